What follows belongs to an exercise in optimizing a design on an open flow for small area, a short achievable clock period and few clock cycles; a production flow would make more cautious choices. Where RTL was checked, it was by simulation tests only, not by an equivalence proof against the original. Order is by start time. A run may have started before the one above it ended, and the first run may already hold edits. Some runs may be left out. An edit can pass the tests and still lose a function that they never use. The RTL of runs 2, 3 and 7 was laid out without a check of its function. Power figures rest on the tool's default switching activity, not on a simulated workload.

==> flow/design.v <==
package rv32i_types_pkg;
localparam DATA_WIDTH = 32;
typedef enum logic [1:0]
{
    MUX_F_A_RS1_DATA_D,
    MUX_F_A_ALU_RESULT_M,
    MUX_F_A_ALU_RESULT_W,
    MUX_F_A_NONE
} mux_forward_A_enum;
typedef enum logic [1:0]
{
    MUX_F_B_RS2_DATA_D,
    MUX_F_B_ALU_RESULT_M,
    MUX_F_B_ALU_RESULT_W,
    MUX_F_B_NONE
} mux_forward_B_enum;
typedef enum logic
{
    MUX_ALU_OPERAND_A_RS1,
    MUX_ALU_OPERAND_A_PC
} mux_ALU_operand_A_enum;
typedef enum logic
{
    MUX_ALU_OPERAND_B_RS2,
    MUX_ALU_OPERAND_B_IMMEDIATE
} mux_ALU_operand_B_enum;
typedef enum logic [2:0]
{
    COND_EQUALS,
    COND_NOT_EQUALS,
    COND_LOWER,
    COND_GREATER_OR_EQUAL,
    COND_LOWER_UNSIGNED,
    COND_GREATER_OR_EQUAL_UNSIGNED,
    COND_NONE
} cond_code_enum;
typedef enum logic [3:0]
{
    ALU_ADD,
    ALU_SUB,
    ALU_XOR,
    ALU_OR,
    ALU_AND,
    ALU_SLL,
    ALU_SRL,
    ALU_SRA,
    ALU_SLT,
    ALU_SLTU,
    ALU_OPERAND_A,
    ALU_OPERAND_B,
    ALU_NONE
} ALU_op_enum;
typedef enum logic [2:0]
{
    WT_BYTE,                
    WT_HALF_WORD,           
    WT_WORD,               
    WT_BYTE_UNSIGNED,       
    WT_HALF_WORD_UNSIGNED   
} width_type_enum;
typedef enum logic [1:0]
{
    MUX_WB_ALU,
    MUX_WB_MEMORY,
    MUX_WB_PC_PLUS_4,
    MUX_WB_NONE
} mux_writeback_enum;
typedef struct packed
{
    logic [DATA_WIDTH-1:0] instruction_F;
    logic [DATA_WIDTH-1:0] PC_F;
    logic [DATA_WIDTH-1:0] PC_plus_4_F;
} pipe_FD_bus_t;
typedef struct packed
{
    logic [31:0] instruction_D;
        logic jump;
        logic i_jump;
        logic branch;
        cond_code_enum cond_code;
        mux_ALU_operand_A_enum mux_ALU_operand_A_select;
        mux_ALU_operand_B_enum mux_ALU_operand_B_select;
        ALU_op_enum ALU_op;
        logic memory_transaction;
        logic mem_write;
        width_type_enum width_type;
        logic reg_write;
        mux_writeback_enum mux_writeback_select;
        logic [4:0] rs1_addr;
        logic [4:0] rs2_addr;
        logic [4:0] rd_addr;
    logic [31:0] rs1_data_D;
    logic [31:0] rs2_data_D;
    logic [31:0] immediate_D;
    logic [31:0] PC_D;
    logic [31:0] PC_plus_4_D;
} DE_pipe_bus_t;
typedef struct packed
{
        logic memory_transaction;
        logic mem_write;
        width_type_enum width_type;
        logic reg_write;
        mux_writeback_enum mux_writeback_select;
        logic [4:0] rd_addr;
    logic [31:0] ALU_result_E;
    logic [31:0] store_data_E;
    logic [31:0] PC_plus_4_E;
} EM_pipe_bus_t;
typedef struct packed
{
    logic reg_write;
    logic [4:0] rd_addr;
    logic [31:0] result_M;
} MW_pipe_bus_t;
endpackage
module mux_generic
#(
    parameter int unsigned CHANNELS_COUNT = 4,
    parameter int unsigned CHANNELS_WIDTH = 8
)
(
	input logic [$clog2(CHANNELS_COUNT)-1:0] select,
	input logic [CHANNELS_COUNT-1:0][CHANNELS_WIDTH-1:0] channels,
	output logic [CHANNELS_WIDTH-1:0] channel_out
);
initial begin
    if (CHANNELS_COUNT < 2) $fatal("multiplexer_mxn: CHANNELS_COUNT must be >= 2 (got %0d)", CHANNELS_COUNT);
    if (CHANNELS_WIDTH < 1) $fatal("multiplexer_mxn: CHANNELS_WIDTH must be >= 1 (got %0d)", CHANNELS_WIDTH);
end
always_comb begin
    int unsigned sel;
    sel = select;
    if (sel < CHANNELS_COUNT) begin
        channel_out = channels[sel];
    end
    else begin
        channel_out = '0;
    end
end
endmodule
module dff_async_rst_n_en
#(
    parameter int unsigned WIDTH = 4
)
(
    input logic clk,
    input logic async_rst_n,
    input logic enabler,
    input logic [WIDTH-1:0] data,
    output logic [WIDTH-1:0] q
);
always_ff @(posedge clk, negedge async_rst_n)
begin
    if(!async_rst_n)
        q <= {WIDTH{1'b0}};
    else if (enabler)
        q <= data;
end
endmodule
module pipe
#(
    parameter int unsigned WIDTH = 32
)
(
        input logic clk,
        input logic async_rst_n,
        input logic sync_rst_n,
        input logic flush,
            input logic [WIDTH-1:0] d,
                output logic ready_out,  
                input logic valid_in,  
            output logic [WIDTH-1:0] q,
                input logic ready_in,  
                output logic valid_out  
);
    assign ready_out = ready_in || !valid_out;
    always_ff @(posedge clk or negedge async_rst_n) begin
        if (!async_rst_n) begin
            q <= '0;
            valid_out <= 1'b0;
        end
        else if (!sync_rst_n) begin
            q <= '0;
            valid_out <= 1'b0;
        end
        else if (flush) begin
            q <= '0;
            valid_out <= 1'b0;
        end
        else begin
            if (ready_in && valid_out) valid_out <= 1'b0;
            if (ready_out && valid_in) begin
                q <= d;
                valid_out <= 1'b1;
            end
        end
    end
endmodule
module regfile
#(
    parameter int unsigned DATA_WIDTH = 32,
    parameter int unsigned ADDR_WIDTH = 5
)
(
    input logic clk,
    input logic async_rst_n,
    input logic write_enable,
    input logic [ADDR_WIDTH-1:0] write_addr,
    input logic [DATA_WIDTH-1:0] write_data,
    input logic [ADDR_WIDTH-1:0] rs1_addr,
    input logic [ADDR_WIDTH-1:0] rs2_addr,
    output logic [DATA_WIDTH-1:0] rs1_data,
    output logic [DATA_WIDTH-1:0] rs2_data
);
localparam int unsigned POSSIBLE_REG_COUNT = 2**ADDR_WIDTH;
localparam int unsigned REAL_REG_COUNT = POSSIBLE_REG_COUNT - 1;  
logic [REAL_REG_COUNT-1:0][DATA_WIDTH-1:0] rf;
integer i;
always_ff @(negedge clk or negedge async_rst_n) begin
    if (!async_rst_n)begin
        for (i = 0; i < REAL_REG_COUNT; i = i + 1) begin
            rf[i] <= '0;
        end
    end
    else begin
        if (write_enable && (write_addr != '0)) begin
            rf[write_addr - 1] <= write_data;
        end
    end
end
assign rs1_data = (rs1_addr != '0) ? rf[rs1_addr - 1] : '0;
assign rs2_data = (rs2_addr != '0) ? rf[rs2_addr - 1] : '0;
endmodule
import rv32i_types_pkg::*;
module ALU
#(
    parameter DATA_WIDTH = 32
)
(
        input rv32i_types_pkg::ALU_op_enum ALU_op,
        input logic [DATA_WIDTH-1:0] A,
        input logic [DATA_WIDTH-1:0] B,
        output logic [DATA_WIDTH-1:0] ALU_result
);
    always_comb begin
        ALU_result = '0;
        unique case (ALU_op)
            ALU_ADD:        ALU_result = A + B;
            ALU_SUB:        ALU_result = A - B;
            ALU_XOR:        ALU_result = A ^ B;
            ALU_OR:         ALU_result = A | B;
            ALU_AND:        ALU_result = A & B;
            ALU_SLL:        ALU_result = A << B[$clog2(DATA_WIDTH)-1:0];
            ALU_SRL:        ALU_result = $unsigned(A) >> B[$clog2(DATA_WIDTH)-1:0];
            ALU_SRA:        ALU_result = $signed(A) >>> B[$clog2(DATA_WIDTH)-1:0];
            ALU_SLT: begin
                if ($signed(A) < $signed(B))
                            ALU_result = {{(DATA_WIDTH-1){1'b0}}, 1'b1};
            end
            ALU_SLTU: begin
                if ($unsigned(A) < $unsigned(B))
                            ALU_result = {{(DATA_WIDTH-1){1'b0}}, 1'b1};
            end
            ALU_OPERAND_A:  ALU_result = A;
            ALU_OPERAND_B:  ALU_result = B;
            ALU_NONE:       ALU_result = '0;
            default:        ALU_result = '0;
        endcase
    end
endmodule
import rv32i_types_pkg::*;
module decode_stage
#(
    parameter DATA_WIDTH = 32
)
(
    input  logic clk,
    input  logic async_rst_n,
    input logic [4:0] rf_write_addr_W,
    input logic rf_write_enable_W,
    input logic [DATA_WIDTH-1:0] instruction,
    input logic [DATA_WIDTH-1:0] rf_write_data_W,
    input logic [DATA_WIDTH-1:0] PC_D,
    output logic jump_D,
    output logic i_jump_D,
    output logic branch_D,
    output rv32i_types_pkg::cond_code_enum cond_code_D,
    output rv32i_types_pkg::mux_ALU_operand_A_enum mux_ALU_operand_A_select_D,
    output rv32i_types_pkg::mux_ALU_operand_B_enum mux_ALU_operand_B_select_D,
    output rv32i_types_pkg::ALU_op_enum ALU_op_D,
    output logic memory_transaction_D,
    output logic mem_write_D,
    output rv32i_types_pkg::width_type_enum width_type_D,
    output logic reg_write_D,
    output rv32i_types_pkg::mux_writeback_enum mux_writeback_select_D,
    output logic [4:0] rs1_addr_D,
    output logic [4:0] rs2_addr_D,
    output logic [4:0] rd_addr_D,
    output logic [DATA_WIDTH-1:0]    rs1_data_D,
    output logic [DATA_WIDTH-1:0]    rs2_data_D,
    output logic [DATA_WIDTH-1:0]    immediate_D,
    output logic [DATA_WIDTH-1:0]    predicted_PC_addr_D
);
    typedef enum logic [2:0]
    {
        IMM_I       = 3'd0,
        IMM_S       = 3'd1,
        IMM_B       = 3'd2,
        IMM_U       = 3'd3,
        IMM_J       = 3'd4,
        IMM_NONE    = 3'd7
    } immediate_enum;
    immediate_enum immediate_type;
    typedef enum logic [6:0]
    {
        OPCODE_R       = 7'b0110011,
        OPCODE_I_ALU   = 7'b0010011,
        OPCODE_I_LOAD  = 7'b0000011,
        OPCODE_S       = 7'b0100011,
        OPCODE_B       = 7'b1100011,
        OPCODE_J       = 7'b1101111,
        OPCODE_I_JUMP  = 7'b1100111,
        OPCODE_U       = 7'b0110111,
        OPCODE_U_PC    = 7'b0010111
    } opcode_enum;
    opcode_enum opcode;
    logic [2:0] funct3;
    logic [6:0] funct7;
    assign opcode = opcode_enum'(instruction[6:0]);
    assign rd_addr_D = instruction[11:7];
    assign funct3 = instruction[14:12];
    assign rs1_addr_D = instruction[19:15];
    assign rs2_addr_D = instruction[24:20];
    assign funct7 = instruction[31:25];
    always_comb begin
        unique case (opcode)  
            OPCODE_R: begin
                immediate_type = IMM_NONE;
                jump_D = 0;
                i_jump_D = 0;
                branch_D = 0;
                mux_ALU_operand_A_select_D = MUX_ALU_OPERAND_A_RS1;
                mux_ALU_operand_B_select_D = MUX_ALU_OPERAND_B_RS2;
                memory_transaction_D = 0;
                mem_write_D = 0;
                reg_write_D = 1;
            end
            OPCODE_I_ALU: begin
                immediate_type = IMM_I;
                jump_D = 0;
                i_jump_D = 0;
                branch_D = 0;
                mux_ALU_operand_A_select_D = MUX_ALU_OPERAND_A_RS1;
                mux_ALU_operand_B_select_D = MUX_ALU_OPERAND_B_IMMEDIATE;
                memory_transaction_D = 0;
                mem_write_D = 0;
                reg_write_D = 1;
            end
            OPCODE_I_LOAD: begin
                immediate_type = IMM_I;
                jump_D = 0;
                i_jump_D = 0;
                branch_D = 0;
                mux_ALU_operand_A_select_D = MUX_ALU_OPERAND_A_RS1;
                mux_ALU_operand_B_select_D = MUX_ALU_OPERAND_B_IMMEDIATE;
                memory_transaction_D = 1;
                mem_write_D = 0;
                reg_write_D = 1;
            end
            OPCODE_S: begin
                immediate_type = IMM_S;
                jump_D = 0;
                i_jump_D = 0;
                branch_D = 0;
                mux_ALU_operand_A_select_D = MUX_ALU_OPERAND_A_RS1;
                mux_ALU_operand_B_select_D = MUX_ALU_OPERAND_B_IMMEDIATE;
                memory_transaction_D = 1;
                mem_write_D = 1;
                reg_write_D = 0;
            end
            OPCODE_B: begin
                immediate_type = IMM_B;
                jump_D = 0;
                i_jump_D = 0;
                branch_D = 1;
                mux_ALU_operand_A_select_D = MUX_ALU_OPERAND_A_PC;
                mux_ALU_operand_B_select_D = MUX_ALU_OPERAND_B_IMMEDIATE;
                memory_transaction_D = 0;
                mem_write_D = 0;
                reg_write_D = 0;
            end
            OPCODE_J: begin
                immediate_type = IMM_J;
                jump_D = 1;
                i_jump_D = 0;
                branch_D = 0;
                mux_ALU_operand_A_select_D = MUX_ALU_OPERAND_A_PC;
                mux_ALU_operand_B_select_D = MUX_ALU_OPERAND_B_IMMEDIATE;
                memory_transaction_D = 0;
                mem_write_D = 0;
                reg_write_D = 1;
            end
            OPCODE_I_JUMP: begin
                immediate_type = IMM_I;
                jump_D = 0;
                i_jump_D = 1;
                branch_D = 0;
                mux_ALU_operand_A_select_D = MUX_ALU_OPERAND_A_RS1;
                mux_ALU_operand_B_select_D = MUX_ALU_OPERAND_B_IMMEDIATE;
                memory_transaction_D = 0;
                mem_write_D = 0;
                reg_write_D = 1;
            end
            OPCODE_U: begin
                immediate_type = IMM_U;
                jump_D = 0;
                i_jump_D = 0;
                branch_D = 0;
                mux_ALU_operand_A_select_D = MUX_ALU_OPERAND_A_RS1;
                mux_ALU_operand_B_select_D = MUX_ALU_OPERAND_B_IMMEDIATE;
                memory_transaction_D = 0;
                mem_write_D = 0;
                reg_write_D = 1;
            end
            OPCODE_U_PC: begin
                immediate_type = IMM_U;
                jump_D = 0;
                i_jump_D = 0;
                branch_D = 0;
                mux_ALU_operand_A_select_D = MUX_ALU_OPERAND_A_PC;
                mux_ALU_operand_B_select_D = MUX_ALU_OPERAND_B_IMMEDIATE;
                memory_transaction_D = 0;
                mem_write_D = 0;
                reg_write_D = 1;
            end
            default: begin
                immediate_type = IMM_NONE;
                jump_D = 0;
                i_jump_D = 0;
                branch_D = 0;
                mux_ALU_operand_A_select_D = MUX_ALU_OPERAND_A_RS1;
                mux_ALU_operand_B_select_D = MUX_ALU_OPERAND_B_RS2;
                memory_transaction_D = 0;
                mem_write_D = 0;
                reg_write_D = 0;
            end
        endcase
    end
    always_comb begin
        unique case (opcode)
            OPCODE_R: begin
                unique case ({funct3, funct7})
                    {3'h0, 7'h0}:   ALU_op_D = ALU_ADD;
                    {3'h0, 7'h20}:  ALU_op_D = ALU_SUB;
                    {3'h4, 7'h0}:   ALU_op_D = ALU_XOR;
                    {3'h6, 7'h0}:   ALU_op_D = ALU_OR;
                    {3'h7, 7'h0}:   ALU_op_D = ALU_AND;
                    {3'h1, 7'h0}:   ALU_op_D = ALU_SLL;
                    {3'h5, 7'h0}:   ALU_op_D = ALU_SRL;
                    {3'h5, 7'h20}:  ALU_op_D = ALU_SRA;
                    {3'h2, 7'h0}:   ALU_op_D = ALU_SLT;
                    {3'h3, 7'h0}:   ALU_op_D = ALU_SLTU;
                    default:        ALU_op_D = ALU_ADD;
                endcase
            end
            OPCODE_I_ALU: begin
                ALU_op_D = ALU_ADD;  
                unique case (funct3)
                    3'h0:   ALU_op_D = ALU_ADD;
                    3'h4:   ALU_op_D = ALU_XOR;
                    3'h6:   ALU_op_D = ALU_OR;
                    3'h7:   ALU_op_D = ALU_AND;
                    3'h1: begin
                        if (funct7 == 7'h0)
                            ALU_op_D = ALU_SLL;
                    end
                    3'h5: begin
                        if (funct7 == 7'h0)
                            ALU_op_D = ALU_SRL;
                        else if (funct7 == 7'h20)
                            ALU_op_D = ALU_SRA;
                    end    
                    3'h2:       ALU_op_D = ALU_SLT;
                    3'h3:       ALU_op_D = ALU_SLTU;
                    default:    ALU_op_D = ALU_ADD;
                endcase
            end
            OPCODE_U: ALU_op_D = ALU_OPERAND_B;
            OPCODE_U_PC: ALU_op_D = ALU_ADD;
            default: ALU_op_D = ALU_ADD;
        endcase
    end
    always_comb begin
        unique case ({opcode, funct3})
            {OPCODE_B, 3'h0}: cond_code_D = COND_EQUALS;
            {OPCODE_B, 3'h1}: cond_code_D = COND_NOT_EQUALS;
            {OPCODE_B, 3'h4}: cond_code_D = COND_LOWER;
            {OPCODE_B, 3'h5}: cond_code_D = COND_GREATER_OR_EQUAL;
            {OPCODE_B, 3'h6}: cond_code_D = COND_LOWER_UNSIGNED;
            {OPCODE_B, 3'h7}: cond_code_D = COND_GREATER_OR_EQUAL_UNSIGNED;
            default: cond_code_D          = COND_NONE;
        endcase
    end
    always_comb begin
        unique case (immediate_type)
            IMM_I:      immediate_D = { {20{instruction[31]}}, instruction[31:20] };
            IMM_S:      immediate_D = {{20{instruction[31]}}, instruction[31:25], instruction[11:7] };
            IMM_B:      immediate_D = { {19{instruction[31]}}, instruction[31], instruction[7], instruction[30:25], instruction[11:8] , 1'b0 };
            IMM_U:      immediate_D = { instruction[31:12], 12'b0 };
            IMM_J:      immediate_D = { {11{instruction[31]}}, instruction[31], instruction[19:12], instruction[20], instruction[30:21], 1'b0 };
            IMM_NONE:   immediate_D = '0;
            default:    immediate_D = '0;
        endcase
    end
    always_comb begin
        unique case (opcode)
            OPCODE_I_LOAD:      mux_writeback_select_D = MUX_WB_MEMORY;
            OPCODE_J:           mux_writeback_select_D = MUX_WB_PC_PLUS_4;
            OPCODE_I_JUMP: begin
                unique case (funct3)
                    3'h0:       mux_writeback_select_D = MUX_WB_PC_PLUS_4;
                    default:    mux_writeback_select_D = MUX_WB_ALU;
                endcase
            end
            default:            mux_writeback_select_D = MUX_WB_ALU;
        endcase
    end
    always_comb begin
        unique case ({opcode, funct3})
            {OPCODE_I_LOAD, 3'h0}:  width_type_D = WT_BYTE;
            {OPCODE_I_LOAD, 3'h1}:  width_type_D = WT_HALF_WORD;
            {OPCODE_I_LOAD, 3'h2}:  width_type_D = WT_WORD;
            {OPCODE_I_LOAD, 3'h4}:  width_type_D = WT_BYTE_UNSIGNED;
            {OPCODE_I_LOAD, 3'h5}:  width_type_D = WT_HALF_WORD_UNSIGNED;
            {OPCODE_S, 3'h0}:       width_type_D = WT_BYTE;
            {OPCODE_S, 3'h1}:       width_type_D = WT_HALF_WORD;
            {OPCODE_S, 3'h2}:       width_type_D = WT_WORD;
            default:                width_type_D = WT_WORD;
        endcase
    end
    regfile
    #(
        .DATA_WIDTH(DATA_WIDTH),
        .ADDR_WIDTH(5)
    )
    rf
    (
        .clk(clk),
        .async_rst_n(async_rst_n),
        .write_enable(rf_write_enable_W),
        .write_addr(rf_write_addr_W),
        .write_data(rf_write_data_W),
        .rs1_addr(rs1_addr_D),
        .rs2_addr(rs2_addr_D),
        .rs1_data(rs1_data_D),
        .rs2_data(rs2_data_D)
    );
    assign predicted_PC_addr_D = PC_D + immediate_D;
endmodule
module fetch_stage
#(
    parameter PC_WIDTH = 32
)
(
    input  logic                     clk,
    input  logic                     async_rst_n,
    input logic [1:0] PC_source_E,
    input logic enable_fetch,
    input logic prediction_source_D,
    input logic [PC_WIDTH-1:0]    PC_plus_4_E,
    input logic [PC_WIDTH-1:0]    ALU_result_E,
    input logic [PC_WIDTH-1:0]    predicted_PC_D,
    output logic [PC_WIDTH-1:0]    PC_F,
    output logic [PC_WIDTH-1:0]    PC_plus_4_F
);
    logic [PC_WIDTH-1:0] mux_PC_source_out;
    logic [PC_WIDTH-1:0] reg_PC_out;
    mux_generic
    #(
        .CHANNELS_COUNT(4),
        .CHANNELS_WIDTH(PC_WIDTH)
    )
    mux_PC_source
    (
        .select(PC_source_E),
        .channels
        (
            {
                '0,              
                ALU_result_E,    
                PC_plus_4_E,     
                PC_plus_4_F      
            }
        ),
        .channel_out(mux_PC_source_out)
    );
    dff_async_rst_n_en
    #(
        .WIDTH(PC_WIDTH)
    )
    reg_PC
    (
        .clk(clk),
        .async_rst_n(async_rst_n),
        .enabler(enable_fetch),
        .data(mux_PC_source_out),
        .q(reg_PC_out)
    );
    mux_generic
    #(
        .CHANNELS_COUNT(2),
        .CHANNELS_WIDTH(PC_WIDTH)
    )
    mux_predictor
    (
        .select(prediction_source_D),
        .channels
        (
            {
                predicted_PC_D,  
                reg_PC_out       
            }
        ),
        .channel_out(PC_F)
    );
    assign PC_plus_4_F = PC_F + 4;
endmodule
import rv32i_types_pkg::*;
module execute_stage
#(
    parameter DATA_WIDTH = 32
)
(
            input logic jump_E,
            input logic i_jump_E,
            input logic branch_E,
            input rv32i_types_pkg::ALU_op_enum ALU_op_E,
            input rv32i_types_pkg::cond_code_enum cond_code_E,
            input rv32i_types_pkg::mux_forward_A_enum mux_forward_A_select_E,
            input rv32i_types_pkg::mux_forward_B_enum mux_forward_B_select_E,
            input rv32i_types_pkg::mux_ALU_operand_A_enum mux_ALU_operand_A_select_E,
            input rv32i_types_pkg::mux_ALU_operand_B_enum mux_ALU_operand_B_select_E,        
            input logic [DATA_WIDTH-1:0] rs1_data_E,
            input logic [DATA_WIDTH-1:0] rs2_data_E,
            input logic [DATA_WIDTH-1:0] ALU_result_M,
            input logic [DATA_WIDTH-1:0] ALU_result_W,
            input logic [DATA_WIDTH-1:0] PC_E,
            input logic [DATA_WIDTH-1:0] immediate_E,
        output logic [1:0] PC_source_E,
        output logic fk_go_back_E,
        output logic [DATA_WIDTH-1:0] ALU_result_E,
        output logic [DATA_WIDTH-1:0] mux_forward_B_out_E
);
    logic [DATA_WIDTH-1:0] mux_forward_A_out_E;
    always_comb begin
        unique case (mux_forward_A_select_E)
            MUX_F_A_RS1_DATA_D:     mux_forward_A_out_E = rs1_data_E;
            MUX_F_A_ALU_RESULT_M:   mux_forward_A_out_E = ALU_result_M;
            MUX_F_A_ALU_RESULT_W:   mux_forward_A_out_E = ALU_result_W;
            MUX_F_A_NONE:           mux_forward_A_out_E = '0;
            default:                mux_forward_A_out_E = '0;
        endcase
    end
    always_comb begin
        unique case (mux_forward_B_select_E)
            MUX_F_B_RS2_DATA_D:     mux_forward_B_out_E = rs2_data_E;
            MUX_F_B_ALU_RESULT_M:   mux_forward_B_out_E = ALU_result_M;
            MUX_F_B_ALU_RESULT_W:   mux_forward_B_out_E = ALU_result_W;
            MUX_F_B_NONE:           mux_forward_B_out_E = '0;
            default:                mux_forward_B_out_E = '0;
        endcase
    end
    logic [DATA_WIDTH-1:0] mux_ALU_operand_A_out;
    always_comb begin
        unique case (mux_ALU_operand_A_select_E)
            MUX_ALU_OPERAND_A_RS1:  mux_ALU_operand_A_out = mux_forward_A_out_E;
            MUX_ALU_OPERAND_A_PC:   mux_ALU_operand_A_out = PC_E;
            default:                mux_ALU_operand_A_out = mux_forward_A_out_E;
        endcase
    end
    logic [DATA_WIDTH-1:0] mux_ALU_operand_B_out;
    always_comb begin
        unique case (mux_ALU_operand_B_select_E)
            MUX_ALU_OPERAND_B_RS2:          mux_ALU_operand_B_out = mux_forward_B_out_E;
            MUX_ALU_OPERAND_B_IMMEDIATE:    mux_ALU_operand_B_out = immediate_E;
            default:                        mux_ALU_operand_B_out = mux_forward_B_out_E;
        endcase
    end
    logic cmp_taken;
    always_comb begin
        cmp_taken = 1'b0;
        unique case (cond_code_E)
            COND_EQUALS: begin
                if (mux_forward_A_out_E == mux_forward_B_out_E)
                    cmp_taken = 1'b1;
            end
            COND_NOT_EQUALS: begin
                if (mux_forward_A_out_E != mux_forward_B_out_E)
                    cmp_taken = 1'b1;
            end
            COND_LOWER: begin
                if ($signed(mux_forward_A_out_E) < $signed(mux_forward_B_out_E))
                    cmp_taken = 1'b1;
            end
            COND_GREATER_OR_EQUAL: begin
                if ($signed(mux_forward_A_out_E) >= $signed(mux_forward_B_out_E))
                    cmp_taken = 1'b1;
            end
            COND_LOWER_UNSIGNED: begin
                if ($unsigned(mux_forward_A_out_E) < $unsigned(mux_forward_B_out_E))
                    cmp_taken = 1'b1;
            end
            COND_GREATER_OR_EQUAL_UNSIGNED: begin
                if ($unsigned(mux_forward_A_out_E) >= $unsigned(mux_forward_B_out_E))
                    cmp_taken = 1'b1;
            end
            COND_NONE: begin
                    cmp_taken = 1'b0;
            end
            default: cmp_taken = 1'b0;
        endcase
    end
    always_comb begin
        PC_source_E = 2'b00;
        if (i_jump_E)                       PC_source_E = 2'b10;  
        else if (branch_E && !cmp_taken)    PC_source_E = 2'b01;  
    end
    assign fk_go_back_E = PC_source_E != 2'b00;  
    ALU
    #(
        .DATA_WIDTH(32)
    )
    alu
    (
            .ALU_op(ALU_op_E),
            .A(mux_ALU_operand_A_out),
            .B(mux_ALU_operand_B_out),
            .ALU_result(ALU_result_E)
    );
endmodule
import rv32i_types_pkg::*;
module memory_stage
#(
    parameter DATA_WIDTH = 32
)
(
            input logic memory_transaction_M,
            input logic mem_write_M,
            input rv32i_types_pkg::width_type_enum width_type_M,
            input rv32i_types_pkg::mux_writeback_enum mux_writeback_select_M,
            input logic [DATA_WIDTH-1:0] ALU_result_M,
            input logic [DATA_WIDTH-1:0] store_data_M,
            input logic [DATA_WIDTH-1:0] PC_plus_4_M,
            input logic [DATA_WIDTH-1:0] data_from_dmem,
            output logic write_enable,
            output logic [DATA_WIDTH-1:0] addr,
            output logic [DATA_WIDTH-1:0] data_to_dmem,
            output logic [3:0] byte_enablers,
            output logic [DATA_WIDTH-1:0] result_M,
            output logic [DATA_WIDTH-1:0] forward_M
);
    assign addr = ALU_result_M;
    assign write_enable = memory_transaction_M && mem_write_M;
    always_comb begin
        data_to_dmem = store_data_M;
        byte_enablers = 4'b0000;
        unique case (width_type_M)
            WT_BYTE: begin
                data_to_dmem = {4{store_data_M[7:0]}};
                byte_enablers = 4'b0001 << ALU_result_M[1:0];
            end
            WT_HALF_WORD: begin
                data_to_dmem = {2{store_data_M[15:0]}};
                byte_enablers = ALU_result_M[1] ? 4'b1100 : 4'b0011;
            end
            default: begin
                data_to_dmem = store_data_M;
                byte_enablers = 4'b1111;
            end
        endcase
        if (!write_enable) byte_enablers = 4'b0000;
    end
    logic [7:0] load_byte;
    logic [15:0] load_half;
    logic [DATA_WIDTH-1:0] load_data;
    always_comb begin
        load_byte = data_from_dmem[8*ALU_result_M[1:0] +: 8];
        load_half = ALU_result_M[1] ? data_from_dmem[31:16] : data_from_dmem[15:0];
        unique case (width_type_M)
            WT_BYTE:                load_data = {{24{load_byte[7]}}, load_byte};
            WT_HALF_WORD:           load_data = {{16{load_half[15]}}, load_half};
            WT_BYTE_UNSIGNED:       load_data = {24'b0, load_byte};
            WT_HALF_WORD_UNSIGNED:  load_data = {16'b0, load_half};
            default:                load_data = data_from_dmem;
        endcase
    end
    assign forward_M = (mux_writeback_select_M == MUX_WB_PC_PLUS_4) ? PC_plus_4_M : ALU_result_M;
    always_comb begin
        unique case (mux_writeback_select_M)
            MUX_WB_MEMORY:      result_M = load_data;
            MUX_WB_PC_PLUS_4:   result_M = PC_plus_4_M;
            default:            result_M = ALU_result_M;
        endcase
    end
endmodule
import rv32i_types_pkg::*;
module core
#(
    parameter PC_WIDTH = 32,
    parameter DATA_WIDTH = 32
)
(
        input logic clk,
        input logic async_rst_n,
        output logic [PC_WIDTH-1:0] PC_F,
        input logic [DATA_WIDTH-1:0] instruction,
        output logic write_enable,
        output logic [DATA_WIDTH-1:0] addr,  
        output logic [DATA_WIDTH-1:0] data_to_dmem,
        output logic [3:0] byte_enablers,
        input logic [DATA_WIDTH-1:0] data_from_dmem
);
        logic stall_D;       
        logic redirect_E;    
                logic [1:0] PC_source_E;
                logic prediction_source_D;
                logic [PC_WIDTH-1:0] PC_plus_4_E;
                logic [DATA_WIDTH-1:0] ALU_result_E;
                logic [PC_WIDTH-1:0] predicted_PC_D;
            logic [PC_WIDTH-1:0] PC_plus_4_F;
            fetch_stage
            #(
                .PC_WIDTH(PC_WIDTH)
            )
            fetch_stage_i
            (
                    .clk(clk),
                    .async_rst_n(async_rst_n),
                    .PC_source_E(PC_source_E),
                    .enable_fetch(!stall_D || redirect_E),
                    .prediction_source_D(prediction_source_D),
                    .PC_plus_4_E(PC_plus_4_E),
                    .ALU_result_E({ALU_result_E[DATA_WIDTH-1:1], 1'b0}),  
                    .predicted_PC_D(predicted_PC_D),
                    .PC_F(PC_F),
                    .PC_plus_4_F(PC_plus_4_F)
            );
        rv32i_types_pkg::pipe_FD_bus_t pipe_FD_d;
        rv32i_types_pkg::pipe_FD_bus_t pipe_FD_q;
        logic pipe_FD_ready_out, pipe_FD_valid_out;
        assign pipe_FD_d.instruction_F = instruction;
        assign pipe_FD_d.PC_F = PC_F;
        assign pipe_FD_d.PC_plus_4_F = PC_plus_4_F;
        pipe
        #(
            .WIDTH($bits(pipe_FD_d))
        )
        pipe_FD_i
        (
            .clk(clk),
            .async_rst_n(async_rst_n),
            .sync_rst_n(1'b1),
            .flush(redirect_E),
            .d(pipe_FD_d),
            .ready_out(pipe_FD_ready_out),
            .valid_in(1'b1),
            .q(pipe_FD_q),
            .ready_in(!stall_D),
            .valid_out(pipe_FD_valid_out)
        );
            logic [4:0] rf_write_addr_W;
            logic rf_write_enable_W;
            logic [DATA_WIDTH-1:0] result_W;
        rv32i_types_pkg::DE_pipe_bus_t pipe_DE_d;
        rv32i_types_pkg::DE_pipe_bus_t pipe_DE_q;
        assign pipe_DE_d.instruction_D = pipe_FD_q.instruction_F;
        assign pipe_DE_d.PC_D = pipe_FD_q.PC_F;
        assign pipe_DE_d.PC_plus_4_D = pipe_FD_q.PC_plus_4_F;
        decode_stage
        #(
            .DATA_WIDTH(DATA_WIDTH)
        )
        decode_stage_i
        (
                .clk(clk),
                .async_rst_n(async_rst_n),
                .rf_write_addr_W(rf_write_addr_W),
                .rf_write_enable_W(rf_write_enable_W),
                .instruction(pipe_FD_q.instruction_F),
                .rf_write_data_W(result_W),
                .PC_D(pipe_FD_q.PC_F),
                .jump_D(pipe_DE_d.jump),
                .i_jump_D(pipe_DE_d.i_jump),
                .branch_D(pipe_DE_d.branch),
                .cond_code_D(pipe_DE_d.cond_code),
                .mux_ALU_operand_A_select_D(pipe_DE_d.mux_ALU_operand_A_select),
                .mux_ALU_operand_B_select_D(pipe_DE_d.mux_ALU_operand_B_select),
                .ALU_op_D(pipe_DE_d.ALU_op),
                .memory_transaction_D(pipe_DE_d.memory_transaction),
                .mem_write_D(pipe_DE_d.mem_write),
                .width_type_D(pipe_DE_d.width_type),
                .reg_write_D(pipe_DE_d.reg_write),
                .mux_writeback_select_D(pipe_DE_d.mux_writeback_select),
                .rs1_addr_D(pipe_DE_d.rs1_addr),
                .rs2_addr_D(pipe_DE_d.rs2_addr),
                .rd_addr_D(pipe_DE_d.rd_addr),
                .rs1_data_D(pipe_DE_d.rs1_data_D),
                .rs2_data_D(pipe_DE_d.rs2_data_D),
                .immediate_D(pipe_DE_d.immediate_D),
                .predicted_PC_addr_D(predicted_PC_D)
        );
        assign prediction_source_D = pipe_DE_d.jump || pipe_DE_d.branch;
        logic pipe_DE_ready_out, pipe_DE_valid_out;
        pipe
        #(
            .WIDTH($bits(pipe_DE_d))
        )
        pipe_DE_i
        (
            .clk(clk),
            .async_rst_n(async_rst_n),
            .sync_rst_n(1'b1),
            .flush(redirect_E || stall_D),
            .d(pipe_DE_d),
            .ready_out(pipe_DE_ready_out),
            .valid_in(1'b1),
            .q(pipe_DE_q),
            .ready_in(1'b1),
            .valid_out(pipe_DE_valid_out)
        );
        rv32i_types_pkg::mux_forward_A_enum mux_forward_A_select_E;
        rv32i_types_pkg::mux_forward_B_enum mux_forward_B_select_E;
        logic fk_go_back_E;
        logic [DATA_WIDTH-1:0] forward_M;
        logic [DATA_WIDTH-1:0] mux_forward_B_out_E;
        rv32i_types_pkg::EM_pipe_bus_t pipe_EM_d;
        rv32i_types_pkg::EM_pipe_bus_t pipe_EM_q;
        rv32i_types_pkg::MW_pipe_bus_t pipe_MW_d;
        rv32i_types_pkg::MW_pipe_bus_t pipe_MW_q;
        execute_stage
        #(
            .DATA_WIDTH(DATA_WIDTH)
        )
        execute_stage_i
        (
            .jump_E(pipe_DE_q.jump),
            .i_jump_E(pipe_DE_q.i_jump),
            .branch_E(pipe_DE_q.branch),
            .ALU_op_E(pipe_DE_q.ALU_op),
            .cond_code_E(pipe_DE_q.cond_code),
            .mux_forward_A_select_E(mux_forward_A_select_E),
            .mux_forward_B_select_E(mux_forward_B_select_E),
            .mux_ALU_operand_A_select_E(pipe_DE_q.mux_ALU_operand_A_select),
            .mux_ALU_operand_B_select_E(pipe_DE_q.mux_ALU_operand_B_select),
            .rs1_data_E(pipe_DE_q.rs1_data_D),
            .rs2_data_E(pipe_DE_q.rs2_data_D),
            .ALU_result_M(forward_M),
            .ALU_result_W(result_W),
            .PC_E(pipe_DE_q.PC_D),
            .immediate_E(pipe_DE_q.immediate_D),
            .PC_source_E(PC_source_E),
            .fk_go_back_E(fk_go_back_E),
            .ALU_result_E(ALU_result_E),
            .mux_forward_B_out_E(mux_forward_B_out_E)
        );
        assign redirect_E = fk_go_back_E;
        assign PC_plus_4_E = pipe_DE_q.PC_plus_4_D;
        always_comb begin
            mux_forward_A_select_E = MUX_F_A_RS1_DATA_D;
            if (pipe_EM_q.reg_write && (pipe_EM_q.rd_addr != '0) && (pipe_EM_q.rd_addr == pipe_DE_q.rs1_addr))
                mux_forward_A_select_E = MUX_F_A_ALU_RESULT_M;
            else if (pipe_MW_q.reg_write && (pipe_MW_q.rd_addr != '0) && (pipe_MW_q.rd_addr == pipe_DE_q.rs1_addr))
                mux_forward_A_select_E = MUX_F_A_ALU_RESULT_W;
        end
        always_comb begin
            mux_forward_B_select_E = MUX_F_B_RS2_DATA_D;
            if (pipe_EM_q.reg_write && (pipe_EM_q.rd_addr != '0) && (pipe_EM_q.rd_addr == pipe_DE_q.rs2_addr))
                mux_forward_B_select_E = MUX_F_B_ALU_RESULT_M;
            else if (pipe_MW_q.reg_write && (pipe_MW_q.rd_addr != '0) && (pipe_MW_q.rd_addr == pipe_DE_q.rs2_addr))
                mux_forward_B_select_E = MUX_F_B_ALU_RESULT_W;
        end
        assign stall_D = pipe_DE_q.memory_transaction && !pipe_DE_q.mem_write && pipe_DE_q.reg_write
                      && (pipe_DE_q.rd_addr != '0)
                      && ((pipe_DE_q.rd_addr == pipe_DE_d.rs1_addr) || (pipe_DE_q.rd_addr == pipe_DE_d.rs2_addr))
                      && !redirect_E;
        logic pipe_EM_ready_out, pipe_EM_valid_out;
        assign pipe_EM_d.memory_transaction = pipe_DE_q.memory_transaction;
        assign pipe_EM_d.mem_write = pipe_DE_q.mem_write;
        assign pipe_EM_d.width_type = pipe_DE_q.width_type;
        assign pipe_EM_d.reg_write = pipe_DE_q.reg_write;
        assign pipe_EM_d.mux_writeback_select = pipe_DE_q.mux_writeback_select;
        assign pipe_EM_d.rd_addr = pipe_DE_q.rd_addr;
        assign pipe_EM_d.ALU_result_E = ALU_result_E;
        assign pipe_EM_d.store_data_E = mux_forward_B_out_E;
        assign pipe_EM_d.PC_plus_4_E = pipe_DE_q.PC_plus_4_D;
        pipe
        #(
            .WIDTH($bits(pipe_EM_d))
        )
        pipe_EM_i
        (
            .clk(clk),
            .async_rst_n(async_rst_n),
            .sync_rst_n(1'b1),
            .flush(1'b0),
            .d(pipe_EM_d),
            .ready_out(pipe_EM_ready_out),
            .valid_in(1'b1),
            .q(pipe_EM_q),
            .ready_in(1'b1),
            .valid_out(pipe_EM_valid_out)
        );
        logic [DATA_WIDTH-1:0] result_M;
        memory_stage
        #(
            .DATA_WIDTH(DATA_WIDTH)
        )
        memory_stage_i
        (
            .memory_transaction_M(pipe_EM_q.memory_transaction),
            .mem_write_M(pipe_EM_q.mem_write),
            .width_type_M(pipe_EM_q.width_type),
            .mux_writeback_select_M(pipe_EM_q.mux_writeback_select),
            .ALU_result_M(pipe_EM_q.ALU_result_E),
            .store_data_M(pipe_EM_q.store_data_E),
            .PC_plus_4_M(pipe_EM_q.PC_plus_4_E),
            .data_from_dmem(data_from_dmem),
            .write_enable(write_enable),
            .addr(addr),
            .data_to_dmem(data_to_dmem),
            .byte_enablers(byte_enablers),
            .result_M(result_M),
            .forward_M(forward_M)
        );
        logic pipe_MW_ready_out, pipe_MW_valid_out;
        assign pipe_MW_d.reg_write = pipe_EM_q.reg_write;
        assign pipe_MW_d.rd_addr = pipe_EM_q.rd_addr;
        assign pipe_MW_d.result_M = result_M;
        pipe
        #(
            .WIDTH($bits(pipe_MW_d))
        )
        pipe_MW_i
        (
            .clk(clk),
            .async_rst_n(async_rst_n),
            .sync_rst_n(1'b1),
            .flush(1'b0),
            .d(pipe_MW_d),
            .ready_out(pipe_MW_ready_out),
            .valid_in(1'b1),
            .q(pipe_MW_q),
            .ready_in(1'b1),
            .valid_out(pipe_MW_valid_out)
        );
        assign rf_write_addr_W = pipe_MW_q.rd_addr;
        assign rf_write_enable_W = pipe_MW_q.reg_write;
        assign result_W = pipe_MW_q.result_M;
endmodule
==> flow/run.sh <==
#!/bin/bash
# synth_recipe.tcl (not shown) runs the flow's synth.tcl, then flattens the netlist and writes it again
# the make line also repeats each setting of config.mk as NAME=value (left out here)
make -C /OpenROAD-flow-scripts/flow DESIGN_CONFIG=/design/flow/config.mk WORK_HOME=/design/flow/orfs CLKGATE_MAP_FILE= SYNTH_SCRIPT=/design/flow/synth_recipe.tcl finish
==> flow/config.mk <==
export PLATFORM = sky130hd
export DESIGN_NAME = core
export DESIGN_NICKNAME = core
export VERILOG_FILES = /design/flow/design.v
export SDC_FILE = /design/flow/constraint.sdc
export NUM_CORES = 8
export LEC_CHECK = 0
export CAP_MARGIN = 20
export CORE_MARGIN = 2
export CORE_UTILIZATION = 40
export SLEW_MARGIN = 20
==> flow/constraint.sdc <==
create_clock -name core_clock -period 10.0 [get_ports {clk}]
set_input_delay 2.0000 -clock core_clock [delete_from_list [all_inputs] [get_ports {clk}]]
set_output_delay 2.0000 -clock core_clock [all_outputs]
set_load 0.01 [all_outputs]
==> impl_metrics.env, run 1 <==
export IMPL_min_to="pipe_EM_i.q[102]$_DFF_PN0_"
export IMPL_final_hold_viol_count=0
export IMPL_grt_start_max_net_pins=128
export IMPL_fp_dieW_um=470
export IMPL_fin_setup_tns_ns=0
export IMPL_p_leak_nw=44.1
export IMPL_crit_chain="buf_4 -> nor2_1 -> xnor2_1 -> a21oi_1 -> or3b_2 -> inv_1 -> ha_1 -> nor4_1 -> nand3_1 -> nor3_1 -> a31oi_1 -> or3_1 -> or3_1 -> or3_4 -> nor2_4 -> buf_12 -> mux2_2"
export IMPL_dr_pass1_iters=8
export IMPL_r2r_cells=17
export IMPL_die_y_um=470
export IMPL_post_place_cells=9982
export IMPL_synth_cell_area_sq_um=86900
export IMPL_synth_cell_types=111
export IMPL_hold_path_class="reg2reg"
export IMPL_gp_congestion=1.01
export IMPL_setup_viol=0
export IMPL_drt_iter0_drc=7175
export IMPL_final_util_pct=45.2
export IMPL_synth_top_area_share_pct=28.6
export IMPL_synth_top_cells_by_count="1,068 x mux2_2, 992 x dfrtn_1, 581 x mux4_2"
export IMPL_max_slew_worst_pin_slew_ns=1.19
export IMPL_crit_buf_inv=3
export IMPL_dieArea_sq_um=221000
export IMPL_synth_seq_area_share_pct=42.0
export IMPL_intPower_mw=11.5
export IMPL_crit_path_frequent_cell="or3_1"
export IMPL_route_vias_total=65249
export IMPL_yosysTopAreaCell="dfrtn_1"
export IMPL_initial_utilization_pct=40.1
export IMPL_io_pins=167
export IMPL_cts_resized=0
export IMPL_route_met3_wl_mm=26.1
export IMPL_critPathMaxStageDelay_ns=0.46
export IMPL_ys_seq_elements=1458
export IMPL_pwr_share_clk_pct=34.3
export IMPL_port_buffers=166
export IMPL_antenna_found_initial=28
export IMPL_r2r_slack_ns=0.25
export IMPL_seq_power_share_pct=41.1
export IMPL_reg2reg_to="decode_stage_i.rf.rf[358]$_DFFE_NN0P_"
export IMPL_grt_pass1_vias=64894
export IMPL_drive_above_1_share_pct=31.9
export IMPL_area_delta_synth_final_pct=12.7
export IMPL_powerDensity_nw_per_um2=181
export IMPL_htree_levels=4
export IMPL_cts_tree="done"
export IMPL_ys_top_cells_by_area="dfrtn_1 29%, mux4_2 15%, mux2_2 14%, dfrtp_1 13%, mux2i_1 3.0%"
export IMPL_top_layer="met5"
export IMPL_core_sq_um=217000
export IMPL_dr_wl_met2_mm=154
export IMPL_synthCells=7378
export IMPL_cp_top_family="simple AND/OR/NAND/NOR gates"
export IMPL_finalPower_mw=17.7
export IMPL_fp_row_count=171
export IMPL_hold_depth=0
export IMPL_end_kind="flip-flop"
export IMPL_synthArstFlopShare_pct=100
export IMPL_cts_setup_buffers=0
export IMPL_worst_clock_skew_ns=0.122
export IMPL_slew_viol_final=0
export IMPL_hpwlAfterDp_mm=234
export IMPL_power_share_switching_pct=35.0
export IMPL_synth_edf_count=0
export IMPL_wl_per_cell_um=32.7
export IMPL_crit_fanout=19
export IMPL_critPathKind="reg2reg"
export IMPL_rr_startpoint="pipe_MW_i.q[32]$_DFF_PN0_"
export IMPL_wl_met1_mm=135
export IMPL_regArea_sq_um=36500
export IMPL_syn_area_per_cell_sq_um=11.8
export IMPL_cts_sinks=1458
export IMPL_ir_drop_v=0.000178
export IMPL_ctsRootBufferMaster="clkbuf_16"
export IMPL_cp_slowest_cell="or3b_2"
export IMPL_multi_input_area_sq_um=47200
export IMPL_yosysWarnings=13
export IMPL_grt_usage_pct=30.1
export IMPL_overflow=0
export IMPL_min_from="pipe_DE_i.q[176]$_DFF_PN0_"
export IMPL_critPathRequiredTime_ns=5.58
export IMPL_max_clock_path_buffers=3
export IMPL_max_cap_viol_count=0
export IMPL_drcViolationCount=0
export IMPL_routed_via_density=6.34
export IMPL_max_slew_margin_pct=20.4
export IMPL_cts_hold_fix_buffers=0
export IMPL_antenna_left=0
export IMPL_final_cells=10286
export IMPL_critical_path_arrival_ns=5.34
export IMPL_clock_latency_ns=0.84
export IMPL_fillers=19771
export IMPL_startpoint_type="flip-flop"
export IMPL_nNetsFinal=7535
export IMPL_cts_buffers=160
export IMPL_p_switching_mw=6.19
export IMPL_synth_flop_cell="dfrtn_1"
export IMPL_cts_reportedPaths_clkPinSlew_ns=0.06
export IMPL_status="complete, no violations"
export IMPL_pwr_share_comb_pct=24.6
export IMPL_finalWirelength_mm=337
export IMPL_grt_pass1_wl_mm=484
export IMPL_yosysMostFrequentCell="mux2_2"
==> state kept, by name (all words and copies together), names as in the netlist <==
register,flops
pipe_DE_i.q,192
pipe_FD_i.valid_out,1
pipe_MW_i.q,38
decode_stage_i.rf.rf,992
pipe_FD_i.q,94
pipe_EM_i.q,109
fetch_stage_i.reg_PC.q,32
==> per-stage QoR <==
step           setup WS (ns)  hold slack [ns]  area, sq um
2_1_floorplan          0.102            0.331        86900
3_3_place_gp           0.112            0.337        92400
3_5_place_dp           0.357            0.346        92500
4_1_cts                0.182            0.349        97800
5_1_grt             -0.00321            0.352        97900
6_report               0.246            0.333        97900
==> power by group through the flow <==
stage | Combinational [mW] | Sequential (mW) | Clock (mW)
finish | 4.35 | 7.27 | 6.08
global route | 4.59 | 7.30 | 6.43
CTS | 4.28 | 7.23 | 6.17
detailed placement | 4.26 | 7.31 | 0
global placement | 4.23 | 7.30 | 0
floorplan | 2.63 | 6.85 | 0
==> cells in the final DEF, fill, tap and decap left out, drive strengths merged, types with 24 or more instances in the layout <==
cell type / count
buf: 275
a211oi: 69
nor2b: 24
ha: 176
o221ai: 26
dfrtp: 466
clkbuf: 229
o31ai: 46
o211ai: 49
nand2: 524
and2: 24
dfrtn: 992
nand4: 37
or3: 27
mux4: 581
a21o: 45
nor3: 168
a31oi: 74
mux2: 1069
a21oi: 281
and3: 114
clkdlybuf4s50: 165
mux2i: 291
inv: 199
o21ai: 328
xor2: 27
a221oi: 38
nand3: 143
clkinv: 46
nor2: 449
xnor2: 79
==> how the worst max path moves through the flow <==
stage,startpoint,to,depth (start not counted)
after floorplan,pipe_MW_i.q[32]$_DFF_PN0_,decode_stage_i.rf.rf[482]$_DFFE_NN0P_,20
after global placement,pipe_MW_i.q[32]$_DFF_PN0_,decode_stage_i.rf.rf[481]$_DFFE_NN0P_,20
after detailed placement,pipe_MW_i.q[32]$_DFF_PN0_,decode_stage_i.rf.rf[371]$_DFFE_NN0P_,18
after CTS,pipe_FD_i.q[65]$_DFFE_PN0P_,PC_F[31],16
after global routing,pipe_MW_i.q[32]$_DFF_PN0_,decode_stage_i.rf.rf[96]$_DFFE_NN0P_,19
final,pipe_MW_i.q[32]$_DFF_PN0_,decode_stage_i.rf.rf[358]$_DFFE_NN0P_,17
==> logic make-up after synthesis <==
| kind of cell | after synthesis | share of synthesized area (%) |
|---|---|---|
| flip-flops | 1458 | 42.0 |
| AND/OR/NAND/NOR | 1610 | 8.57 |
| AO/OA/AOI/OAI | 1199 | 9.06 |
| adder cells (fa/ha/maj) | 179 | 2.60 |
| XOR/XNOR | 106 | 1.07 |
| buffers and inverters | 885 | 4.17 |
| multiplexers | 1941 | 32.5 |
==> metal layers <==
layer  up-vias  global-route usage, %
li1      27310                      -
met1     34341                   39.8
met2      2906                   46.7
met3       678                   6.20
met4        14                   15.7
met5         -                      0
==> layout make-up <==
class,instances,share of cell area (%)
clock buffers,229,4.71
flip-flops and latches,1458,37.3
repair buffers,440,4.58
multi-input cells,5035,48.2
inverters,195,0.755
diodes,14,0.0358
clock inverters,61,0.783
well taps,2854,3.65
Testbench counts, summed over its fixed seeds: cycles 62,981.
==> run 2, diff against run 1 <==
==> flow/design.v (replaced) <==
module regfile
(
    input  logic        clk,
    input  logic        async_rst_n,
    input  logic        write_enable,    
    input  logic [4:0]  write_addr,
    input  logic [31:0] write_data,
    input  logic [4:0]  rs1_addr,
    input  logic [4:0]  rs2_addr,
    output logic [31:0] rs1_data,
    output logic [31:0] rs2_data
);
    logic [31:0] rf [1:31];
    logic [31:0] written;    
    genvar i;
    generate
        for (i = 1; i < 32; i = i + 1) begin : g_reg
            always_ff @(posedge clk) begin
                if (write_enable && write_addr == i)
                    rf[i] <= write_data;
            end
            always_ff @(posedge clk or negedge async_rst_n) begin
                if (!async_rst_n)
                    written[i] <= 1'b0;
                else if (write_enable && write_addr == i)
                    written[i] <= 1'b1;
            end
        end
    endgenerate
    assign written[0] = 1'b0;
    logic [31:0] sel1, sel2;
    always_comb begin
        for (int k = 0; k < 32; k++) begin
            sel1[k] = (rs1_addr == k) && written[k];
            sel2[k] = (rs2_addr == k) && written[k];
        end
    end
    always_comb begin
        rs1_data = '0;
        rs2_data = '0;
        for (int k = 1; k < 32; k++) begin
            rs1_data = rs1_data | ({32{sel1[k]}} & rf[k]);
            rs2_data = rs2_data | ({32{sel2[k]}} & rf[k]);
        end
    end
endmodule
module core
#(
    parameter PC_WIDTH = 32,
    parameter DATA_WIDTH = 32
)
(
    input  logic        clk,
    input  logic        async_rst_n,
    output logic [PC_WIDTH-1:0]   PC_F,
    input  logic [DATA_WIDTH-1:0] instruction,
    output logic                  write_enable,
    output logic [DATA_WIDTH-1:0] addr,
    output logic [DATA_WIDTH-1:0] data_to_dmem,
    output logic [3:0]            byte_enablers,
    input  logic [DATA_WIDTH-1:0] data_from_dmem
);
    localparam int R_SUM  = 0;
    localparam int R_XOR  = 1;
    localparam int R_OR   = 2;
    localparam int R_AND  = 3;
    localparam int R_SLL  = 4;
    localparam int R_SR   = 5;
    localparam int R_SLT  = 6;
    localparam int R_SLTU = 7;
    localparam int R_X    = 8;
    logic        stall_D;
    logic        redirect_E;
    logic [31:2] redirect_pc_E;
    logic [31:2] pc_q;
    assign PC_F = {pc_q, 2'b00};
    logic [31:0] ins_F;
    assign ins_F = instruction;
    logic f_is_br, f_is_jal, f_is_auipc, f_pred;
    assign f_is_br    = ins_F[6:2] == 5'b11000;
    assign f_is_jal   = ins_F[6:2] == 5'b11011;
    assign f_is_auipc = ins_F[6:2] == 5'b00101;
    assign f_pred     = f_is_jal || (f_is_br && ins_F[31]);
    logic [31:2] f_imm;
    always_comb begin
        if (!ins_F[2])
            f_imm = {{19{ins_F[31]}}, ins_F[31], ins_F[7], ins_F[30:25], ins_F[11:9]};
        else if (ins_F[3])
            f_imm = {{11{ins_F[31]}}, ins_F[31], ins_F[19:12], ins_F[20], ins_F[30:22]};
        else
            f_imm = {ins_F[31:12], 10'b0};
    end
    logic [31:2] f_target, f_seq, f_alt, pc_next;
    assign f_target = pc_q + f_imm;
    assign f_seq    = pc_q + 30'd1;
    assign f_alt    = ((f_is_br && !ins_F[31]) || f_is_auipc) ? f_target : f_seq;
    always_comb begin
        if (redirect_E)   pc_next = redirect_pc_E;
        else if (stall_D) pc_next = pc_q;
        else if (f_pred)  pc_next = f_target;
        else              pc_next = f_seq;
    end
    always_ff @(posedge clk or negedge async_rst_n) begin
        if (!async_rst_n) pc_q <= '0;
        else              pc_q <= pc_next;
    end
    logic        valid_D;
    logic [31:0] ir_D;
    logic [31:2] alt_D;      
    logic        pred_D;
    always_ff @(posedge clk or negedge async_rst_n) begin
        if (!async_rst_n)     valid_D <= 1'b0;
        else if (redirect_E)  valid_D <= 1'b0;
        else if (!stall_D)    valid_D <= 1'b1;
    end
    always_ff @(posedge clk) begin
        if (!stall_D) begin
            ir_D   <= ins_F;
            alt_D  <= f_alt;
            pred_D <= f_pred;
        end
    end
    logic [4:0] rd_D, rs1_D, rs2_D;
    logic [2:0] f3_D;
    assign rd_D  = ir_D[11:7];
    assign f3_D  = ir_D[14:12];
    assign rs1_D = ir_D[19:15];
    assign rs2_D = ir_D[24:20];
    logic d_lui, d_auipc, d_jal, d_jalr, d_br, d_load, d_store, d_opimm, d_op;
    assign d_lui   = ir_D[6:2] == 5'b01101;
    assign d_auipc = ir_D[6:2] == 5'b00101;
    assign d_jal   = ir_D[6:2] == 5'b11011;
    assign d_jalr  = ir_D[6:2] == 5'b11001;
    assign d_br    = ir_D[6:2] == 5'b11000;
    assign d_load  = ir_D[6:2] == 5'b00000;
    assign d_store = ir_D[6:2] == 5'b01000;
    assign d_opimm = ir_D[6:2] == 5'b00100;
    assign d_op    = ir_D[6:2] == 5'b01100;
    logic d_use1, d_use2, d_rw;
    assign d_use1 = d_jalr || d_br || d_load || d_store || d_opimm || d_op;
    assign d_use2 = d_br || d_store || d_op;
    assign d_rw   = (d_lui || d_auipc || d_jal || d_jalr || d_load || d_opimm || d_op) && (rd_D != 5'd0);
    logic [8:0] d_rsel;
    logic       d_sub, d_sra;
    always_comb begin
        d_rsel = '0;
        d_sub  = 1'b0;
        d_sra  = ir_D[30];
        if (d_op || d_opimm) begin
            case (f3_D)
                3'd0: d_rsel[R_SUM]  = 1'b1;
                3'd1: d_rsel[R_SLL]  = 1'b1;
                3'd2: d_rsel[R_SLT]  = 1'b1;
                3'd3: d_rsel[R_SLTU] = 1'b1;
                3'd4: d_rsel[R_XOR]  = 1'b1;
                3'd5: d_rsel[R_SR]   = 1'b1;
                3'd6: d_rsel[R_OR]   = 1'b1;
                default: d_rsel[R_AND] = 1'b1;
            endcase
            d_sub = (d_op && f3_D == 3'd0 && ir_D[30]) || f3_D == 3'd2 || f3_D == 3'd3;
        end
        else if (d_lui || d_auipc || d_jal || d_jalr)
            d_rsel[R_X] = 1'b1;
        else begin
            d_rsel[R_SUM] = 1'b1;           
            d_sub = d_br;                   
        end
    end
    logic        rw_W;
    logic [4:0]  rd_W;
    logic [31:0] res_W;
    logic [31:0] rf1, rf2, rs1v, rs2v;
    regfile rf_i
    (
        .clk(clk),
        .async_rst_n(async_rst_n),
        .write_enable(rw_W),
        .write_addr(rd_W),
        .write_data(res_W),
        .rs1_addr(rs1_D),
        .rs2_addr(rs2_D),
        .rs1_data(rf1),
        .rs2_data(rf2)
    );
    assign rs1v = (rw_W && rd_W == rs1_D) ? res_W : rf1;
    assign rs2v = (rw_W && rd_W == rs2_D) ? res_W : rf2;
    logic [31:0] imm_I, imm_S, imm_U;
    assign imm_I = {{20{ir_D[31]}}, ir_D[31:20]};
    assign imm_S = {{20{ir_D[31]}}, ir_D[31:25], ir_D[11:7]};
    assign imm_U = {ir_D[31:12], 12'b0};
    logic [31:0] a_D, b_D, x_D;
    assign a_D = rs1v;
    assign b_D = (d_op || d_br) ? rs2v : (d_store ? imm_S : imm_I);
    assign x_D = d_store ? rs2v : (d_lui ? imm_U : {alt_D, 2'b00});
    logic        rw_E, ld_E;
    logic [4:0]  rd_E;
    logic        rw_M;
    logic [4:0]  rd_M;
    assign stall_D = valid_D && ld_E &&
                     ((d_use1 && rd_E == rs1_D) || (d_use2 && rd_E == rs2_D));
    logic fa_M_D, fa_W_D, fb_M_D, fb_W_D, fx_M_D, fx_W_D;
    assign fa_M_D = rw_E && rd_E == rs1_D;
    assign fa_W_D = rw_M && rd_M == rs1_D && !fa_M_D;
    assign fb_M_D = (d_op || d_br) && rw_E && rd_E == rs2_D;
    assign fb_W_D = (d_op || d_br) && rw_M && rd_M == rs2_D && !(rw_E && rd_E == rs2_D);
    assign fx_M_D = d_store && rw_E && rd_E == rs2_D;
    assign fx_W_D = d_store && rw_M && rd_M == rs2_D && !(rw_E && rd_E == rs2_D);
    logic go_D;
    assign go_D = valid_D && !stall_D && !redirect_E;
    logic        st_E, br_E, jalr_E;
    logic [31:0] a_E, b_E, x_E;
    logic [8:0]  rsel_E;
    logic        sub_E, sra_E, pred_E;
    logic [2:0]  f3_E;
    logic        fa_M, fa_W, fb_M, fb_W, fx_M, fx_W;
    always_ff @(posedge clk or negedge async_rst_n) begin
        if (!async_rst_n) begin
            rw_E   <= 1'b0;
            ld_E   <= 1'b0;
            st_E   <= 1'b0;
            br_E   <= 1'b0;
            jalr_E <= 1'b0;
        end
        else begin
            rw_E   <= go_D && d_rw;
            ld_E   <= go_D && d_load && (rd_D != 5'd0);
            st_E   <= go_D && d_store;
            br_E   <= go_D && d_br;
            jalr_E <= go_D && d_jalr;
        end
    end
    always_ff @(posedge clk) begin
        rd_E   <= rd_D;
        a_E    <= a_D;
        b_E    <= b_D;
        x_E    <= x_D;
        rsel_E <= d_rsel;
        sub_E  <= d_sub;
        sra_E  <= d_sra;
        pred_E <= pred_D;
        f3_E   <= f3_D;
        fa_M   <= fa_M_D;
        fa_W   <= fa_W_D;
        fb_M   <= fb_M_D;
        fb_W   <= fb_W_D;
        fx_M   <= fx_M_D;
        fx_W   <= fx_W_D;
    end
    logic [31:0] res_M;
    logic [31:0] a, b, x;
    assign a = fa_M ? res_M : (fa_W ? res_W : a_E);
    assign b = fb_M ? res_M : (fb_W ? res_W : b_E);
    assign x = fx_M ? res_M : (fx_W ? res_W : x_E);
    logic [32:0] sum;
    assign sum = {1'b0, a} + {1'b0, (sub_E ? ~b : b)} + {32'b0, sub_E};
    logic lt, ltu, eq;
    assign eq  = a == b;
    assign ltu = !sum[32];
    assign lt  = (a[31] != b[31]) ? a[31] : sum[31];
    logic [31:0] sll, sr;
    assign sll = a << b[4:0];
    assign sr  = $signed({sra_E && a[31], a}) >>> b[4:0];
    logic [31:0] result_E;
    always_comb begin
        result_E = ({32{rsel_E[R_SUM]}}  & sum[31:0])
                 | ({32{rsel_E[R_XOR]}}  & (a ^ b))
                 | ({32{rsel_E[R_OR]}}   & (a | b))
                 | ({32{rsel_E[R_AND]}}  & (a & b))
                 | ({32{rsel_E[R_SLL]}}  & sll)
                 | ({32{rsel_E[R_SR]}}   & sr)
                 | ({32{rsel_E[R_SLT]}}  & {31'b0, lt})
                 | ({32{rsel_E[R_SLTU]}} & {31'b0, ltu})
                 | ({32{rsel_E[R_X]}}    & x);
    end
    logic taken;
    always_comb begin
        case (f3_E)
            3'd0: taken = eq;
            3'd1: taken = !eq;
            3'd4: taken = lt;
            3'd5: taken = !lt;
            3'd6: taken = ltu;
            default: taken = !ltu;
        endcase
    end
    assign redirect_E    = (br_E && (taken != pred_E)) || jalr_E;
    assign redirect_pc_E = jalr_E ? sum[31:2] : x[31:2];
    logic [31:0] sd_E;
    logic [3:0]  be_E;
    always_comb begin
        case (f3_E[1:0])
            2'd0: begin
                sd_E = {4{x[7:0]}};
                be_E = 4'b0001 << sum[1:0];
            end
            2'd1: begin
                sd_E = {2{x[15:0]}};
                be_E = sum[1] ? 4'b1100 : 4'b0011;
            end
            default: begin
                sd_E = x;
                be_E = 4'b1111;
            end
        endcase
    end
    logic        ld_M, we_M;
    logic [2:0]  f3_M;
    logic [31:0] sd_M;
    logic [3:0]  be_M;
    always_ff @(posedge clk or negedge async_rst_n) begin
        if (!async_rst_n) begin
            rw_M <= 1'b0;
            ld_M <= 1'b0;
            we_M <= 1'b0;
        end
        else begin
            rw_M <= rw_E;
            ld_M <= ld_E;
            we_M <= st_E;
        end
    end
    always_ff @(posedge clk) begin
        rd_M  <= rd_E;
        f3_M  <= f3_E;
        res_M <= result_E;
        sd_M  <= sd_E;
        be_M  <= be_E;
    end
    assign write_enable  = we_M;
    assign addr          = res_M;
    assign data_to_dmem  = sd_M;
    assign byte_enablers = be_M;
    logic [7:0]  ld_byte;
    logic [15:0] ld_half;
    logic [31:0] ld_data;
    always_comb begin
        case (res_M[1:0])
            2'd0: ld_byte = data_from_dmem[7:0];
            2'd1: ld_byte = data_from_dmem[15:8];
            2'd2: ld_byte = data_from_dmem[23:16];
            default: ld_byte = data_from_dmem[31:24];
        endcase
        ld_half = res_M[1] ? data_from_dmem[31:16] : data_from_dmem[15:0];
        case (f3_M)
            3'd0: ld_data = {{24{ld_byte[7]}}, ld_byte};
            3'd1: ld_data = {{16{ld_half[15]}}, ld_half};
            3'd4: ld_data = {24'b0, ld_byte};
            3'd5: ld_data = {16'b0, ld_half};
            default: ld_data = data_from_dmem;
        endcase
    end
    always_ff @(posedge clk or negedge async_rst_n) begin
        if (!async_rst_n) rw_W <= 1'b0;
        else              rw_W <= rw_M;
    end
    always_ff @(posedge clk) begin
        rd_W  <= rd_M;
        res_W <= ld_M ? ld_data : res_M;
    end
endmodule
--- a/flow/config.mk
+++ b/flow/config.mk
@@ -6,6 +6,8 @@
 export NUM_CORES = 8
 export LEC_CHECK = 0
+export ABC_CLOCK_PERIOD_IN_PS = 3000
 export CAP_MARGIN = 20
 export CORE_MARGIN = 2
 export CORE_UTILIZATION = 40
+export SETUP_SLACK_MARGIN = 5
 export SLEW_MARGIN = 20
==> run 2 against run 1 <==
  * Worst setup slack gained 4.7 ns
  * Still clean
  * Clock-buffer cell count shrank 53
  * Core utilization grew 1.4 points
  * Highest routed layer unchanged
  * Cell count shrank 21%
  * Clock power shrank 7.2%
  * Largest cell class is now flip-flops and latches
  * Via count shrank 10%
  * Routed wire length shrank 0.37%
  * Non-clock buffer count shrank 37
  * Clock skew shrank 0.053 ns
  * Sequential cell count shrank 99
  * Synthesized cell count shrank 22%
==> impl_metrics.env, run 2 <==
export IMPL_p_switching_mw=5.79
export IMPL_dieArea_sq_um=168000
export IMPL_r2r_slack_ns=4.98
export IMPL_synthCells=5763
export IMPL_startpoint_type="flip-flop"
export IMPL_synthArstFlopShare_pct=5.22
export IMPL_largest_reg_flops=992
export IMPL_crit_fanout=19
export IMPL_synth_edf_count=1053
export IMPL_min_to="pred_E$_DFF_P_"
export IMPL_powerDensity_nw_per_um2=224
export IMPL_dr_pass1_iters=12
export IMPL_rsz0062_at_grt="yes"
export IMPL_status="complete, no violations"
export IMPL_synth_cell_types=82
export IMPL_yosysTopAreaCell="edfxtp_1"
export IMPL_synth_top_cells_by_count="1,053 x edfxtp_1, 425 x nand2_1, 402 x clkbuf_1"
export IMPL_core_sq_um=164000
export IMPL_holdWs_ns=0.344
export IMPL_grt_start_max_net_pins=95
export IMPL_ys_top_cells_by_area="edfxtp_1 48%, dfxtp_1 7.1%, a221oi_1 4.1%, a22o_1 3.9%, a22oi_1 3.8%"
export IMPL_drive_above_1_share_pct=13.0
export IMPL_final_common_cell="edfxtp_1"
export IMPL_setup_viol=0
export IMPL_reg2reg_to="pc_q[31]$_DFFE_PN0P_"
export IMPL_grt_pass1_vias=55202
export IMPL_drt_iter0_drc=12717
export IMPL_drcViolationCount=0
export IMPL_grt_usage_pct=38.3
export IMPL_fin_crit_sh_pct=50.2
export IMPL_hold_depth=0
export IMPL_min_from="pred_D$_DFFE_PN_"
export IMPL_nNetsFinal=6033
export IMPL_finalCriticalPeriod_ns=5.02
export IMPL_intPower_mw=11.4
export IMPL_antenna_left=0
export IMPL_port_buffers=162
export IMPL_syn_area_per_cell_sq_um=11.5
export IMPL_final_hold_viol_count=0
export IMPL_synth_top_area_share_pct=47.9
export IMPL_final_area_sq_um=76700
export IMPL_wl_per_cell_um=41.1
export IMPL_critPathKind="reg2reg"
export IMPL_ctsRootBufferMaster="clkbuf_16"
export IMPL_cts_tree="done"
export IMPL_cts_sinks=1359
export IMPL_area_delta_synth_final_pct=16.1
export IMPL_fp_dieW_um=410
export IMPL_routed_via_density=7.19
export IMPL_antenna_found_initial=17
export IMPL_max_slew_worst_pin_slew_ns=1.36
export IMPL_slew_viol_final=0
export IMPL_placed_area_sq_um=70300
export IMPL_end_kind="flip-flop"
export IMPL_pwr_share_comb_pct=22.6
export IMPL_fin_setup_tns_ns=0
export IMPL_cts_reportedPaths_clkPinSlew_ns=0.06
export IMPL_finalPower_mw=17.2
export IMPL_critPathRequiredTime_ns=10.71
export IMPL_finalWirelength_mm=335
export IMPL_synth_flop_cell="edfxtp_1"
export IMPL_layout_common_cells="1,053 x edfxtp_1, 424 x nand2_1, 334 x a22oi_1, 310 x nor2_1, 305 x a221oi_1"
export IMPL_route_vias_total=58620
export IMPL_max_cap_viol_count=0
export IMPL_ir_drop_v=0.000179
export IMPL_max_clock_path_buffers=3
export IMPL_clock_latency_ns=0.86
export IMPL_power_share_switching_pct=33.7
export IMPL_regMostFlops="rf_i.rf"
export IMPL_seq_power_share_pct=44.5
export IMPL_gp_congestion=0.985
export IMPL_ys_seq_elements=1359
export IMPL_max_freq_mhz=199
export IMPL_cts_buffers=147
export IMPL_hold_path_class="reg2reg"
export IMPL_cts_hold_fix_buffers=0
export IMPL_yosysWarnings=4
export IMPL_synth_seq_area_share_pct=57.7
export IMPL_worst_clock_skew_ns=0.0691
export IMPL_p_leak_nw=26.7
export IMPL_final_cells=8154
export IMPL_die_y_um=410
export IMPL_io_pins=167
export IMPL_rr_startpoint="fb_W$_DFF_P_"
export IMPL_pwr_share_clk_pct=32.8
export IMPL_r2r_cells=19
export IMPL_hpwlAfterDp_mm=206
export IMPL_overflow=0
export IMPL_critical_path_arrival_ns=5.73
export IMPL_max_slew_margin_pct=8.33
export IMPL_htree_levels=4
export IMPL_synth_cell_area_sq_um=66000
export IMPL_grt_pass1_wl_mm=448
export IMPL_initial_utilization_pct=40.2
export IMPL_post_place_cells=7809
export IMPL_fp_row_count=149
export IMPL_yosysMostFrequentCell="edfxtp_1"
==> run 2: changes by cell type in the layout (fill, tap and decap cells not counted), sizes merged, moves of 235 or more <==
cell	previous run	this run
a22o	6	297
dfxtp	0	235
dfrtn	992	0
dfrtp	466	71
a22oi	9	334
mux4	581	0
mux2	1069	24
edfxtp	0	1053
a221oi	38	307
==> run 2: area by class of cell <==
type | instances | area, sq um
fill | 14992 | 87700
inverter | 115 | 442
tap | 2189 | 2740
clock buffer | 176 | 3830
timing repair buffer | 403 | 3810
antenna | 5 | 12.5
clock inverter | 94 | 1100
multi-input combinational | 3813 | 26600
sequential | 1359 | 38200
==> run 2: worst max path at each step <==
| stage | startpoint | slack, ns | endpoint | cells after the start |
|---|---|---|---|---|
| floorplan | instruction[2] | 4.94 | pc_q[28]$_DFFE_PN0P_ | 17 |
| global placement | instruction[2] | 3.31 | pc_q[31]$_DFFE_PN0P_ | 17 |
| detailed placement | instruction[2] | 3.30 | pc_q[31]$_DFFE_PN0P_ | 17 |
| CTS | instruction[22] | 5.00 | pc_q[28]$_DFFE_PN0P_ | 16 |
| global route | fb_W$_DFF_P_ | 4.90 | pc_q[31]$_DFFE_PN0P_ | 21 |
| finish | fb_W$_DFF_P_ | 4.98 | pc_q[31]$_DFFE_PN0P_ | 19 |
==> run 2: metrics by stage <==
step                      worst slack, ns  utilization (%)
after detailed placement             3.30             42.8
after global placement               3.31             42.8
after global routing                 4.90             46.6
after floorplan                      4.94                -
after CTS                            5.00             46.1
final                                4.98             46.6
==> run 2: power groups by stage <==
stage / Combinational [mW] / Clock (mW) / Sequential [mW]
floorplan: 1.69 / 0 / 7.57
global placement: 3.61 / 0 / 7.70
detailed placement: 3.62 / 0 / 7.70
CTS: 3.68 / 5.62 / 7.59
global route: 4.04 / 5.84 / 7.66
finish: 3.89 / 5.64 / 7.65
==> run 2: cells by family after synthesis <==
kind of cell	after synthesis	share of synthesized area (%)
compound gates	1926	21.4
xor+xnor	145	1.92
fa+ha+maj	128	2.45
buf+inv	595	3.43
flops	1359	57.7
mux	198	3.07
other cells	1	0.00568
simple gates	1411	10.0
==> run 2: critical path, cell delays in order (launching register included) <==
cell,delay (ns)
dfxtp_4,0.42
clkbuf_16,0.18
buf_4,0.12
mux2i_4,0.41
o21a_4,0.22
xnor2_1,0.08
ha_1,0.37
nor2b_4,0.22
o31ai_4,0.08
a211o_1,0.37
o211a_4,0.31
o31ai_4,0.19
nand4_1,0.21
and3_1,0.25
a211o_1,0.32
buf_4,0.16
o21ai_4,0.31
buf_4,0.32
nand4_1,0.15
o311a_1,0.18
==> run 2: metal layers <==
metal	wire [um]	vias to the layer above	part of all wire (%)	GRT usage, %
met5	147	-	0.044	0
met4	29600	24	8.8	26.1
met3	51100	1662	15	14.5
met2	140000	5729	42	56.3
met1	115000	28328	34	46.4
li1	-	22877	-	-
==> run 2: what timing repair did <==
item | in CTS | in global routing
resized for setup | 94 | 72
gates cloned | 5 | 9
endpoints found under the setup margin | 62 | 40
pin swaps | 4 | 17
setup buffers | 16 | 38
==> run 3, diff against run 2 <==
==> flow/design.v (replaced) <==
module regfile
(
    input  logic        clk,
    input  logic        async_rst_n,
    input  logic        write_enable,    
    input  logic [4:0]  write_addr,
    input  logic [31:0] write_data,
    input  logic [4:0]  rs1_addr,
    input  logic [4:0]  rs2_addr,
    output logic [31:0] rs1_data,
    output logic [31:0] rs2_data
);
    logic [31:0] rf [1:31];
    logic [31:0] written;    
    genvar i;
    generate
        for (i = 1; i < 32; i = i + 1) begin : g_reg
            always_ff @(posedge clk) begin
                if (write_enable && write_addr == i)
                    rf[i] <= write_data;
            end
            always_ff @(posedge clk or negedge async_rst_n) begin
                if (!async_rst_n)
                    written[i] <= 1'b0;
                else if (write_enable && write_addr == i)
                    written[i] <= 1'b1;
            end
        end
    endgenerate
    assign written[0] = 1'b0;
    logic [31:0] sel1, sel2;
    always_comb begin
        for (int k = 0; k < 32; k++) begin
            sel1[k] = (rs1_addr == k) && written[k];
            sel2[k] = (rs2_addr == k) && written[k];
        end
    end
    always_comb begin
        rs1_data = '0;
        rs2_data = '0;
        for (int k = 1; k < 32; k++) begin
            rs1_data = rs1_data | ({32{sel1[k]}} & rf[k]);
            rs2_data = rs2_data | ({32{sel2[k]}} & rf[k]);
        end
    end
endmodule
module core
#(
    parameter PC_WIDTH = 32,
    parameter DATA_WIDTH = 32
)
(
    input  logic        clk,
    input  logic        async_rst_n,
    output logic [PC_WIDTH-1:0]   PC_F,
    input  logic [DATA_WIDTH-1:0] instruction,
    output logic                  write_enable,
    output logic [DATA_WIDTH-1:0] addr,
    output logic [DATA_WIDTH-1:0] data_to_dmem,
    output logic [3:0]            byte_enablers,
    input  logic [DATA_WIDTH-1:0] data_from_dmem
);
    localparam int R_SUM  = 0;
    localparam int R_XOR  = 1;
    localparam int R_OR   = 2;
    localparam int R_AND  = 3;
    localparam int R_SH   = 4;
    localparam int R_SLT  = 5;
    localparam int R_SLTU = 6;
    localparam int R_X    = 7;
    logic        stall_F;
    logic        redirect_E;
    logic [31:2] redirect_pc_E;
    logic [31:2] pc_q;
    assign PC_F = {pc_q, 2'b00};
    logic [31:0] ir;
    assign ir = instruction;
    logic [4:0] rd_F, rs1_F, rs2_F;
    logic [2:0] f3_F;
    assign rd_F  = ir[11:7];
    assign f3_F  = ir[14:12];
    assign rs1_F = ir[19:15];
    assign rs2_F = ir[24:20];
    logic is_lui, is_auipc, is_jal, is_jalr, is_br, is_load, is_store, is_opimm, is_op;
    assign is_lui   = ir[6:2] == 5'b01101;
    assign is_auipc = ir[6:2] == 5'b00101;
    assign is_jal   = ir[6:2] == 5'b11011;
    assign is_jalr  = ir[6:2] == 5'b11001;
    assign is_br    = ir[6:2] == 5'b11000;
    assign is_load  = ir[6:2] == 5'b00000;
    assign is_store = ir[6:2] == 5'b01000;
    assign is_opimm = ir[6:2] == 5'b00100;
    assign is_op    = ir[6:2] == 5'b01100;
    logic pred_F;
    assign pred_F = is_jal || (is_br && ir[31]);
    logic [31:2] f_imm;
    always_comb begin
        if (!ir[2])
            f_imm = {{19{ir[31]}}, ir[31], ir[7], ir[30:25], ir[11:9]};
        else if (ir[3])
            f_imm = {{11{ir[31]}}, ir[31], ir[19:12], ir[20], ir[30:22]};
        else
            f_imm = {ir[31:12], 10'b0};
    end
    logic [31:2] f_target, f_seq, f_alt, pc_next;
    assign f_target = pc_q + f_imm;
    assign f_seq    = pc_q + 30'd1;
    assign f_alt    = ((is_br && !ir[31]) || is_auipc) ? f_target : f_seq;
    always_comb begin
        if (redirect_E)   pc_next = redirect_pc_E;
        else if (stall_F) pc_next = pc_q;
        else if (pred_F)  pc_next = f_target;
        else              pc_next = f_seq;
    end
    always_ff @(posedge clk or negedge async_rst_n) begin
        if (!async_rst_n) pc_q <= '0;
        else              pc_q <= pc_next;
    end
    logic use1, use2, rw_F;
    assign use1 = is_jalr || is_br || is_load || is_store || is_opimm || is_op;
    assign use2 = is_br || is_store || is_op;
    assign rw_F = (is_lui || is_auipc || is_jal || is_jalr || is_load || is_opimm || is_op) && (rd_F != 5'd0);
    logic [7:0] rsel_F;
    logic       sub_F;
    always_comb begin
        rsel_F = '0;
        sub_F  = 1'b0;
        if (is_op || is_opimm) begin
            case (f3_F)
                3'd0: rsel_F[R_SUM]  = 1'b1;
                3'd2: rsel_F[R_SLT]  = 1'b1;
                3'd3: rsel_F[R_SLTU] = 1'b1;
                3'd4: rsel_F[R_XOR]  = 1'b1;
                3'd6: rsel_F[R_OR]   = 1'b1;
                3'd7: rsel_F[R_AND]  = 1'b1;
                default: rsel_F[R_SH] = 1'b1;
            endcase
            sub_F = (is_op && f3_F == 3'd0 && ir[30]) || f3_F == 3'd2 || f3_F == 3'd3;
        end
        else if (is_lui || is_auipc || is_jal || is_jalr)
            rsel_F[R_X] = 1'b1;
        else begin
            rsel_F[R_SUM] = 1'b1;           
            sub_F = is_br;                  
        end
    end
    logic        rw_W;
    logic [4:0]  rd_W;
    logic [31:0] res_W;
    logic [31:0] rf1, rf2, rs1v, rs2v;
    regfile rf_i
    (
        .clk(clk),
        .async_rst_n(async_rst_n),
        .write_enable(rw_W),
        .write_addr(rd_W),
        .write_data(res_W),
        .rs1_addr(rs1_F),
        .rs2_addr(rs2_F),
        .rs1_data(rf1),
        .rs2_data(rf2)
    );
    assign rs1v = (rw_W && rd_W == rs1_F) ? res_W : rf1;
    assign rs2v = (rw_W && rd_W == rs2_F) ? res_W : rf2;
    logic [31:0] imm_I, imm_S, imm_U;
    assign imm_I = {{20{ir[31]}}, ir[31:20]};
    assign imm_S = {{20{ir[31]}}, ir[31:25], ir[11:7]};
    assign imm_U = {ir[31:12], 12'b0};
    logic [31:0] a_F, b_F, x_F;
    assign a_F = rs1v;
    assign b_F = (is_op || is_br) ? rs2v : (is_store ? imm_S : imm_I);
    assign x_F = is_store ? rs2v : (is_lui ? imm_U : {f_alt, 2'b00});
    logic        rw_E, ld_E;
    logic [4:0]  rd_E;
    logic        rw_M;
    logic [4:0]  rd_M;
    assign stall_F = ld_E && ((use1 && rd_E == rs1_F) || (use2 && rd_E == rs2_F));
    logic m1, m2, w1, w2;
    assign m1 = rw_E && rd_E == rs1_F;
    assign m2 = rw_E && rd_E == rs2_F;
    assign w1 = rw_M && rd_M == rs1_F;
    assign w2 = rw_M && rd_M == rs2_F;
    logic go_F;
    assign go_F = !stall_F && !redirect_E;
    logic        st_E, br_E, jalr_E;
    logic [31:0] a_E, b_E, x_E;
    logic [7:0]  rsel_E;
    logic        sub_E, sra_E, left_E, pred_E;
    logic [2:0]  f3_E;
    logic        fa_M, fa_W, fb_M, fb_W, fx_M, fx_W;
    always_ff @(posedge clk or negedge async_rst_n) begin
        if (!async_rst_n) begin
            rw_E   <= 1'b0;
            ld_E   <= 1'b0;
            st_E   <= 1'b0;
            br_E   <= 1'b0;
            jalr_E <= 1'b0;
        end
        else begin
            rw_E   <= go_F && rw_F;
            ld_E   <= go_F && is_load && (rd_F != 5'd0);
            st_E   <= go_F && is_store;
            br_E   <= go_F && is_br;
            jalr_E <= go_F && is_jalr;
        end
    end
    always_ff @(posedge clk) begin
        rd_E   <= rd_F;
        a_E    <= a_F;
        b_E    <= b_F;
        x_E    <= x_F;
        rsel_E <= rsel_F;
        sub_E  <= sub_F;
        sra_E  <= ir[30];
        left_E <= !f3_F[2];
        pred_E <= pred_F;
        f3_E   <= f3_F;
        fa_M   <= m1;
        fa_W   <= w1 && !m1;
        fb_M   <= (is_op || is_br) && m2;
        fb_W   <= (is_op || is_br) && w2 && !m2;
        fx_M   <= is_store && m2;
        fx_W   <= is_store && w2 && !m2;
    end
    logic [31:0] res_M;
    logic [31:0] a, b, x;
    assign a = fa_M ? res_M : (fa_W ? res_W : a_E);
    assign b = fb_M ? res_M : (fb_W ? res_W : b_E);
    assign x = fx_M ? res_M : (fx_W ? res_W : x_E);
    logic [32:0] sum;
    assign sum = {1'b0, a} + {1'b0, (sub_E ? ~b : b)} + {32'b0, sub_E};
    logic lt, ltu, eq;
    assign eq  = a == b;
    assign ltu = !sum[32];
    assign lt  = (a[31] != b[31]) ? a[31] : sum[31];
    logic [31:0] sh_in, sh_out, sh;
    always_comb begin
        for (int k = 0; k < 32; k++) sh_in[k] = left_E ? a[31-k] : a[k];
    end
    assign sh_out = 32'($signed({sra_E && !left_E && a[31], sh_in}) >>> b[4:0]);
    always_comb begin
        for (int k = 0; k < 32; k++) sh[k] = left_E ? sh_out[31-k] : sh_out[k];
    end
    logic [31:0] result_E;
    always_comb begin
        result_E = ({32{rsel_E[R_SUM]}}  & sum[31:0])
                 | ({32{rsel_E[R_XOR]}}  & (a ^ b))
                 | ({32{rsel_E[R_OR]}}   & (a | b))
                 | ({32{rsel_E[R_AND]}}  & (a & b))
                 | ({32{rsel_E[R_SH]}}   & sh)
                 | ({32{rsel_E[R_SLT]}}  & {31'b0, lt})
                 | ({32{rsel_E[R_SLTU]}} & {31'b0, ltu})
                 | ({32{rsel_E[R_X]}}    & x);
    end
    logic taken;
    always_comb begin
        case (f3_E)
            3'd0: taken = eq;
            3'd1: taken = !eq;
            3'd4: taken = lt;
            3'd5: taken = !lt;
            3'd6: taken = ltu;
            default: taken = !ltu;
        endcase
    end
    assign redirect_E    = (br_E && (taken != pred_E)) || jalr_E;
    assign redirect_pc_E = jalr_E ? sum[31:2] : x[31:2];
    logic [31:0] sd_E;
    logic [3:0]  be_E;
    always_comb begin
        case (f3_E[1:0])
            2'd0: begin
                sd_E = {4{x[7:0]}};
                be_E = 4'b0001 << sum[1:0];
            end
            2'd1: begin
                sd_E = {2{x[15:0]}};
                be_E = sum[1] ? 4'b1100 : 4'b0011;
            end
            default: begin
                sd_E = x;
                be_E = 4'b1111;
            end
        endcase
    end
    logic        ld_M, we_M;
    logic [2:0]  f3_M;
    logic [31:0] sd_M;
    logic [3:0]  be_M;
    always_ff @(posedge clk or negedge async_rst_n) begin
        if (!async_rst_n) begin
            rw_M <= 1'b0;
            ld_M <= 1'b0;
            we_M <= 1'b0;
        end
        else begin
            rw_M <= rw_E;
            ld_M <= ld_E;
            we_M <= st_E;
        end
    end
    always_ff @(posedge clk) begin
        rd_M  <= rd_E;
        f3_M  <= f3_E;
        res_M <= result_E;
        sd_M  <= sd_E;
        be_M  <= be_E;
    end
    assign write_enable  = we_M;
    assign addr          = res_M;
    assign data_to_dmem  = sd_M;
    assign byte_enablers = be_M;
    logic [7:0]  ld_byte;
    logic [15:0] ld_half;
    logic [31:0] ld_data;
    always_comb begin
        case (res_M[1:0])
            2'd0: ld_byte = data_from_dmem[7:0];
            2'd1: ld_byte = data_from_dmem[15:8];
            2'd2: ld_byte = data_from_dmem[23:16];
            default: ld_byte = data_from_dmem[31:24];
        endcase
        ld_half = res_M[1] ? data_from_dmem[31:16] : data_from_dmem[15:0];
        case (f3_M)
            3'd0: ld_data = {{24{ld_byte[7]}}, ld_byte};
            3'd1: ld_data = {{16{ld_half[15]}}, ld_half};
            3'd4: ld_data = {24'b0, ld_byte};
            3'd5: ld_data = {16'b0, ld_half};
            default: ld_data = data_from_dmem;
        endcase
    end
    always_ff @(posedge clk or negedge async_rst_n) begin
        if (!async_rst_n) rw_W <= 1'b0;
        else              rw_W <= rw_M;
    end
    always_ff @(posedge clk) begin
        rd_W  <= rd_M;
        res_W <= ld_M ? ld_data : res_M;
    end
endmodule
==> flow/flow/run.sh (new file) <==
#!/bin/bash
set -euo pipefail
MARGIN=$(cat flow/setup_margin)
bash standard.sh SETUP_SLACK_MARGIN="$MARGIN" finish > standard_flow.log 2>&1
==> flow/flow/setup_margin (new file) <==
5.5
==> flow/standard.sh (new file) <==
#!/bin/bash
# synth_recipe.tcl (not shown) runs the flow's synth.tcl, then flattens the netlist and writes it again
# the make line also repeats each setting of config.mk as NAME=value (left out here)
make -C /OpenROAD-flow-scripts/flow DESIGN_CONFIG=/design/flow/config.mk WORK_HOME=/design/flow/orfs CLKGATE_MAP_FILE= SYNTH_SCRIPT=/design/flow/synth_recipe.tcl "${@:-finish}"
--- a/flow/config.mk
+++ b/flow/config.mk
@@ -6,8 +6,6 @@
 export NUM_CORES = 8
 export LEC_CHECK = 0
-export ABC_CLOCK_PERIOD_IN_PS = 3000
 export CAP_MARGIN = 20
 export CORE_MARGIN = 2
 export CORE_UTILIZATION = 40
-export SETUP_SLACK_MARGIN = 5
 export SLEW_MARGIN = 20
removed: flow/run.sh
==> run 3 against run 2 <==
  * Still clean
  * Maximum frequency increased by 4.9%
  * Hold slack improved by 0.016 ns
  * Synthesized area decreased by 4.1%
  * Power decreased by 0.29%
  * Cell count decreased by 4.2%
  * Register-to-register slack improved by 0.24 ns
  * Critical endpoint is now pc_q[22]$_DFFE_PN0P_
  * Highest routed layer unchanged
==> impl_metrics.env, run 3 <==
export IMPL_fin_crit_sh_pct=47.9
export IMPL_port_buffers=162
export IMPL_p_switching_mw=5.79
export IMPL_drt_iter0_drc=14210
export IMPL_ir_drop_v=0.000196
export IMPL_critPathMaxStageDelay_ns=0.46
export IMPL_antenna_found_initial=26
export IMPL_grt_pass1_vias=53033
export IMPL_grt_start_max_net_pins=89
export IMPL_dieArea_sq_um=162000
export IMPL_wl_per_cell_um=41.6
export IMPL_fp_dieW_um=402
export IMPL_grt_pass1_wl_mm=434
export IMPL_post_place_cells=7362
export IMPL_hpwlAfterDp_mm=190
export IMPL_cts_tree="done"
export IMPL_regMostFlops="rf_i.rf"
export IMPL_ys_seq_elements=1297
export IMPL_pwr_share_clk_pct=31.3
export IMPL_max_cap_viol_count=0
export IMPL_crit_fanout=7
export IMPL_synthArstFlopShare_pct=5.40
export IMPL_routed_via_density=7.39
export IMPL_drive_above_1_share_pct=20.3
export IMPL_setup_viol=0
export IMPL_syn_area_per_cell_sq_um=11.8
export IMPL_synth_top_cells_by_count="992 x edfxtp_1, 379 x clkbuf_1, 325 x a22oi_1"
export IMPL_area_delta_synth_final_pct=21.6
export IMPL_intPower_mw=11.3
export IMPL_yosysTopAreaCell="edfxtp_1"
export IMPL_final_hold_viol_count=0
export IMPL_final_area_sq_um=77000
export IMPL_finalPower_mw=17.1
export IMPL_seq_power_share_pct=41.6
export IMPL_htree_levels=4
export IMPL_status="complete, no violations"
export IMPL_overflow=0
export IMPL_power_share_switching_pct=33.8
export IMPL_initial_utilization_pct=40.1
export IMPL_holdWs_ns=0.360
export IMPL_synth_cell_types=85
export IMPL_layout_common_cells="992 x edfxtp_1, 324 x a22oi_1, 317 x nand2_1, 295 x a221oi_1, 295 x buf_4"
export IMPL_hold_path_class="reg2reg"
export IMPL_nNetsFinal=5812
export IMPL_cts_buffers=138
export IMPL_route_vias_total=57749
export IMPL_route_met3_wl_mm=58.5
export IMPL_synth_edf_count=992
export IMPL_ctsRootBufferMaster="clkbuf_16"
export IMPL_drcViolationCount=0
export IMPL_final_cells=7811
export IMPL_pwr_share_comb_pct=27.1
export IMPL_synthCells=5383
export IMPL_max_freq_mhz=209
export IMPL_max_slew_margin_pct=13.1
export IMPL_clock_latency_ns=0.81
export IMPL_fp_row_count=146
export IMPL_placed_area_sq_um=67900
export IMPL_powerDensity_nw_per_um2=222
export IMPL_dpl_worst_slack_ns=2.91
export IMPL_synth_seq_area_share_pct=57.2
export IMPL_ys_top_cells_by_area="edfxtp_1 47%, dfxtp_1 7.4%, a221oi_1 4.1%, a22o_1 4.1%, a22oi_1 3.9%"
export IMPL_grt_usage_pct=38.7
export IMPL_antenna_left=0
export IMPL_p_leak_nw=27.2
export IMPL_startpoint_type="flip-flop"
export IMPL_rsz0062_at_grt="yes"
export IMPL_io_pins=167
export IMPL_layout_setup_ws_ns=5.21
export IMPL_top_layer="met5"
export IMPL_synth_top_area_share_pct=47.0
export IMPL_dr_wl_met2_mm=126
export IMPL_synth_cell_area_sq_um=63400
export IMPL_wl_met1_mm=116
export IMPL_slew_viol_final=0
export IMPL_worst_clock_skew_ns=0.0535
export IMPL_critPathRequiredTime_ns=10.68
export IMPL_final_util_pct=48.8
export IMPL_max_slew_worst_pin_slew_ns=1.29
export IMPL_final_common_cell="edfxtp_1"
export IMPL_core_sq_um=158000
export IMPL_finalWirelength_mm=325
export IMPL_fin_setup_tns_ns=0
export IMPL_cts_reportedPaths_clkPinSlew_ns=0.06
export IMPL_cts_sinks=1297
export IMPL_yosysWarnings=4
export IMPL_cp_slowest_cell="dfxtp_4"
export IMPL_largest_reg_flops=992
export IMPL_dr_pass1_iters=17
export IMPL_gp_congestion=1.03
export IMPL_finalCriticalPeriod_ns=4.79
export IMPL_synth_flop_cell="edfxtp_1"
export IMPL_yosysMostFrequentCell="edfxtp_1"
export IMPL_crit_chain="buf_8 -> buf_12 -> mux2i_1 -> nor2_1 -> a21oi_4 -> xnor2_1 -> ha_4 -> and4_4 -> a21bo_4 -> o21ai_4 -> o211ai_1 -> a21o_1 -> a31o_2 -> o41ai_4 -> buf_4 -> and2_4 -> buf_8 -> nand3_4 -> buf_4 -> a2bb2oi_2"
export IMPL_critPathKind="reg2reg"
export IMPL_critical_path_arrival_ns=5.47
export IMPL_end_kind="flip-flop"
export IMPL_die_y_um=402
export IMPL_max_clock_path_buffers=3
==> run 3: cell types whose count changed in the layout (fill, tap and decap cells not counted), moves of 27 or more <==
| cell | before | now |
|---|---|---|
| o21ai_0 | 242 | 162 |
| nor3_1 | 84 | 56 |
| edfxtp_1 | 1053 | 992 |
| buf_4 | 215 | 295 |
| mux4_2 | 0 | 31 |
| nor3_4 | 0 | 28 |
| o211ai_1 | 58 | 30 |
| a21oi_1 | 275 | 218 |
| mux2i_1 | 172 | 145 |
| ha_1 | 120 | 93 |
| nand2_1 | 424 | 317 |
| nor2_1 | 310 | 258 |
| a21oi_2 | 18 | 52 |
| mux2_2 | 23 | 58 |
==> run 3: final cells by class <==
| type | count | area (sq um) |
|---|---|---|
| Antenna cell | 11 | 27.5 |
| Clock buffer | 178 | 3840 |
| Clock inverter | 71 | 796 |
| Fill cell | 13972 | 80800 |
| Inverter | 112 | 424 |
| Multi-Input combinational cell | 3534 | 27700 |
| Sequential cell | 1297 | 36300 |
| Tap cell | 2072 | 2590 |
| Timing Repair Buffer | 536 | 5310 |
==> run 3: cell families after synthesis <==
logic type | Yosys count | share of synthesized area (%)
and+or+nand+nor | 1225 | 9.23
AOI/OAI and AO/OA | 1762 | 20.6
adders and majority gates | 127 | 2.53
buffers and inverters | 558 | 3.39
muxes | 267 | 4.97
other | 1 | 0.00592
xor gates and xnor gates | 146 | 2.03
DFF | 1297 | 57.2
==> run 3: path summary, 6_finish.rpt <==
kind,from,endpoint,cells past startpoint,slack (ns)
worst min register to register,st_E$_DFF_PN0_,we_M$_DFF_PN0_,0,0.36
worst max register to register,fb_W$_DFF_P_,pc_q[22]$_DFFE_PN0P_,20,5.21
max in group asynchronous,async_rst_n,rf_i.written[29]$_DFFE_PN0P_,2,7.83
worst min-delay path,st_E$_DFF_PN0_,we_M$_DFF_PN0_,0,0.36
worst max-delay path,fb_W$_DFF_P_,pc_q[22]$_DFFE_PN0P_,20,5.21
min in group asynchronous,async_rst_n,pc_q[2]$_DFFE_PN0P_,1,1.03
==> run 3: power groups by stage <==
stage | registers [mW] | logic, mW | clock network, mW
CTS | 7.09 | 4.16 | 5.34
global route | 7.14 | 4.77 | 5.52
detailed placement | 7.20 | 3.74 | 0
finish | 7.13 | 4.64 | 5.36
floorplan | 7.24 | 1.72 | 0
global placement | 7.19 | 3.71 | 0
==> run 3: worst max-delay path, delay by kind of cell, from the launching register on <==
family / cells / cell delay, ns
muxes: 1 / 0.20
and+or+nand+nor: 4 / 0.67
adders and majority gates: 1 / 0.37
buffers and inverters: 5 / 0.84
AOI/OAI and AO/OA: 8 / 1.96
DFF: 1 / 0.46
xor gates and xnor gates: 1 / 0.16
==> run 3: repair_timing <==
action | CTS | global route
setup endpoints to repair | 158 | 124
pin swaps | 82 | 81
buffers inserted | 114 | 55
hold buffers | 0 | 0
gates resized for setup | 422 | 211
cloned | 15 | 5
==> run 3: metal layers <==
| metal | up-vias | GRT usage, % |
|---|---|---|
| met3 | 1493 | 18.0 |
| li1 | 21874 | - |
| met1 | 28141 | 51.0 |
| met5 | - | 0.149 |
| met4 | 29 | 22.9 |
| met2 | 6212 | 51.4 |
==> run 4, diff against run 3 <==
--- a/flow/design.v
+++ b/flow/design.v
@@ -45,4 +45,56 @@
     end
 endmodule
+module ks_add
+#(
+    parameter int W = 32
+)
+(
+    input  logic [W-1:0] a,
+    input  logic [W-1:0] b,
+    input  logic         cin,
+    output logic [W-1:0] sum,
+    output logic         cout
+);
+    localparam int L = $clog2(W);
+    logic [W-1:0] g [0:L];
+    logic [W-1:0] p [0:L];
+    logic [W-1:0] p0;
+    assign p0 = a ^ b;
+    always_comb begin
+        g[0] = a & b;
+        p[0] = p0;
+        g[0][0] = (a[0] & b[0]) | (p0[0] & cin);
+        for (int l = 0; l < L; l++) begin
+            for (int i = 0; i < W; i++) begin
+                if (i >= (1 << l)) begin
+                    g[l+1][i] = g[l][i] | (p[l][i] & g[l][i - (1 << l)]);
+                    p[l+1][i] = p[l][i] & p[l][i - (1 << l)];
+                end
+                else begin
+                    g[l+1][i] = g[l][i];
+                    p[l+1][i] = p[l][i];
+                end
+            end
+        end
+    end
+    assign sum[0] = p0[0] ^ cin;
+    always_comb begin
+        for (int i = 1; i < W; i++) sum[i] = p0[i] ^ g[L][i-1];
+    end
+    assign cout = g[L][W-1];
+endmodule
+module br_cond
+(
+    input  logic [31:0] p,
+    input  logic [31:0] q,
+    input  logic [2:0]  f3,
+    output logic        c
+);
+    always_comb begin
+        if (!f3[2])     c = p == q;
+        else if (f3[1]) c = p < q;
+        else            c = $signed(p) < $signed(q);
+    end
+endmodule
 module core
 #(
@@ -72,4 +124,11 @@
     logic        redirect_E;
     logic [31:2] redirect_pc_E;
+    logic        rw_E, ld_E;
+    logic [4:0]  rd_E;
+    logic        rw_M;
+    logic [4:0]  rd_M;
+    logic        rw_W;
+    logic [4:0]  rd_W;
+    logic [31:0] res_M, res_W, wb_next;
     logic [31:2] pc_q;
     assign PC_F = {pc_q, 2'b00};
@@ -103,13 +162,16 @@
             f_imm = {ir[31:12], 10'b0};
     end
-    logic [31:2] f_target, f_seq, f_alt, pc_next;
-    assign f_target = pc_q + f_imm;
-    assign f_seq    = pc_q + 30'd1;
-    assign f_alt    = ((is_br && !ir[31]) || is_auipc) ? f_target : f_seq;
-    always_comb begin
-        if (redirect_E)   pc_next = redirect_pc_E;
-        else if (stall_F) pc_next = pc_q;
-        else if (pred_F)  pc_next = f_target;
-        else              pc_next = f_seq;
+    logic [31:2] f_target, f_seq, f_alt;
+    ks_add #(.W(30)) f_add (.a(pc_q), .b(f_imm), .cin(1'b0), .sum(f_target), .cout());
+    assign f_seq = pc_q + 30'd1;
+    assign f_alt = ((is_br && !ir[31]) || is_auipc) ? f_target : f_seq;
+    logic        take_t;
+    logic [31:2] pc_hold_seq, pc_next;
+    assign take_t      = pred_F && !stall_F;
+    assign pc_hold_seq = stall_F ? pc_q : f_seq;
+    always_comb begin
+        if (redirect_E)  pc_next = redirect_pc_E;
+        else if (take_t) pc_next = f_target;
+        else             pc_next = pc_hold_seq;
     end
     always_ff @(posedge clk or negedge async_rst_n) begin
@@ -145,8 +207,5 @@
         end
     end
-    logic        rw_W;
-    logic [4:0]  rd_W;
-    logic [31:0] res_W;
-    logic [31:0] rf1, rf2, rs1v, rs2v;
+    logic [31:0] rf1, rf2;
     regfile rf_i
     (
@@ -161,24 +220,38 @@
         .rs2_data(rf2)
     );
-    assign rs1v = (rw_W && rd_W == rs1_F) ? res_W : rf1;
-    assign rs2v = (rw_W && rd_W == rs2_F) ? res_W : rf2;
+    logic hit1_M, hit1_W, hit2_M, hit2_W;
+    assign hit1_M = rw_M && rd_M == rs1_F;
+    assign hit1_W = rw_W && rd_W == rs1_F && !hit1_M;
+    assign hit2_M = rw_M && rd_M == rs2_F;
+    assign hit2_W = rw_W && rd_W == rs2_F && !hit2_M;
     logic [31:0] imm_I, imm_S, imm_U;
     assign imm_I = {{20{ir[31]}}, ir[31:20]};
     assign imm_S = {{20{ir[31]}}, ir[31:25], ir[11:7]};
     assign imm_U = {ir[31:12], 12'b0};
+    logic b_reg, x_reg;                 
+    assign b_reg = is_op || is_br;
+    assign x_reg = is_store;
     logic [31:0] a_F, b_F, x_F;
-    assign a_F = rs1v;
-    assign b_F = (is_op || is_br) ? rs2v : (is_store ? imm_S : imm_I);
-    assign x_F = is_store ? rs2v : (is_lui ? imm_U : {f_alt, 2'b00});
-    logic        rw_E, ld_E;
-    logic [4:0]  rd_E;
-    logic        rw_M;
-    logic [4:0]  rd_M;
+    always_comb begin
+        a_F = ({32{hit1_M}} & wb_next)
+            | ({32{hit1_W}} & res_W)
+            | ({32{!hit1_M && !hit1_W}} & rf1);
+        b_F = ({32{b_reg && hit2_M}} & wb_next)
+            | ({32{b_reg && hit2_W}} & res_W)
+            | ({32{b_reg && !hit2_M && !hit2_W}} & rf2)
+            | ({32{!b_reg && is_store}} & imm_S)
+            | ({32{!b_reg && !is_store}} & imm_I);
+        x_F = ({32{x_reg && hit2_M}} & wb_next)
+            | ({32{x_reg && hit2_W}} & res_W)
+            | ({32{x_reg && !hit2_M && !hit2_W}} & rf2)
+            | ({32{!x_reg && is_lui}} & imm_U)
+            | ({32{!x_reg && !is_lui}} & {f_alt, 2'b00});
+    end
     assign stall_F = ld_E && ((use1 && rd_E == rs1_F) || (use2 && rd_E == rs2_F));
-    logic m1, m2, w1, w2;
+    logic m1, m2;
     assign m1 = rw_E && rd_E == rs1_F;
     assign m2 = rw_E && rd_E == rs2_F;
-    assign w1 = rw_M && rd_M == rs1_F;
-    assign w2 = rw_M && rd_M == rs2_F;
+    logic k_F;
+    assign k_F = f3_F[0] ^ pred_F;
     logic go_F;
     assign go_F = !stall_F && !redirect_E;
@@ -186,7 +259,7 @@
     logic [31:0] a_E, b_E, x_E;
     logic [7:0]  rsel_E;
-    logic        sub_E, sra_E, left_E, pred_E;
+    logic        sub_E, sra_E, left_E, k_E;
     logic [2:0]  f3_E;
-    logic        fa_M, fa_W, fb_M, fb_W, fx_M, fx_W;
+    logic        fa_M, fb_M, fx_M;
     always_ff @(posedge clk or negedge async_rst_n) begin
         if (!async_rst_n) begin
@@ -214,24 +287,20 @@
         sra_E  <= ir[30];
         left_E <= !f3_F[2];
-        pred_E <= pred_F;
+        k_E    <= k_F;
         f3_E   <= f3_F;
-        fa_M   <= m1;
-        fa_W   <= w1 && !m1;
-        fb_M   <= (is_op || is_br) && m2;
-        fb_W   <= (is_op || is_br) && w2 && !m2;
-        fx_M   <= is_store && m2;
-        fx_W   <= is_store && w2 && !m2;
+        fa_M   <= use1 && m1;
+        fb_M   <= b_reg && m2;
+        fx_M   <= x_reg && m2;
     end
-    logic [31:0] res_M;
     logic [31:0] a, b, x;
-    assign a = fa_M ? res_M : (fa_W ? res_W : a_E);
-    assign b = fb_M ? res_M : (fb_W ? res_W : b_E);
-    assign x = fx_M ? res_M : (fx_W ? res_W : x_E);
-    logic [32:0] sum;
-    assign sum = {1'b0, a} + {1'b0, (sub_E ? ~b : b)} + {32'b0, sub_E};
-    logic lt, ltu, eq;
-    assign eq  = a == b;
-    assign ltu = !sum[32];
-    assign lt  = (a[31] != b[31]) ? a[31] : sum[31];
+    assign a = fa_M ? res_M : a_E;
+    assign b = fb_M ? res_M : b_E;
+    assign x = fx_M ? res_M : x_E;
+    logic [31:0] sum;
+    logic        cout;
+    ks_add #(.W(32)) e_add (.a(a), .b(sub_E ? ~b : b), .cin(sub_E), .sum(sum), .cout(cout));
+    logic lt, ltu;
+    assign ltu = !cout;
+    assign lt  = ltu ^ a[31] ^ b[31];
     logic [31:0] sh_in, sh_out, sh;
     always_comb begin
@@ -244,5 +313,5 @@
     logic [31:0] result_E;
     always_comb begin
-        result_E = ({32{rsel_E[R_SUM]}}  & sum[31:0])
+        result_E = ({32{rsel_E[R_SUM]}}  & sum)
                  | ({32{rsel_E[R_XOR]}}  & (a ^ b))
                  | ({32{rsel_E[R_OR]}}   & (a | b))
@@ -253,17 +322,19 @@
                  | ({32{rsel_E[R_X]}}    & x);
     end
-    logic taken;
+    logic c_EE, c_ME, c_EM, c_MM, cond;
+    br_cond cmp_EE (.p(a_E),   .q(b_E),   .f3(f3_E), .c(c_EE));
+    br_cond cmp_ME (.p(res_M), .q(b_E),   .f3(f3_E), .c(c_ME));
+    br_cond cmp_EM (.p(a_E),   .q(res_M), .f3(f3_E), .c(c_EM));
+    assign c_MM = !f3_E[2];             
     always_comb begin
-        case (f3_E)
-            3'd0: taken = eq;
-            3'd1: taken = !eq;
-            3'd4: taken = lt;
-            3'd5: taken = !lt;
-            3'd6: taken = ltu;
-            default: taken = !ltu;
+        case ({fa_M, fb_M})
+            2'b00: cond = c_EE;
+            2'b10: cond = c_ME;
+            2'b01: cond = c_EM;
+            default: cond = c_MM;
         endcase
     end
-    assign redirect_E    = (br_E && (taken != pred_E)) || jalr_E;
-    assign redirect_pc_E = jalr_E ? sum[31:2] : x[31:2];
+    assign redirect_E    = (br_E && (cond ^ k_E)) || jalr_E;
+    assign redirect_pc_E = jalr_E ? sum[31:2] : x_E[31:2];
     logic [31:0] sd_E;
     logic [3:0]  be_E;
@@ -330,4 +401,5 @@
         endcase
     end
+    assign wb_next = ld_M ? ld_data : res_M;
     always_ff @(posedge clk or negedge async_rst_n) begin
         if (!async_rst_n) rw_W <= 1'b0;
@@ -336,5 +408,5 @@
     always_ff @(posedge clk) begin
         rd_W  <= rd_M;
-        res_W <= ld_M ? ld_data : res_M;
+        res_W <= wb_next;
     end
 endmodule
==> flow/flow/run.sh (replaced) <==
#!/bin/bash
set -euo pipefail
mapfile -t ARGS < flow/make_args
bash standard.sh "${ARGS[@]}" finish > standard_flow.log 2>&1
==> flow/flow/make_args (new file) <==
SETUP_SLACK_MARGIN=6.5
CTS_ARGS=-sink_clustering_enable -repair_clock_nets -dont_use_dummy_load -buf_list sky130_fd_sc_hd__clkbuf_16 -sink_clustering_size 25 -sink_clustering_max_diameter 60
--- a/flow/config.mk
+++ b/flow/config.mk
@@ -8,4 +8,4 @@
 export CAP_MARGIN = 20
 export CORE_MARGIN = 2
-export CORE_UTILIZATION = 40
+export CORE_UTILIZATION = 30
 export SLEW_MARGIN = 20
removed: flow/flow/setup_margin
==> run 4 against run 3 <==
  * Non-clock buffer count rose by 504
  * Design area rose by 15%
  * Combinational power rose by 24%
  * Via count rose by 13%
  * Clock power fell by 35%
  * Sequential power rose by 3%
  * Routed wire length rose by 18%
  * Critical endpoint is now x_E[30]$_DFF_P_
  * Largest power group unchanged
  * Highest routed layer unchanged
==> impl_metrics.env, run 4 <==
export IMPL_seq_power_share_pct=44.2
export IMPL_port_buffers=162
export IMPL_powerDensity_nw_per_um2=187
export IMPL_hpwlAfterDp_mm=210
export IMPL_reg2reg_to="pc_q[7]$_DFFE_PN0P_"
export IMPL_fin_crit_sh_pct=43.9
export IMPL_grt_pass1_wl_mm=495
export IMPL_area_delta_synth_final_pct=35.3
export IMPL_rsz0062_at_grt="yes"
export IMPL_synthArstFlopShare_pct=5.41
export IMPL_gp_congestion=1.02
export IMPL_crit_chain="buf_12 -> buf_12 -> and2_4 -> and3_4 -> buf_12 -> buf_12 -> a222oi_1 -> nand3_1 -> or4_4 -> a222oi_1 -> o221ai_1"
export IMPL_grt_start_max_net_pins=67
export IMPL_nNetsFinal=6632
export IMPL_initial_utilization_pct=30.2
export IMPL_crit_path_frequent_cell="buf_12"
export IMPL_synthCells=5653
export IMPL_synth_cell_types=87
export IMPL_synth_top_area_share_pct=45.4
export IMPL_min_from="st_E$_DFF_PN0_"
export IMPL_r2r_cells=14
export IMPL_final_common_cell="edfxtp_1"
export IMPL_hold_path_class="reg2reg"
export IMPL_synth_flop_cell="edfxtp_1"
export IMPL_cp_top_family="simple AND/OR/NAND/NOR gates"
export IMPL_overflow=0
export IMPL_dr_pass1_iters=22
export IMPL_final_util_pct=40.9
export IMPL_route_vias_total=65189
export IMPL_critical_path_arrival_ns=4.93
export IMPL_synth_edf_count=992
export IMPL_grt_pass1_vias=58574
export IMPL_cts_buffers=91
export IMPL_rr_startpoint="b_E[13]$_DFF_P_"
export IMPL_fp_row_count=171
export IMPL_end_kind="flip-flop"
export IMPL_p_leak_nw=32.1
export IMPL_cp_slowest_cell="or4_4"
export IMPL_synth_seq_area_share_pct=55.1
export IMPL_pwr_share_clk_pct=21.1
export IMPL_cts_hold_fix_buffers=0
export IMPL_finalWirelength_mm=382
export IMPL_status="complete, no violations"
export IMPL_ys_seq_elements=1294
export IMPL_critPathMaxStageDelay_ns=0.59
export IMPL_crit_fanout=16
export IMPL_ctsRootBufferMaster="clkbuf_16"
export IMPL_antenna_found_initial=34
export IMPL_critPathRequiredTime_ns=10.54
export IMPL_synth_top_cells_by_count="992 x edfxtp_1, 462 x a22oi_1, 352 x clkbuf_1"
export IMPL_max_slew_worst_pin_slew_ns=1.18
export IMPL_critPathKind="in2reg"
export IMPL_regMostFlops="rf_i.rf"
export IMPL_yosysMostFrequentCell="edfxtp_1"
export IMPL_slew_viol_final=0
export IMPL_p_switching_mw=6.08
export IMPL_crit_buf_inv=4
export IMPL_wl_per_cell_um=41.5
export IMPL_yosysTopAreaCell="edfxtp_1"
export IMPL_io_pins=167
export IMPL_startpoint_type="input port"
export IMPL_cts_reportedPaths_clkPinSlew_ns=0.06
export IMPL_yosysWarnings=11
export IMPL_layout_common_cells="992 x edfxtp_1, 531 x buf_4, 395 x a22oi_1, 314 x nand2_1, 227 x a22o_1"
export IMPL_max_cap_viol_count=0
export IMPL_max_slew_margin_pct=21.0
export IMPL_grt_usage_pct=32.1
export IMPL_htree_levels=3
export IMPL_placed_area_sq_um=72500
export IMPL_largest_reg_flops=992
export IMPL_fp_dieW_um=472
export IMPL_fillers=19863
export IMPL_max_freq_mhz=228
export IMPL_dieArea_sq_um=223000
export IMPL_die_y_um=472
export IMPL_finalCriticalPeriod_ns=4.39
export IMPL_antenna_left=0
export IMPL_final_area_sq_um=88800
export IMPL_drcViolationCount=0
export IMPL_setup_viol=0
export IMPL_r2r_slack_ns=6.12
export IMPL_clock_latency_ns=0.83
export IMPL_cts_sinks=1294
export IMPL_routed_via_density=7.07
export IMPL_core_sq_um=217000
export IMPL_ir_drop_v=0.000142
export IMPL_power_share_switching_pct=36.7
export IMPL_min_to="we_M$_DFF_PN0_"
export IMPL_syn_area_per_cell_sq_um=11.6
export IMPL_holdWs_ns=0.349
export IMPL_worst_clock_skew_ns=0.138
export IMPL_fin_setup_tns_ns=0
export IMPL_cts_tree="done"
export IMPL_final_hold_viol_count=0
export IMPL_drive_above_1_share_pct=34.6
export IMPL_max_clock_path_buffers=3
export IMPL_hold_depth=0
export IMPL_ys_top_cells_by_area="edfxtp_1 45%, dfxtp_1 7.1%, a22oi_1 5.3%, ha_1 4.2%, a221oi_1 3.5%"
export IMPL_intPower_mw=10.5
export IMPL_synth_cell_area_sq_um=65700
export IMPL_pwr_share_comb_pct=34.8
export IMPL_drt_iter0_drc=15997
[run 4: logic make-up after synthesis]
| logic type | after synthesis | synth area share (%) |
|---|---|---|
| DFF | 1294 | 55.1 |
| AOI/OAI and AO/OA | 1836 | 20.8 |
| muxes | 237 | 4.42 |
| buffers and inverters | 647 | 3.92 |
| xor gates and xnor gates | 147 | 1.96 |
| and+or+nand+nor | 1268 | 9.47 |
| other | 1 | 0.00571 |
| adders and majority gates | 223 | 4.27 |
[run 4: metrics by stage]
step,cells,worst slack [ns],power [mW]
floorplan,5654,5.33,9.25
global placement,8413,3.33,11.4
detailed placement,8413,3.28,11.4
CTS,8991,5.65,15.8
global route,9200,5.61,16.8
finish,9217,5.61,16.6
[run 4: repair_timing]
action,4_1_cts,5_1_grt
setup buffers,432,191
setup endpoints to repair,288,194
gates cloned,55,12
pin swaps,376,358
resized for setup,1486,374
[run 4: how the worst max path moves through the flow]
stage	from	to	slack, ns	cells after the start
after global placement	instruction[23]	x_E[7]$_DFF_P_	3.33	9
after detailed placement	instruction[2]	x_E[16]$_DFF_P_	3.28	14
final	instruction[22]	x_E[30]$_DFF_P_	5.61	11
after floorplan	instruction[2]	pc_q[27]$_DFFE_PN0P_	5.33	17
after CTS	instruction[22]	x_E[7]$_DFF_P_	5.65	11
after global routing	instruction[24]	x_E[31]$_DFF_P_	5.61	17
[run 4: worst register-to-register path: cells and delay by family (launching register included)]
family,cells,cell delay (ns)
adders and majority gates,1,0.31
buffers and inverters,3,0.47
and+or+nand+nor,6,1.69
AOI/OAI and AO/OA,4,0.83
DFF,1,0.44
[run 4: final cells by class]
cell class / instances / area, sq um / share of cell area, %
clock buffers: 91 / 2280 / 2.56
well taps: 2854 / 3570 / 4.02
repair buffers: 1040 / 12300 / 13.8
inverters: 195 / 749 / 0.844
multi-input cells: 3721 / 33400 / 37.7
diodes: 22 / 55.1 / 0.0620
flip-flops and latches: 1294 / 36400 / 41.0
[run 4: power by group through the flow]
stage               registers [mW]  logic [mW]  clock network (mW)
finish                        7.32        5.76                3.49
global route                  7.29        5.92                3.62
CTS                           7.23        5.14                3.44
detailed placement            7.45        3.97                   0
global placement              7.44        3.93                   0
floorplan                     7.24        2.01                   0
[run 4: metal layers]
layer  part of all wire [%]  global-route usage (%)
met2                     39                    43.9
met1                     32                    36.7
met4                     11                    26.0
met5                   0.40                    1.88
met3                     18                    17.0
Testbench counts for the RTL of run 4, summed over its fixed seeds: cycles 58,520.
==> run 5, diff against run 4 <==
--- a/flow/config.mk
+++ b/flow/config.mk
@@ -8,4 +8,4 @@
 export CAP_MARGIN = 20
 export CORE_MARGIN = 2
-export CORE_UTILIZATION = 30
+export CORE_UTILIZATION = 40
 export SLEW_MARGIN = 20
==> run 5 against run 4 <==
  * Cell count decreased by 7.0%
  * Global-route usage is 12 points higher
  * Hold slack got worse by 0.0031 ns
  * Clock power rose by 9.2%
  * Register-to-register slack gained 0.13 ns
  * Synthesized cell count is the same
  * Largest power group unchanged
  * Highest routed layer unchanged
==> impl_metrics.env, run 5 <==
export IMPL_grt_pass1_wl_mm=507
export IMPL_crit_chain="buf_8 -> buf_12 -> nor2b_4 -> buf_8 -> nor2b_1 -> ha_1 -> o211ai_1 -> o21ai_2 -> o211ai_1 -> buf_4 -> a31o_4 -> a31oi_4 -> a21oi_2 -> xor2_1 -> o21ai_1 -> a221oi_2 -> o31ai_1"
export IMPL_hold_depth=0
export IMPL_setup_viol=0
export IMPL_startpoint_type="input port"
export IMPL_syn_area_per_cell_sq_um=11.6
export IMPL_max_clock_path_buffers=3
export IMPL_critPathRequiredTime_ns=10.58
export IMPL_r2r_slack_ns=6.25
export IMPL_finalWirelength_mm=388
export IMPL_initial_utilization_pct=40.3
export IMPL_status="complete, no violations"
export IMPL_critPathMaxStageDelay_ns=0.36
export IMPL_drt_iter0_drc=15926
export IMPL_max_freq_mhz=229
export IMPL_gp_congestion=1.03
export IMPL_dr_wl_met2_mm=152
export IMPL_antenna_found_initial=17
export IMPL_dieArea_sq_um=167000
export IMPL_wl_met1_mm=122
export IMPL_yosysWarnings=11
export IMPL_fillers=13371
export IMPL_route_met3_wl_mm=64.8
export IMPL_drcViolationCount=0
export IMPL_synthCells=5653
export IMPL_yosysTopAreaCell="edfxtp_1"
export IMPL_synth_edf_count=992
export IMPL_critical_path_arrival_ns=4.95
export IMPL_fp_dieW_um=409
export IMPL_grt_start_max_net_pins=71
export IMPL_grt_pass1_vias=59375
export IMPL_slew_viol_final=0
export IMPL_min_to="we_M$_DFF_PN0_"
export IMPL_ys_seq_elements=1294
export IMPL_ir_drop_v=0.000157
export IMPL_r2r_cells=15
export IMPL_overflow=0
export IMPL_cts_reportedPaths_clkPinSlew_ns=0.06
export IMPL_synth_flop_cell="edfxtp_1"
export IMPL_end_kind="flip-flop"
export IMPL_dr_pass1_iters=17
export IMPL_crit_fanout=6
export IMPL_synthArstFlopShare_pct=5.41
export IMPL_core_sq_um=163000
export IMPL_wl_per_cell_um=45.2
export IMPL_fp_row_count=148
export IMPL_grt_usage_pct=44.0
export IMPL_regMostFlops="rf_i.rf"
export IMPL_route_vias_total=65500
export IMPL_yosysMostFrequentCell="edfxtp_1"
export IMPL_fin_crit_sh_pct=43.7
export IMPL_antenna_left=0
export IMPL_synth_seq_area_share_pct=55.1
export IMPL_layout_common_cells="992 x edfxtp_1, 524 x buf_4, 394 x a22oi_1, 315 x nand2_1, 226 x a22o_1"
export IMPL_finalCriticalPeriod_ns=4.37
export IMPL_clock_latency_ns=0.85
export IMPL_powerDensity_nw_per_um2=191
export IMPL_ctsRootBufferMaster="clkbuf_16"
export IMPL_synth_cell_types=87
export IMPL_nNetsFinal=6657
export IMPL_p_leak_nw=32.3
export IMPL_die_y_um=409
export IMPL_hpwlAfterDp_mm=208
export IMPL_area_delta_synth_final_pct=34.2
export IMPL_cts_sinks=1294
export IMPL_rsz0062_at_grt="yes"
export IMPL_holdWs_ns=0.346
export IMPL_max_slew_worst_pin_slew_ns=1.24
export IMPL_min_from="st_E$_DFF_PN0_"
export IMPL_final_hold_viol_count=0
export IMPL_cp_slowest_cell="ha_1"
export IMPL_port_buffers=162
export IMPL_ys_top_cells_by_area="edfxtp_1 45%, dfxtp_1 7.1%, a22oi_1 5.3%, ha_1 4.2%, a221oi_1 3.5%"
export IMPL_cts_buffers=107
export IMPL_worst_clock_skew_ns=0.152
export IMPL_max_cap_viol_count=0
export IMPL_reg2reg_to="pc_q[15]$_DFFE_PN0P_"
export IMPL_fin_setup_tns_ns=0
export IMPL_final_common_cell="edfxtp_1"
export IMPL_max_slew_margin_pct=17.4
export IMPL_synth_cell_area_sq_um=65700
export IMPL_synth_top_area_share_pct=45.4
export IMPL_hold_path_class="reg2reg"
export IMPL_routed_via_density=7.64
export IMPL_htree_levels=3
export IMPL_cts_tree="done"
export IMPL_io_pins=167
export IMPL_drive_above_1_share_pct=34.4
export IMPL_rr_startpoint="res_M[8]$_DFF_P_"
export IMPL_top_layer="met5"
export IMPL_synth_top_cells_by_count="992 x edfxtp_1, 462 x a22oi_1, 352 x clkbuf_1"
export IMPL_critPathKind="in2reg"
export IMPL_largest_reg_flops=992
## run 5: final cells by class
| cell class | instances | area, sq um | share of cell area (%) |
|---|---|---|---|
| inverters | 195 | 749 | 0.850 |
| flip-flops and latches | 1294 | 36400 | 41.3 |
| repair buffers | 1046 | 12400 | 14.1 |
| diodes | 27 | 67.6 | 0.0767 |
| well taps | 2175 | 2720 | 3.09 |
| clock buffers | 107 | 2680 | 3.04 |
| multi-input cells | 3724 | 33100 | 37.5 |
## run 5: how the worst max path moves through the flow
stage                           end  cells after the start  slack [ns]       startpoint
2_1_floorplan  pc_q[27]$_DFFE_PN0P_                     17        5.33   instruction[2]
5_1_grt        pc_q[29]$_DFFE_PN0P_                     17        5.57   instruction[2]
4_1_cts        pc_q[27]$_DFFE_PN0P_                     17        5.68   instruction[2]
3_3_place_gp         x_E[9]$_DFF_P_                     11        3.44  instruction[23]
6_report       pc_q[27]$_DFFE_PN0P_                     17        5.63   instruction[2]
3_5_place_dp         x_E[9]$_DFF_P_                     11        3.42  instruction[23]
## run 5: per-layer routing
metal / up-vias / GRT usage [%]
li1: 23932 / -
met1: 31369 / 49.2
met2: 7499 / 60.6
met3: 2648 / 22.0
met4: 52 / 39.4
met5: - / 7.18
## run 5: kinds of logic (layout without fill, tap and decap cells)
group / Yosys count / after routing / share of synthesized area (%)
flip-flops: 1294 / 1294 / 55.1
adder cells (fa/ha/maj): 223 / 223 / 4.27
buffers and inverters: 647 / 1348 / 3.92
AND/OR/NAND/NOR: 1268 / 1279 / 9.47
XOR/XNOR: 147 / 147 / 1.96
multiplexers: 237 / 237 / 4.42
AO/OA/AOI/OAI: 1836 / 1836 / 20.8
other: 1 / 29 / 0.00571
## run 5: timing repair
item / CTS / global route
endpoints found under the setup margin: 281 / 184
pin swaps: 427 / 301
cloned: 66 / 6
hold buffers: 0 / 0
gates resized for setup: 1466 / 339
setup buffers: 485 / 142
## run 5: where the power goes
part | leakage, nW | internal, mW | switching [mW]
Combinational | 19.2 | 2.30 | 3.43
Clock | 1.32 | 1.87 | 1.95
Sequential | 11.8 | 6.59 | 0.718
## run 5: per-stage QoR
step | cells | utilization, % | instance area [sq um] | total power, mW | setup slack (ns)
finish | 8568 | 54.1 | 88100 | 16.9 | 5.63
global route | 8546 | 54.0 | 88100 | 17.1 | 5.57
CTS | 8393 | 52.3 | 85300 | 16.1 | 5.68
detailed placement | 7735 | 43.9 | 71600 | 11.4 | 3.42
global placement | 7735 | 43.9 | 71600 | 11.4 | 3.44
floorplan | 5654 | - | 68700 | 9.25 | 5.33
## run 5: worst max-delay path, delay by kind of cell
family | cells | cell delay [ns]
AO/OA/AOI/OAI | 9 | 1.59
XOR/XNOR | 1 | 0.23
adder cells (fa/ha/maj) | 1 | 0.36
buffers and inverters | 4 | 0.51
AND/OR/NAND/NOR | 2 | 0.25
==> run 6, diff against run 5 <==
--- a/flow/design.v
+++ b/flow/design.v
@@ -128,7 +128,5 @@
     logic        rw_M;
     logic [4:0]  rd_M;
-    logic        rw_W;
-    logic [4:0]  rd_W;
-    logic [31:0] res_M, res_W, wb_next;
+    logic [31:0] res_M, wb_next;
     logic [31:2] pc_q;
     assign PC_F = {pc_q, 2'b00};
@@ -170,9 +168,7 @@
     assign take_t      = pred_F && !stall_F;
     assign pc_hold_seq = stall_F ? pc_q : f_seq;
-    always_comb begin
-        if (redirect_E)  pc_next = redirect_pc_E;
-        else if (take_t) pc_next = f_target;
-        else             pc_next = pc_hold_seq;
-    end
+    assign pc_next = ({30{redirect_E}} & redirect_pc_E)
+                   | ({30{!redirect_E && take_t}} & f_target)
+                   | ({30{!redirect_E && !take_t}} & pc_hold_seq);
     always_ff @(posedge clk or negedge async_rst_n) begin
         if (!async_rst_n) pc_q <= '0;
@@ -212,7 +208,7 @@
         .clk(clk),
         .async_rst_n(async_rst_n),
-        .write_enable(rw_W),
-        .write_addr(rd_W),
-        .write_data(res_W),
+        .write_enable(rw_M),
+        .write_addr(rd_M),
+        .write_data(wb_next),
         .rs1_addr(rs1_F),
         .rs2_addr(rs2_F),
@@ -220,31 +216,23 @@
         .rs2_data(rf2)
     );
-    logic hit1_M, hit1_W, hit2_M, hit2_W;
+    logic hit1_M, hit2_M;
     assign hit1_M = rw_M && rd_M == rs1_F;
-    assign hit1_W = rw_W && rd_W == rs1_F && !hit1_M;
     assign hit2_M = rw_M && rd_M == rs2_F;
-    assign hit2_W = rw_W && rd_W == rs2_F && !hit2_M;
     logic [31:0] imm_I, imm_S, imm_U;
     assign imm_I = {{20{ir[31]}}, ir[31:20]};
     assign imm_S = {{20{ir[31]}}, ir[31:25], ir[11:7]};
     assign imm_U = {ir[31:12], 12'b0};
-    logic b_reg, x_reg;                 
-    assign b_reg = is_op || is_br;
-    assign x_reg = is_store;
+    logic b_reg;                        
+    assign b_reg = is_op || is_br || is_store;
     logic [31:0] a_F, b_F, x_F;
     always_comb begin
         a_F = ({32{hit1_M}} & wb_next)
-            | ({32{hit1_W}} & res_W)
-            | ({32{!hit1_M && !hit1_W}} & rf1);
+            | ({32{!hit1_M}} & rf1);
         b_F = ({32{b_reg && hit2_M}} & wb_next)
-            | ({32{b_reg && hit2_W}} & res_W)
-            | ({32{b_reg && !hit2_M && !hit2_W}} & rf2)
-            | ({32{!b_reg && is_store}} & imm_S)
-            | ({32{!b_reg && !is_store}} & imm_I);
-        x_F = ({32{x_reg && hit2_M}} & wb_next)
-            | ({32{x_reg && hit2_W}} & res_W)
-            | ({32{x_reg && !hit2_M && !hit2_W}} & rf2)
-            | ({32{!x_reg && is_lui}} & imm_U)
-            | ({32{!x_reg && !is_lui}} & {f_alt, 2'b00});
+            | ({32{b_reg && !hit2_M}} & rf2)
+            | ({32{!b_reg}} & imm_I);
+        x_F = ({32{is_store}} & imm_S)
+            | ({32{is_lui}} & imm_U)
+            | ({32{!is_store && !is_lui}} & {f_alt, 2'b00});
     end
     assign stall_F = ld_E && ((use1 && rd_E == rs1_F) || (use2 && rd_E == rs2_F));
@@ -261,5 +249,5 @@
     logic        sub_E, sra_E, left_E, k_E;
     logic [2:0]  f3_E;
-    logic        fa_M, fb_M, fx_M;
+    logic        fa_M, fb_M, ob_M, ob_E, ob_X;
     always_ff @(posedge clk or negedge async_rst_n) begin
         if (!async_rst_n) begin
@@ -291,21 +279,24 @@
         fa_M   <= use1 && m1;
         fb_M   <= b_reg && m2;
-        fx_M   <= x_reg && m2;
+        ob_M   <= b_reg && m2 && !is_store;
+        ob_E   <= !(b_reg && m2) && !is_store;
+        ob_X   <= is_store;
     end
-    logic [31:0] a, b, x;
+    logic [31:0] a, b;
     assign a = fa_M ? res_M : a_E;
-    assign b = fb_M ? res_M : b_E;
-    assign x = fx_M ? res_M : x_E;
+    logic [31:0] bo;
+    assign b  = fb_M ? res_M : b_E;
+    assign bo = ({32{ob_M}} & res_M) | ({32{ob_E}} & b_E) | ({32{ob_X}} & x_E);
     logic [31:0] sum;
     logic        cout;
-    ks_add #(.W(32)) e_add (.a(a), .b(sub_E ? ~b : b), .cin(sub_E), .sum(sum), .cout(cout));
+    ks_add #(.W(32)) e_add (.a(a), .b(sub_E ? ~bo : bo), .cin(sub_E), .sum(sum), .cout(cout));
     logic lt, ltu;
     assign ltu = !cout;
-    assign lt  = ltu ^ a[31] ^ b[31];
+    assign lt  = ltu ^ a[31] ^ bo[31];
     logic [31:0] sh_in, sh_out, sh;
     always_comb begin
         for (int k = 0; k < 32; k++) sh_in[k] = left_E ? a[31-k] : a[k];
     end
-    assign sh_out = 32'($signed({sra_E && !left_E && a[31], sh_in}) >>> b[4:0]);
+    assign sh_out = 32'($signed({sra_E && !left_E && a[31], sh_in}) >>> bo[4:0]);
     always_comb begin
         for (int k = 0; k < 32; k++) sh[k] = left_E ? sh_out[31-k] : sh_out[k];
@@ -314,11 +305,11 @@
     always_comb begin
         result_E = ({32{rsel_E[R_SUM]}}  & sum)
-                 | ({32{rsel_E[R_XOR]}}  & (a ^ b))
-                 | ({32{rsel_E[R_OR]}}   & (a | b))
-                 | ({32{rsel_E[R_AND]}}  & (a & b))
+                 | ({32{rsel_E[R_XOR]}}  & (a ^ bo))
+                 | ({32{rsel_E[R_OR]}}   & (a | bo))
+                 | ({32{rsel_E[R_AND]}}  & (a & bo))
                  | ({32{rsel_E[R_SH]}}   & sh)
                  | ({32{rsel_E[R_SLT]}}  & {31'b0, lt})
                  | ({32{rsel_E[R_SLTU]}} & {31'b0, ltu})
-                 | ({32{rsel_E[R_X]}}    & x);
+                 | ({32{rsel_E[R_X]}}    & x_E);
     end
     logic c_EE, c_ME, c_EM, c_MM, cond;
@@ -342,13 +333,13 @@
         case (f3_E[1:0])
             2'd0: begin
-                sd_E = {4{x[7:0]}};
+                sd_E = {4{b[7:0]}};
                 be_E = 4'b0001 << sum[1:0];
             end
             2'd1: begin
-                sd_E = {2{x[15:0]}};
+                sd_E = {2{b[15:0]}};
                 be_E = sum[1] ? 4'b1100 : 4'b0011;
             end
             default: begin
-                sd_E = x;
+                sd_E = b;
                 be_E = 4'b1111;
             end
@@ -402,11 +393,3 @@
     end
     assign wb_next = ld_M ? ld_data : res_M;
-    always_ff @(posedge clk or negedge async_rst_n) begin
-        if (!async_rst_n) rw_W <= 1'b0;
-        else              rw_W <= rw_M;
-    end
-    always_ff @(posedge clk) begin
-        rd_W  <= rd_M;
-        res_W <= wb_next;
-    end
 endmodule
==> flow/flow/make_args (replaced) <==
SETUP_SLACK_MARGIN=5.0
CTS_ARGS=-sink_clustering_enable -repair_clock_nets -dont_use_dummy_load -buf_list sky130_fd_sc_hd__clkbuf_16 -sink_clustering_size 25 -sink_clustering_max_diameter 60
==> run 6 against run 5 <==
  * Clock power shrank 5%
  * Critical path depth shrank 6
  * Die area shrank 3.1%
  * Hold slack gained 0.0030 ns
  * Largest cell class unchanged
  * Clock skew grew 0.022 ns
  * Combinational power shrank 36%
  * Clock-buffer cell count shrank 5
  * Register-to-register slack lost 1.2 ns
  * Routed wire length shrank 18%
  * Via count shrank 14%
  * Highest routed layer unchanged
==> impl_metrics.env, run 6 <==
export IMPL_synthArstFlopShare_pct=5.48
export IMPL_route_vias_total=56459
export IMPL_antenna_left=0
export IMPL_cts_hold_fix_buffers=0
export IMPL_status="complete, no violations"
export IMPL_synth_mux_area_fraction_pct=2.75
export IMPL_worst_clock_skew_ns=0.173
export IMPL_initial_utilization_pct=40.2
export IMPL_powerDensity_nw_per_um2=199
export IMPL_max_slew_margin_pct=19.8
export IMPL_grt_pass1_vias=52424
export IMPL_yosysMostFrequentCell="edfxtp_1"
export IMPL_final_common_cell="edfxtp_1"
export IMPL_synth_simple_area_share_pct=9.37
export IMPL_synth_top_area_share_pct=46.8
export IMPL_cp_slowest_cell="nor3_1"
export IMPL_drive_above_1_share_pct=11.4
export IMPL_routed_via_density=7.42
export IMPL_synth_flop_cell="edfxtp_1"
export IMPL_max_clock_path_buffers=3
export IMPL_critPathLaunch="instruction[24]"
export IMPL_setup_viol=0
export IMPL_grt_pass1_wl_mm=427
export IMPL_largest_reg_flops=992
export IMPL_holdWs_ns=0.349
export IMPL_ctsRootBufferMaster="clkbuf_16"
export IMPL_r2r_cells=14
export IMPL_cts_sinks=1258
export IMPL_r2r_slack_ns=5.03
export IMPL_p_leak_nw=25.4
export IMPL_synth_top_cells_by_count="992 x edfxtp_1, 378 x clkbuf_1, 345 x a22oi_1"
export IMPL_hold_depth=0
export IMPL_regMostFlops="rf_i.rf"
export IMPL_synth_xor_area_share_pct=1.93
export IMPL_reg2reg_to="pc_q[31]$_DFF_PN0_"
export IMPL_synthCells=5499
export IMPL_yosysTopAreaCell="edfxtp_1"
export IMPL_synth_compound_area_share_pct=22.1
export IMPL_critical_path_arrival_ns=5.65
export IMPL_io_pins=167
export IMPL_grt_start_max_net_pins=66
export IMPL_drt_iter0_drc=12593
export IMPL_dr_pass1_iters=12
export IMPL_drcViolationCount=0
export IMPL_synth_fa_ha_area_share_pct=4.41
export IMPL_max_slew_worst_pin_slew_ns=1.20
export IMPL_finalWirelength_mm=317
export IMPL_wl_per_cell_um=41.7
export IMPL_antenna_found_initial=11
export IMPL_synth_edf_count=992
export IMPL_max_freq_mhz=199
export IMPL_fin_crit_sh_pct=50.4
export IMPL_crit_fanout=20
export IMPL_die_y_um=403
export IMPL_hpwlAfterDp_mm=191
export IMPL_yosysWarnings=11
export IMPL_crit_chain="clkdlybuf4s15_2 -> and3b_1 -> and3_2 -> buf_4 -> a22o_1 -> a221oi_1 -> nand4_1 -> nor3_1 -> nand2_1 -> o21ai_0 -> o21ai_0"
export IMPL_clock_latency_ns=0.82
export IMPL_fp_dieW_um=403
export IMPL_cts_tree="done"
export IMPL_synth_cell_types=87
export IMPL_syn_area_per_cell_sq_um=11.6
export IMPL_synth_seq_area_share_pct=55.8
export IMPL_core_sq_um=158000
export IMPL_cts_reportedPaths_clkPinSlew_ns=0.08
export IMPL_overflow=0
export IMPL_port_buffers=162
export IMPL_nNetsFinal=5816
export IMPL_fp_row_count=146
export IMPL_hold_path_class="reg2reg"
export IMPL_ir_drop_v=0.000161
export IMPL_slew_viol_final=0
export IMPL_max_cap_viol_count=0
export IMPL_gp_congestion=1.01
export IMPL_grt_usage_pct=37.8
export IMPL_dieArea_sq_um=162000
export IMPL_synth_top_family_by_area="compound AO/OA/AOI/OAI gates"
export IMPL_min_from="st_E$_DFF_PN0_"
export IMPL_rr_startpoint="fa_M$_DFF_P_"
export IMPL_ys_top_cells_by_area="edfxtp_1 47%, dfxtp_1 6.2%, ha_1 4.3%, a221oi_1 4.1%, a22oi_1 4.1%"
export IMPL_area_delta_synth_final_pct=11.9
export IMPL_synth_cell_area_sq_um=63600
export IMPL_layout_common_cells="992 x edfxtp_1, 345 x a22oi_1, 310 x nand2_1, 300 x a221oi_1, 291 x a22o_1"
export IMPL_startpoint_type="input port"
export IMPL_crit_path_frequent_cell="o21ai_0"
export IMPL_finalCriticalPeriod_ns=5.04
export IMPL_final_hold_viol_count=0
export IMPL_critPathKind="in2reg"
export IMPL_critPathMaxStageDelay_ns=0.64
export IMPL_end_kind="flip-flop"
export IMPL_rsz0062_at_grt="yes"
export IMPL_cts_buffers=102
export IMPL_min_to="we_M$_DFF_PN0_"
export IMPL_fin_setup_tns_ns=0
export IMPL_critPathRequiredTime_ns=10.61
export IMPL_htree_levels=3
export IMPL_ys_seq_elements=1258
==> run 6: cell count changes after synthesis, moves of 33 or more <==
cell,change
a22oi_1,-117
a21oi_1,+91
nor2_1,+77
a22o_1,+64
nand3_1,-56
mux2i_1,-48
o211ai_1,-44
mux2_2,-42
a221oi_1,+37
dfxtp_1,-35
nand2_1,-33
==> run 6: worst max-delay path: cells and delay by family <==
kind                   cells  cell delay [ns]
buffers and inverters      2             0.90
AO/OA/AOI/OAI              4             0.88
AND/OR/NAND/NOR            5             1.84
==> run 6: timing repair <==
| action | in CTS | in global routing |
|---|---|---|
| pin swaps | 2 | 6 |
| hold endpoints to repair | 0 | 0 |
| setup endpoints to repair | 112 | 62 |
| gates resized for setup | 64 | 61 |
| cloned | 1 | 0 |
| setup buffers | 2 | 6 |
==> run 6: area by class of cell <==
cell class	count	area (sq um)
tap	2072	2590
multi-input combinational	3633	26700
inverter	165	627
clock buffer	102	2550
sequential	1258	35500
antenna	8	20.0
fill	14529	87000
timing repair buffer	367	3180
==> run 6: where the power goes <==
group          internal, mW  switching [mW]
combinational          1.31            2.33
clock                  1.78            1.84
sequential             6.31           0.589
total                  9.40            4.76
==> run 6: how the worst max path moves through the flow <==
| stage | end | slack [ns] | depth (start not counted) |
|---|---|---|---|
| after floorplan | pc_q[30]$_DFF_PN0_ | 4.92 | 18 |
| after global placement | pc_q[22]$_DFF_PN0_ | 3.36 | 15 |
| after detailed placement | pc_q[30]$_DFF_PN0_ | 3.26 | 11 |
| after CTS | pc_q[30]$_DFF_PN0_ | 4.93 | 17 |
| after global routing | pc_q[30]$_DFF_PN0_ | 4.83 | 17 |
| final | b_E[10]$_DFF_P_ | 4.96 | 11 |
==> run 6: cells by family (layout without fill, tap and decap cells) <==
group,Yosys count,in the layout
simple gates,1243,1243
flops,1258,1258
xor+xnor,139,139
other cells,1,10
compound gates,1889,1889
fa+ha+maj,223,223
buf+inv,609,634
mux,137,137
==> run 6: per-layer routing <==
| metal | vias up | part of all wire, % | global-route usage (%) |
|---|---|---|---|
| li1 | 21833 | - | - |
| met1 | 27254 | 33 | 45.6 |
| met2 | 5733 | 42 | 55.2 |
| met3 | 1629 | 15 | 14.0 |
| met4 | 10 | 9.7 | 27.9 |
| met5 | - | 0.023 | 0 |
==> run 6: metrics by stage <==
step / area (sq um) / setup slack [ns] / util, % / instances / power, mW
2_1_floorplan: 63700 / 4.92 / - / 5500 / 8.68
3_3_place_gp: 68100 / 3.36 / 43.1 / 7486 / 10.4
5_1_grt: 71200 / 4.83 / 45.0 / 7601 / 14.5
3_5_place_dp: 68200 / 3.26 / 43.1 / 7486 / 10.4
6_report: 71200 / 4.96 / 45.0 / 7605 / 14.2
4_1_cts: 70900 / 4.93 / 44.8 / 7591 / 13.9
Testbench counts for the RTL of run 6, summed over its fixed seeds: cycles 58,520.
==> run 7, diff against run 6 <==
--- a/flow/design.v
+++ b/flow/design.v
@@ -84,16 +84,15 @@
     assign cout = g[L][W-1];
 endmodule
-module br_cond
+module br_cmp
 (
     input  logic [31:0] p,
     input  logic [31:0] q,
-    input  logic [2:0]  f3,
-    output logic        c
+    output logic        eq,
+    output logic        lt,
+    output logic        ltu
 );
-    always_comb begin
-        if (!f3[2])     c = p == q;
-        else if (f3[1]) c = p < q;
-        else            c = $signed(p) < $signed(q);
-    end
+    assign eq  = p == q;
+    assign ltu = p < q;
+    assign lt  = $signed(p) < $signed(q);
 endmodule
 module core
@@ -151,17 +150,33 @@
     logic pred_F;
     assign pred_F = is_jal || (is_br && ir[31]);
-    logic [31:2] f_imm;
+    logic [20:2] f_imm;
+    always_comb begin
+        if (!ir[2])    
+            f_imm = {{9{ir[31]}}, ir[7], ir[30:25], ir[11:9]};
+        else           
+            f_imm = {ir[31], ir[19:12], ir[20], ir[30:22]};
+    end
+    logic [20:2] f_lo;
+    logic        f_c;
+    ks_add #(.W(19)) f_add (.a(pc_q[20:2]), .b(f_imm), .cin(1'b0), .sum(f_lo), .cout(f_c));
+    logic [31:21] pc_hi_p1, pc_hi_m1, f_hi;
+    assign pc_hi_p1 = pc_q[31:21] + 11'd1;
+    assign pc_hi_m1 = pc_q[31:21] - 11'd1;
+    always_comb begin
+        case ({ir[31], f_c})
+            2'b01:   f_hi = pc_hi_p1;
+            2'b10:   f_hi = pc_hi_m1;
+            default: f_hi = pc_q[31:21];
+        endcase
+    end
+    logic [31:2] f_target, f_seq, f_alt, f_auipc;
+    assign f_target = {f_hi, f_lo};
+    assign f_seq    = pc_q + 30'd1;
+    assign f_auipc  = {pc_q[31:12] + ir[31:12], pc_q[11:2]};
     always_comb begin
-        if (!ir[2])
-            f_imm = {{19{ir[31]}}, ir[31], ir[7], ir[30:25], ir[11:9]};
-        else if (ir[3])
-            f_imm = {{11{ir[31]}}, ir[31], ir[19:12], ir[20], ir[30:22]};
-        else
-            f_imm = {ir[31:12], 10'b0};
-    end
-    logic [31:2] f_target, f_seq, f_alt;
-    ks_add #(.W(30)) f_add (.a(pc_q), .b(f_imm), .cin(1'b0), .sum(f_target), .cout());
-    assign f_seq = pc_q + 30'd1;
-    assign f_alt = ((is_br && !ir[31]) || is_auipc) ? f_target : f_seq;
+        if (is_auipc)                f_alt = f_auipc;
+        else if (is_br && !ir[31])   f_alt = f_target;
+        else                         f_alt = f_seq;
+    end
     logic        take_t;
     logic [31:2] pc_hold_seq, pc_next;
@@ -200,5 +215,5 @@
         else begin
             rsel_F[R_SUM] = 1'b1;           
-            sub_F = is_br;                  
+            sub_F = 1'b0;                   
         end
     end
@@ -236,4 +251,6 @@
             | ({32{!is_store && !is_lui}} & {f_alt, 2'b00});
     end
+    logic go_F;
+    assign go_F = !stall_F && !redirect_E;
     assign stall_F = ld_E && ((use1 && rd_E == rs1_F) || (use2 && rd_E == rs2_F));
     logic m1, m2;
@@ -242,10 +259,26 @@
     logic k_F;
     assign k_F = f3_F[0] ^ pred_F;
-    logic go_F;
-    assign go_F = !stall_F && !redirect_E;
-    logic        st_E, br_E, jalr_E;
+    logic fa_F, fb_F;
+    assign fa_F = use1 && m1;
+    assign fb_F = b_reg && m2;
+    logic [2:0] case_F, kind_F;         
+    assign case_F = {!fa_F && fb_F, fa_F && !fb_F, !fa_F && !fb_F};
+    assign kind_F = {f3_F[2] && f3_F[1], f3_F[2] && !f3_F[1], !f3_F[2]};
+    logic [8:0] pos_F, neg_F;
+    always_comb begin
+        for (int c = 0; c < 3; c++)
+            for (int t = 0; t < 3; t++) begin
+                pos_F[3*c+t] = go_F && is_br && case_F[c] && kind_F[t] && !k_F;
+                neg_F[3*c+t] = go_F && is_br && case_F[c] && kind_F[t] && k_F;
+            end
+    end
+    logic mpc_F;
+    assign mpc_F = go_F && is_br && fa_F && fb_F && (!f3_F[2] ^ k_F);
+    logic        st_E, jalr_E;
+    logic [8:0]  pos_E, neg_E;
+    logic        mpc_E;
     logic [31:0] a_E, b_E, x_E;
     logic [7:0]  rsel_E;
-    logic        sub_E, sra_E, left_E, k_E;
+    logic        sub_E, sra_E, left_E;
     logic [2:0]  f3_E;
     logic        fa_M, fb_M, ob_M, ob_E, ob_X;
@@ -255,6 +288,8 @@
             ld_E   <= 1'b0;
             st_E   <= 1'b0;
-            br_E   <= 1'b0;
             jalr_E <= 1'b0;
+            pos_E  <= '0;
+            neg_E  <= '0;
+            mpc_E  <= 1'b0;
         end
         else begin
@@ -262,6 +297,8 @@
             ld_E   <= go_F && is_load && (rd_F != 5'd0);
             st_E   <= go_F && is_store;
-            br_E   <= go_F && is_br;
             jalr_E <= go_F && is_jalr;
+            pos_E  <= pos_F;
+            neg_E  <= neg_F;
+            mpc_E  <= mpc_F;
         end
     end
@@ -269,5 +306,5 @@
         rd_E   <= rd_F;
         a_E    <= a_F;
-        b_E    <= b_F;
+        b_E    <= sub_F ? ~b_F : b_F;    
         x_E    <= x_F;
         rsel_E <= rsel_F;
@@ -275,8 +312,7 @@
         sra_E  <= ir[30];
         left_E <= !f3_F[2];
-        k_E    <= k_F;
         f3_E   <= f3_F;
-        fa_M   <= use1 && m1;
-        fb_M   <= b_reg && m2;
+        fa_M   <= fa_F;
+        fb_M   <= fb_F;
         ob_M   <= b_reg && m2 && !is_store;
         ob_E   <= !(b_reg && m2) && !is_store;
@@ -287,11 +323,11 @@
     logic [31:0] bo;
     assign b  = fb_M ? res_M : b_E;
-    assign bo = ({32{ob_M}} & res_M) | ({32{ob_E}} & b_E) | ({32{ob_X}} & x_E);
+    assign bo = ({32{ob_M}} & (res_M ^ {32{sub_E}})) | ({32{ob_E}} & b_E) | ({32{ob_X}} & x_E);
     logic [31:0] sum;
     logic        cout;
-    ks_add #(.W(32)) e_add (.a(a), .b(sub_E ? ~bo : bo), .cin(sub_E), .sum(sum), .cout(cout));
+    ks_add #(.W(32)) e_add (.a(a), .b(bo), .cin(sub_E), .sum(sum), .cout(cout));
     logic lt, ltu;
     assign ltu = !cout;
-    assign lt  = ltu ^ a[31] ^ bo[31];
+    assign lt  = ltu ^ a[31] ^ !bo[31];    
     logic [31:0] sh_in, sh_out, sh;
     always_comb begin
@@ -313,18 +349,9 @@
                  | ({32{rsel_E[R_X]}}    & x_E);
     end
-    logic c_EE, c_ME, c_EM, c_MM, cond;
-    br_cond cmp_EE (.p(a_E),   .q(b_E),   .f3(f3_E), .c(c_EE));
-    br_cond cmp_ME (.p(res_M), .q(b_E),   .f3(f3_E), .c(c_ME));
-    br_cond cmp_EM (.p(a_E),   .q(res_M), .f3(f3_E), .c(c_EM));
-    assign c_MM = !f3_E[2];             
-    always_comb begin
-        case ({fa_M, fb_M})
-            2'b00: cond = c_EE;
-            2'b10: cond = c_ME;
-            2'b01: cond = c_EM;
-            default: cond = c_MM;
-        endcase
-    end
-    assign redirect_E    = (br_E && (cond ^ k_E)) || jalr_E;
+    logic [8:0] r;
+    br_cmp cmp_EE (.p(a_E),   .q(b_E),   .eq(r[0]), .lt(r[1]), .ltu(r[2]));
+    br_cmp cmp_ME (.p(res_M), .q(b_E),   .eq(r[3]), .lt(r[4]), .ltu(r[5]));
+    br_cmp cmp_EM (.p(a_E),   .q(res_M), .eq(r[6]), .lt(r[7]), .ltu(r[8]));
+    assign redirect_E    = |(pos_E & r) || |(neg_E & ~r) || mpc_E || jalr_E;
     assign redirect_pc_E = jalr_E ? sum[31:2] : x_E[31:2];
     logic [31:0] sd_E;
@@ -350,4 +377,5 @@
     logic [31:0] sd_M;
     logic [3:0]  be_M;
+    logic [31:0] addr_M;              
     always_ff @(posedge clk or negedge async_rst_n) begin
         if (!async_rst_n) begin
@@ -366,9 +394,10 @@
         f3_M  <= f3_E;
         res_M <= result_E;
+        addr_M <= sum;
         sd_M  <= sd_E;
         be_M  <= be_E;
     end
     assign write_enable  = we_M;
-    assign addr          = res_M;
+    assign addr          = addr_M;
     assign data_to_dmem  = sd_M;
     assign byte_enablers = be_M;
@@ -377,5 +406,5 @@
     logic [31:0] ld_data;
     always_comb begin
-        case (res_M[1:0])
+        case (addr_M[1:0])
             2'd0: ld_byte = data_from_dmem[7:0];
             2'd1: ld_byte = data_from_dmem[15:8];
@@ -383,5 +412,5 @@
             default: ld_byte = data_from_dmem[31:24];
         endcase
-        ld_half = res_M[1] ? data_from_dmem[31:16] : data_from_dmem[15:0];
+        ld_half = addr_M[1] ? data_from_dmem[31:16] : data_from_dmem[15:0];
         case (f3_M)
             3'd0: ld_data = {{24{ld_byte[7]}}, ld_byte};
==> flow/flow/make_args (replaced) <==
SETUP_SLACK_MARGIN=5.5
CTS_ARGS=-sink_clustering_enable -repair_clock_nets -dont_use_dummy_load -buf_list sky130_fd_sc_hd__clkbuf_16 -sink_clustering_size 25 -sink_clustering_max_diameter 60
--- a/flow/config.mk
+++ b/flow/config.mk
@@ -9,3 +9,4 @@
 export CORE_MARGIN = 2
 export CORE_UTILIZATION = 40
+export PLACE_DENSITY = 0.6
 export SLEW_MARGIN = 20
==> run 7 against run 6 <==
  * Global-route usage shrank 0.090 points
  * First-iteration DRC count increased by 1.6%
  * Power rose by 8.6%
  * Combinational power rose by 23%
  * Core utilization up 0.97 points
  * Sequential cell count rose by 49
  * Hold slack got worse by 0.016 ns
  * Clock power is 4% higher
  * Synthesized area grew 3.8%
  * Synthesized cell count rose by 3.4%
  * Highest routed layer unchanged
  * Still clean on timing, DRC and antenna
==> impl_metrics.env, run 7 <==
export IMPL_final_common_cell="edfxtp_1"
export IMPL_antenna_left=0
export IMPL_synth_cell_area_sq_um=66000
export IMPL_min_to="f3_M[2]$_DFF_P_"
export IMPL_synth_edf_count=992
export IMPL_final_cells=7984
export IMPL_ys_seq_elements=1307
export IMPL_layout_common_cells="992 x edfxtp_1, 336 x a22oi_1, 305 x a221oi_1, 295 x a22o_1, 275 x a21oi_1"
export IMPL_wl_per_cell_um=41.3
export IMPL_layout_setup_ws_ns=4.30
export IMPL_fp_dieW_um=410
export IMPL_synth_top_cells_by_count="992 x edfxtp_1, 358 x clkbuf_1, 341 x a22oi_1"
export IMPL_pwr_share_comb_pct=29.1
export IMPL_cts_reportedPaths_clkPinSlew_ns=0.05
export IMPL_intPower_mw=10.1
export IMPL_nNetsFinal=6064
export IMPL_max_clock_path_buffers=3
export IMPL_final_util_pct=46.0
export IMPL_finalPower_mw=15.4
export IMPL_core_sq_um=164000
export IMPL_grt_pass1_vias=54585
export IMPL_initial_utilization_pct=40.2
export IMPL_cts_buffers=106
export IMPL_htree_levels=3
export IMPL_p_switching_mw=5.27
export IMPL_finalCriticalPeriod_ns=5.70
export IMPL_max_freq_mhz=176
export IMPL_end_kind="flip-flop"
export IMPL_final_hold_viol_count=0
export IMPL_ctsRootBufferMaster="clkbuf_16"
export IMPL_hold_path_class="reg2reg"
export IMPL_reg2reg_to="x_E[31]$_DFF_P_"
export IMPL_slew_viol_final=0
export IMPL_drive_above_1_share_pct=14.4
export IMPL_dieArea_sq_um=168000
export IMPL_dr_pass1_iters=14
export IMPL_p_leak_nw=26.7
export IMPL_syn_area_per_cell_sq_um=11.6
export IMPL_cts_tree="done"
export IMPL_hold_depth=0
export IMPL_finalWirelength_mm=330
export IMPL_max_cap_viol_count=0
export IMPL_antenna_found_initial=19
export IMPL_gp_congestion=1.03
export IMPL_synth_cell_types=85
export IMPL_fp_row_count=149
export IMPL_powerDensity_nw_per_um2=203
export IMPL_synthCells=5685
export IMPL_dpl_worst_slack_ns=2.43
export IMPL_pwr_share_clk_pct=24.5
export IMPL_synthArstFlopShare_pct=6.66
export IMPL_drcViolationCount=0
export IMPL_worst_clock_skew_ns=0.165
export IMPL_regMostFlops="rf_i.rf"
export IMPL_grt_usage_pct=37.7
export IMPL_ir_drop_v=0.000164
export IMPL_die_y_um=410
export IMPL_synth_flop_cell="edfxtp_1"
export IMPL_synth_seq_area_share_pct=55.3
export IMPL_critPathRequiredTime_ns=10.63
export IMPL_largest_reg_flops=992
export IMPL_fin_setup_tns_ns=0
export IMPL_r2r_slack_ns=5.43
export IMPL_setup_viol=0
export IMPL_cts_hold_fix_buffers=0
export IMPL_io_pins=167
export IMPL_grt_pass1_wl_mm=443
export IMPL_critPathKind="in2reg"
export IMPL_area_delta_synth_final_pct=14.5
export IMPL_overflow=0
export IMPL_clock_latency_ns=0.83
export IMPL_drt_iter0_drc=12793
export IMPL_yosysWarnings=10
export IMPL_port_buffers=162
export IMPL_r2r_cells=22
export IMPL_power_share_switching_pct=34.3
export IMPL_route_vias_total=58956
export IMPL_synth_top_area_share_pct=45.1
export IMPL_min_from="f3_E[2]$_DFF_P_"
export IMPL_post_place_cells=7807
export IMPL_yosysMostFrequentCell="edfxtp_1"
export IMPL_rr_startpoint="pc_q[6]$_DFF_PN0_"
export IMPL_yosysTopAreaCell="edfxtp_1"
export IMPL_max_slew_margin_pct=17.3
export IMPL_critical_path_arrival_ns=6.33
export IMPL_status="complete, no violations"
export IMPL_routed_via_density=7.38
export IMPL_hpwlAfterDp_mm=199
export IMPL_rsz0062_at_grt="yes"
export IMPL_startpoint_type="input port"
export IMPL_seq_power_share_pct=46.4
export IMPL_crit_fanout=5
export IMPL_fin_crit_sh_pct=57.0
export IMPL_cts_sinks=1307
export IMPL_ys_top_cells_by_area="edfxtp_1 45%, dfxtp_1 6.9%, a221oi_1 4.1%, ha_1 4.0%, a22o_1 3.9%"
export IMPL_max_slew_worst_pin_slew_ns=1.24
export IMPL_grt_start_max_net_pins=64
[run 7: changes by cell type after synthesis, sizes merged, moves of 28 or more]
cell / delta
mux2i: +83
nand2: -47
o21ai: -52
xor2: +30
mux2: +28
dfxtp: +31
[run 7: critical path: stages]
cell             delay (ns)
clkdlybuf4s15_2        0.35
ha_1                   0.44
nor3_1                 0.07
nor2_1                 0.16
nand4_1                0.18
o21ba_4                0.25
o21ai_4                0.16
a31oi_4                0.11
o21ai_2                0.16
a21o_1                 0.17
a21oi_2                0.09
ha_4                   0.20
fa_2                   0.35
a21o_1                 0.23
a21oi_4                0.18
buf_4                  0.14
o2111ai_2              0.13
a21oi_2                0.20
xnor2_2                0.16
a22oi_2                0.12
xnor2_1                0.16
nor2_1                 0.07
nor4_1                 0.24
[run 7: timing repair]
action | CTS | global route
pin swaps | 55 | 67
resized for setup | 252 | 154
setup buffers | 30 | 22
cloned | 4 | 2
endpoints found under the setup margin | 260 | 216
[run 7: power by group through the flow]
stage / logic (mW) / registers [mW] / clock network (mW)
floorplan: 2.35 / 6.97 / 0
global placement: 3.86 / 7.21 / 0
detailed placement: 3.90 / 7.21 / 0
CTS: 4.14 / 7.10 / 3.74
global route: 4.73 / 7.14 / 3.93
finish: 4.47 / 7.14 / 3.76
[run 7: cell type report]
type,instances,area [sq um]
flip-flops and latches,1307,36500
repair inverters,4,27.5
fillers,14835,88800
well taps,2189,2740
multi-input cells,3754,29000
clock buffers,106,2650
inverters,180,711
diodes,13,32.5
repair buffers,431,3910
[run 7: cells by family (layout without fill, tap and decap cells)]
| kind of cell | count (synthesis) | in the layout | share of synthesized area, % |
|---|---|---|---|
| AOI/OAI and AO/OA | 1893 | 1895 | 21.4 |
| and+or+nand+nor | 1238 | 1238 | 9.26 |
| muxes | 238 | 238 | 4.05 |
| buffers and inverters | 627 | 721 | 3.66 |
| adders and majority gates | 214 | 214 | 4.11 |
| DFF | 1307 | 1307 | 55.3 |
| other | 1 | 15 | 0.00568 |
| xor gates and xnor gates | 167 | 167 | 2.21 |
[run 7: worst max-delay path by stage]
stage	startpoint	endpoint	slack (ns)	depth (start not counted)
finish	instruction[26]	x_E[31]$_DFF_P_	4.30	23
global route	instruction[31]	pc_q[31]$_DFF_PN0_	4.15	24
CTS	instruction[23]	pc_q[29]$_DFF_PN0_	4.35	24
detailed placement	instruction[22]	pc_q[29]$_DFF_PN0_	2.43	23
global placement	instruction[22]	pc_q[29]$_DFF_PN0_	2.25	23
floorplan	instruction[2]	pc_q[29]$_DFF_PN0_	3.94	23
[run 7: through the flow]
stage / area (sq um) / hold WS [ns]
after CTS: 74800 / 0.333
after detailed placement: 70900 / 0.320
final: 75600 / 0.333
after floorplan: 66300 / 0.310
after global routing: 75600 / 0.335
after global placement: 70900 / 0.314
[run 7: layer usage]
| metal | wire, um | GRT usage, % | part of all wire, % |
|---|---|---|---|
| met4 | 32900 | 27.6 | 10 |
| met3 | 50400 | 14.3 | 15 |
| met1 | 110000 | 44.8 | 33 |
| met2 | 136000 | 55.4 | 41 |
| met5 | 232 | 0.0862 | 0.070 |
==> run 8, diff against run 7 <==
==> flow/design.v: back to that of run 6 <==
==> flow/flow/make_args (replaced) <==
SETUP_SLACK_MARGIN=6.0
CTS_ARGS=-sink_clustering_enable -repair_clock_nets -dont_use_dummy_load -buf_list sky130_fd_sc_hd__clkbuf_16 -sink_clustering_size 25 -sink_clustering_max_diameter 60
--- a/flow/config.mk
+++ b/flow/config.mk
@@ -8,5 +8,5 @@
 export CAP_MARGIN = 20
 export CORE_MARGIN = 2
-export CORE_UTILIZATION = 40
-export PLACE_DENSITY = 0.6
+export CORE_UTILIZATION = 50
+export PLACE_DENSITY = 0.7
 export SLEW_MARGIN = 20
==> run 8 against run 7 <==
  * Largest cell class unchanged
  * Maximum frequency grew 33%
  * Clock skew fell by 0.018 ns
  * Hold slack gained 0.014 ns
  * Critical path depth down 7
  * Die area fell by 23%
  * Clock power fell by 9.6%
  * Core utilization grew 14 points
  * Via count grew 3.0%
  * Critical path type unchanged
  * Combinational power shrank 4%
  * Worst setup slack improved by 1.4 ns
  * Power decreased by 4.6%
  * Sequential share of layout area fell by 1.2 points
==> impl_metrics.env, run 8 <==
export IMPL_status="complete, no violations"
export IMPL_synth_edf_count=992
export IMPL_area_delta_synth_final_pct=18.5
export IMPL_crit_fanout=11
export IMPL_r2r_cells=13
export IMPL_io_pins=167
export IMPL_final_util_pct=59.9
export IMPL_syn_area_per_cell_sq_um=11.6
export IMPL_route_met3_wl_mm=64.4
export IMPL_slew_viol_final=0
export IMPL_initial_utilization_pct=50.5
export IMPL_grt_pass1_vias=54404
export IMPL_grt_start_max_net_pins=70
export IMPL_synth_mux_area_fraction_pct=2.75
export IMPL_routed_via_density=8.19
export IMPL_max_slew_worst_pin_slew_ns=1.26
export IMPL_synth_top_cells_by_count="992 x edfxtp_1, 378 x clkbuf_1, 345 x a22oi_1"
export IMPL_powerDensity_nw_per_um2=194
export IMPL_htree_levels=3
export IMPL_ys_top_cells_by_area="edfxtp_1 47%, dfxtp_1 6.2%, ha_1 4.3%, a221oi_1 4.1%, a22oi_1 4.1%"
export IMPL_top_layer="met5"
export IMPL_synth_fa_ha_area_share_pct=4.41
export IMPL_layout_setup_ws_ns=5.72
export IMPL_die_y_um=361
export IMPL_fp_dieW_um=361
export IMPL_synth_cell_types=87
export IMPL_finalPower_mw=14.7
export IMPL_antenna_found_initial=27
export IMPL_fin_setup_tns_ns=0
export IMPL_critPathRequiredTime_ns=10.60
export IMPL_multi_input_area_sq_um=28600
export IMPL_critical_path_arrival_ns=4.87
export IMPL_ctsRootBufferMaster="clkbuf_16"
export IMPL_gp_congestion=1.11
export IMPL_drive_above_1_share_pct=19.2
export IMPL_cts_sinks=1258
export IMPL_cts_reportedPaths_clkPinSlew_ns=0.07
export IMPL_rsz0062_at_grt="yes"
export IMPL_cts_tree="done"
export IMPL_setup_viol=0
export IMPL_fin_crit_sh_pct=42.8
export IMPL_hpwlAfterDp_mm=173
export IMPL_max_clock_path_buffers=3
export IMPL_max_freq_mhz=234
export IMPL_regArea_sq_um=35600
export IMPL_ys_seq_elements=1258
export IMPL_yosysMostFrequentCell="edfxtp_1"
export IMPL_ir_drop_v=0.000148
export IMPL_yosysTopAreaCell="edfxtp_1"
export IMPL_critPathKind="in2reg"
export IMPL_dieArea_sq_um=130000
export IMPL_layout_common_cells="992 x edfxtp_1, 344 x a22oi_1, 303 x nand2_1, 290 x a22o_1, 269 x buf_4"
export IMPL_dr_pass1_iters=20
export IMPL_max_cap_viol_count=0
export IMPL_wl_per_cell_um=43.4
export IMPL_placed_area_sq_um=67400
export IMPL_finalCriticalPeriod_ns=4.28
export IMPL_drcViolationCount=0
export IMPL_holdWs_ns=0.347
export IMPL_synth_top_area_share_pct=46.8
export IMPL_core_sq_um=126000
export IMPL_final_cells=7414
export IMPL_hold_depth=0
export IMPL_synthCells=5499
export IMPL_yosysWarnings=11
export IMPL_fillers=9738
export IMPL_antenna_left=0
export IMPL_min_from="ld_E$_DFF_PN0_"
export IMPL_worst_clock_skew_ns=0.147
export IMPL_port_buffers=162
export IMPL_route_vias_total=60743
export IMPL_cts_buffers=92
export IMPL_final_area_sq_um=75400
export IMPL_wl_met1_mm=94.8
export IMPL_post_place_cells=7028
export IMPL_synth_flop_cell="edfxtp_1"
export IMPL_max_slew_margin_pct=15.5
export IMPL_synthArstFlopShare_pct=5.48
export IMPL_overflow=0
export IMPL_largest_reg_flops=992
export IMPL_nNetsFinal=6031
export IMPL_p_leak_nw=27.2
export IMPL_finalWirelength_mm=322
export IMPL_final_hold_viol_count=0
export IMPL_regMostFlops="rf_i.rf"
export IMPL_cts_hold_fix_buffers=0
export IMPL_dpl_worst_slack_ns=3.32
export IMPL_rr_startpoint="a_E[21]$_DFF_P_"
export IMPL_synth_simple_area_share_pct=9.37
export IMPL_synth_seq_area_share_pct=55.8
export IMPL_drt_iter0_drc=16281
export IMPL_clock_latency_ns=0.76
export IMPL_r2r_slack_ns=5.80
export IMPL_synth_cell_area_sq_um=63600
export IMPL_end_kind="flip-flop"
export IMPL_hold_path_class="reg2reg"
export IMPL_min_to="ld_M$_DFF_PN0_"
export IMPL_reg2reg_to="pc_q[30]$_DFF_PN0_"
export IMPL_final_common_cell="edfxtp_1"
export IMPL_dr_wl_met2_mm=122
export IMPL_grt_pass1_wl_mm=420
export IMPL_synth_top_family_by_area="compound AO/OA/AOI/OAI gates"
export IMPL_synth_xor_area_share_pct=1.93
export IMPL_synth_compound_area_share_pct=22.1
export IMPL_startpoint_type="input port"
export IMPL_fp_row_count=130
export IMPL_grt_usage_pct=46.0
==> run 8: changes by cell type after synthesis, sizes merged, moves of 28 or more <==
cell	previous run	this run
mux2i	168	85
nand2	265	312
xor2	83	53
o21ai	200	252
mux2	52	24
dfxtp	228	197
==> run 8: final cells by class <==
| cell class | count | area share, % |
|---|---|---|
| Antenna cell | 24 | 0.0797 |
| Timing Repair inverter | 1 | 0.0116 |
| Sequential cell | 1258 | 47.2 |
| Timing Repair Buffer | 570 | 8.13 |
| Inverter | 165 | 0.898 |
| Multi-Input combinational cell | 3654 | 37.9 |
| Tap cell | 1650 | 2.74 |
| Clock buffer | 92 | 3.06 |
==> run 8: where the power goes <==
part	internal (mW)	leakage, nW	switching, mW
logic	1.67	14.6	2.60
registers	6.31	11.5	0.673
clock network	1.62	1.13	1.78
==> run 8: worst max-delay path by stage <==
stage,startpoint,endpoint,slack [ns],depth (start not counted)
4_1_cts,instruction[22],pc_q[30]$_DFF_PN0_,5.75,17
5_1_grt,instruction[2],pc_q[23]$_DFF_PN0_,5.62,18
3_5_place_dp,instruction[2],x_E[31]$_DFF_P_,3.32,17
6_report,instruction[23],pc_q[30]$_DFF_PN0_,5.72,16
2_1_floorplan,instruction[2],pc_q[30]$_DFF_PN0_,4.92,18
3_3_place_gp,instruction[2],x_E[31]$_DFF_P_,3.41,17
==> run 8: timing repair <==
item,CTS,global route
setup buffers,93,136
pin swaps,73,124
gates cloned,23,18
gates resized for setup,522,328
setup endpoints to repair,888,298
==> run 8: cell families (layout without fill, tap and decap cells) <==
| group | Yosys count | after routing |
|---|---|---|
| adders and majority gates | 223 | 223 |
| other | 1 | 26 |
| buffers and inverters | 609 | 828 |
| DFF | 1258 | 1258 |
| muxes | 137 | 137 |
| and+or+nand+nor | 1243 | 1262 |
| AOI/OAI and AO/OA | 1889 | 1891 |
| xor gates and xnor gates | 139 | 139 |
==> run 8: critical path: stages <==
cell,delay (ns)
buf_6,0.21
nand3_1,0.13
o21ai_2,0.09
inv_1,0.08
fa_2,0.36
nand2b_4,0.15
a21o_1,0.20
a21oi_4,0.19
a31oi_4,0.14
o41a_1,0.39
a21oi_2,0.17
o21ai_1,0.09
nand2b_1,0.12
xnor2_2,0.15
a2111oi_2,0.10
a221o_1,0.28
==> run 8: metal layers <==
| layer | up-vias | GRT usage (%) |
|---|---|---|
| met5 | - | 2.77 |
| met4 | 42 | 38.7 |
| met3 | 2715 | 25.4 |
| met2 | 7563 | 63.1 |
| met1 | 28081 | 51.6 |
| li1 | 22342 | - |
Testbench counts for the RTL of run 8, summed over its fixed seeds: cycles 58,520.
==> run 9, diff against run 8 <==
==> flow/flow/make_args (replaced) <==
SETUP_SLACK_MARGIN=5.5
CTS_ARGS=-sink_clustering_enable -repair_clock_nets -dont_use_dummy_load -buf_list sky130_fd_sc_hd__clkbuf_16 -sink_clustering_size 25 -sink_clustering_max_diameter 60
--- a/flow/config.mk
+++ b/flow/config.mk
@@ -8,5 +8,4 @@
 export CAP_MARGIN = 20
 export CORE_MARGIN = 2
-export CORE_UTILIZATION = 50
-export PLACE_DENSITY = 0.7
+export CORE_UTILIZATION = 40
 export SLEW_MARGIN = 20
==> run 9 against run 8 <==
  * Global-route usage decreased by 8.3 points
  * Hold slack got worse by 0.00094 ns
  * Clock power increased by 7.4%
  * Sequential cell count unchanged
  * Critical path depth decreased by 7
  * Sequential share of layout area increased by 2.1 points
  * Routed wire length decreased by 0.64%
  * First-iteration DRC count decreased by 23%
  * Combinational power decreased by 13%
  * Register-to-register slack got worse by 0.25 ns
  * Via count decreased by 6.4%
  * Critical path type unchanged
  * Largest cell class unchanged
  * Largest power group unchanged
  * Highest routed layer unchanged
==> impl_metrics.env, run 9 <==
export IMPL_status="complete, no violations"
export IMPL_hold_path_class="reg2reg"
export IMPL_crit_chain="clkdlybuf4s15_2 -> nor3b_1 -> and3_2 -> buf_4 -> a22o_1 -> a221oi_1 -> nand4_1 -> nor3_2 -> a21oi_1"
export IMPL_synth_top_area_share_pct=46.8
export IMPL_synth_top_cells_by_count="992 x edfxtp_1, 378 x clkbuf_1, 345 x a22oi_1"
export IMPL_cp_slowest_cell="buf_4"
export IMPL_ys_seq_elements=1258
export IMPL_layout_setup_ws_ns=5.26
export IMPL_largest_reg_flops=992
export IMPL_ctsRootBufferMaster="clkbuf_16"
export IMPL_area_delta_synth_final_pct=13.2
export IMPL_grt_start_max_net_pins=70
export IMPL_route_vias_total=56876
export IMPL_fp_row_count=146
export IMPL_placed_area_sq_um=68100
export IMPL_critPathMaxStageDelay_ns=0.76
export IMPL_rr_startpoint="ob_E$_DFF_P_"
export IMPL_rsz0062_at_grt="yes"
export IMPL_power_share_switching_pct=33.7
export IMPL_finalCriticalPeriod_ns=4.74
export IMPL_fp_dieW_um=403
export IMPL_reg2reg_to="pc_q[31]$_DFF_PN0_"
export IMPL_antenna_found_initial=13
export IMPL_hpwlAfterDp_mm=190
export IMPL_grt_usage_pct=37.7
export IMPL_intPower_mw=9.47
export IMPL_synth_seq_area_share_pct=55.8
export IMPL_gp_congestion=1.02
export IMPL_finalWirelength_mm=319
export IMPL_fin_crit_sh_pct=47.4
export IMPL_powerDensity_nw_per_um2=198
export IMPL_regMostFlops="rf_i.rf"
export IMPL_fin_setup_tns_ns=0
export IMPL_synth_cell_types=87
export IMPL_critPathRequiredTime_ns=10.53
export IMPL_r2r_slack_ns=5.55
export IMPL_drt_iter0_drc=12594
export IMPL_initial_utilization_pct=40.2
export IMPL_max_clock_path_buffers=3
export IMPL_synth_flop_cell="edfxtp_1"
export IMPL_cts_reportedPaths_clkPinSlew_ns=0.05
export IMPL_nNetsFinal=5838
export IMPL_end_kind="flip-flop"
export IMPL_cts_tree="done"
export IMPL_io_pins=167
export IMPL_pwr_share_clk_pct=25.5
export IMPL_synthCells=5499
export IMPL_setup_viol=0
export IMPL_syn_area_per_cell_sq_um=11.6
export IMPL_min_to="we_M$_DFF_PN0_"
export IMPL_yosysMostFrequentCell="edfxtp_1"
export IMPL_die_y_um=403
export IMPL_htree_levels=3
export IMPL_cts_hold_fix_buffers=0
export IMPL_ys_top_cells_by_area="edfxtp_1 47%, dfxtp_1 6.2%, ha_1 4.3%, a221oi_1 4.1%, a22oi_1 4.1%"
export IMPL_synth_cell_area_sq_um=63600
export IMPL_finalPower_mw=14.3
export IMPL_core_sq_um=158000
export IMPL_worst_clock_skew_ns=0.147
export IMPL_dieArea_sq_um=162000
export IMPL_grt_pass1_wl_mm=427
export IMPL_critical_path_arrival_ns=5.28
export IMPL_layout_common_cells="992 x edfxtp_1, 345 x a22oi_1, 310 x nand2_1, 300 x a221oi_1, 291 x a22o_1"
export IMPL_dr_pass1_iters=12
export IMPL_crit_fanout=27
export IMPL_routed_via_density=7.46
export IMPL_dpl_worst_slack_ns=3.15
export IMPL_max_slew_worst_pin_slew_ns=1.23
export IMPL_yosysWarnings=11
export IMPL_yosysTopAreaCell="edfxtp_1"
export IMPL_cts_sinks=1258
export IMPL_drcViolationCount=0
export IMPL_min_from="st_E$_DFF_PN0_"
export IMPL_max_slew_margin_pct=17.4
export IMPL_port_buffers=162
export IMPL_synthArstFlopShare_pct=5.48
export IMPL_clock_latency_ns=0.78
export IMPL_final_common_cell="edfxtp_1"
export IMPL_pwr_share_comb_pct=25.9
export IMPL_final_hold_viol_count=0
export IMPL_drive_above_1_share_pct=13.0
export IMPL_startpoint_type="input port"
export IMPL_hold_depth=0
export IMPL_critPathKind="in2reg"
export IMPL_p_switching_mw=4.81
export IMPL_wl_per_cell_um=41.9
export IMPL_overflow=0
export IMPL_ir_drop_v=0.000145
export IMPL_final_area_sq_um=72000
export IMPL_p_leak_nw=25.6
export IMPL_slew_viol_final=0
export IMPL_cts_buffers=104
export IMPL_synth_edf_count=992
export IMPL_antenna_left=0
export IMPL_grt_pass1_vias=52195
export IMPL_r2r_cells=18
export IMPL_max_cap_viol_count=0
export IMPL_holdWs_ns=0.346
export IMPL_seq_power_share_pct=48.6
export IMPL_max_freq_mhz=211
## run 9: cell count changes in the layout (fill, tap and decap cells not counted), moves of 22 or more
cell      previous run  this run
a221oi_2            38         0
buf_6               53        16
nor3_4              38        14
buf_12              61         5
o21ai_0            191       219
dfxtp_2             47        10
o21ai_1             34        12
dfxtp_1            138       185
buf_4              269       196
a221oi_1           261       300
## run 9: logic make-up after synthesis
family,after synthesis,synth area share [%]
AO/OA/AOI/OAI,1889,22.1
XOR/XNOR,139,1.93
adder cells (fa/ha/maj),223,4.41
buffers and inverters,609,3.67
flip-flops,1258,55.8
multiplexers,137,2.75
other,1,0.00590
AND/OR/NAND/NOR,1243,9.37
## run 9: layout make-up
type / count / area [sq um]
sequential: 1258 / 35500
multi-input combinational: 3637 / 27300
timing repair buffer: 382 / 3430
tap: 2072 / 2590
fill: 14371 / 86200
clock buffer: 104 / 2600
timing repair inverter: 1 / 8.76
antenna: 8 / 20.0
inverter: 165 / 639
## run 9: metal layers
metal	up-vias	global-route usage, %	part of all wire, %
li1	21903	-	-
met1	27438	45.7	33
met2	5818	54.6	41
met3	1698	14.8	16
met4	19	27.3	9.6
met5	-	0.178	0.079
## run 9: power by group through the flow
stage	registers [mW]	logic, mW	clock network (mW)
after floorplan	6.74	1.96	0
after global placement	7.00	3.36	0
after detailed placement	7.00	3.41	0
after CTS	6.89	3.50	3.64
after global routing	6.92	3.90	3.81
final	6.93	3.70	3.65
## run 9: stage by stage
stage / std cells / util, %
2_1_floorplan: 5500 / -
3_3_place_gp: 7473 / 43.0
3_5_place_dp: 7474 / 43.1
4_1_cts: 7603 / 45.3
5_1_grt: 7619 / 45.5
6_report: 7627 / 45.5
## run 9: repair_timing
| item | CTS | global route |
|---|---|---|
| gates cloned | 3 | 6 |
| pin swaps | 18 | 24 |
| buffers inserted | 22 | 10 |
| setup endpoints to repair | 275 | 83 |
| gates resized for setup | 241 | 94 |
## run 9: how the worst max path moves through the flow
stage	start	to	slack, ns	cells after the start
after detailed placement	instruction[2]	pc_q[30]$_DFF_PN0_	3.15	17
after CTS	instruction[2]	x_E[31]$_DFF_P_	5.44	17
after global placement	instruction[2]	x_E[31]$_DFF_P_	3.22	17
after global routing	data_from_dmem[31]	b_E[16]$_DFF_P_	5.37	11
final	instruction[17]	a_E[16]$_DFF_P_	5.26	9
after floorplan	instruction[2]	pc_q[30]$_DFF_PN0_	4.92	18
## run 9: worst max-delay path, delay by kind of cell
family | cells | cell delay [ns]
simple gates | 4 | 1.48
buf+inv | 2 | 1.14
compound gates | 3 | 0.62
==> run 10, diff against run 9 <==
==> flow/flow/make_args (replaced) <==
SETUP_SLACK_MARGIN=6.0
CTS_ARGS=-sink_clustering_enable -repair_clock_nets -dont_use_dummy_load -buf_list sky130_fd_sc_hd__clkbuf_16 -sink_clustering_size 25 -sink_clustering_max_diameter 60
--- a/flow/config.mk
+++ b/flow/config.mk
@@ -8,4 +8,5 @@
 export CAP_MARGIN = 20
 export CORE_MARGIN = 2
-export CORE_UTILIZATION = 40
+export CORE_UTILIZATION = 60
+export PLACE_DENSITY = 0.75
 export SLEW_MARGIN = 20
==> run 10 against run 9 <==
  * Still clean on timing, DRC and antenna
  * Clock skew up 0.012 ns
  * Sequential power up 0.9%
  * First-iteration DRC count up 35%
  * Synthesized cell count unchanged
  * Power up 3.2%
  * Clock-buffer cell count down 7
  * Cell count down 6.4%
  * Sequential cell count unchanged
  * Critical path type unchanged
  * Largest cell class unchanged
  * Largest power group unchanged
  * Highest routed layer unchanged
==> impl_metrics.env, run 10 <==
export IMPL_critPathRequiredTime_ns=10.63
export IMPL_rsz0062_at_grt="yes"
export IMPL_critPathMaxStageDelay_ns=0.39
export IMPL_placed_area_sq_um=67100
export IMPL_final_hold_viol_count=0
export IMPL_crit_buf_inv=3
export IMPL_power_share_switching_pct=34.3
export IMPL_yosysMostFrequentCell="edfxtp_1"
export IMPL_final_area_sq_um=75100
export IMPL_route_vias_total=61469
export IMPL_post_place_cells=6767
export IMPL_antenna_found_initial=23
export IMPL_yosysWarnings=11
export IMPL_wl_per_cell_um=44.9
export IMPL_drive_above_1_share_pct=19.5
export IMPL_core_sq_um=105000
export IMPL_area_delta_synth_final_pct=18.1
export IMPL_fin_crit_sh_pct=42.7
export IMPL_cts_sinks=1258
export IMPL_multi_input_area_sq_um=28700
export IMPL_die_y_um=330
export IMPL_synthCells=5499
export IMPL_drcViolationCount=0
export IMPL_final_common_cell="edfxtp_1"
export IMPL_hold_path_class="reg2reg"
export IMPL_nNetsFinal=6008
export IMPL_routed_via_density=8.61
export IMPL_setup_viol=0
export IMPL_synth_top_cells_by_count="992 x edfxtp_1, 378 x clkbuf_1, 345 x a22oi_1"
export IMPL_intPower_mw=9.68
export IMPL_clock_latency_ns=0.81
export IMPL_fillers=7156
export IMPL_grt_start_max_net_pins=70
export IMPL_drt_iter0_drc=17048
export IMPL_p_leak_nw=27.2
export IMPL_max_slew_worst_pin_slew_ns=1.25
export IMPL_p_switching_mw=5.05
export IMPL_gp_congestion=1.09
export IMPL_pwr_share_comb_pct=28.8
export IMPL_status="complete, no violations"
export IMPL_antenna_left=0
export IMPL_synth_top_area_share_pct=46.8
export IMPL_cp_slowest_cell="o41a_1"
export IMPL_synth_seq_area_share_pct=55.8
export IMPL_grt_pass1_vias=54983
export IMPL_crit_fanout=4
export IMPL_critical_path_arrival_ns=4.90
export IMPL_pwr_share_clk_pct=23.7
export IMPL_cts_buffers=97
export IMPL_fin_setup_tns_ns=0
export IMPL_port_buffers=162
export IMPL_max_cap_viol_count=0
export IMPL_cp_top_family="compound AO/OA/AOI/OAI gates"
export IMPL_end_kind="flip-flop"
export IMPL_grt_pass1_wl_mm=420
export IMPL_synth_edf_count=992
export IMPL_regMostFlops="rf_i.rf"
export IMPL_startpoint_type="input port"
export IMPL_cts_reportedPaths_clkPinSlew_ns=0.08
export IMPL_synth_cell_area_sq_um=63600
export IMPL_ctsRootBufferMaster="clkbuf_16"
export IMPL_max_slew_margin_pct=16.7
export IMPL_initial_utilization_pct=60.4
export IMPL_seq_power_share_pct=47.4
export IMPL_regArea_sq_um=35600
export IMPL_powerDensity_nw_per_um2=196
export IMPL_worst_clock_skew_ns=0.158
export IMPL_ys_top_cells_by_area="edfxtp_1 47%, dfxtp_1 6.2%, ha_1 4.3%, a221oi_1 4.1%, a22oi_1 4.1%"
export IMPL_slew_viol_final=0
export IMPL_syn_area_per_cell_sq_um=11.6
export IMPL_final_cells=7138
export IMPL_synth_cell_types=87
export IMPL_max_freq_mhz=234
export IMPL_synth_flop_cell="edfxtp_1"
export IMPL_htree_levels=3
export IMPL_cts_tree="done"
export IMPL_crit_chain="buf_8 -> inv_4 -> o21ai_4 -> ha_4 -> inv_2 -> fa_2 -> nand2b_4 -> a21o_1 -> a21oi_4 -> a31oi_4 -> o41a_1 -> a21oi_2 -> o21ai_1 -> nand2b_1 -> xnor2_2 -> a2111oi_2 -> a221o_1"
export IMPL_io_pins=167
export IMPL_synthArstFlopShare_pct=5.48
export IMPL_ys_seq_elements=1258
export IMPL_largest_reg_flops=992
export IMPL_fp_row_count=119
export IMPL_ir_drop_v=0.000179
export IMPL_yosysTopAreaCell="edfxtp_1"
export IMPL_overflow=0
export IMPL_finalCriticalPeriod_ns=4.27
export IMPL_fp_dieW_um=330
export IMPL_layout_common_cells="992 x edfxtp_1, 342 x a22oi_1, 295 x nand2_1, 291 x a22o_1, 267 x a221oi_1"
export IMPL_finalWirelength_mm=321
export IMPL_critPathKind="in2reg"
export IMPL_hpwlAfterDp_mm=168
export IMPL_dr_pass1_iters=17
export IMPL_dieArea_sq_um=109000
export IMPL_grt_usage_pct=55.7
export IMPL_max_clock_path_buffers=3
[run 10: cell counts after synthesis]
Identical to the previous run, type by type.
[run 10: what timing repair did]
item | CTS | global route
setup endpoints to repair | 893 | 425
pin swaps | 119 | 138
gates cloned | 28 | 20
resized for setup | 557 | 305
setup buffers | 123 | 73
hold buffers | 0 | 0
[run 10: cell type report]
cell class	count	share of cell area, %
inverters	165	0.941
repair inverters	2	0.0266
repair buffers	541	7.90
well taps	1391	2.32
diodes	30	0.0999
clock buffers	97	3.23
flip-flops and latches	1258	47.3
multi-input cells	3654	38.2
[run 10: power groups by stage]
stage	combinational, mW	sequential, mW	clock (mW)
3_3_place_gp	3.23	6.99	0
2_1_floorplan	2.00	6.73	0
4_1_cts	3.77	6.90	3.42
3_5_place_dp	3.30	6.99	0
6_report	4.25	6.99	3.50
5_1_grt	4.42	6.95	3.60
[run 10: cells by family after synthesis]
| family | Yosys count | synth area share (%) |
|---|---|---|
| AOI/OAI and AO/OA | 1889 | 22.1 |
| xor gates and xnor gates | 139 | 1.93 |
| adders and majority gates | 223 | 4.41 |
| buffers and inverters | 609 | 3.67 |
| DFF | 1258 | 55.8 |
| muxes | 137 | 2.75 |
| other | 1 | 0.00590 |
| and+or+nand+nor | 1243 | 9.37 |
[run 10: layer usage]
layer  share of wire [%]  vias up  GRT usage, %
met4                  13       40          47.8
met5                0.39        -          7.61
met1                  29    28577          62.0
li1                    -    22311             -
met3                  19     2940          32.2
met2                  38     7601          75.3
[run 10: worst paths after layout]
path,from,to,slack (ns),depth (start not counted)
min in group asynchronous,async_rst_n,we_M$_DFF_PN0_,1.41,1
worst min-delay path,st_E$_DFF_PN0_,we_M$_DFF_PN0_,0.37,0
worst max register to register,b_E[6]$_DFF_P_,pc_q[29]$_DFF_PN0_,5.90,14
worst min register to register,st_E$_DFF_PN0_,we_M$_DFF_PN0_,0.37,0
max in group asynchronous,async_rst_n,pc_q[7]$_DFF_PN0_,7.84,1
worst max-delay path,instruction[9],pc_q[30]$_DFF_PN0_,5.73,17
[run 10: per-stage QoR]
step           setup WS [ns]  util (%)  hold WS [ns]  power [mW]
2_1_floorplan           4.92         -         0.329        8.73
3_3_place_gp            3.45      63.7         0.334        10.2
3_5_place_dp            3.37      63.7         0.336        10.3
4_1_cts                 5.74      69.2         0.353        14.1
5_1_grt                 5.63      71.3         0.376        15.0
6_report                5.73      71.4         0.366        14.7
==> run 11, diff against run 10 <==
==> flow/flow/make_args (replaced) <==
SETUP_SLACK_MARGIN=5.75
CTS_ARGS=-sink_clustering_enable -repair_clock_nets -dont_use_dummy_load -buf_list sky130_fd_sc_hd__clkbuf_16 -sink_clustering_size 25 -sink_clustering_max_diameter 60
--- a/flow/config.mk
+++ b/flow/config.mk
@@ -8,5 +8,5 @@
 export CAP_MARGIN = 20
 export CORE_MARGIN = 2
-export CORE_UTILIZATION = 60
-export PLACE_DENSITY = 0.75
+export CORE_UTILIZATION = 50
+export PLACE_DENSITY = 0.7
 export SLEW_MARGIN = 20
==> run 11 against run 10 <==
  * Combinational power down 2%
  * Clock power shrank 1%
  * Routed wire length fell by 0.89%
  * Synthesized area is the same
  * First-iteration DRC count is 7.9% lower
  * Design area down 2.6%
  * Core utilization down 13 points
  * Clock skew down 0.013 ns
  * Worst setup slack lost 0.29 ns
  * Sequential power is 1% lower
  * Largest cell class unchanged
==> impl_metrics.env, run 11 <==
export IMPL_status="complete, no violations"
export IMPL_critPathLaunch="instruction[17]"
export IMPL_cts_hold_fix_buffers=0
export IMPL_finalWirelength_mm=318
export IMPL_crit_buf_inv=2
export IMPL_area_delta_synth_final_pct=15.1
export IMPL_nNetsFinal=5927
export IMPL_htree_levels=3
export IMPL_fp_dieW_um=361
export IMPL_ys_seq_elements=1258
export IMPL_r2r_cells=12
export IMPL_syn_area_per_cell_sq_um=11.6
export IMPL_critPathRequiredTime_ns=10.66
export IMPL_core_sq_um=126000
export IMPL_intPower_mw=9.53
export IMPL_powerDensity_nw_per_um2=198
export IMPL_max_freq_mhz=219
export IMPL_critical_path_arrival_ns=5.22
export IMPL_endpoint="a_E[4]$_DFF_P_"
export IMPL_cp_top_family="simple AND/OR/NAND/NOR gates"
export IMPL_grt_usage_pct=46.1
export IMPL_drive_above_1_share_pct=15.9
export IMPL_max_slew_worst_pin_slew_ns=1.29
export IMPL_final_util_pct=58.2
export IMPL_max_cap_viol_count=0
export IMPL_end_kind="flip-flop"
export IMPL_crit_cells=8
export IMPL_clock_latency_ns=0.77
export IMPL_route_vias_total=59353
export IMPL_slew_viol_final=0
export IMPL_hold_path_class="reg2reg"
export IMPL_cts_tree="done"
export IMPL_max_clock_path_buffers=3
export IMPL_synthArstFlopShare_pct=5.48
export IMPL_setup_viol=0
export IMPL_ctsRootBufferMaster="clkbuf_16"
export IMPL_cts_sinks=1258
export IMPL_final_common_cell="edfxtp_1"
export IMPL_synth_cell_area_sq_um=63600
export IMPL_pwr_share_clk_pct=23.8
export IMPL_yosysTopAreaCell="edfxtp_1"
export IMPL_yosysMostFrequentCell="edfxtp_1"
export IMPL_crit_fanout=16
export IMPL_grt_start_max_net_pins=70
export IMPL_synth_cell_types=87
export IMPL_port_buffers=162
export IMPL_cp_slowest_cell="and3_2"
export IMPL_critPathMaxStageDelay_ns=1.20
export IMPL_gp_congestion=1.08
export IMPL_largest_reg_flops=992
export IMPL_yosysWarnings=11
export IMPL_ys_top_cells_by_area="edfxtp_1 47%, dfxtp_1 6.2%, ha_1 4.3%, a221oi_1 4.1%, a22oi_1 4.1%"
export IMPL_synth_flop_cell="edfxtp_1"
export IMPL_synth_edf_count=992
export IMPL_fin_setup_tns_ns=0
export IMPL_layout_common_cells="992 x edfxtp_1, 343 x a22oi_1, 307 x nand2_1, 295 x a221oi_1, 291 x a22o_1"
export IMPL_fp_row_count=130
export IMPL_io_pins=167
export IMPL_worst_clock_skew_ns=0.145
export IMPL_antenna_found_initial=21
export IMPL_wl_per_cell_um=43.5
export IMPL_synthCells=5499
export IMPL_grt_pass1_wl_mm=419
export IMPL_fillers=10179
export IMPL_fin_crit_sh_pct=45.6
export IMPL_synth_top_area_share_pct=46.8
export IMPL_regMostFlops="rf_i.rf"
export IMPL_drt_iter0_drc=15696
export IMPL_p_switching_mw=5.00
export IMPL_critPathKind="in2reg"
export IMPL_rsz0062_at_grt="yes"
export IMPL_initial_utilization_pct=50.5
export IMPL_cts_reportedPaths_clkPinSlew_ns=0.09
export IMPL_dieArea_sq_um=130000
export IMPL_cts_buffers=95
export IMPL_startpoint_type="input port"
export IMPL_ir_drop_v=0.000161
export IMPL_finalCriticalPeriod_ns=4.56
export IMPL_power_share_switching_pct=34.4
export IMPL_hpwlAfterDp_mm=177
export IMPL_r2r_slack_ns=5.70
export IMPL_grt_pass1_vias=53533
export IMPL_dr_pass1_iters=15
export IMPL_routed_via_density=8.13
export IMPL_synth_seq_area_share_pct=55.8
export IMPL_seq_power_share_pct=47.4
export IMPL_drcViolationCount=0
export IMPL_max_slew_margin_pct=14.0
export IMPL_pwr_share_comb_pct=28.7
export IMPL_final_hold_viol_count=0
export IMPL_crit_chain="dlygate4sd2_1 -> buf_6 -> nor3b_2 -> and3_2 -> a222oi_1 -> nand4_1 -> nor3_4 -> a21oi_1"
export IMPL_overflow=0
export IMPL_reg2reg_to="res_M[8]$_DFF_P_"
export IMPL_synth_top_cells_by_count="992 x edfxtp_1, 378 x clkbuf_1, 345 x a22oi_1"
export IMPL_p_leak_nw=26.3
export IMPL_rr_startpoint="fa_M$_DFF_P_"
export IMPL_antenna_left=0
export IMPL_die_y_um=361
[run 11: worst min-delay path by stage]
| stage | from | end | depth (start not counted) |
|---|---|---|---|
| finish | st_E$_DFF_PN0_ | we_M$_DFF_PN0_ | 0 |
| global route | st_E$_DFF_PN0_ | we_M$_DFF_PN0_ | 0 |
| CTS | st_E$_DFF_PN0_ | we_M$_DFF_PN0_ | 0 |
| detailed placement | st_E$_DFF_PN0_ | we_M$_DFF_PN0_ | 0 |
| global placement | st_E$_DFF_PN0_ | we_M$_DFF_PN0_ | 0 |
| floorplan | f3_E[0]$_DFF_P_ | f3_M[0]$_DFF_P_ | 0 |
[run 11: kinds of logic (layout without fill, tap and decap cells)]
family | Yosys count | count (layout) | synth area share, %
flip-flops | 1258 | 1258 | 55.8
other | 1 | 18 | 0.00590
AND/OR/NAND/NOR | 1243 | 1257 | 9.37
AO/OA/AOI/OAI | 1889 | 1889 | 22.1
XOR/XNOR | 139 | 139 | 1.93
adder cells (fa/ha/maj) | 223 | 223 | 4.41
multiplexers | 137 | 137 | 2.75
buffers and inverters | 609 | 731 | 3.67
[run 11: layout make-up]
| type | count | area, sq um | area share (%) |
|---|---|---|---|
| antenna | 16 | 40.0 | 0.0547 |
| clock buffer | 95 | 2380 | 3.25 |
| inverter | 165 | 657 | 0.897 |
| multi-input combinational | 3647 | 27900 | 38.1 |
| sequential | 1258 | 35500 | 48.5 |
| tap | 1650 | 2060 | 2.82 |
| timing repair buffer | 470 | 4680 | 6.39 |
| timing repair inverter | 1 | 8.76 | 0.0120 |
[run 11: repair_timing]
item                       4_1_cts  5_1_grt
setup buffers                   38       87
pin swaps                       43       80
hold endpoints to repair         0        0
setup endpoints to repair      724      219
gates resized for setup        345      230
gates cloned                    16        9
[run 11: power groups by stage]
stage | clock network [mW] | logic (mW) | registers (mW)
2_1_floorplan | 0 | 1.98 | 6.73
3_3_place_gp | 0 | 3.39 | 6.94
3_5_place_dp | 0 | 3.44 | 6.94
4_1_cts | 3.41 | 3.68 | 6.83
5_1_grt | 3.60 | 4.33 | 6.86
6_report | 3.46 | 4.17 | 6.89
[run 11: per-stage QoR]
step / instance area (sq um) / setup WS [ns] / power, mW / hold slack (ns) / cells
6_report: 73200 / 5.44 / 14.5 / 0.358 / 7302
5_1_grt: 73200 / 5.48 / 14.8 / 0.361 / 7289
4_1_cts: 71400 / 5.64 / 13.9 / 0.359 / 7190
3_5_place_dp: 67500 / 3.30 / 10.4 / 0.343 / 7041
3_3_place_gp: 67500 / 3.40 / 10.3 / 0.334 / 7041
2_1_floorplan: 63900 / 4.92 / 8.72 / 0.329 / 5500
[run 11: routing by layer]
metal | up-vias | part of all wire [%] | global-route usage (%)
li1 | 22105 | - | -
met1 | 27828 | 31 | 53.3
met2 | 7043 | 39 | 63.7
met3 | 2328 | 19 | 24.8
met4 | 49 | 11 | 34.7
met5 | - | 0.39 | 3.03
==> run 12, diff against run 11 <==
==> flow/flow/make_args (replaced) <==
SETUP_SLACK_MARGIN=6.25
CTS_ARGS=-sink_clustering_enable -repair_clock_nets -dont_use_dummy_load -buf_list sky130_fd_sc_hd__clkbuf_16 -sink_clustering_size 25 -sink_clustering_max_diameter 60
--- a/flow/config.mk
+++ b/flow/config.mk
@@ -8,5 +8,5 @@
 export CAP_MARGIN = 20
 export CORE_MARGIN = 2
-export CORE_UTILIZATION = 50
-export PLACE_DENSITY = 0.7
+export CORE_UTILIZATION = 60
+export PLACE_DENSITY = 0.75
 export SLEW_MARGIN = 20
==> run 12 against run 11 <==
  * Still clean
  * Global-route usage grew 11 points
  * Synthesized area did not move
  * Power increased by 4.6%
  * Clock skew is 0.013 ns higher
  * Worst setup slack better by 0.11 ns
  * Register-to-register slack improved by 0.18 ns
  * Sequential share of layout area is 2.7 points lower
  * Cell count down 0.19%
  * Sequential cell count unchanged
  * Clock-buffer cell count grew 3
  * Die area decreased by 16%
  * Maximum frequency increased by 2.4%
  * Critical endpoint is now pc_q[28]$_DFF_PN0_
==> impl_metrics.env, run 12 <==
export IMPL_grt_usage_pct=56.9
export IMPL_antenna_left=0
export IMPL_critPathKind="in2reg"
export IMPL_port_buffers=162
export IMPL_max_slew_margin_pct=18.3
export IMPL_synth_edf_count=992
export IMPL_powerDensity_nw_per_um2=195
export IMPL_die_y_um=330
export IMPL_final_hold_viol_count=0
export IMPL_drive_above_1_share_pct=24.5
export IMPL_finalWirelength_mm=331
export IMPL_fin_setup_tns_ns=0
export IMPL_hold_path_class="reg2reg"
export IMPL_fillers=6760
export IMPL_largest_reg_flops=992
export IMPL_critPathRequiredTime_ns=10.54
export IMPL_final_common_cell="edfxtp_1"
export IMPL_setup_viol=0
export IMPL_max_cap_viol_count=0
export IMPL_area_delta_synth_final_pct=22.7
export IMPL_worst_clock_skew_ns=0.158
export IMPL_min_from="st_E$_DFF_PN0_"
export IMPL_wl_per_cell_um=45.4
export IMPL_synth_cell_types=87
export IMPL_core_sq_um=105000
export IMPL_fp_dieW_um=330
export IMPL_io_pins=167
export IMPL_crit_fanout=8
export IMPL_max_slew_worst_pin_slew_ns=1.22
export IMPL_max_clock_path_buffers=3
export IMPL_rsz0062_at_grt="yes"
export IMPL_final_area_sq_um=78000
export IMPL_synth_seq_area_share_pct=55.8
export IMPL_drt_iter0_drc=17462
export IMPL_ys_top_cells_by_area="edfxtp_1 47%, dfxtp_1 6.2%, ha_1 4.3%, a221oi_1 4.1%, a22oi_1 4.1%"
export IMPL_yosysTopAreaCell="edfxtp_1"
export IMPL_fp_row_count=119
export IMPL_grt_start_max_net_pins=70
export IMPL_hpwlAfterDp_mm=171
export IMPL_synthArstFlopShare_pct=5.48
export IMPL_p_leak_nw=28.4
export IMPL_synth_top_area_share_pct=46.8
export IMPL_antenna_found_initial=20
export IMPL_end_kind="flip-flop"
export IMPL_yosysWarnings=11
export IMPL_regMostFlops="rf_i.rf"
export IMPL_route_vias_total=62818
export IMPL_synth_top_cells_by_count="992 x edfxtp_1, 378 x clkbuf_1, 345 x a22oi_1"
export IMPL_synth_flop_cell="edfxtp_1"
export IMPL_gp_congestion=1.05
export IMPL_clock_latency_ns=0.79
export IMPL_ir_drop_v=0.000217
export IMPL_grt_pass1_wl_mm=426
export IMPL_layout_common_cells="992 x edfxtp_1, 335 x a22oi_1, 334 x buf_4, 293 x nand2_1, 290 x a22o_1"
export IMPL_dieArea_sq_um=109000
export IMPL_grt_pass1_vias=55335
export IMPL_synthCells=5499
export IMPL_nNetsFinal=6155
export IMPL_cts_hold_fix_buffers=0
export IMPL_startpoint_type="input port"
export IMPL_slew_viol_final=0
export IMPL_ys_seq_elements=1258
export IMPL_drcViolationCount=0
export IMPL_cts_tree="done"
export IMPL_routed_via_density=8.62
export IMPL_initial_utilization_pct=60.4
export IMPL_overflow=0
export IMPL_dr_pass1_iters=23
export IMPL_placed_area_sq_um=67300
export IMPL_htree_levels=3
export IMPL_synth_cell_area_sq_um=63600
export IMPL_finalCriticalPeriod_ns=4.45
export IMPL_rr_startpoint="b_E[13]$_DFF_P_"
export IMPL_cts_reportedPaths_clkPinSlew_ns=0.09
export IMPL_cts_buffers=98
export IMPL_ctsRootBufferMaster="clkbuf_16"
export IMPL_critical_path_arrival_ns=4.99
export IMPL_fin_crit_sh_pct=44.5
export IMPL_max_freq_mhz=225
export IMPL_cts_sinks=1258
export IMPL_critPathLaunch="instruction[2]"
export IMPL_status="complete, no violations"
export IMPL_syn_area_per_cell_sq_um=11.6
export IMPL_yosysMostFrequentCell="edfxtp_1"
## run 12: layout make-up
| type | count | area (sq um) | share of cell area, % |
|---|---|---|---|
| clock buffers | 98 | 2450 | 3.14 |
| multi-input cells | 3655 | 29700 | 38.1 |
| well taps | 1391 | 1740 | 2.23 |
| repair buffers | 685 | 7600 | 9.74 |
| repair inverters | 3 | 25.0 | 0.0321 |
| inverters | 165 | 729 | 0.935 |
| flip-flops and latches | 1258 | 35700 | 45.7 |
| diodes | 33 | 82.6 | 0.106 |
## run 12: power by group
group | internal (mW) | switching, mW
Sequential | 6.34 | 0.645
Clock | 1.72 | 1.81
Combinational | 1.90 | 2.79
## run 12: worst paths after layout
path                                      endpoint  slack, ns  cells past startpoint
worst max-delay path            pc_q[28]$_DFF_PN0_       5.55                     18
worst min-delay path                we_M$_DFF_PN0_       0.36                      0
worst max register to register  pc_q[22]$_DFF_PN0_       5.88                     15
worst min register to register      we_M$_DFF_PN0_       0.36                      0
max in group asynchronous        pc_q[7]$_DFF_PN0_       7.73                      1
min in group asynchronous           we_M$_DFF_PN0_       1.45                      1
## run 12: logic make-up (layout without fill, tap and decap cells)
family,after synthesis,in the layout,synth area share [%]
other,1,35,0.00590
buffers and inverters,609,951,3.67
muxes,137,137,2.75
DFF,1258,1258,55.8
AOI/OAI and AO/OA,1889,1897,22.1
adders and majority gates,223,223,4.41
and+or+nand+nor,1243,1257,9.37
xor gates and xnor gates,139,139,1.93
## run 12: what timing repair did
item	4_1_cts	5_1_grt
cloned	35	20
pin swaps	130	212
resized for setup	818	417
endpoints found under the hold margin	0	0
setup endpoints to repair	964	417
buffers inserted	168	171
## run 12: stage by stage
step                instances  util [%]  worst slack [ns]  total power [mW]  hold slack [ns]
floorplan                5500         -              4.92              8.75            0.329
global placement         6763      63.9              3.26              10.2            0.333
global route             7262      74.0              5.49              15.4            0.375
CTS                      7064      70.7              5.70              14.3            0.356
finish                   7288      74.1              5.55              15.2            0.360
detailed placement       6763      63.9              3.18              10.3            0.337
## run 12: layer usage
| layer | global-route usage [%] | vias up | wire, um |
|---|---|---|---|
| li1 | - | 22640 | - |
| met1 | 62.9 | 29070 | 95500 |
| met2 | 77.3 | 7892 | 125000 |
| met3 | 31.8 | 3145 | 62800 |
| met4 | 51.0 | 71 | 45400 |
| met5 | 4.43 | - | 1990 |
## run 12: worst max-delay path: stages
cell      delay (ns)
buf_16          0.11
nor2b_4         0.21
buf_8           0.16
nor2b_4         0.07
buf_4           0.14
a21o_1          0.15
ha_2            0.18
or3_4           0.33
a211oi_2        0.20
a22oi_2         0.10
nand2_1         0.08
o41a_1          0.24
nand2b_1        0.10
a211oi_2        0.28
nor2_4          0.07
a211oi_2        0.23
nor3_1          0.08
a311o_1         0.27
==> run 13, diff against run 12 <==
==> flow/flow/make_args (replaced) <==
SETUP_SLACK_MARGIN=6.0
CTS_ARGS=-sink_clustering_enable -repair_clock_nets -dont_use_dummy_load -buf_list sky130_fd_sc_hd__clkbuf_16 -sink_clustering_size 25 -sink_clustering_max_diameter 60
--- a/flow/config.mk
+++ b/flow/config.mk
@@ -8,5 +8,5 @@
 export CAP_MARGIN = 20
 export CORE_MARGIN = 2
-export CORE_UTILIZATION = 60
-export PLACE_DENSITY = 0.75
+export CORE_UTILIZATION = 65
+export PLACE_DENSITY = 0.8
 export SLEW_MARGIN = 20
==> run 13 against run 12 <==
  * Still clean
  * Maximum frequency up 1.2%
  * Power down 4.9%
  * Routed wire length down 9.1%
  * Critical path type unchanged
  * Largest power group unchanged
==> impl_metrics.env, run 13 <==
export IMPL_dr_pass1_iters=22
export IMPL_synth_flop_cell="edfxtp_1"
export IMPL_grt_pass1_wl_mm=406
export IMPL_synth_seq_area_share_pct=55.8
export IMPL_htree_levels=3
export IMPL_core_sq_um=96900
export IMPL_crit_cells=11
export IMPL_synthCells=5499
export IMPL_regMostFlops="rf_i.rf"
export IMPL_post_place_cells=6651
export IMPL_fillers=6158
export IMPL_synth_top_area_share_pct=46.8
export IMPL_finalCriticalPeriod_ns=4.40
export IMPL_final_common_cell="edfxtp_1"
export IMPL_ctsRootBufferMaster="clkbuf_16"
export IMPL_grt_usage_pct=58.1
export IMPL_rsz0062_at_grt="yes"
export IMPL_setup_viol=0
export IMPL_port_buffers=162
export IMPL_worst_clock_skew_ns=0.144
export IMPL_synthArstFlopShare_pct=5.48
export IMPL_fp_row_count=114
export IMPL_max_clock_path_buffers=3
export IMPL_critical_path_arrival_ns=4.91
export IMPL_ys_top_cells_by_area="edfxtp_1 47%, dfxtp_1 6.2%, ha_1 4.3%, a221oi_1 4.1%, a22oi_1 4.1%"
export IMPL_cp_top_family="simple AND/OR/NAND/NOR gates"
export IMPL_endpoint="b_E[16]$_DFF_P_"
export IMPL_nNetsFinal=5920
export IMPL_critPathMaxStageDelay_ns=0.63
export IMPL_initial_utilization_pct=65.7
export IMPL_hold_path_class="reg2reg"
export IMPL_status="complete, no violations"
export IMPL_startpoint_type="input port"
export IMPL_layout_common_cells="992 x edfxtp_1, 344 x a22oi_1, 305 x nand2_1, 291 x a22o_1, 290 x a221oi_1"
export IMPL_fp_dieW_um=317
export IMPL_cts_tree="done"
export IMPL_slew_viol_final=0
export IMPL_cts_sinks=1258
export IMPL_reg2reg_to="pc_q[22]$_DFF_PN0_"
export IMPL_fin_crit_sh_pct=44.0
export IMPL_wl_per_cell_um=43.5
export IMPL_yosysTopAreaCell="edfxtp_1"
export IMPL_synth_edf_count=992
export IMPL_r2r_cells=15
export IMPL_overflow=0
export IMPL_clock_latency_ns=0.79
export IMPL_route_vias_total=60169
export IMPL_end_kind="flip-flop"
export IMPL_yosysWarnings=11
export IMPL_max_slew_margin_pct=21.5
export IMPL_synth_top_cells_by_count="992 x edfxtp_1, 378 x clkbuf_1, 345 x a22oi_1"
export IMPL_io_pins=167
export IMPL_dieArea_sq_um=100000
export IMPL_crit_chain="buf_8 -> nor3_1 -> and3_4 -> buf_4 -> a22o_1 -> a221oi_1 -> nand4_1 -> nor3_2 -> nand2_1 -> o21ai_0 -> o21ai_0"
export IMPL_die_y_um=317
export IMPL_powerDensity_nw_per_um2=198
export IMPL_max_slew_worst_pin_slew_ns=1.17
export IMPL_crit_path_frequent_cell="o21ai_0"
export IMPL_final_hold_viol_count=0
export IMPL_routed_via_density=8.69
export IMPL_grt_start_max_net_pins=70
export IMPL_critPathLaunch="instruction[20]"
export IMPL_cp_slowest_cell="and3_4"
export IMPL_gp_congestion=1.09
export IMPL_area_delta_synth_final_pct=14.8
export IMPL_cts_reportedPaths_clkPinSlew_ns=0.07
export IMPL_antenna_left=0
export IMPL_r2r_slack_ns=5.91
export IMPL_critPathRequiredTime_ns=10.51
export IMPL_yosysMostFrequentCell="edfxtp_1"
export IMPL_synth_cell_types=87
export IMPL_drcViolationCount=0
export IMPL_finalWirelength_mm=301
export IMPL_final_cells=6924
export IMPL_crit_buf_inv=2
export IMPL_max_freq_mhz=227
export IMPL_drive_above_1_share_pct=16.9
export IMPL_hpwlAfterDp_mm=163
export IMPL_p_leak_nw=26.3
export IMPL_critPathKind="in2reg"
export IMPL_fin_setup_tns_ns=0
export IMPL_synth_cell_area_sq_um=63600
export IMPL_antenna_found_initial=18
export IMPL_cts_hold_fix_buffers=0
export IMPL_ys_seq_elements=1258
export IMPL_rr_startpoint="b_E[5]$_DFF_P_"
export IMPL_drt_iter0_drc=16848
export IMPL_crit_fanout=19
export IMPL_ir_drop_v=0.000208
export IMPL_largest_reg_flops=992
export IMPL_syn_area_per_cell_sq_um=11.6
export IMPL_max_cap_viol_count=0
export IMPL_cts_buffers=93
export IMPL_grt_pass1_vias=55248
-- run 13: cell counts after synthesis --
Identical to the previous run, type by type.
-- run 13: logic make-up (layout without fill, tap and decap cells) --
kind of cell	Yosys count	after routing	synth area share, %
AND/OR/NAND/NOR	1243	1259	9.37
buffers and inverters	609	721	3.67
adder cells (fa/ha/maj)	223	223	4.41
AO/OA/AOI/OAI	1889	1890	22.1
other	1	21	0.00590
flip-flops	1258	1258	55.8
XOR/XNOR	139	139	1.93
multiplexers	137	137	2.75
-- run 13: how the worst min path moves through the flow --
| stage | from | endpoint | slack (ns) | depth (start not counted) |
|---|---|---|---|---|
| floorplan | f3_E[0]$_DFF_P_ | f3_M[0]$_DFF_P_ | 0.33 | 0 |
| global placement | st_E$_DFF_PN0_ | we_M$_DFF_PN0_ | 0.33 | 0 |
| detailed placement | st_E$_DFF_PN0_ | we_M$_DFF_PN0_ | 0.34 | 0 |
| CTS | st_E$_DFF_PN0_ | we_M$_DFF_PN0_ | 0.35 | 0 |
| global route | st_E$_DFF_PN0_ | we_M$_DFF_PN0_ | 0.36 | 0 |
| finish | st_E$_DFF_PN0_ | we_M$_DFF_PN0_ | 0.35 | 0 |
-- run 13: cell type report --
cell class,count,area (sq um),area share [%]
timing repair inverter,1,8.76,0.0120
multi-input combinational,3650,28200,38.6
inverter,165,679,0.930
tap,1276,1600,2.19
antenna,19,47.5,0.0651
timing repair buffer,462,4650,6.36
sequential,1258,35500,48.7
clock buffer,93,2330,3.19
-- run 13: report_power, final --
part	switching [mW]	total [mW]	leakage [nW]	internal, mW
Clock	1.77	3.40	1.15	1.63
Combinational	2.47	4.06	13.7	1.59
Sequential	0.675	6.99	11.5	6.31
-- run 13: stage by stage --
| step | utilization, % | hold slack (ns) | setup WS [ns] | power [mW] | area, sq um |
|---|---|---|---|---|---|
| floorplan | - | 0.329 | 4.92 | 8.73 | 63900 |
| global placement | 69.1 | 0.335 | 3.34 | 10.2 | 66900 |
| detailed placement | 69.1 | 0.336 | 3.25 | 10.2 | 66900 |
| CTS | 73.7 | 0.352 | 5.72 | 13.8 | 71400 |
| global route | 75.4 | 0.358 | 5.58 | 14.7 | 73000 |
| finish | 75.4 | 0.353 | 5.60 | 14.5 | 73000 |
-- run 13: timing repair --
action / 4_1_cts / 5_1_grt
cloned: 21 / 9
setup buffers: 67 / 64
endpoints found under the setup margin: 632 / 522
gates resized for setup: 466 / 230
pin swaps: 79 / 85
endpoints found under the hold margin: 0 / 0
-- run 13: layer usage --
metal	up-vias	global-route usage, %	routed length (um)
li1	22104	-	-
met1	27500	64.4	86500
met2	7511	77.9	114000
met3	2993	34.1	57300
met4	61	50.2	40500
met5	-	11.9	2300
-- run 13: worst register-to-register path, stage by stage, from the launching register on --
cell and delay, ns:
dfxtp_2 0.40, inv_2 0.10, ha_1 0.32, a41oi_2 0.19, o21ai_1 0.13, a221o_1 0.36, a211o_1 0.27, a2111oi_4 0.39
mux2i_2 0.32, o2111ai_4 0.28, xor2_4 0.30, a31oi_4 0.13, buf_12 0.16, buf_4 0.17, and3_1 0.18, a221o_1 0.26
==> run 14, diff against run 13 <==
--- a/flow/design.v
+++ b/flow/design.v
@@ -149,6 +149,12 @@
     assign is_opimm = ir[6:2] == 5'b00100;
     assign is_op    = ir[6:2] == 5'b01100;
+    localparam int BHT_BITS = 3;
+    logic [1:0] bht [0:(1<<BHT_BITS)-1];
+    logic [BHT_BITS-1:0] bidx_F;
+    assign bidx_F = pc_q[BHT_BITS+1:2];
+    logic flip_F;
+    assign flip_F = bht[bidx_F][1];
     logic pred_F;
-    assign pred_F = is_jal || (is_br && ir[31]);
+    assign pred_F = is_jal || (is_br && (ir[31] ^ flip_F));
     logic [31:2] f_imm;
     always_comb begin
@@ -163,5 +169,5 @@
     ks_add #(.W(30)) f_add (.a(pc_q), .b(f_imm), .cin(1'b0), .sum(f_target), .cout());
     assign f_seq = pc_q + 30'd1;
-    assign f_alt = ((is_br && !ir[31]) || is_auipc) ? f_target : f_seq;
+    assign f_alt = ((is_br && !pred_F) || is_auipc) ? f_target : f_seq;
     logic        take_t;
     logic [31:2] pc_hold_seq, pc_next;
@@ -247,5 +253,6 @@
     logic [31:0] a_E, b_E, x_E;
     logic [7:0]  rsel_E;
-    logic        sub_E, sra_E, left_E, k_E;
+    logic        sub_E, sra_E, left_E, k_E, bwd_E, pred_E;
+    logic [BHT_BITS-1:0] bidx_E;
     logic [2:0]  f3_E;
     logic        fa_M, fb_M, ob_M, ob_E, ob_X;
@@ -276,4 +283,7 @@
         left_E <= !f3_F[2];
         k_E    <= k_F;
+        bidx_E <= bidx_F;
+        bwd_E  <= ir[31];
+        pred_E <= pred_F;
         f3_E   <= f3_F;
         fa_M   <= use1 && m1;
@@ -393,3 +403,16 @@
     end
     assign wb_next = ld_M ? ld_data : res_M;
+    logic taken_E;
+    assign taken_E = pred_E ^ (cond ^ k_E);
+    always_ff @(posedge clk or negedge async_rst_n) begin
+        if (!async_rst_n) begin
+            for (int j = 0; j < (1<<BHT_BITS); j++) bht[j] <= 2'b00;
+        end
+        else if (br_E) begin
+            if (taken_E != bwd_E) begin
+                if (bht[bidx_E] != 2'b11) bht[bidx_E] <= bht[bidx_E] + 2'b01;
+            end
+            else if (bht[bidx_E] != 2'b00) bht[bidx_E] <= bht[bidx_E] - 2'b01;
+        end
+    end
 endmodule
--- a/flow/config.mk
+++ b/flow/config.mk
@@ -8,5 +8,5 @@
 export CAP_MARGIN = 20
 export CORE_MARGIN = 2
-export CORE_UTILIZATION = 65
-export PLACE_DENSITY = 0.8
+export CORE_UTILIZATION = 60
+export PLACE_DENSITY = 0.75
 export SLEW_MARGIN = 20
==> run 14 against run 13 <==
  * Cell count rose by 6.3%
  * Design area rose by 6.9%
  * Non-clock buffer count rose by 223
  * Via count rose by 4.8%
  * Synthesized area rose by 1.5%
  * Sequential share of layout area fell by 2.5 points
  * Worst setup slack got worse by 0.043 ns
  * First-iteration DRC count fell by 0.58%
  * Critical path type unchanged
  * Highest routed layer unchanged
==> impl_metrics.env, run 14 <==
export IMPL_max_clock_path_buffers=3
export IMPL_antenna_left=0
export IMPL_intPower_mw=9.95
export IMPL_route_vias_total=63043
export IMPL_final_hold_viol_count=0
export IMPL_htree_levels=3
export IMPL_p_switching_mw=5.30
export IMPL_pwr_share_comb_pct=30.7
export IMPL_io_pins=167
export IMPL_finalWirelength_mm=326
export IMPL_final_common_cell="edfxtp_1"
export IMPL_worst_clock_skew_ns=0.142
export IMPL_layout_common_cells="992 x edfxtp_1, 380 x a22oi_1, 346 x buf_4, 326 x nand2_1, 282 x a22o_1"
export IMPL_fp_row_count=120
export IMPL_grt_pass1_wl_mm=427
export IMPL_synth_edf_count=992
export IMPL_nNetsFinal=6220
export IMPL_yosysWarnings=12
export IMPL_r2r_cells=18
export IMPL_synthCells=5558
export IMPL_yosysTopAreaCell="edfxtp_1"
export IMPL_drcViolationCount=0
export IMPL_ctsRootBufferMaster="clkbuf_16"
export IMPL_end_kind="flip-flop"
export IMPL_drive_above_1_share_pct=21.8
export IMPL_slew_viol_final=0
export IMPL_power_share_switching_pct=34.7
export IMPL_rsz0062_at_grt="yes"
export IMPL_initial_utilization_pct=60.4
export IMPL_ys_seq_elements=1279
export IMPL_hold_path_class="reg2reg"
export IMPL_post_place_cells=6853
export IMPL_die_y_um=332
export IMPL_pwr_share_clk_pct=22.8
export IMPL_max_slew_margin_pct=13.9
export IMPL_p_leak_nw=28.6
export IMPL_critical_path_arrival_ns=5.03
export IMPL_critPathKind="in2reg"
export IMPL_wl_per_cell_um=44.2
export IMPL_largest_reg_flops=992
export IMPL_hpwlAfterDp_mm=174
export IMPL_cts_hold_fix_buffers=0
export IMPL_synth_seq_area_share_pct=55.7
export IMPL_crit_fanout=4
export IMPL_synth_cell_types=85
export IMPL_port_buffers=162
export IMPL_syn_area_per_cell_sq_um=11.6
export IMPL_max_slew_worst_pin_slew_ns=1.29
export IMPL_rr_startpoint="ob_M$_DFF_P_"
export IMPL_startpoint_type="input port"
export IMPL_fin_setup_tns_ns=0
export IMPL_grt_usage_pct=55.2
export IMPL_grt_start_max_net_pins=64
export IMPL_fin_crit_sh_pct=44.4
export IMPL_max_cap_viol_count=0
export IMPL_cts_buffers=95
export IMPL_ys_top_cells_by_area="edfxtp_1 46%, dfxtp_1 6.3%, a22oi_1 4.5%, ha_1 4.4%, a221oi_1 3.9%"
export IMPL_fillers=7030
export IMPL_drt_iter0_drc=16750
export IMPL_reg2reg_to="pc_q[22]$_DFF_PN0_"
export IMPL_gp_congestion=1.04
export IMPL_cts_reportedPaths_clkPinSlew_ns=0.07
export IMPL_dr_pass1_iters=22
export IMPL_setup_viol=0
export IMPL_final_cells=7362
export IMPL_synth_top_cells_by_count="992 x edfxtp_1, 386 x a22oi_1, 379 x clkbuf_1"
export IMPL_powerDensity_nw_per_um2=195
export IMPL_regMostFlops="rf_i.rf"
export IMPL_clock_latency_ns=0.78
export IMPL_critPathRequiredTime_ns=10.58
export IMPL_endpoint="x_E[29]$_DFF_P_"
export IMPL_synth_cell_area_sq_um=64600
export IMPL_r2r_slack_ns=5.65
export IMPL_synthArstFlopShare_pct=6.65
export IMPL_antenna_found_initial=29
export IMPL_ir_drop_v=0.000189
export IMPL_synth_top_area_share_pct=46.1
export IMPL_core_sq_um=107000
export IMPL_fp_dieW_um=332
export IMPL_cts_sinks=1279
export IMPL_critPathLaunch="instruction[2]"
export IMPL_synth_flop_cell="edfxtp_1"
export IMPL_routed_via_density=8.56
export IMPL_max_freq_mhz=225
export IMPL_area_delta_synth_final_pct=20.9
export IMPL_seq_power_share_pct=46.5
export IMPL_yosysMostFrequentCell="edfxtp_1"
export IMPL_status="complete, no violations"
export IMPL_finalCriticalPeriod_ns=4.44
export IMPL_overflow=0
export IMPL_cts_tree="done"
export IMPL_grt_pass1_vias=56282
export IMPL_dieArea_sq_um=110000
## run 14: cell types whose count changed after synthesis, moves of 15 or more
cell,delta
a21oi_1,-32
nor2_1,-40
xnor2_1,+28
dfrtp_1,+16
mux2i_1,+19
a22oi_1,+41
nand2_1,+32
nand4_1,+15
## run 14: area by class of cell
class,count,area [sq um],area share (%)
Timing Repair Buffer,685,7460,9.55
Tap cell,1403,1760,2.25
Clock buffer,95,2380,3.04
Inverter,162,686,0.878
Multi-Input combinational cell,3700,29600,37.9
Timing Repair inverter,3,22.5,0.0288
Antenna cell,35,87.6,0.112
Sequential cell,1279,36100,46.2
## run 14: layer usage
metal | track usage, % | share of wire, %
met5 | 8.08 | 0.61
met4 | 47.5 | 13
met3 | 31.7 | 19
met2 | 75.2 | 38
met1 | 60.8 | 29
## run 14: through the flow
stage	utilization (%)	hold WS [ns]	setup WS [ns]	total power [mW]	instance area, sq um
3_5_place_dp	63.9	0.343	3.94	10.6	68300
6_report	73.0	0.359	5.56	15.2	78100
2_1_floorplan	-	0.329	5.37	9.01	65000
4_1_cts	69.9	0.356	5.65	14.4	74700
3_3_place_gp	63.9	0.336	3.94	10.6	68300
5_1_grt	73.0	0.369	5.50	15.5	78000
## run 14: cell families (layout without fill, tap and decap cells)
family                     Yosys count  count (layout)  share of synthesized area (%)
AOI/OAI and AO/OA                 1873            1876                           21.7
xor gates and xnor gates           168             168                           2.28
adders and majority gates          228             228                           4.44
buffers and inverters              604             945                           3.59
DFF                               1279            1279                           55.7
muxes                              153             153                           2.96
other                                1              37                        0.00581
and+or+nand+nor                   1252            1273                           9.38
## run 14: what timing repair did
action                                  4_1_cts  5_1_grt
pin swaps                                   136      189
resized for setup                           550      387
setup buffers                               175      146
endpoints found under the setup margin      876      815
cloned                                       36       20
## run 14: worst max-delay path, cell delays in order
cell,delay (ns)
buf_12,0.10
buf_12,0.12
buf_8,0.12
buf_6,0.10
nand3_2,0.07
o21ai_4,0.07
ha_4,0.16
buf_4,0.12
buf_4,0.12
a21o_1,0.19
a21oi_2,0.23
o21ai_2,0.11
a21oi_2,0.24
o221ai_4,0.16
a41oi_2,0.28
o21ai_2,0.13
xor2_2,0.21
nand2_1,0.07
o21ai_0,0.09
a221o_1,0.32
## run 14: power by group through the flow
stage          Sequential, mW  Clock (mW)  Combinational, mW
2_1_floorplan            6.86           0               2.15
3_3_place_gp             7.11           0               3.45
3_5_place_dp             7.11           0               3.52
4_1_cts                  7.01        3.40               4.03
5_1_grt                  7.07        3.58               4.82
6_report                 7.09        3.48               4.68
## run 14: worst min path at each step
stage | slack, ns | end | cells past startpoint | from
after floorplan | 0.33 | f3_M[0]$_DFF_P_ | 0 | f3_E[0]$_DFF_P_
after global placement | 0.34 | we_M$_DFF_PN0_ | 0 | st_E$_DFF_PN0_
after detailed placement | 0.34 | we_M$_DFF_PN0_ | 0 | st_E$_DFF_PN0_
after CTS | 0.36 | we_M$_DFF_PN0_ | 0 | st_E$_DFF_PN0_
after global routing | 0.37 | we_M$_DFF_PN0_ | 0 | st_E$_DFF_PN0_
final | 0.36 | we_M$_DFF_PN0_ | 0 | st_E$_DFF_PN0_
Testbench counts for the RTL of run 14, summed over its fixed seeds: cycles 57,539.
==> run 15, diff against run 14 <==
--- a/flow/design.v
+++ b/flow/design.v
@@ -149,12 +149,6 @@
     assign is_opimm = ir[6:2] == 5'b00100;
     assign is_op    = ir[6:2] == 5'b01100;
-    localparam int BHT_BITS = 3;
-    logic [1:0] bht [0:(1<<BHT_BITS)-1];
-    logic [BHT_BITS-1:0] bidx_F;
-    assign bidx_F = pc_q[BHT_BITS+1:2];
-    logic flip_F;
-    assign flip_F = bht[bidx_F][1];
     logic pred_F;
-    assign pred_F = is_jal || (is_br && (ir[31] ^ flip_F));
+    assign pred_F = is_jal || (is_br && ir[31]);
     logic [31:2] f_imm;
     always_comb begin
@@ -169,5 +163,5 @@
     ks_add #(.W(30)) f_add (.a(pc_q), .b(f_imm), .cin(1'b0), .sum(f_target), .cout());
     assign f_seq = pc_q + 30'd1;
-    assign f_alt = ((is_br && !pred_F) || is_auipc) ? f_target : f_seq;
+    assign f_alt = ((is_br && !ir[31]) || is_auipc) ? f_target : f_seq;
     logic        take_t;
     logic [31:2] pc_hold_seq, pc_next;
@@ -253,6 +247,5 @@
     logic [31:0] a_E, b_E, x_E;
     logic [7:0]  rsel_E;
-    logic        sub_E, sra_E, left_E, k_E, bwd_E, pred_E;
-    logic [BHT_BITS-1:0] bidx_E;
+    logic        sub_E, sra_E, left_E, k_E;
     logic [2:0]  f3_E;
     logic        fa_M, fb_M, ob_M, ob_E, ob_X;
@@ -283,7 +276,4 @@
         left_E <= !f3_F[2];
         k_E    <= k_F;
-        bidx_E <= bidx_F;
-        bwd_E  <= ir[31];
-        pred_E <= pred_F;
         f3_E   <= f3_F;
         fa_M   <= use1 && m1;
@@ -403,16 +393,3 @@
     end
     assign wb_next = ld_M ? ld_data : res_M;
-    logic taken_E;
-    assign taken_E = pred_E ^ (cond ^ k_E);
-    always_ff @(posedge clk or negedge async_rst_n) begin
-        if (!async_rst_n) begin
-            for (int j = 0; j < (1<<BHT_BITS); j++) bht[j] <= 2'b00;
-        end
-        else if (br_E) begin
-            if (taken_E != bwd_E) begin
-                if (bht[bidx_E] != 2'b11) bht[bidx_E] <= bht[bidx_E] + 2'b01;
-            end
-            else if (bht[bidx_E] != 2'b00) bht[bidx_E] <= bht[bidx_E] - 2'b01;
-        end
-    end
 endmodule
--- a/flow/config.mk
+++ b/flow/config.mk
@@ -8,5 +8,5 @@
 export CAP_MARGIN = 20
 export CORE_MARGIN = 2
-export CORE_UTILIZATION = 60
-export PLACE_DENSITY = 0.75
+export CORE_UTILIZATION = 55
+export PLACE_DENSITY = 0.72
 export SLEW_MARGIN = 20
==> run 15 against run 14 <==
  * Register-to-register slack better by 0.17 ns
  * Combinational power is 4.5% lower
  * Critical endpoint is now pc_q[24]$_DFF_PN0_
  * Routed wire length is 1.8% lower
  * Clock skew is 0.0035 ns higher
  * Clock power hardly changed
  * Clock-buffer cell count is 2 higher
  * Sequential cell count is 21 lower
  * Still clean
  * Sequential share of layout area is 1.0 points higher
  * Core utilization is 7.3 points lower
  * Critical path type unchanged
  * Cell count is 1.2% lower
  * Worst setup slack worse by 0.16 ns
==> impl_metrics.env, run 15 <==
export IMPL_status="complete, no violations"
export IMPL_ctsRootBufferMaster="clkbuf_16"
export IMPL_drive_above_1_share_pct=19.7
export IMPL_grt_usage_pct=51.4
export IMPL_critPathLaunch="instruction[2]"
export IMPL_max_freq_mhz=217
export IMPL_fp_row_count=124
export IMPL_rr_startpoint="b_E[21]$_DFF_P_"
export IMPL_ir_drop_v=0.000189
export IMPL_max_clock_path_buffers=3
export IMPL_finalCriticalPeriod_ns=4.60
export IMPL_drcViolationCount=0
export IMPL_final_util_pct=65.8
export IMPL_critPathKind="in2reg"
export IMPL_synth_top_area_share_pct=46.8
export IMPL_powerDensity_nw_per_um2=198
export IMPL_critPathMaxStageDelay_ns=0.36
export IMPL_hpwlAfterDp_mm=171
export IMPL_reg2reg_to="pc_q[25]$_DFF_PN0_"
export IMPL_slew_viol_final=0
export IMPL_synth_edf_count=992
export IMPL_p_switching_mw=5.11
export IMPL_initial_utilization_pct=55.5
export IMPL_synthArstFlopShare_pct=5.48
export IMPL_cts_hold_fix_buffers=0
export IMPL_crit_cells=17
export IMPL_port_buffers=162
export IMPL_fillers=8424
export IMPL_synth_top_cells_by_count="992 x edfxtp_1, 378 x clkbuf_1, 345 x a22oi_1"
export IMPL_grt_start_max_net_pins=70
export IMPL_antenna_found_initial=29
export IMPL_startpoint_type="input port"
export IMPL_dr_pass1_iters=15
export IMPL_dieArea_sq_um=118000
export IMPL_setup_viol=0
export IMPL_final_hold_viol_count=0
export IMPL_fp_dieW_um=344
export IMPL_grt_pass1_vias=54215
export IMPL_gp_congestion=1.06
export IMPL_rsz0062_at_grt="yes"
export IMPL_pwr_share_comb_pct=30.0
export IMPL_core_sq_um=115000
export IMPL_drt_iter0_drc=14788
export IMPL_power_share_switching_pct=34.3
export IMPL_crit_chain="buf_8 -> buf_12 -> buf_8 -> buf_6 -> o21ai_4 -> ha_4 -> a21o_1 -> a21o_1 -> a221o_1 -> a31oi_4 -> buf_4 -> o21ai_2 -> a21oi_2 -> o21a_1 -> xnor2_2 -> o311a_1 -> a221o_1"
export IMPL_routed_via_density=8.30
export IMPL_r2r_cells=13
export IMPL_nNetsFinal=6029
export IMPL_finalWirelength_mm=320
export IMPL_fin_setup_tns_ns=0
export IMPL_route_vias_total=60365
export IMPL_cts_sinks=1258
export IMPL_area_delta_synth_final_pct=18.4
export IMPL_overflow=0
export IMPL_ys_top_cells_by_area="edfxtp_1 47%, dfxtp_1 6.2%, ha_1 4.3%, a221oi_1 4.1%, a22oi_1 4.1%"
export IMPL_intPower_mw=9.80
export IMPL_layout_common_cells="992 x edfxtp_1, 341 x a22oi_1, 295 x nand2_1, 291 x a22o_1, 274 x a221oi_1"
export IMPL_critPathRequiredTime_ns=10.55
export IMPL_max_slew_worst_pin_slew_ns=1.14
export IMPL_die_y_um=344
export IMPL_cp_slowest_cell="a221o_1"
export IMPL_final_common_cell="edfxtp_1"
export IMPL_synthCells=5499
export IMPL_syn_area_per_cell_sq_um=11.6
export IMPL_clock_latency_ns=0.78
export IMPL_regMostFlops="rf_i.rf"
export IMPL_htree_levels=3
export IMPL_r2r_slack_ns=5.82
export IMPL_critical_path_arrival_ns=5.15
export IMPL_synth_seq_area_share_pct=55.8
export IMPL_largest_reg_flops=992
export IMPL_fin_crit_sh_pct=46.0
export IMPL_synth_cell_types=87
export IMPL_yosysTopAreaCell="edfxtp_1"
export IMPL_hold_depth=0
export IMPL_worst_clock_skew_ns=0.145
export IMPL_synth_flop_cell="edfxtp_1"
export IMPL_p_leak_nw=27.3
export IMPL_cts_buffers=97
export IMPL_cts_tree="done"
export IMPL_endpoint="pc_q[24]$_DFF_PN0_"
export IMPL_yosysWarnings=11
export IMPL_wl_per_cell_um=44.0
export IMPL_crit_buf_inv=5
export IMPL_seq_power_share_pct=46.5
export IMPL_synth_cell_area_sq_um=63600
export IMPL_io_pins=167
export IMPL_max_cap_viol_count=0
export IMPL_pwr_share_clk_pct=23.5
export IMPL_antenna_left=0
export IMPL_cp_top_family="compound AO/OA/AOI/OAI gates"
export IMPL_ys_seq_elements=1258
export IMPL_hold_path_class="reg2reg"
export IMPL_crit_fanout=5
export IMPL_grt_pass1_wl_mm=421
export IMPL_cts_reportedPaths_clkPinSlew_ns=0.07
export IMPL_end_kind="flip-flop"
export IMPL_max_slew_margin_pct=23.6
export IMPL_yosysMostFrequentCell="edfxtp_1"
[run 15: cell count changes in the layout (fill, tap and decap cells not counted), sizes merged, moves of 14 or more]
cell and change:
dfrtp -16, a21oi +33, xnor2 -28, nand2 -32
mux2i -20, nor2 +40, buf -117, a22oi -41
a221o -14, nand4 -15
[run 15: worst min path at each step]
| stage | from | endpoint | slack [ns] |
|---|---|---|---|
| 2_1_floorplan | f3_E[0]$_DFF_P_ | f3_M[0]$_DFF_P_ | 0.33 |
| 3_3_place_gp | st_E$_DFF_PN0_ | we_M$_DFF_PN0_ | 0.33 |
| 3_5_place_dp | st_E$_DFF_PN0_ | we_M$_DFF_PN0_ | 0.35 |
| 4_1_cts | st_E$_DFF_PN0_ | we_M$_DFF_PN0_ | 0.37 |
| 5_1_grt | st_E$_DFF_PN0_ | we_M$_DFF_PN0_ | 0.39 |
| 6_report | st_E$_DFF_PN0_ | we_M$_DFF_PN0_ | 0.38 |
[run 15: power groups by stage]
stage	logic, mW	clock network, mW	registers [mW]
after floorplan	2.00	0	6.73
after global placement	3.32	0	6.97
after detailed placement	3.38	0	6.96
after CTS	3.80	3.44	6.87
after global routing	4.65	3.61	6.91
final	4.47	3.50	6.94
[run 15: per-stage QoR]
| step | hold slack [ns] | cells | worst slack, ns | instance area (sq um) | power [mW] |
|---|---|---|---|---|---|
| after floorplan | 0.329 | 5500 | 4.92 | 63900 | 8.73 |
| after global placement | 0.333 | 6896 | 3.63 | 67300 | 10.3 |
| after detailed placement | 0.352 | 6896 | 3.58 | 67300 | 10.3 |
| after CTS | 0.368 | 7126 | 5.54 | 72800 | 14.1 |
| after global routing | 0.388 | 7253 | 5.30 | 75300 | 15.2 |
| final | 0.382 | 7272 | 5.40 | 75300 | 14.9 |
[run 15: what timing repair did]
action                                  in CTS  in global routing
endpoints found under the setup margin     910                222
buffers inserted                           108                105
gates cloned                                25                 18
pin swaps                                  100                150
gates resized for setup                    543                290
[run 15: cell families after synthesis]
family | Yosys count | share of synthesized area (%)
compound gates | 1889 | 22.1
flops | 1258 | 55.8
simple gates | 1243 | 9.37
buf+inv | 609 | 3.67
fa+ha+maj | 223 | 4.41
xor+xnor | 139 | 1.93
mux | 137 | 2.75
other cells | 1 | 0.00590
[run 15: routing by layer]
layer / up-vias / global-route usage (%) / wire, um
li1: 22354 / - / -
met1: 28115 / 58.4 / 96000
met2: 7370 / 70.8 / 124000
met3: 2499 / 26.7 / 60000
met4: 27 / 43.3 / 38600
met5: - / 3.25 / 635
[run 15: cell type report]
class	count	area, sq um	share of cell area, %
Sequential cell	1258	35600	47.2
Multi-Input combinational cell	3653	28700	38.1
Timing Repair Buffer	563	5940	7.89
Clock buffer	97	2430	3.22
Tap cell	1512	1890	2.51
Inverter	165	699	0.929
Antenna cell	22	55.1	0.0731
Timing Repair inverter	2	20.0	0.0266
Testbench counts for the RTL of run 15, summed over its fixed seeds: cycles 58,520.

-- afterwards: timing with drivers on the ports --
How much do the figures lean on ideal ports? The routed layouts below were timed once more, with nothing changed but the port constraints.
Step 1 assumes that a clkbuf_16 drives the clock port and a buf_2 every other input.
Step 2 adds t to the input delays and takes it off the output delays; t is the mean of the earliest and latest rising clock arrival at the registers after step 1. Input paths then give back, and output paths get back, about the clock's delay inside the block.
Slacks: ideal ports / drivers / drivers and shift; pairs: ideal ports / drivers.
| run | shift t [ns] | slack for setup (ns) | hold slack, ns | worst setup path after step 2 | cell pins on the clock port's net |
|---|---|---|---|---|---|
| run 2 | 0.906 | 4.977 / 4.977 / 4.299 | 0.344 / 0.344 / 0.344 | input to register | 1 |
| run 3 | 0.878 | 5.213 / 5.213 / 4.509 | 0.360 / 0.360 / 0.360 | input to register | 1 |
| run 4 | 0.843 | 5.611 / 5.654 / 4.812 | 0.349 / 0.349 / 0.349 | input to register | 1 |
| run 5 | 0.858 | 5.630 / 5.563 / 4.706 | 0.346 / 0.346 / 0.346 | input to register | 1 |
| run 6 | 0.819 | 4.963 / 5.029 / 4.210 | 0.349 / 0.349 / 0.349 | input to register | 1 |
| run 7 | 0.817 | 4.303 / 4.344 / 3.527 | 0.333 / 0.333 / 0.333 | input to register | 1 |
| run 8 | 0.763 | 5.720 / 5.598 / 4.835 | 0.347 / 0.347 / 0.347 | input to register | 1 |
| run 9 | 0.785 | 5.256 / 5.314 / 4.529 | 0.346 / 0.346 / 0.346 | input to register | 1 |
| run 10 | 0.801 | 5.731 / 5.587 / 4.786 | 0.366 / 0.366 / 0.366 | input to register | 1 |
| run 11 | 0.775 | 5.439 / 5.470 / 4.695 | 0.358 / 0.358 / 0.358 | input to register | 1 |
| run 12 | 0.787 | 5.548 / 5.516 / 4.729 | 0.360 / 0.360 / 0.360 | input to register | 1 |
| run 13 | 0.792 | 5.600 / 5.513 / 4.721 | 0.353 / 0.353 / 0.353 | input to register | 1 |
| run 14 | 0.787 | 5.557 / 5.592 / 4.805 | 0.359 / 0.359 / 0.359 | input to register | 1 |
| run 15 | 0.781 | 5.400 / 5.434 / 4.652 | 0.382 / 0.382 / 0.382 | input to register | 1 |
After both steps every run listed still meets setup and hold. The setup slack of run 10, which loses most, moves by -0.144 ns with the drivers and by -0.945 ns with both steps.
